This design comes from an exercise in tuning for small area, a short achievable clock period and few clock cycles per item on the open sky130 flow, not from production work. At most, simulation tests tie the RTL to the original design; equivalence was not proved. Order is by start time. A run may have started before the one above it ended, and the first run may already hold edits. Some runs may be left out. An edit can pass the tests and still lose a function that they never use. Function not checked in runs 7, 8, 11, 16 and 19 to 22: the RTL went through the layout flow alone. Power figures rest on the tool's default switching activity, not on a simulated workload.

==> flow/design.v <==
module interpolate_cal #(
  parameter  int unsigned HALF_SIZE = 16,  
  parameter  int unsigned DATA_SIZE = 32,  
  localparam [3:0] IDLE    = 4'b1111,
  localparam [3:0] X_MINUS = 4'b0000,
  localparam [3:0] X_DIV   = 4'b0001,
  localparam [3:0] X_MULT  = 4'b0010,
  localparam [3:0] X_ADD   = 4'b0011,
  localparam [3:0] Y_MINUS = 4'b0100,
  localparam [3:0] Y_DIV   = 4'b0101,
  localparam [3:0] Y_MULT  = 4'b0110,
  localparam [3:0] Y_ADD   = 4'b0111,
  localparam [3:0] Z_MINUS = 4'b1000,
  localparam [3:0] Z_DIV   = 4'b1001,
  localparam [3:0] Z_MULT  = 4'b1010,
  localparam [3:0] Z_ADD   = 4'b1011
) (
  input clk,
  input rstn,
  input en,
  input [0:7][DATA_SIZE-1:0] feat,
  input [0:8][DATA_SIZE-1:0] x,  
  input [0:8][DATA_SIZE-1:0] y,
  input [0:8][DATA_SIZE-1:0] z,
  output logic [DATA_SIZE-1:0] interpolated_feat,
  output logic done
);
logic m_done;
logic [DATA_SIZE-1:0] f01, f01_0, f01_1, f01_upper0, f01_lower, f01_upper1;
logic [DATA_SIZE-1:0] f23, f23_0, f23_1, f23_upper0, f23_lower, f23_upper1;
logic [DATA_SIZE-1:0] f45, f45_0, f45_1, f45_upper0, f45_lower, f45_upper1;
logic [DATA_SIZE-1:0] f67, f67_0, f67_1, f67_upper0, f67_lower, f67_upper1;
logic [DATA_SIZE-1:0] f0123, f0123_0, f0123_1, f0123_upper0, f0123_lower, f0123_upper1;
logic [DATA_SIZE-1:0] f4567, f4567_0, f4567_1, f4567_upper0, f4567_lower, f4567_upper1;
logic [DATA_SIZE-1:0] fout_0, fout_1, fout_upper0, fout_lower, fout_upper1;
logic [DATA_SIZE-1:0] m_f01, m_f01_0, m_f01_1, m_f01_upper0, m_f01_lower, m_f01_upper1;
logic [DATA_SIZE-1:0] m_f23, m_f23_0, m_f23_1, m_f23_upper0, m_f23_lower, m_f23_upper1;
logic [DATA_SIZE-1:0] m_f45, m_f45_0, m_f45_1, m_f45_upper0, m_f45_lower, m_f45_upper1;
logic [DATA_SIZE-1:0] m_f67, m_f67_0, m_f67_1, m_f67_upper0, m_f67_lower, m_f67_upper1;
logic [DATA_SIZE-1:0] m_f0123, m_f0123_0, m_f0123_1, m_f0123_upper0, m_f0123_lower, m_f0123_upper1;
logic [DATA_SIZE-1:0] m_f4567, m_f4567_0, m_f4567_1, m_f4567_upper0, m_f4567_lower, m_f4567_upper1;
logic [DATA_SIZE-1:0] m_fout_0, m_fout_1, m_fout_upper0, m_fout_lower, m_fout_upper1;
logic [DATA_SIZE-1:0] m_interpolated_feat;
logic [3:0] state, m_state;
always_ff @(posedge clk) begin
  state <= m_state;
  done <= m_done;
  f01 <= m_f01;
  f01_0 <= m_f01_0;
  f01_1 <= m_f01_1;
  f01_upper0 <= m_f01_upper0;
  f01_upper1 <= m_f01_upper1;
  f01_lower <= m_f01_lower;
  f23 <= m_f23;
  f23_0 <= m_f23_0;
  f23_1 <= m_f23_1;
  f23_upper0 <= m_f23_upper0;
  f23_upper1 <= m_f23_upper1;
  f23_lower <= m_f23_lower;
  f45 <= m_f45;
  f45_0 <= m_f45_0;
  f45_1 <= m_f45_1;
  f45_upper0 <= m_f45_upper0;
  f45_upper1 <= m_f45_upper1;
  f45_lower <= m_f45_lower;
  f67 <= m_f67;
  f67_0 <= m_f67_0;
  f67_1 <= m_f67_1;
  f67_upper0 <= m_f67_upper0;
  f67_upper1 <= m_f67_upper1;
  f67_lower <= m_f67_lower;
  f0123 <= m_f0123;
  f0123_0 <= m_f0123_0;
  f0123_1 <= m_f0123_1;
  f0123_upper0 <= m_f0123_upper0;
  f0123_upper1 <= m_f0123_upper1;
  f0123_lower <= m_f0123_lower;
  f4567 <= m_f4567;
  f4567_0 <= m_f4567_0;
  f4567_1 <= m_f4567_1;
  f4567_upper0 <= m_f4567_upper0;
  f4567_upper1 <= m_f4567_upper1;
  f4567_lower <= m_f4567_lower;
  interpolated_feat <= m_interpolated_feat;
  fout_0 <= m_fout_0;
  fout_1 <= m_fout_1;
  fout_upper0 <= m_fout_upper0;
  fout_upper1 <= m_fout_upper1;
  fout_lower <= m_fout_lower;
end
always_comb begin
  m_f01 = f01;
  m_f01_0 = f01_0;
  m_f01_1 = f01_1;
  m_f01_upper0 = f01_upper0;
  m_f01_upper1 = f01_upper1;
  m_f01_lower= f01_lower;
  m_f23 = f23;
  m_f23_0 = f23_0;
  m_f23_1 = f23_1;
  m_f23_upper0 = f23_upper0;
  m_f23_upper1 = f23_upper1;
  m_f23_lower= f23_lower;
  m_f45 = f45;
  m_f45_0 = f45_0;
  m_f45_1 = f45_1;
  m_f45_upper0 = f45_upper0;
  m_f45_upper1 = f45_upper1;
  m_f45_lower= f45_lower;
  m_f67 = f67;
  m_f67_0 = f67_0;
  m_f67_1 = f67_1;
  m_f67_upper0 = f67_upper0;
  m_f67_upper1 = f67_upper1;
  m_f67_lower= f67_lower;
  m_f0123 = f0123;
  m_f0123_0 = f0123_0;
  m_f0123_1 = f0123_1;
  m_f0123_upper0 = f0123_upper0;
  m_f0123_upper1 = f0123_upper1;
  m_f0123_lower= f0123_lower;
  m_f4567 = f4567;
  m_f4567_0 = f4567_0;
  m_f4567_1 = f4567_1;
  m_f4567_upper0 = f4567_upper0;
  m_f4567_upper1 = f4567_upper1;
  m_f4567_lower= f4567_lower;
  m_interpolated_feat = 0;
  m_fout_0 = fout_0;
  m_fout_1 = fout_1;
  m_fout_upper0 = fout_upper0;
  m_fout_upper1 = fout_upper1;
  m_fout_lower= fout_lower;
  m_done = done;
  unique case (state)
    IDLE: begin
      m_state = IDLE;
      m_done = 1'b0;
      if (en) begin
        m_state = X_MINUS;
      end
    end
    X_MINUS: begin
      m_state = X_DIV;
      m_f01_upper0 = x[8] - x[0];
      m_f01_upper1 = x[1] - x[8];
      m_f01_lower  = x[1] - x[0];
      m_f23_upper0 = x[8] - x[2];
      m_f23_upper1 = x[3] - x[8];
      m_f23_lower  = x[3] - x[2];
      m_f45_upper0 = x[8] - x[4];
      m_f45_upper1 = x[5] - x[8];
      m_f45_lower  = x[5] - x[4];
      m_f67_upper0 = x[8] - x[6];
      m_f67_upper1 = x[7] - x[8];
      m_f67_lower  = x[7] - x[6];
    end
    X_DIV: begin
      m_state = X_MULT;
      m_f01_0 = f01_upper0 / f01_lower;
      m_f01_1 = f01_upper1 / f01_lower;
      m_f23_0 = f23_upper0 / f23_lower;
      m_f23_1 = f23_upper1 / f23_lower;
      m_f45_0 = f45_upper0 / f45_lower;
      m_f45_1 = f45_upper1 / f45_lower;
      m_f67_0 = f67_upper0 / f67_lower;
      m_f67_1 = f67_upper1 / f67_lower;
    end
    X_MULT: begin
      m_state = X_ADD;
      m_f01_0 = f01_0 * feat[1];
      m_f01_1 = f01_0 * feat[0];
      m_f23_0 = f23_0 * feat[3];
      m_f23_1 = f23_0 * feat[2];
      m_f45_0 = f45_0 * feat[5];
      m_f45_1 = f45_0 * feat[4];
      m_f67_0 = f67_0 * feat[7];
      m_f67_1 = f67_0 * feat[6];
    end
    X_ADD: begin
      m_state = Y_MINUS;
      m_f01 = f01_0 + f01_1;
      m_f23 = f23_0 + f23_1;
      m_f45 = f45_0 + f45_1;
      m_f67 = f67_0 + f67_1;
    end
    Y_MINUS: begin
      m_state = Y_DIV;
      m_f0123_upper0 = y[8] - y[0];
      m_f0123_upper1 = y[2] - y[8];
      m_f0123_lower = y[2] - y[0];
      m_f4567_upper0 = y[8] - y[4];
      m_f4567_upper1 = y[6] - y[8];
      m_f4567_lower = y[6] - y[4];
    end
    Y_DIV: begin
      m_state = Y_MULT;
      m_f0123_0 = f0123_upper0 / f0123_lower;
      m_f0123_1 = f0123_upper1 / f0123_lower;
      m_f4567_0 = f4567_upper0 / f4567_lower;
      m_f4567_1 = f4567_upper1 / f4567_lower;
    end
    Y_MULT: begin
      m_state = Y_ADD;
      m_f0123_0 = f0123_0 * f01;
      m_f0123_1 = f0123_1 * f23;
      m_f4567_0 = f4567_0 * f45;
      m_f4567_1 = f4567_1 * f67;
    end
    Y_ADD: begin
      m_state = Z_MINUS;
      m_f0123 = f0123_0 + f0123_1;
      m_f4567 = f4567_0 + f4567_1;
    end
    Z_MINUS: begin
      m_state = Z_DIV;
      m_fout_upper0 = z[8] - z[0];
      m_fout_upper1 = z[4] - z[8];
      m_fout_lower  = z[4] - z[0];
    end
    Z_DIV: begin
      m_state = Z_MULT;
      m_fout_0 = fout_upper0 / fout_lower;
      m_fout_1 = fout_upper1 / fout_lower;
    end
    Z_MULT: begin
      m_state = Z_ADD;
      m_fout_0 = fout_0 * f0123;
      m_fout_1 = fout_1 * f4567;
    end
    Z_ADD: begin
      m_state = IDLE;
      m_interpolated_feat = fout_0 + fout_1;
      m_done = 1'b1;
    end
    default: begin
      m_state = IDLE;
    end
  endcase
  if (!rstn) begin
    m_state = IDLE;
    m_done = 1'b0;
  end
end
endmodule
module interp_top #(
  parameter  int unsigned W = 16
) (
  input              clk,
  input              rstn,
  input              en,
  input  [8*W-1:0]   feat,
  input  [9*W-1:0]   x,
  input  [9*W-1:0]   y,
  input  [9*W-1:0]   z,
  output [W-1:0]     interpolated_feat,
  output             done
);
logic [0:7][W-1:0] feat_arr;
logic [0:8][W-1:0] x_arr, y_arr, z_arr;
genvar g;
generate
  for (g = 0; g < 8; g = g + 1) begin : feat_unpack
    assign feat_arr[g] = feat[g*W +: W];
  end
  for (g = 0; g < 9; g = g + 1) begin : xyz_unpack
    assign x_arr[g] = x[g*W +: W];
    assign y_arr[g] = y[g*W +: W];
    assign z_arr[g] = z[g*W +: W];
  end
endgenerate
interpolate_cal #(
  .DATA_SIZE(W)
) INTERP (
  .clk               (clk),
  .rstn              (rstn),
  .en                (en),
  .feat              (feat_arr),
  .x                 (x_arr),
  .y                 (y_arr),
  .z                 (z_arr),
  .interpolated_feat (interpolated_feat),
  .done              (done)
);
endmodule
==> flow/run.sh <==
#!/bin/bash
# synth_recipe.tcl (not shown) runs the flow's synth.tcl, then flattens the netlist and writes it again
# the make line also repeats each setting of config.mk as NAME=value (left out here)
make -C /OpenROAD-flow-scripts/flow DESIGN_CONFIG=/design/flow/config.mk WORK_HOME=/design/flow/orfs CLKGATE_MAP_FILE= SYNTH_SCRIPT=/design/flow/synth_recipe.tcl finish
==> flow/config.mk <==
export PLATFORM = sky130hd
export DESIGN_NAME = interp_top
export DESIGN_NICKNAME = interp_top
export VERILOG_FILES = /design/flow/design.v
export SDC_FILE = /design/flow/constraint.sdc
export NUM_CORES = 4
export LEC_CHECK = 0
export CAP_MARGIN = 20
export CORE_MARGIN = 2
export CORE_UTILIZATION = 40
export PLACE_DENSITY = 0.6
export SLEW_MARGIN = 20
==> flow/constraint.sdc <==
create_clock -name core_clock -period 33.0 [get_ports {clk}]
set_input_delay 6.6000 -clock core_clock [delete_from_list [all_inputs] [get_ports {clk}]]
set_output_delay 6.6000 -clock core_clock [all_outputs]
set_load 0.01 [all_outputs]
==> out/results.txt, run 1 <==
The filler cell count came out at 46200. The highest-delay cell along the critical path was a2111o_1. The number of enable-type register cells in the synthesized netlist was 656; the synthesized area per cell was 7.99 um^2. The run gives 33.53 ns as the worst endpoint required time.

The area of the multi-input gates came out at 153000 um^2. For this run, global-route usage on met1 was measured as 32.0%. The post-synthesis net count is 27800, and the via-per-instance ratio is 5.62.

The first global-routing pass estimated 910 mm of wire. The synthesized netlist occupies a cell area of 185000 um^2. Worst ir drop on vdd: 63.1 uV. The run gives 161000 as the number of global-route vias before repair.

The power density over cell area is 32.3 nW/um^2. For the total chip power, the log shows 6.48 mW. The tools report the category of the worst setup path capture point as a flip-flop. The routed length per instance came out at 19.9 um.

The most numerous cell type found on the critical path is ha_1. The HPWL after detailed placement is 468 mm. The run gives 4 as the number of buffers on the longest clock path. The tools report the number of nets still failing antenna checks after routing as 0. The library cells used most frequently in the layout, excluding fill and tap cells, are 3028 x ha_1, 2530 x nand2_1, 2510 x inv_1, 1607 x nor2_1, 1229 x a21oi_1. In the synthesized netlist the dominant register cell turns out to be edfxtp_1. The total of buffers placed on input and output ports was 419; the met3 track utilization from global routing was 2.28%. Final clock skew: 0.102 ns. Static timing analysis puts the maximum clock frequency at 0.0324 GHz. Compared with the post-synthesis result, the final layout area differs by 8.61%. TritonCTS built the clock tree. The number of buffers added by the clock tree synthesis step is 104, and the total overflow reported by the global router is 0. The number of synthesized register bits came out at 677. The run finished with no timing, DRC or antenna violations. For this run, design rule violations remaining after detail routing come to 0. The floorplan step defined a die boundary enclosing 467000 um^2.

At the worst endpoint, the arrival time is 31.42 ns. For the CTS sink count, the log shows 677. For the initial antenna violation count, the log shows 95. Startpoint kind of the worst setup timing path: a flip-flop.

The H-tree depth is 3, and the async set-or-reset flop fraction in the synthesized netlist is 0%. The root buffer cell chosen for the clock tree is clkbuf_16. Clock latency on the worst-skew pair, taken at its later pin, is 0.91 ns. At the end of routability-driven placement, the weighted congestion stood at 0.923. The die is 683 um wide. The logs give 25.6% for the worst max-slew margin expressed relative to the limit and 0 for the number of setup violations in the final report.

Across all layers, the routed design uses 166000 vias. The net total in the final layout was 28000; the share of post-route cells with drive strength above 1 was 5.60%. The final max-slew violation count is 0, and the detailed-routing iteration count for the pre-antenna-repair pass is 6. For the final number of hold-violating endpoints, the log shows 0. The total wirelength of the detailed-routed design is 587 mm, and the routing usage on met2 is 40.8%. After clock tree synthesis, the flow added hold-fix buffers numbering 0. The transition time at the pin with the least slew margin is 1.12 ns, and the clock transition at the registers of the reported paths is 0.07 ns. The run gives 249 as the floorplan row count.

Max-capacitance violation count: 0. The sequential-to-total area share from yosys stat was 10.9%; the post-route fraction of the period consumed by the critical path was 93.6%. met2 is the most crowded layer.

The critical path's largest stage delay is 0.70 ns, and the overall routing resource usage is 24.3%. The placed cell area came out at 196000 um^2. Number of violations reported at the end of detailed-routing iteration 0: 11400. In this run the worst hold path is classified as flip-flop to flip-flop. The instance count of the mapped netlist is 23100, and the largest fanout on the critical path is 19.

The sequential cells in the finished layout cover a total of 20100 um^2. In this run the static leakage power is 91.8 nW. For the number of warnings printed during yosys synthesis, the log shows 1. The floorplan core area is 460000 um^2. The effective utilization at floorplan is 40.2%.

The worst setup path is of the flip-flop to flip-flop kind. Leaving out fill and tap cells, the most frequent cell in the layout is ha_1. I/O pin count: 580. Floorplan die height: 683 um. The post-synthesis cell type count was 92; the post-layout minimum cycle time was 30.89 ns. The finished layout cell area came out at 200000 um^2. Entering global routing, the biggest net connects 83 pins.
[final timing paths]
check	cells past startpoint	slack, ns	end	startpoint
setup / recovery	108	2.11	INTERP.f01_0[0]	INTERP.f01_lower[3]
hold / removal	1	0.55	INTERP.state[0]	INTERP.state[0]
setup reg to reg	108	2.11	INTERP.f01_0[0]	INTERP.f01_lower[3]
hold reg to reg	1	0.55	INTERP.state[0]	INTERP.state[0]
[timing repair]
action | in CTS | in global routing
setup buffers | 0 | 5
gates resized for setup | 0 | 70
endpoints found under the setup margin | 0 | 13
[layout make-up]
| type | count | share of cell area, % |
|---|---|---|
| multi-input combinational | 19200 | 76.3 |
| sequential | 677 | 10.0 |
| inverter | 2515 | 4.71 |
| tap | 6149 | 3.84 |
| timing repair buffer | 742 | 3.35 |
| clock buffer | 124 | 1.39 |
| clock inverter | 65 | 0.334 |
| antenna | 61 | 0.0762 |
[through the flow]
step	hold WS [ns]	worst slack [ns]	setup TNS [ns]	std cells	utilization (%)
after floorplan	0.488	4.84	0	23100	-
after global placement	0.527	1.30	0	29300	42.7
after detailed placement	0.537	0.978	0	29300	42.7
after CTS	0.552	0.840	0	29400	43.5
after global routing	0.597	-0.00833	-0.0169	29500	43.6
final	0.548	2.11	0	29500	43.6
[where the power goes]
part	total, mW	internal (mW)	switching (mW)
clock	1.17	0.673	0.500
sequential	1.04	0.990	0.0512
combinational	4.27	1.91	2.36
[critical path: cells and delay by family (launching register included)]
kind / cells / cell delay [ns]
AO/OA/AOI/OAI: 59 / 16.59
adder cells (fa/ha/maj): 15 / 4.75
buffers and inverters: 2 / 0.44
flip-flops: 1 / 0.59
multiplexers: 4 / 1.25
AND/OR/NAND/NOR: 28 / 6.88
[cell families (layout without fill, tap and decap cells)]
family	count (synthesis)	in the layout	share of synthesized area, %
AO/OA/AOI/OAI	5229	5229	18.7
XOR/XNOR	1737	1737	8.24
adder cells (fa/ha/maj)	4176	4176	33.0
buffers and inverters	3226	3446	6.57
flip-flops	677	677	10.9
multiplexers	553	553	3.29
other	0	61	0
AND/OR/NAND/NOR	7485	7485	19.3
[layer usage]
metal  part of all wire [%]  up-vias
met3                    5.1      790
met1                     44    80000
met4                    4.6       10
li1                       -    81000
met2                     46     4072
met5                 0.0097        -
[Yosys cell counts (531+ instances only)]
library cell	n	area share, %
and2_1	972	3.3
nor2_1	1615	3.3
edfxtp_1	656	11
clkbuf_1	687	1.4
o21a_1	531	2.2
o21ai_0	1064	2.9
ha_1	3028	21
fa_1	1148	12
xnor2_1	1218	5.8
inv_1	2511	5.1
nand2_1	2531	5.1
a21oi_1	1238	3.4
nor3_1	657	1.8
a21o_1	553	2.2
Testbench counts, summed over its fixed seeds: cycles 31,200, items 2,400.
==> run 2, diff against run 1 <==
==> flow/design.v (replaced) <==
module interpolate_cal #(
  parameter  int unsigned HALF_SIZE = 16,
  parameter  int unsigned DATA_SIZE = 16
) (
  input clk,
  input rstn,
  input en,
  input [0:7][DATA_SIZE-1:0] feat,
  input [0:8][DATA_SIZE-1:0] x,  
  input [0:8][DATA_SIZE-1:0] y,
  input [0:8][DATA_SIZE-1:0] z,
  output logic [DATA_SIZE-1:0] interpolated_feat,
  output logic done
);
localparam int W = DATA_SIZE;
logic         busy;         
logic [3:0]   op;           
logic [1:0]   cnt;          
logic         first;        
logic [W-1:0] r;            
logic [W-1:0] d;            
logic         p_valid, p_first, p_last;
logic [3:0]   p_nib;
logic [3:0]   p_op;
logic [W-1:0] p, m, a, b;
wire idle   = !busy && !p_valid;
wire start  = idle && en;
wire last   = busy && (cnt == 2'd0);
wire load   = start || (last && op != 4'd10);
wire [3:0] lop = busy ? op + 4'd1 : 4'd1;    
logic [W-1:0] n_a, n_b, d_a, d_b;
always_comb begin
  n_a = x[8]; n_b = x[0]; d_a = x[1]; d_b = x[0];
  case (lop)
    4'd1:  begin n_a = x[8]; n_b = x[0]; d_a = x[1]; d_b = x[0]; end
    4'd2:  begin n_a = y[8]; n_b = y[0]; d_a = y[2]; d_b = y[0]; end
    4'd3:  begin n_a = x[8]; n_b = x[2]; d_a = x[3]; d_b = x[2]; end
    4'd4:  begin n_a = y[2]; n_b = y[8]; d_a = y[2]; d_b = y[0]; end
    4'd5:  begin n_a = z[8]; n_b = z[0]; d_a = z[4]; d_b = z[0]; end
    4'd6:  begin n_a = x[8]; n_b = x[4]; d_a = x[5]; d_b = x[4]; end
    4'd7:  begin n_a = y[8]; n_b = y[4]; d_a = y[6]; d_b = y[4]; end
    4'd8:  begin n_a = x[8]; n_b = x[6]; d_a = x[7]; d_b = x[6]; end
    4'd9:  begin n_a = y[6]; n_b = y[8]; d_a = y[6]; d_b = y[4]; end
    4'd10: begin n_a = z[4]; n_b = z[8]; d_a = z[4]; d_b = z[0]; end
    default: ;
  endcase
end
wire [W-1:0] n_new = n_a - n_b;
wire [W-1:0] d_raw = d_a - d_b;
logic [W-1:0] d_norm;
logic [1:0]   k_norm;
always_comb begin
  if (d_raw[15:12] != 4'd0)     begin d_norm = d_raw;         k_norm = 2'd0; end
  else if (d_raw[11:8] != 4'd0) begin d_norm = d_raw << 4;    k_norm = 2'd1; end
  else if (d_raw[7:4] != 4'd0)  begin d_norm = d_raw << 8;    k_norm = 2'd2; end
  else                          begin d_norm = d_raw << 12;   k_norm = 2'd3; end
end
logic [W-1:0] rs [0:4];
logic [3:0]   nib;
always_comb begin
  rs[0] = r;
  for (int j = 0; j < 4; j++) begin
    logic [W+3:0] t;
    t = {4'd0, rs[j]} - ({4'd0, d} << (3 - j));
    nib[3-j] = ~t[W+3];
    rs[j+1]  = nib[3-j] ? t[W-1:0] : rs[j];
  end
end
always_ff @(posedge clk) begin
  if (!rstn) begin
    busy  <= 1'b0;
    op    <= 4'd1;
  end else if (load) begin
    busy  <= 1'b1;
    op    <= lop;
  end else if (last) begin
    busy  <= 1'b0;
  end
end
always_ff @(posedge clk) begin
  first <= load;
  if (load) begin
    r   <= n_new;
    d   <= d_norm;
    cnt <= k_norm;
  end else begin
    r   <= rs[4];
    d   <= d >> 4;
    cnt <= cnt - 2'd1;
  end
end
always_ff @(posedge clk) begin
  if (!rstn) begin
    p_valid <= 1'b0;
    done    <= 1'b0;
  end else begin
    p_valid <= busy;
    done    <= p_valid && p_last && p_op == 4'd10;
  end
  p_first <= first;
  p_last  <= last;
  p_nib   <= nib;
  p_op    <= op;
end
wire x_op  = (op == 4'd1) || (op == 4'd3) || (op == 4'd6) || (op == 4'd8);
wire [W-1:0] f_a = (op == 4'd1) ? feat[0] : (op == 4'd3) ? feat[2] :
                   (op == 4'd6) ? feat[4] : feat[6];
wire [W-1:0] f_b = (op == 4'd1) ? feat[1] : (op == 4'd3) ? feat[3] :
                   (op == 4'd6) ? feat[5] : feat[7];
wire p_src_p  = (p_op == 4'd2) || (p_op == 4'd4) || (p_op == 4'd7) || (p_op == 4'd9);
wire p_src_ap = (p_op == 4'd5) || (p_op == 4'd10);
wire [W-1:0] ap   = a + p;
wire [W-1:0] meff = (p_first && p_src_p)  ? p  :
                    (p_first && p_src_ap) ? ap : m;
wire [W-1:0] pbase = p_first ? '0 : (p << 4);
wire [W-1:0] p_new = pbase + (p_nib[3] ? (meff << 3) : '0)
                           + (p_nib[2] ? (meff << 2) : '0)
                           + (p_nib[1] ? (meff << 1) : '0)
                           + (p_nib[0] ? meff : '0);
always_ff @(posedge clk) begin
  if (p_valid) p <= p_new;
  if (busy && first && x_op)
    m <= f_a + f_b;
  else if (p_valid && p_first && (p_src_p || p_src_ap))
    m <= meff;
  if (p_valid && p_first && (p_op == 4'd3 || p_op == 4'd8)) a <= p;
  if (p_valid && p_first && p_op == 4'd6) b <= p;
end
assign interpolated_feat = b + p;
endmodule
module interp_top #(
  parameter  int unsigned W = 16
) (
  input              clk,
  input              rstn,
  input              en,
  input  [8*W-1:0]   feat,
  input  [9*W-1:0]   x,
  input  [9*W-1:0]   y,
  input  [9*W-1:0]   z,
  output [W-1:0]     interpolated_feat,
  output             done
);
logic [0:7][W-1:0] feat_arr;
logic [0:8][W-1:0] x_arr, y_arr, z_arr;
genvar g;
generate
  for (g = 0; g < 8; g = g + 1) begin : feat_unpack
    assign feat_arr[g] = feat[g*W +: W];
  end
  for (g = 0; g < 9; g = g + 1) begin : xyz_unpack
    assign x_arr[g] = x[g*W +: W];
    assign y_arr[g] = y[g*W +: W];
    assign z_arr[g] = z[g*W +: W];
  end
endgenerate
interpolate_cal #(
  .DATA_SIZE(W)
) INTERP (
  .clk               (clk),
  .rstn              (rstn),
  .en                (en),
  .feat              (feat_arr),
  .x                 (x_arr),
  .y                 (y_arr),
  .z                 (z_arr),
  .interpolated_feat (interpolated_feat),
  .done              (done)
);
endmodule
==> run 2 against run 1 <==
Against the previous run:
- critical path depth fell by 69
- first-iteration DRC count is 87% lower
- largest cell class unchanged
- utilization is 10 points higher
- wire length decreased by 88%
- clock skew decreased by 0.089 ns
- non-clock buffer count is 296 lower
- setup slack improved by 19 ns
- sequential share of layout area up 3.7 points
- synthesized cell count shrank 91%
==> out/results.txt, run 2 <==
The area of the multi-input gates was 12500 um^2. Buffers inserted to repair hold after CTS numbered 0. The clock transition at the registers of the reported paths works out to 0.06 ns.

The run gives 0 as the final number of hold-violating endpoints. The startpoint kind of the worst setup timing path was a flip-flop. In this run, the number of DRC markers left after iteration 0 of detailed routing was 1520. STA classifies the critical path endpoint as a flip-flop. For this run, the post-layout net count is 3223. The critical path's largest stage delay was 0.60 ns; the met3 track utilization from global routing was 5.66%. For this configuration, the core starts out at a cell density of 40.8%.

In this run the most used layer during global routing was met2. In the global route stage, met2 resource usage came out at 55.6%. Counting the buffers created by CTS gives 17. The instance count of the mapped netlist came out at 2106. The path class of the tightest hold or removal check is flip-flop to flip-flop.

The worst register-to-register path has a setup slack of 21.15 ns. In this run the post-CTS setup repair buffer count came out at 0. By instance count, the cell type seen most on the critical path is inv_1. In this run, placement finished with an instance count of 2968.

The number of different library cells used by synthesis comes to 84. The flow ran to the end and the layout has no timing, DRC or antenna violations. For the pin with the worst max-slew slack, the measured transition is 1.01 ns. The final max-slew violation count came out at 0. The critical path startpoint was INTERP.d[1].

The floorplan step defined a core boundary enclosing 40000 um^2. Headroom to the max-slew limit came out at 32.4%. The H-tree was split into 4 levels. 580 I/O pins were placed.

The library cells used most frequently in the layout, excluding fill and tap cells, are 419 x clkdlybuf4s50_1, 214 x nand2_1, 195 x nor2_1, 151 x ha_1, 139 x o21ai_0. For this design, the slowest cell found on the critical path is and2_1. Summed over all layers, the global routing overflow is 0. TritonCTS built the clock tree. The tools report the final sum of negative setup slack as 0 ns. The worst endpoint required time was 33.29 ns; the final weighted congestion in routability-driven placement was 0.984. The share of post-route cells with drive strength above 1 is 4.69%, and the overall routing resource usage is 31.2%.

Entering global routing, the biggest net connects 77 pins. The clock passes through at most 2 buffers. The number of enable-type register cells in the synthesized netlist was 65; the number of global-route vias before repair was 17500. The via-per-instance ratio is 6.00. The die covers 42400 um^2. A synthesized cell averages 7.74 um^2.

The post-route fraction of the period consumed by the critical path works out to 35.9%. The critical path in this run is classified as flip-flop to flip-flop. The share of synthesized area in the top cell type comes to 12.0%. The first global-routing pass estimated 101 mm of wire. Summed over all instances, the cell type with the most area after synthesis is edfxtp_1.

The fraction of met1 tracks used by global routing is 36.7%. The worst path in the final design needs a cycle of 11.85 ns, including I/O delays and setup. For this run, design rule violations remaining after detail routing come to 0. The tools report the startpoint of the worst hold path as INTERP.first. Number of synthesized register bits: 116. CTS placed an instance of clkbuf_16 at the clock tree root. Measured along the y axis, the die boundary spans 206 um.

In this run, post-CTS repair resized a total of 0 instances. The tree built by TritonCTS fans out to 116 sinks. For this run, the number of Yosys warnings is 2. The finished layout holds 3011 standard cells, fillers aside. The total of buffers placed on input and output ports was 419; the area of the mapped netlist was 16300 um^2. The async set-or-reset flop fraction in the synthesized netlist works out to 0%. The tools report the detailed-routing iteration count for the pre-antenna-repair pass as 9. Setup violations remaining at the end of the flow were counted as 0. The routed layout has 18100 vias. Sequential cells were found to cover 18.2% of the synthesized design area. The max-capacitance violation count came out at 0. Setup repair after global routing left no endpoint under its margin. The logs give 73 for the floorplan row count and 3861 for the filler cell count. For this run, the leading register cell type out of synthesis is edfxtp_1.

Clock latency on the worst-skew pair, taken at its later pin, is 0.43 ns. Ranked by instance count, the synthesized netlist is headed by 214 x nand2_1, 199 x nor2_1, 152 x ha_1. The most common cell after layout, fill and taps aside was clkdlybuf4s50_1. After detailed routing, the total wire length is 67.6 mm.

Data on the critical path arrives at its endpoint at 12.14 ns. For the final database, setup skew stands at 0.0131 ns. The count of nets left with antenna violations once routing finished came out at 0. The dominant cell by count in the synthesized netlist is nand2_1. After detailed routing, the average wire length per cell comes to 22.5 um. Before CTS, the worst setup slack after placement is 21.36 ns. The wire-length estimate of the detail-placed layout is 54.3 mm. For the highest achievable clock rate, the log shows 0.0844 GHz. The worst register-to-register path begins at INTERP.d[1]. For the register cell area after layout, the log shows 2970 um^2. For the initial antenna violation count, the log shows 12. Along the worst path, the maximum fanout reaches 17. Ranked by total cell area, the synthesized netlist is headed by edfxtp_1 12%, ha_1 12%, dfxtp_1 6.3%. Post-synthesis to final-layout area growth: 32.4%. The final worst slack came out at 21.15 ns. From left edge to right edge, the die measures 206 um. The post-synthesis net count came out at 2867.
[run 2: layout make-up]
class	instances	share of cell area, %
diodes	11	0.127
clock buffers	19	2.20
clock inverters	13	0.492
inverters	119	2.07
multi-input cells	1762	57.9
flip-flops and latches	116	13.8
well taps	525	3.04
repair buffers	446	20.4
[run 2: cell families after synthesis]
logic type,after synthesis,share of synthesized area [%]
AOI/OAI and AO/OA,707,29.6
muxes,64,4.07
DFF,116,18.2
xor gates and xnor gates,109,5.98
buffers and inverters,228,5.37
and+or+nand+nor,684,19.4
adders and majority gates,198,17.3
[run 2: worst max-delay path: cells and delay by family, from the launching register on]
family,cells,cell delay (ns)
AOI/OAI and AO/OA,18,4.33
adders and majority gates,4,1.54
buffers and inverters,6,1.82
DFF,1,0.49
muxes,3,1.25
and+or+nand+nor,8,2.23
[run 2: metal layers]
layer / wire (um) / vias up
li1: - / 8595
met1: 27300 / 8648
met2: 32900 / 706
met3: 4580 / 125
met4: 2870 / 4
met5: 27 / -
[run 2: stage by stage]
| stage | util [%] | cell area [um^2] | hold slack [ns] |
|---|---|---|---|
| 6_report | 54.0 | 21600 | 0.354 |
| 5_1_grt | 53.9 | 21600 | 0.365 |
| 4_1_cts | 53.9 | 21600 | 0.358 |
| 3_5_place_dp | 52.5 | 21000 | 0.342 |
| 3_3_place_gp | 52.5 | 21000 | 0.340 |
| 2_1_floorplan | - | 16300 | 0.326 |
[run 2: worst paths after layout]
path	endpoint	depth (start not counted)
max	INTERP.r[13]	39
min	INTERP.p_first	0
max reg2reg	INTERP.r[13]	39
min reg2reg	INTERP.p_first	0
Testbench counts for the RTL of run 2, summed over its fixed seeds: cycles 65,649, items 2,400.
Power of run 2 is left out: the tool's default activity adds up to more than one toggle a clock period on the data nets, which glitch-free logic cannot reach.
==> run 3, diff against run 2 <==
--- a/flow/design.v
+++ b/flow/design.v
@@ -20,5 +20,5 @@
 logic [W-1:0] r;            
 logic [W-1:0] d;            
-logic         p_valid, p_first, p_last;
+logic         p_valid, p_last;
 logic [3:0]   p_nib;
 logic [3:0]   p_op;
@@ -29,19 +29,30 @@
 wire load   = start || (last && op != 4'd10);
 wire [3:0] lop = busy ? op + 4'd1 : 4'd1;    
-logic [W-1:0] n_a, n_b, d_a, d_b;
+logic [W-1:0] d_a, d_b, n_a, n_b;
 always_comb begin
-  n_a = x[8]; n_b = x[0]; d_a = x[1]; d_b = x[0];
+  d_a = x[1]; d_b = x[0];
   case (lop)
-    4'd1:  begin n_a = x[8]; n_b = x[0]; d_a = x[1]; d_b = x[0]; end
-    4'd2:  begin n_a = y[8]; n_b = y[0]; d_a = y[2]; d_b = y[0]; end
-    4'd3:  begin n_a = x[8]; n_b = x[2]; d_a = x[3]; d_b = x[2]; end
-    4'd4:  begin n_a = y[2]; n_b = y[8]; d_a = y[2]; d_b = y[0]; end
-    4'd5:  begin n_a = z[8]; n_b = z[0]; d_a = z[4]; d_b = z[0]; end
-    4'd6:  begin n_a = x[8]; n_b = x[4]; d_a = x[5]; d_b = x[4]; end
-    4'd7:  begin n_a = y[8]; n_b = y[4]; d_a = y[6]; d_b = y[4]; end
-    4'd8:  begin n_a = x[8]; n_b = x[6]; d_a = x[7]; d_b = x[6]; end
-    4'd9:  begin n_a = y[6]; n_b = y[8]; d_a = y[6]; d_b = y[4]; end
-    4'd10: begin n_a = z[4]; n_b = z[8]; d_a = z[4]; d_b = z[0]; end
+    4'd1:  begin d_a = x[1]; d_b = x[0]; end
+    4'd2:  begin d_a = y[2]; d_b = y[0]; end
+    4'd3:  begin d_a = x[3]; d_b = x[2]; end
+    4'd4:  begin d_a = y[2]; d_b = y[0]; end
+    4'd5:  begin d_a = z[4]; d_b = z[0]; end
+    4'd6:  begin d_a = x[5]; d_b = x[4]; end
+    4'd7:  begin d_a = y[6]; d_b = y[4]; end
+    4'd8:  begin d_a = x[7]; d_b = x[6]; end
+    4'd9:  begin d_a = y[6]; d_b = y[4]; end
+    4'd10: begin d_a = z[4]; d_b = z[0]; end
     default: ;
+  endcase
+  case (lop)
+    4'd2, 4'd7: n_a = y[8];
+    4'd5:       n_a = z[8];
+    4'd4, 4'd9, 4'd10: n_a = d_a;
+    default:    n_a = x[8];
+  endcase
+  case (lop)
+    4'd4, 4'd9: n_b = y[8];
+    4'd10:      n_b = z[8];
+    default:    n_b = d_b;
   endcase
 end
@@ -98,5 +109,4 @@
     done    <= p_valid && p_last && p_op == 4'd10;
   end
-  p_first <= first;
   p_last  <= last;
   p_nib   <= nib;
@@ -108,24 +118,27 @@
 wire [W-1:0] f_b = (op == 4'd1) ? feat[1] : (op == 4'd3) ? feat[3] :
                    (op == 4'd6) ? feat[5] : feat[7];
-wire p_src_p  = (p_op == 4'd2) || (p_op == 4'd4) || (p_op == 4'd7) || (p_op == 4'd9);
-wire p_src_ap = (p_op == 4'd5) || (p_op == 4'd10);
-wire [W-1:0] ap   = a + p;
-wire [W-1:0] meff = (p_first && p_src_p)  ? p  :
-                    (p_first && p_src_ap) ? ap : m;
-wire [W-1:0] pbase = p_first ? '0 : (p << 4);
-wire [W-1:0] p_new = pbase + (p_nib[3] ? (meff << 3) : '0)
-                           + (p_nib[2] ? (meff << 2) : '0)
-                           + (p_nib[1] ? (meff << 1) : '0)
-                           + (p_nib[0] ? meff : '0);
+wire add_a = p_last && (p_op == 4'd4 || p_op == 4'd9);
+wire add_b = p_last && (p_op == 4'd10);
+wire [W-1:0] addend = add_a ? a : add_b ? b : '0;
+wire [W-1:0] p_new = (p << 4) + addend
+                   + (p_nib[3] ? (m << 3) : '0)
+                   + (p_nib[2] ? (m << 2) : '0)
+                   + (p_nib[1] ? (m << 1) : '0)
+                   + (p_nib[0] ? m : '0);
+wire to_m = p_op == 4'd1 || p_op == 4'd3 || p_op == 4'd4 ||
+            p_op == 4'd6 || p_op == 4'd8 || p_op == 4'd9;
 always_ff @(posedge clk) begin
-  if (p_valid) p <= p_new;
+  if (start)
+    p <= '0;
+  else if (p_valid)
+    p <= (p_last && p_op != 4'd10) ? '0 : p_new;
   if (busy && first && x_op)
     m <= f_a + f_b;
-  else if (p_valid && p_first && (p_src_p || p_src_ap))
-    m <= meff;
-  if (p_valid && p_first && (p_op == 4'd3 || p_op == 4'd8)) a <= p;
-  if (p_valid && p_first && p_op == 4'd6) b <= p;
+  else if (p_valid && p_last && to_m)
+    m <= p_new;
+  if (p_valid && p_last && (p_op == 4'd2 || p_op == 4'd7)) a <= p_new;
+  if (p_valid && p_last && p_op == 4'd5) b <= p_new;
 end
-assign interpolated_feat = b + p;
+assign interpolated_feat = p;
 endmodule
 module interp_top #(
==> flow/flow/run.sh (new file) <==
#!/bin/bash
set -euo pipefail
export BUFFER_PORTS_ARGS="-buffer_cell sky130_fd_sc_hd__buf_1"
bash standard.sh > standard_flow.log 2>&1
==> flow/standard.sh (new file) <==
#!/bin/bash
# synth_recipe.tcl (not shown) runs the flow's synth.tcl, then flattens the netlist and writes it again
# the make line also repeats each setting of config.mk as NAME=value (left out here)
make -C /OpenROAD-flow-scripts/flow DESIGN_CONFIG=/design/flow/config.mk WORK_HOME=/design/flow/orfs CLKGATE_MAP_FILE= SYNTH_SCRIPT=/design/flow/synth_recipe.tcl "${@:-finish}"
removed: flow/run.sh
==> run 3 against run 2 <==
Against the previous run:
- still clean on timing, DRC and antenna
- worst hold slack improved by 0.090 ns
- final cell count down 12%
- synthesized cell count fell by 14%
==> out/results.txt, run 3 <==
In the final timing run, aggregate negative setup slack is 0 ns. Headroom to the max-slew limit came out at 32.8%. For the detailed-routing iteration count for the pre-antenna-repair pass, the log shows 9. Floorplan row count: 69.

The number of global-route vias before repair is 15900, and the floorplan die height is 194 um. The clock transition at the registers of the reported paths was 0.07 ns; the instance count of the mapped netlist was 1810. During I/O placement, the number of pins put on the boundary was 580. The cell depth of the worst hold path came out at 2.

Among cell families on the critical path, the largest total delay comes from compound AO/OA/AOI/OAI gates. The maximum number of pins on one net before global-route repair was 43. Highest-delay cell along the critical path: a31oi_2. STA classifies the critical path endpoint as a flip-flop.

The worst hold path begins at INTERP.d[4]. The logs give 40.7% for the effective utilization at floorplan and 1.02 for the final weighted congestion in routability-driven placement. The worst hold path terminates at INTERP.d[0].

The post-route fraction of the period consumed by the critical path is 36.8%, and the number of gates resized after CTS is 0. For this run, the leading register cell type out of synthesis is dfxtp_1. The share of synthesized area in the top cell type comes to 10.8%. The run gives 49.6 mm as the HPWL after detailed placement.

At the worst endpoint, the arrival time is 12.49 ns. The filler cells instantiated in the layout total 3595. The most common cell after layout, fill and taps aside is buf_1.

The net count of the finished layout is 2923. The tightest min-delay check is of the flip-flop to flip-flop type. The placed instances occupy a cell area of 16500 um^2. Worst endpoint required time: 33.35 ns. The finished cells cover 17100 um^2. The run gives 2 as the number of buffers on the longest clock path. The worst setup path is launched from a flip-flop.

Max-cap violations in this run came to 0. In this run the worst path has a maximum fanout of 20. The cell count along the critical path was 37; the final max-slew violation count was 0.

The number of synthesized register bits was 115; the critical path's largest stage delay was 0.86 ns. The run gives 0.444 ns as the final hold slack. The logs give 0 for the final number of hold-violating endpoints and 19.3% for the sequential-to-total area share from yosys stat. In this run the critical register-to-register path is captured at INTERP.r[11]. In this run the remaining antenna-violating nets after routing total 0. The region available for standard cell placement spans 35600 um^2.

The run finished with no timing, DRC or antenna violations. The die is 194 um wide. The transition time at the pin with the least slew margin was 1.01 ns. The number of nets in the synthesized netlist is 2555. The cell type with the highest aggregate area in the netlist was ha_1.

The overall routing resource usage is 31.3%. For this block, the routed nets add up to 60.2 mm of wire. For the number of violations reported at the end of detailed-routing iteration 0, the log shows 1182. By count the netlist is led by 250 x nand2_1, 125 x ha_1, 121 x nor2_1. The buffer and inverter count on the worst path was 6. The synthesized design contains 49 enable-type register cells. The average instance in the mapped netlist occupies 7.99 um^2. The first global-routing pass estimated 91.2 mm of wire. In the final layout, the share of cells above drive strength 1 is 5.16%. The clock latency of the later-clocked register in the worst-skew pair is 0.44 ns. The slack of the worst reg-to-reg path came out at 20.86 ns.

Counting every sink on the clock net gives 115. Post-synthesis to final-layout area growth: 18.6%. The initial antenna violation count is 16.

For this run, the top clock speed supported by timing is 0.0824 GHz. Setup violations remaining at the end of the flow were counted as 0. By startpoint and endpoint, the worst setup path is classified as flip-flop to flip-flop. TritonCTS built the clock tree.

Among all cell types in the netlist, the one instantiated most often is nand2_1. Number of warnings printed during yosys synthesis: 2. The area of the die is 37700 um^2. The final core area utilization is 48.2%. After detailed routing, the average wire length per cell comes to 22.6 um. The tools report the area of the mapped netlist as 14500 um^2. Setup repair after global routing left no endpoint under its margin. After clock tree synthesis, the flow added hold-fix buffers numbering 0. Buffer cell driving the clock tree root: clkbuf_16.

After clock tree synthesis, the setup repair step added 0 buffers. In this run the critical register-to-register path is launched from INTERP.d[1]. The post-synthesis cell type count was 82; the final clock skew was 0.0214 ns.

The H-tree depth is 4, and the total overflow reported by the global router is 0. The total of buffers placed on input and output ports is 419, and the post-layout minimum cycle time is 12.14 ns. The worst reg-to-reg path cell count is 37.

The async set-or-reset flop fraction in the synthesized netlist came out at 0%. After detailed routing, the number of vias per cell comes to 5.94. The top cell types in the final layout, fill and taps aside, are 419 x buf_1, 250 x nand2_1, 125 x ha_1, 121 x nor2_1, 109 x inv_1. Routed via count: 15800.

The number of buffers added by the clock tree synthesis step came out at 17. After detailed routing, the number of remaining DRC violations is 0. Yosys attributes the largest share of cell area to ha_1 11%, edfxtp_1 10%, dfxtp_1 9.1%.
-- run 3: cell count changes after synthesis, moves of 24 or more --
| cell | delta |
|---|---|
| ha_1 | -27 |
| a22oi_1 | -24 |
| o21ai_0 | -51 |
| nand3_1 | -34 |
| nand2_1 | +36 |
| a221oi_1 | +34 |
| nor2_1 | -78 |
| mux2i_1 | -37 |
-- run 3: final cells by class --
class | instances | area [um^2] | share of cell area [%]
inverter | 111 | 417 | 2.43
tap | 461 | 577 | 3.36
antenna | 10 | 25.0 | 0.146
multi-input combinational | 1492 | 11000 | 64.1
timing repair buffer | 441 | 1750 | 10.2
sequential | 115 | 2790 | 16.3
clock inverter | 15 | 181 | 1.06
clock buffer | 17 | 425 | 2.48
-- run 3: worst max-delay path by stage --
| stage | start | endpoint |
|---|---|---|
| after global placement | INTERP.d[1] | INTERP.r[0] |
| final | INTERP.d[1] | INTERP.r[11] |
| after detailed placement | INTERP.d[1] | INTERP.r[11] |
| after global routing | INTERP.d[1] | INTERP.r[11] |
| after floorplan | y[32] | INTERP.d[4] |
| after CTS | INTERP.d[1] | INTERP.r[11] |
-- run 3: metal layers --
metal	global-route usage [%]	part of all wire [%]
met1	34.4	38
met2	54.3	48
met3	6.30	6.7
met4	21.8	7.8
met5	0	0.070
-- run 3: kinds of logic (layout without fill, tap and decap cells) --
family	Yosys count	after routing	share of synthesized area (%)
other	0	10	0
flip-flops	115	115	19.3
AO/OA/AOI/OAI	598	598	29.5
buffers and inverters	203	584	5.38
XOR/XNOR	100	100	6.29
AND/OR/NAND/NOR	582	582	18.5
multiplexers	30	30	2.28
adder cells (fa/ha/maj)	182	182	18.7
-- run 3: per-stage QoR --
stage | std cells | setup slack (ns)
5_1_grt | 2655 | 20.03
4_1_cts | 2652 | 20.96
2_1_floorplan | 1810 | 22.62
3_3_place_gp | 2619 | 21.09
3_5_place_dp | 2620 | 21.02
6_report | 2662 | 20.86
-- run 3: tightest hold or removal path, cell delays in order, from the launching register on --
cell	delay, ns
dfxtp_1	0.32
nand2_1	0.05
o31ai_1	0.05
Testbench counts for the RTL of run 3, summed over its fixed seeds: cycles 65,649, items 2,400.
Power of run 3 is left out for the same reason.
==> run 4, diff against run 3 <==
--- a/flow/design.v
+++ b/flow/design.v
@@ -1,2 +1,49 @@
+module interp_add #(
+  parameter int N    = 16,
+  parameter int ARCH = 1
+) (
+  input  [N-1:0] a,
+  input  [N-1:0] b,
+  input          ci,
+  output [N-1:0] s,
+  output         co
+);
+  logic [N:0] g0, p0, g, pp;
+  always_comb begin
+    g0[0] = ci; p0[0] = 1'b0;
+    for (int i = 0; i < N; i++) begin
+      g0[i+1] = a[i] & b[i];
+      p0[i+1] = a[i] ^ b[i];
+    end
+    g = g0; pp = p0;
+    if (ARCH == 0) begin
+      for (int i = 1; i <= N; i++) g[i] = g0[i] | (p0[i] & g[i-1]);
+    end else if (ARCH == 2) begin
+      for (int l = 1; l <= N; l = l * 2) begin
+        for (int i = N; i >= l; i--) begin
+          g[i]  = g[i] | (pp[i] & g[i-l]);
+          pp[i] = pp[i] & pp[i-l];
+        end
+      end
+    end else begin
+      for (int l = 1; 2 * l <= N + 1; l = l * 2) begin
+        for (int i = 2 * l - 1; i <= N; i += 2 * l) begin
+          g[i]  = g[i] | (pp[i] & g[i-l]);
+          pp[i] = pp[i] & pp[i-l];
+        end
+      end
+      for (int l = 16; l >= 1; l = l / 2) begin
+        for (int i = 3 * l - 1; i <= N; i += 2 * l) begin
+          g[i]  = g[i] | (pp[i] & g[i-l]);
+          pp[i] = pp[i] & pp[i-l];
+        end
+      end
+    end
+  end
+  for (genvar i = 0; i < N; i++) begin : sum
+    assign s[i] = p0[i+1] ^ g[i];
+  end
+  assign co = g[N];
+endmodule
 module interpolate_cal #(
   parameter  int unsigned HALF_SIZE = 16,
@@ -20,11 +67,20 @@
 logic [W-1:0] r;            
 logic [W-1:0] d;            
-logic         p_valid, p_last;
-logic [3:0]   p_nib;
-logic [3:0]   p_op;
+logic         p_valid;      
+logic [3:0]   p_nib;        
 logic [W-1:0] p, m, a, b;
+logic [W-1:0] d_norm;
+logic [1:0]   k_norm;
+always_comb begin
+  if (d[15:12] != 4'd0)     begin d_norm = d;         k_norm = 2'd0; end
+  else if (d[11:8] != 4'd0) begin d_norm = d << 4;    k_norm = 2'd1; end
+  else if (d[7:4] != 4'd0)  begin d_norm = d << 8;    k_norm = 2'd2; end
+  else                      begin d_norm = d << 12;   k_norm = 2'd3; end
+end
+wire [W-1:0] dv   = first ? d_norm : d;
+wire [1:0]   left = first ? k_norm : cnt;
 wire idle   = !busy && !p_valid;
 wire start  = idle && en;
-wire last   = busy && (cnt == 2'd0);
+wire last   = busy && (left == 2'd0);
 wire load   = start || (last && op != 4'd10);
 wire [3:0] lop = busy ? op + 4'd1 : 4'd1;    
@@ -57,24 +113,19 @@
   endcase
 end
-wire [W-1:0] n_new = n_a - n_b;
-wire [W-1:0] d_raw = d_a - d_b;
-logic [W-1:0] d_norm;
-logic [1:0]   k_norm;
-always_comb begin
-  if (d_raw[15:12] != 4'd0)     begin d_norm = d_raw;         k_norm = 2'd0; end
-  else if (d_raw[11:8] != 4'd0) begin d_norm = d_raw << 4;    k_norm = 2'd1; end
-  else if (d_raw[7:4] != 4'd0)  begin d_norm = d_raw << 8;    k_norm = 2'd2; end
-  else                          begin d_norm = d_raw << 12;   k_norm = 2'd3; end
-end
+wire [W-1:0] n_new, d_new;
+interp_add #(W, 1) u_nsub (.a(n_a), .b(~n_b), .ci(1'b1), .s(n_new), .co());
+interp_add #(W, 1) u_dsub (.a(d_a), .b(~d_b), .ci(1'b1), .s(d_new), .co());
 logic [W-1:0] rs [0:4];
 logic [3:0]   nib;
-always_comb begin
-  rs[0] = r;
-  for (int j = 0; j < 4; j++) begin
-    logic [W+3:0] t;
-    t = {4'd0, rs[j]} - ({4'd0, d} << (3 - j));
-    nib[3-j] = ~t[W+3];
-    rs[j+1]  = nib[3-j] ? t[W-1:0] : rs[j];
-  end
+assign rs[0] = r;
+for (genvar j = 0; j < 4; j++) begin : step
+  localparam int S = 3 - j;
+  wire [W-1:0] dsh  = dv << S;
+  wire         fits = (S == 0) ? 1'b1 : ~|dv[W-1 -: (S == 0 ? 1 : S)];
+  wire [W-1:0] diff;
+  wire         nb;
+  interp_add #(W, 2) u_sub (.a(rs[j]), .b(~dsh), .ci(1'b1), .s(diff), .co(nb));
+  assign nib[S]  = nb & fits;
+  assign rs[j+1] = nib[S] ? diff : rs[j];
 end
 always_ff @(posedge clk) begin
@@ -93,11 +144,10 @@
   if (load) begin
     r   <= n_new;
-    d   <= d_norm;
-    cnt <= k_norm;
+    d   <= d_new;
   end else begin
     r   <= rs[4];
-    d   <= d >> 4;
-    cnt <= cnt - 2'd1;
-  end
+    d   <= dv >> 4;
+  end
+  cnt <= left - 2'd1;
 end
 always_ff @(posedge clk) begin
@@ -107,9 +157,7 @@
   end else begin
     p_valid <= busy;
-    done    <= p_valid && p_last && p_op == 4'd10;
-  end
-  p_last  <= last;
+    done    <= p_valid && !busy;
+  end
   p_nib   <= nib;
-  p_op    <= op;
 end
 wire x_op  = (op == 4'd1) || (op == 4'd3) || (op == 4'd6) || (op == 4'd8);
@@ -118,6 +166,9 @@
 wire [W-1:0] f_b = (op == 4'd1) ? feat[1] : (op == 4'd3) ? feat[3] :
                    (op == 4'd6) ? feat[5] : feat[7];
-wire add_a = p_last && (p_op == 4'd4 || p_op == 4'd9);
-wire add_b = p_last && (p_op == 4'd10);
+wire [W-1:0] f_sum;
+interp_add #(W, 1) u_fadd (.a(f_a), .b(f_b), .ci(1'b0), .s(f_sum), .co());
+wire p_fin  = first || !busy;                               
+wire add_a  = first && (op == 4'd5 || op == 4'd10);         
+wire add_b  = !busy;                                        
 wire [W-1:0] addend = add_a ? a : add_b ? b : '0;
 wire [W-1:0] p_new = (p << 4) + addend
@@ -126,17 +177,13 @@
                    + (p_nib[1] ? (m << 1) : '0)
                    + (p_nib[0] ? m : '0);
-wire to_m = p_op == 4'd1 || p_op == 4'd3 || p_op == 4'd4 ||
-            p_op == 4'd6 || p_op == 4'd8 || p_op == 4'd9;
 always_ff @(posedge clk) begin
   if (start)
     p <= '0;
   else if (p_valid)
-    p <= (p_last && p_op != 4'd10) ? '0 : p_new;
-  if (busy && first && x_op)
-    m <= f_a + f_b;
-  else if (p_valid && p_last && to_m)
-    m <= p_new;
-  if (p_valid && p_last && (p_op == 4'd2 || p_op == 4'd7)) a <= p_new;
-  if (p_valid && p_last && p_op == 4'd5) b <= p_new;
+    p <= (p_fin && busy) ? '0 : p_new;
+  if (busy && first)
+    m <= x_op ? f_sum : p_new;
+  if (p_valid && first && (op == 4'd3 || op == 4'd8)) a <= p_new;   
+  if (p_valid && first && op == 4'd6) b <= p_new;                    
 end
 assign interpolated_feat = p;
==> run 4 against run 3 <==
Against the previous run:
- still clean
- cell area fell by 2.2%
- clock skew is 0.0067 ns higher
- utilization shrank 0.93 points
- highest routed layer unchanged
==> out/results.txt, run 4 <==
At the pin with the least slew margin, the transition time is 1.04 ns. nand2_1 is the most common cell in the netlist. The largest total area in the synthesized netlist belongs to ha_1. TritonCTS built the clock tree. In this run the horizontal extent of the chip is 193 um. Yosys mapped a number of flops with a built-in enable equal to 49. The I/O pin count is 580.

The final number of hold-violating endpoints is 0, and the number of global-route vias before repair is 15100. In the synthesized netlist the dominant register cell turns out to be dfxtp_1. After floorplanning, the core was divided into 69 placement rows. The routed length per instance was 23.4 um; the total wirelength of the detailed-routed design was 61.1 mm. Clock tree synthesis selected as its root buffer the cell clkbuf_16.

The arrival time of data at the critical path endpoint came out at 13.66 ns. After detailed routing, the number of vias per cell comes to 5.90. For the effective utilization at floorplan, the log shows 40.4%. Post-CTS timing repair inserted 0 buffers for setup. In this run the cell area measured after placement is 16400 um^2. The area fraction of the dominant cell type after synthesis came out at 10.7%.

Area of the die: 37400 um^2. The worst hold path belongs to the class flip-flop to flip-flop. The first global-routing pass estimated 90.6 mm of wire. On the final layout, the worst clock skew is 0.0280 ns. Entering global routing, the biggest net connects 64 pins. The routed layout has 15400 vias. At the later pin of the worst-skew pair, clock insertion delay measures 0.37 ns. For the area of the mapped netlist, the log shows 14300 um^2.

The most common cell after layout, fill and taps aside was buf_1. Once layout is done, the placed cells without fillers occupy 16800 um^2. For this run the aggregate overflow at the end of global routing stands at 0. The number of warnings printed during yosys synthesis is 5.

The flow ran to the end and the layout has no timing, DRC or antenna violations. Setup repair after global routing left no endpoint under its margin. The logs give 110 for the CTS sink count and 0 for the hold buffer count at cts.

In this run the number of H-tree levels came out at 3. In this run the standard cell core region covers 35500 um^2. The wire-length estimate of the detail-placed layout is 49.7 mm.

After routing, the total negative slack on setup checks comes to 0 ns. For the sequential-to-total area share from yosys stat, the log shows 18.8%. The instance count of the mapped netlist was 1766; the worst endpoint required time was 33.23 ns. After detailed routing, the number of remaining DRC violations is 0. The number of buffers on the longest clock path was 2; the share of post-route cells with drive strength above 1 was 5.63%. The floorplan step set the die height to 193 um.

The run gives 0 as the final max-slew violation count. Post-synthesis to final-layout area growth: 16.9%. The tools report the net total in the final layout as 2882.

The final core area utilization is 47.3%. At the end of routability-driven placement, the weighted congestion stood at 1.04. The clock transition at the registers of the reported paths is 0.09 ns, and the critical path's largest stage delay is 0.72 ns. The tools report the post-synthesis cell type count as 97. The top cell types in the final layout, fill and taps aside, are 419 x buf_1, 197 x nand2_1, 159 x a21oi_1, 123 x inv_1, 123 x ha_1. The synthesized design contains 110 register bits. Dividing the synthesized area by the synthesized cell count gives 8.12 um^2. The initial antenna violation count was 33. The tools report the startpoint kind of the worst setup timing path as a flip-flop. Post-layout minimum cycle time: 13.43 ns.

During placement, the flow inserted port buffers numbering 419. In the post-synthesis netlist, the biggest area contributors are ha_1 11%, edfxtp_1 10%, fa_1 9.9%. The async set-or-reset flop fraction in the synthesized netlist works out to 0%. Once the clock tree was built, the resizer swapped 0 gates to a different size. Highest-delay cell along the critical path: o41ai_1.

The logs give 30.9% for the worst max-slew margin expressed relative to the limit and 0 for the number of nets still failing antenna checks after routing. Max-cap violations in this run came to 0. STA classifies the critical path endpoint as a flip-flop.

The highest achievable clock rate was 0.0744 GHz; the overall routing resource usage was 31.6%. The tools report the number of violations reported at the end of detailed-routing iteration 0 as 1298. In this run the worst path has a maximum fanout of 20. Post-synthesis net count: 2523. The class of the most critical setup path was flip-flop to flip-flop. The commonest cells after synthesis are 197 x nand2_1, 159 x a21oi_1, 129 x nor2_1. Clock tree synthesis inserted a total of 9 buffers. The most used cell along the critical path was a21oi_1.

The run gives 0 as the number of setup violations in the final report. The detailed-routing iteration count for the pre-antenna-repair pass was 9. In the finished design, the share of the clock period the worst path needs comes to 40.7%.
## run 4: changes by cell type after synthesis, sizes merged, moves of 15 or more
| cell | delta |
|---|---|
| nand3 | +22 |
| a21oi | +52 |
| a211oi | -15 |
| o22ai | -16 |
| mux2i | +23 |
| nand2 | -53 |
| a31oi | -24 |
| nor3 | -22 |
| nor3b | +15 |
## run 4: critical path, delay by kind of cell, from the launching register on
| family | cells | cell delay [ns] |
|---|---|---|
| adders and majority gates | 4 | 1.28 |
| and+or+nand+nor | 8 | 2.43 |
| DFF | 1 | 0.39 |
| buffers and inverters | 7 | 1.97 |
| muxes | 2 | 0.67 |
| AOI/OAI and AO/OA | 23 | 6.51 |
## run 4: final timing paths
path / startpoint / endpoint / slack [ns] / cells after the start
max reg2reg: INTERP.first / INTERP.r[3] / 19.57 / 44
max: INTERP.first / INTERP.r[3] / 19.57 / 44
min: INTERP.cnt[0] / INTERP.cnt[0] / 0.45 / 1
min reg2reg: INTERP.cnt[0] / INTERP.cnt[0] / 0.45 / 1
## run 4: cell families (layout without fill, tap and decap cells)
group / after synthesis / after routing / share of synthesized area (%)
flops: 110 / 110 / 18.8
mux: 55 / 55 / 4.27
other cells: 0 / 23 / 0
xor+xnor: 96 / 96 / 5.86
compound gates: 530 / 530 / 25.6
buf+inv: 228 / 592 / 6.20
simple gates: 552 / 552 / 18.6
fa+ha+maj: 195 / 195 / 20.7
## run 4: layout make-up
cell class                 count  area (um^2)
timing repair buffer         450         1820
multi-input combinational   1428        10800
sequential                   110         2690
clock buffer                  10          250
clock inverter                 6         68.8
antenna                       23         57.6
inverter                     126          473
tap                          461          577
fill                        3603        18700
## run 4: per-layer routing
metal	GRT usage (%)	wire (um)
met4	19.8	4420
met5	0	58
met1	37.7	23400
met2	50.0	26800
met3	9.31	6460
## run 4: stage by stage
stage | setup slack (ns) | hold slack (ns) | cells
2_1_floorplan | 23.00 | 0.407 | 1766
3_3_place_gp | 19.76 | 0.422 | 2573
3_5_place_dp | 19.64 | 0.431 | 2573
4_1_cts | 19.58 | 0.443 | 2589
5_1_grt | 18.29 | 0.480 | 2593
6_report | 19.57 | 0.447 | 2614
Testbench counts for the RTL of run 4, summed over its fixed seeds: cycles 65,649, items 2,400.
Power of run 4 is left out for the same reason.
==> run 5, diff against run 4 <==
==> flow/flow/run.sh (replaced) <==
#!/bin/bash
set -euo pipefail
export BUFFER_PORTS_ARGS="-buffer_cell sky130_fd_sc_hd__buf_1"
export SETUP_SLACK_MARGIN=22
bash standard.sh > standard_flow.log 2>&1
==> run 5 against run 4 <==
Against the previous run:
- register-to-register slack better by 3.0 ns
- critical path depth rose by 3
- via count increased by 0.25%
- synthesized area unchanged
- still clean on timing, DRC and antenna
- clock skew barely moved
- non-clock buffer count rose by 13
- flip-flop and latch count did not move
- utilization rose by 0.64 points
==> out/results.txt, run 5 <==
STA classifies the critical path endpoint as a flip-flop. The worst reg-to-reg path cell count came out at 47. In the routed design, unresolved DRC markers number 0. The final max-slew violation count was 0; the transition time at the pin with the least slew margin was 1.03 ns. At the end of routability-driven placement, the weighted congestion stood at 1.04. After synthesis, the cell types taking the most area are ha_1 11%, edfxtp_1 10%, fa_1 9.9%.

Setup violations remaining at the end of the flow were counted as 0. Class of the most critical setup path: flip-flop to flip-flop. Synthesis produced a netlist whose cell count is 1766. Clock-pin slew was measured on the worst setup and hold paths at 0.09 ns.

After floorplanning, the core was sized to cover 35500 um^2. Measured against its own limit, the worst slew margin works out to 31.4%. Once detail routing completed, the nets flagged for antenna violations numbered 0. Startpoint kind of the worst setup timing path: a flip-flop. Final number of hold-violating endpoints: 0. Setup slack on the critical path of the routed design comes to 22.59 ns. For the number of global-route vias before repair, the log shows 15100. Once the floorplan was initialized, standard cells occupied 40.4% of the core. STA puts the critical path data arrival time at 10.67 ns. The number of enable-type register cells in the synthesized netlist was 49; the floorplan row count was 69. The floorplan step defined a die boundary enclosing 37400 um^2. On the worst path, the slowest cell contributes a delay of 0.55 ns.

After synthesis, flip-flops and latches occupy 18.8% of the total area. The worst register-to-register path ends at INTERP.r[4]. Leaving out fill and tap cells, the most frequent cell in the layout is buf_1. For the max-capacitance violation count, the log shows 0.

Leaving out fill and tap cells, the most frequent cells in the layout are 419 x buf_1, 196 x nand2_1, 157 x a21oi_1, 123 x ha_1, 121 x inv_1. In this run the cell area of the synthesized design comes to 14300 um^2. During placement, the flow inserted port buffers numbering 419. The tools report the routed via count as 15500.

The tools report the HPWL after detailed placement as 49.7 mm. The worst hold path terminates at INTERP.cnt[0]. The cell type with the highest aggregate area in the netlist is ha_1. During synthesis, Yosys emitted a total of 5 warnings. Global routing used 31.8% of the available tracks across all layers. Setup repair after global routing left no endpoint under its margin. The number of synthesized register bits came out at 110. Among all flip-flop cells after synthesis, the most frequent one is dfxtp_1. The floorplan die height was 193 um; the via-per-instance ratio was 5.88. The first-pass GRT wire length is 90.9 mm, and the share of post-route cells with drive strength above 1 is 7.09%. The horizontal die dimension works out to 193 um. Timing would allow up to 0.0960 GHz.

STA puts the critical path data required time at 33.26 ns. Startpoint of the worst hold path: INTERP.cnt[0]. In this run, the number of DRC markers left after iteration 0 of detailed routing was 1225. The routed length per instance came out at 23.3 um. The synthesized area per cell is 8.12 um^2. TritonCTS built the clock tree. CTS placed an instance of clkbuf_16 at the clock tree root. The share of synthesized area in the top cell type comes to 10.7%. The logs give 3586 for the filler cell count and 2523 for the post-synthesis net count.

Compared with the post-synthesis result, the final layout area differs by 18.5%. The initial antenna violation count was 33; the post-synthesis cell type count was 97. For the clock latency of the later-clocked register in the worst-skew pair, the log shows 0.37 ns. Among all cell types in the netlist, the one instantiated most often is nand2_1. In this run the worst path has a maximum fanout of 18.

The startpoint identified for the worst register-to-register timing path is INTERP.first. The run gives 19.64 ns as the pre-CTS setup slack. The run finished with no timing, DRC or antenna violations. The total overflow left after global routing is 0. Summed over all layers, the routed wires come to 61.2 mm. In the final timing run, aggregate negative setup slack is 0 ns.

The post-layout minimum cycle time is 10.41 ns. The clock passes through at most 2 buffers. CTS saw 110 sinks. Counting flops with an async set or reset pin after synthesis yields a share of 0%. The post-route fraction of the period consumed by the critical path is 31.6%, and the hold buffer count at cts is 0.

The cell depth of the worst hold path works out to 1. Clock tree synthesis inserted a total of 9 buffers. The tightest min-delay check is of the flip-flop to flip-flop type. For this design the top-level I/O count stands at 580. In this run the register-to-register setup slack is 22.59 ns.

For the H-tree depth, the log shows 3. The commonest cells after synthesis are 197 x nand2_1, 159 x a21oi_1, 129 x nor2_1. The largest individual stage delay along the critical path comes from the cell or3b_2.

The pre-antenna-repair detailed-routing pass consisted of 8 iterations. The net total in the final layout was 2896; the final clock skew was 0.0280 ns. Entering global routing, the biggest net connects 64 pins.
run 5: critical path: cells and delay by family, from the launching register on:
kind | cells | cell delay, ns
DFF | 1 | 0.41
AOI/OAI and AO/OA | 23 | 4.60
buffers and inverters | 7 | 1.00
and+or+nand+nor | 10 | 1.90
adders and majority gates | 4 | 1.40
muxes | 3 | 0.97
run 5: area by class of cell:
cell class / count / area [um^2] / area share [%]
inverters: 126 / 484 / 2.85
flip-flops and latches: 110 / 2690 / 15.8
multi-input cells: 1428 / 10900 / 64.3
diodes: 26 / 65.1 / 0.383
repair buffers: 463 / 1930 / 11.4
clock buffers: 10 / 250 / 1.47
well taps: 461 / 577 / 3.39
repair inverters: 1 / 5.00 / 0.0294
clock inverters: 6 / 68.8 / 0.405
run 5: worst max path at each step:
stage                       end  depth (start not counted)         start  slack [ns]
global route        INTERP.r[4]                         46  INTERP.first       21.99
finish              INTERP.r[4]                         47  INTERP.first       22.59
detailed placement  INTERP.r[3]                         44  INTERP.first       19.64
floorplan           INTERP.r[5]                         47   INTERP.d[9]       23.00
CTS                 INTERP.r[3]                         46  INTERP.first       22.08
global placement    INTERP.r[3]                         44  INTERP.first       19.76
run 5: kinds of logic (layout without fill, tap and decap cells):
logic type,after synthesis,after routing,share of synthesized area (%)
AND/OR/NAND/NOR,552,552,18.6
AO/OA/AOI/OAI,530,530,25.6
buffers and inverters,228,606,6.20
adder cells (fa/ha/maj),195,195,20.7
flip-flops,110,110,18.8
XOR/XNOR,96,96,5.86
multiplexers,55,55,4.27
other,0,26,0
run 5: routing by layer:
metal / global-route usage [%] / share of wire [%] / up-vias
li1: - / - / 7227
met1: 37.9 / 38 / 7310
met2: 50.2 / 44 / 750
met3: 9.64 / 11 / 159
met4: 19.6 / 7.2 / 12
met5: 0 / 0.091 / -
run 5: through the flow:
step                      hold slack, ns  std cells  cell area, um^2  utilization, %
after floorplan                    0.407       1766            14300               -
after global placement             0.422       2573            16400            46.1
after detailed placement           0.431       2573            16400            46.1
after CTS                          0.443       2593            16800            47.3
after global routing               0.480       2607            16900            47.7
final                              0.445       2631            17000            47.9
run 5: repair_timing:
| action | CTS | global route |
|---|---|---|
| gates resized for setup | 17 | 10 |
| setup endpoints to repair | 18 | 18 |
| setup buffers | 3 | 10 |
| pin swaps | 2 | 8 |
| gates cloned | 1 | 0 |
Power of run 5 is left out for the same reason.
==> run 6, diff against run 5 <==
==> flow/flow/run.sh (replaced) <==
#!/bin/bash
set -euo pipefail
export BUFFER_PORTS_ARGS="-buffer_cell sky130_fd_sc_hd__buf_1"
export SETUP_SLACK_MARGIN=24
bash standard.sh > standard_flow.log 2>&1
==> run 6 against run 5 <==
Against the previous run:
- still clean on timing, DRC and antenna
- sequential share of layout area shrank 1.3 points
- utilization increased by 4.5 points
- fmax is 8.1% higher
==> out/results.txt, run 6 <==
The run finished with no timing, DRC or antenna violations. The count of cells in the finished layout, fillers not included, comes to 2702. The hold buffer count at cts is 0, and the via-per-instance ratio is 5.90. The clock period could shrink to 9.64 ns. The tools report the category of the worst setup path capture point as a flip-flop. Number of global-route vias before repair: 15300.

Once detail routing completed, the nets flagged for antenna violations numbered 0. The largest fanout on the critical path was 2. After detailed placement, the design holds a cell count of 2571. The cell that appears most often on the critical path is o21a_1. The post-synthesis net count came out at 2523. The critical path's largest stage delay is 0.51 ns, and the I/O pin count is 580. The initialized floorplan defines 69 standard-cell rows. The post-synthesis to final-layout area growth works out to 29.7%. In the synthesized netlist the dominant register cell turns out to be dfxtp_1. Across the routed clock network, the largest skew measured is 0.0162 ns. After detailed routing, the average wire length per cell comes to 23.2 um.

The floorplan core area is 35500 um^2. The highest-delay cell along the critical path was a222oi_1. Pre-CTS setup slack: 20.85 ns. The buffer cell driving the clock tree root is clkbuf_16.

Filler cell count: 3423. The area fraction of the dominant cell type after synthesis was 10.7%; the H-tree depth was 3. The floorplan die height was 193 um.

The worst setup path is of the input port to flip-flop kind. The number of enable-type register cells in the synthesized netlist was 49. Global routing consumed, over all layers together, 32.0% of the routing resources.

After detailed routing, the number of remaining DRC violations is 0. ha_1 takes more of the synthesized area than any other cell. The total wirelength of the detailed-routed design came out at 62.7 mm. The number of clock buffers added by TritonCTS is 9. Sequential elements use 18.8% of the synthesized area.

For hold timing, the worst endpoint is INTERP.cnt[0]. The startpoint identified for the worst hold timing path is INTERP.cnt[0]. The horizontal die dimension works out to 193 um.

The number of buffers on the longest clock path was 2. After layout, the worst setup slack is 23.37 ns. The async set-or-reset flop fraction in the synthesized netlist works out to 0%.

The first global-routing pass estimated 91.5 mm of wire. After clock tree synthesis, the clock-pin slew on the worst setup and hold paths is 0.09 ns. Worst endpoint required time: 33.25 ns. Setup repair after global routing could not meet its margin everywhere. Max-cap violations in this run came to 0. The buffer and inverter count on the worst path is 1, and the final sum of negative setup slack is 0 ns. The maximum number of pins on one net before global-route repair is 65.

The post-route fraction of the period consumed by the critical path works out to 29.2%. The final number of hold-violating endpoints is 0, and the instance count of the mapped netlist is 1766. The number of warnings printed during yosys synthesis was 5. Data arrives at the worst endpoint at 9.88 ns.

In the layout the commonest cells are 419 x buf_1, 188 x nand2_1, 133 x a21oi_1, 117 x inv_1, 114 x nor2_1. The signal on the critical path passes through buf_1 > a22oi_2 > nand3_1 > a222oi_1 > a21oi_1 > ha_1 > o21ai_2 > a21oi_2 > o41ai_2 > o21a_1 > o2bb2ai_2 > o21a_1 > fa_2 > xor2_2 > nor2_1 > a221o_1. The die covers 37400 um^2. The HPWL after detailed placement is 49.3 mm, and the total of buffers placed on input and output ports is 419. A synthesized cell averages 8.12 um^2.

Static timing analysis puts the maximum clock frequency at 0.104 GHz. The startpoint identified for the worst register-to-register timing path is INTERP.d[13]. The routed via count is 15900, and the final max-slew violation count is 0. In the post-synthesis netlist, the biggest area contributors are ha_1 11%, edfxtp_1 10%, fa_1 9.9%.

In this run the tightest slew margin relative to its limit is 34.1%. For the total overflow reported by the global router, the log shows 0. After synthesis the netlist holds a flip-flop and latch count of 110. The number of setup violations in the final report was 0; the slack of the worst reg-to-reg path was 23.60 ns. The final layout contains 2964 nets.

For this configuration, the core starts out at a cell density of 40.4%. The worst reg-to-reg path cell count is 43. By count the netlist is led by 197 x nand2_1, 159 x a21oi_1, 129 x nor2_1. The number of different library cells used by synthesis comes to 97. In this run the worst hold path is classified as flip-flop to flip-flop. The run gives 0.441 ns as the final hold slack. Capture instance of the worst register-to-register path: INTERP.r[15].

TritonCTS built the clock tree. The first detailed-routing pass ran for 8 iterations. The final weighted congestion in routability-driven placement was 1.00.

The dominant cell by count in the synthesized netlist was nand2_1. The clock latency of the later-clocked register in the worst-skew pair was 0.37 ns. The synthesized netlist occupies a cell area of 14300 um^2.

The first routing iteration left 1629 violations. The CTS sink count came out at 110. The most common cell after layout, fill and taps aside is buf_1. The cell family contributing the most delay on the critical path is compound AO/OA/AOI/OAI gates. The startpoint kind of the worst setup timing path was an input port.

In the final layout, the share of cells above drive strength 1 is 16.3%. The initial antenna violation count is 35. Cell depth of the worst hold path: 1. The transition time at the pin with the least slew margin works out to 0.988 ns.
==> run 6: cell counts after synthesis <==
No cell type changed its count.
==> run 6: metrics by stage <==
stage          cell area (um^2)  util, %
6_report                  18600     52.5
2_1_floorplan             14700        -
3_3_place_gp              16700     46.9
5_1_grt                   18600     52.3
4_1_cts                   18000     50.7
3_5_place_dp              16700     46.9
==> run 6: layout make-up <==
type | instances | area, um^2 | share of cell area (%)
antenna | 29 | 72.6 | 0.390
clock inverter | 7 | 71.3 | 0.383
timing repair inverter | 2 | 13.8 | 0.0739
multi-input combinational | 1428 | 12000 | 64.3
clock buffer | 9 | 225 | 1.21
inverter | 126 | 499 | 2.68
sequential | 110 | 2700 | 14.5
timing repair buffer | 530 | 2490 | 13.4
tap | 461 | 577 | 3.10
==> run 6: what timing repair did <==
action	4_1_cts	5_1_grt
setup endpoints to repair	34	34
setup buffers	64	18
cloned	1	2
resized for setup	101	77
pin swaps	78	71
==> run 6: cells by family after synthesis <==
logic type,Yosys count,synth area share (%)
buffers and inverters,228,6.20
xor gates and xnor gates,96,5.86
muxes,55,4.27
adders and majority gates,195,20.7
AOI/OAI and AO/OA,530,25.6
DFF,110,18.8
and+or+nand+nor,552,18.6
==> run 6: worst max path at each step <==
stage	start	to	slack (ns)	cells past startpoint
after floorplan	x[33]	INTERP.r[13]	23.54	15
after global placement	INTERP.first	INTERP.r[5]	20.97	42
after detailed placement	INTERP.first	INTERP.r[5]	20.85	41
after CTS	x[33]	INTERP.r[13]	23.28	16
after global routing	x[50]	INTERP.r[13]	23.21	14
final	y[98]	INTERP.r[14]	23.37	16
==> run 6: layer usage <==
metal  GRT usage, %  wire length [um]
met1           38.9             24000
met2           50.8             28100
met3           8.70              6410
met4           19.1              4170
met5              0                66
Power of run 6 is left out for the same reason.
==> run 7, diff against run 6 <==
--- a/flow/design.v
+++ b/flow/design.v
@@ -70,14 +70,21 @@
 logic [3:0]   p_nib;        
 logic [W-1:0] p, m, a, b;
-logic [W-1:0] d_norm;
-logic [1:0]   k_norm;
+logic [1:0] k_norm;
 always_comb begin
-  if (d[15:12] != 4'd0)     begin d_norm = d;         k_norm = 2'd0; end
-  else if (d[11:8] != 4'd0) begin d_norm = d << 4;    k_norm = 2'd1; end
-  else if (d[7:4] != 4'd0)  begin d_norm = d << 8;    k_norm = 2'd2; end
-  else                      begin d_norm = d << 12;   k_norm = 2'd3; end
-end
-wire [W-1:0] dv   = first ? d_norm : d;
-wire [1:0]   left = first ? k_norm : cnt;
+  if (d[15:12] != 4'd0)     k_norm = 2'd0;
+  else if (d[11:8] != 4'd0) k_norm = 2'd1;
+  else if (d[7:4] != 4'd0)  k_norm = 2'd2;
+  else                      k_norm = 2'd3;
+end
+wire [1:0]   left = first ? k_norm : cnt;    
+logic [W-1:0] dv;
+always_comb begin
+  case (left)
+    2'd0: dv = d;
+    2'd1: dv = d << 4;
+    2'd2: dv = d << 8;
+    default: dv = d << 12;
+  endcase
+end
 wire idle   = !busy && !p_valid;
 wire start  = idle && en;
@@ -101,14 +108,17 @@
     default: ;
   endcase
+  n_a = x[8]; n_b = x[0];
   case (lop)
-    4'd2, 4'd7: n_a = y[8];
-    4'd5:       n_a = z[8];
-    4'd4, 4'd9, 4'd10: n_a = d_a;
-    default:    n_a = x[8];
-  endcase
-  case (lop)
-    4'd4, 4'd9: n_b = y[8];
-    4'd10:      n_b = z[8];
-    default:    n_b = d_b;
+    4'd1:  begin n_a = x[8]; n_b = x[0]; end
+    4'd2:  begin n_a = y[8]; n_b = y[0]; end
+    4'd3:  begin n_a = x[8]; n_b = x[2]; end
+    4'd4:  begin n_a = y[2]; n_b = y[8]; end
+    4'd5:  begin n_a = z[8]; n_b = z[0]; end
+    4'd6:  begin n_a = x[8]; n_b = x[4]; end
+    4'd7:  begin n_a = y[8]; n_b = y[4]; end
+    4'd8:  begin n_a = x[8]; n_b = x[6]; end
+    4'd9:  begin n_a = y[6]; n_b = y[8]; end
+    4'd10: begin n_a = z[4]; n_b = z[8]; end
+    default: ;
   endcase
 end
@@ -147,5 +157,4 @@
   end else begin
     r   <= rs[4];
-    d   <= dv >> 4;
   end
   cnt <= left - 2'd1;
==> flow/flow/run.sh (replaced) <==
#!/bin/bash
set -euo pipefail
export BUFFER_PORTS_ARGS="-buffer_cell sky130_fd_sc_hd__buf_1"
export SETUP_SLACK_MARGIN=23
bash standard.sh > standard_flow.log 2>&1
==> run 7 against run 6 <==
Against the previous run:
- synthesized area up 3.8%
- non-clock buffer count down 38
- global-route usage down 1.2 points
- cell area down 0.87%
- synthesized cell count up 2.5%
- register-to-register slack worse by 0.42 ns
- critical path depth up 2
- clock skew down 0.0022 ns
- highest routed layer unchanged
- via count up 3.1%
- clock-buffer cell count up 3
- utilization down 2.1 points
- fmax down 2.3%
==> out/results.txt, run 7 <==
In the synthesized netlist the async set-or-reset flop fraction comes to 0%. The run gives 0 as the max-capacitance violation count. Setup violations remaining at the end of the flow were counted as 0.

The run finished with no timing, DRC or antenna violations. The number of enable-type register cells in the synthesized netlist was 65. The gate family responsible for the most delay along the worst path was compound AO/OA/AOI/OAI gates. The floorplan has 70 rows. The final cell count without fillers is 2710.

For this run the aggregate overflow at the end of global routing stands at 0. At the pin with the least slew margin, the transition time is 0.893 ns. The post-layout minimum cycle time is 9.86 ns, and the area of the die is 38800 um^2. The tools report the final number of hold-violating endpoints as 0. Final max-slew violation count: 0. Data on the critical path is required at its endpoint by 33.28 ns. The largest individual stage delay along the critical path comes from the cell a31oi_2. The sequential cells in the finished layout cover a total of 2850 um^2.

The run gives 63.0 mm as the total wirelength of the detailed-routed design. The net total in the final layout came out at 2977. The overall routing resource usage was 30.8%. Sorting the synthesized cells by how often they occur yields 210 x nand2_1, 148 x inv_1, 129 x ha_1.

The worst reg-to-reg path cell count is 44, and the largest fanout on the critical path is 3. TritonCTS built the clock tree. In this run, placement finished with an instance count of 2626. The H-tree generated during clock tree synthesis spans 3 levels.

The floorplan die height is 197 um, and the buffer and inverter count on the worst path is 2. The top cell types in the final layout, fill and taps aside, are 419 x buf_1, 202 x nand2_1, 144 x inv_1, 113 x a21oi_1, 113 x nor2_1. Data arrives at the worst endpoint at 10.14 ns. The slack of the worst reg-to-reg path is 23.18 ns. During placement, the flow inserted port buffers numbering 419.

The number of global-route vias before repair was 15200. The prevailing post-synth register cell was edfxtp_1. nand2_1 is the most common cell in the netlist. The critical path's largest stage delay was 0.45 ns. The worst setup path is of the input port to flip-flop kind. For this run, the number of Yosys warnings is 5.

The area of the mapped netlist was 14900 um^2; the number of violations reported at the end of detailed-routing iteration 0 was 2004. The cell count along the critical path is 18, and the number of buffers added by the clock tree synthesis step is 9. The share of post-route cells with drive strength above 1 came out at 10.9%. During I/O placement, the number of pins put on the boundary was 580.

The tools report the category of the worst setup path capture point as a flip-flop. The first TritonRoute pass finished after 10 iterations. The clock reaches the later pin of the worst-skew pair after 0.37 ns. The clock transition at the registers of the reported paths was 0.08 ns; the final sum of negative setup slack was 0 ns. Buffer cell driving the clock tree root: clkbuf_16. The horizontal die dimension is 197 um. The number of buffers on the longest clock path came out at 2.

The highest achievable clock rate is 0.101 GHz, and the area fraction of the dominant cell type after synthesis is 13.1%. Relative to the synthesized area, the layout overhead comes to 23.9%. In the routed design, unresolved DRC markers number 0. In this run the standard cell core region covers 36600 um^2. When the netlist entered floorplanning its net count stood at 2573.

The startpoint kind of the worst setup timing path is an input port. Worst min-delay path class: flip-flop to flip-flop. Counting the fill cells in the layout gives 3636. The sequential-to-total area share from yosys stat was 19.2%. Headroom to the max-slew limit came out at 40.5%. The synthesized area per cell came out at 8.23 um^2. In the final routed layout, each cell accounts on average for 23.3 um. The count of nets left with antenna violations once routing finished came out at 0. The post-route fraction of the period consumed by the critical path works out to 29.9%.

Leaving out fill and tap cells, the most frequent cell in the layout is buf_1. The logs give 40.7% for the effective utilization at floorplan and 23 for the initial antenna violation count. In this run, synthesis produced a sequential element count of 110. The final weighted congestion in routability-driven placement was 1.01.

The signal on the critical path passes through buf_1 > nor2b_1 > a21oi_1 > o2bb2ai_1 > a222oi_1 > a31oi_2 > inv_1 > ha_1 > o21a_1 > nor2_1 > a211oi_2 > nor2_1 > a211o_1 > o21a_1 > fa_1 > xnor2_2 > o21ai_0 > a21oi_1. Between clock sinks in the finished design, the worst skew comes to 0.0140 ns. Counting instances, the worst hold path has a depth of 2. Summing all multi-input logic gate instances after layout gives 11900 um^2. The cell type with the highest aggregate area in the netlist is edfxtp_1. Ranked by total cell area, the synthesized netlist is headed by edfxtp_1 13%, ha_1 11%, fa_1 9.5%. Buffers inserted to repair hold after CTS numbered 0.

The post-synthesis cell type count is 79, and the HPWL after detailed placement is 49.6 mm. The CTS sink count came out at 110. Setup repair after global routing left no endpoint under its margin. Using the TritonRoute via totals, the vias-per-cell ratio works out to 6.06.

The logs give 16400 for the routed via count and 1810 for the instance count of the mapped netlist. The first global-routing pass estimated 90.8 mm of wire. The tools report the maximum number of pins on one net before global-route repair as 63.
## run 7: changes by cell type after synthesis, sizes merged, moves of 16 or more
cell and change:
dfxtp -16, a221oi -22, mux2i +18, a222oi +50, a22oi -24, a31oi +25, inv +26, nand3 -18
a21oi -37, edfxtp +16
## run 7: worst paths after layout
check,startpoint,to
worst max-delay path,z[5],INTERP.r[14]
worst min register to register,INTERP.p[15],INTERP.p[15]
worst max register to register,INTERP.d[9],INTERP.r[5]
worst min-delay path,INTERP.p[15],INTERP.p[15]
## run 7: cell type report
class | count | area share [%]
Tap cell | 468 | 3.17
Timing Repair Buffer | 492 | 11.8
Sequential cell | 110 | 15.5
Antenna cell | 23 | 0.312
Inverter | 150 | 3.14
Clock buffer | 12 | 1.34
Multi-Input combinational cell | 1451 | 64.6
Clock inverter | 4 | 0.203
## run 7: kinds of logic after synthesis
| logic type | share of synthesized area [%] |
|---|---|
| AO/OA/AOI/OAI | 26.3 |
| XOR/XNOR | 5.16 |
| adder cells (fa/ha/maj) | 20.4 |
| buffers and inverters | 6.53 |
| flip-flops | 19.1 |
| multiplexers | 5.40 |
| AND/OR/NAND/NOR | 17.1 |
## run 7: per-layer routing
metal	vias to the layer above	part of all wire [%]	GRT usage, %
met5	-	0.032	0
met4	4	4.5	13.1
met3	145	8.4	5.24
met2	879	47	50.3
met1	7894	40	40.3
li1	7510	-	-
## run 7: repair_timing
item,in CTS,in global routing
setup buffers,16,28
gates cloned,1,0
hold endpoints to repair,0,0
pin swaps,10,33
gates resized for setup,27,119
endpoints found under the setup margin,20,22
## run 7: through the flow
| stage | util (%) | hold slack, ns | area (um^2) | setup slack [ns] |
|---|---|---|---|---|
| finish | 50.4 | 0.466 | 18500 | 23.14 |
| floorplan | - | 0.483 | 14900 | 23.30 |
| CTS | 47.7 | 0.467 | 17500 | 23.00 |
| global route | 50.3 | 0.512 | 18400 | 22.90 |
| detailed placement | 46.3 | 0.450 | 16900 | 20.36 |
| global placement | 46.3 | 0.448 | 16900 | 20.56 |
## run 7: worst reg2reg max path: cells and delay by family (launching register included)
family / cells / cell delay [ns]
AOI/OAI and AO/OA: 20 / 4.18
DFF: 1 / 0.41
adders and majority gates: 5 / 1.24
buffers and inverters: 6 / 0.97
muxes: 3 / 0.77
and+or+nand+nor: 10 / 2.14
Power of run 7 is left out for the same reason.
==> run 8, diff against run 7 <==
--- a/flow/design.v
+++ b/flow/design.v
@@ -135,5 +135,5 @@
   wire [W-1:0] diff;
   wire         nb;
-  interp_add #(W, 2) u_sub (.a(rs[j]), .b(~dsh), .ci(1'b1), .s(diff), .co(nb));
+  interp_add #(W, 1) u_sub (.a(rs[j]), .b(~dsh), .ci(1'b1), .s(diff), .co(nb));
   assign nib[S]  = nb & fits;
   assign rs[j+1] = nib[S] ? diff : rs[j];
==> run 8 against run 7 <==
Against the previous run:
- clock-buffer cell count fell by 3
- non-clock buffer count rose by 17
- register-to-register slack got worse by 1.6 ns
- synthesized cell count shrank 2.7%
- critical path depth is 39 higher
- flip-flop and latch count stayed put
==> out/results.txt, run 8 <==
In the final design database the tool counted 2972 nets. On the critical path, the stage with the largest delay is an instance of or4_4. On the final layout, the worst clock skew is 0.0184 ns. TritonCTS built the clock tree. The effective utilization at floorplan was 40.3%.

The slack of the worst reg-to-reg path was 21.54 ns; the number of enable-type register cells in the synthesized netlist was 65. Clock latency of the later-clocked register in the worst-skew pair: 0.38 ns. After synthesis, flip-flops and latches occupy 19.4% of the total area. The worst reg-to-reg path cell count works out to 57. The die covers 38300 um^2. The capture instance of the worst register-to-register path is INTERP.r[7]. The worst min-delay path class is flip-flop to flip-flop.

STA classifies the critical path startpoint as a flip-flop. The logs give 0 ns for the final sum of negative setup slack and 110 for the CTS sink count. Once detail routing completed, the nets flagged for antenna violations numbered 0.

The run finished with no timing, DRC or antenna violations. The HPWL after detailed placement is 50.8 mm. For this run, the number of Yosys warnings is 4. Once layout is done, the placed cells without fillers occupy 18500 um^2.

Ranked by instance count, the synthesized netlist is headed by 255 x nand2_1, 146 x inv_1, 125 x ha_1. Of all flip-flops after synthesis, the portion carrying an async set or reset was 0%. The worst setup path is of the flip-flop to flip-flop kind. The post-synthesis net count is 2550, and the I/O pin count is 580.

In the routed layout, each cell is associated on average with a via count of 5.86. The final route contains 15700 vias. Measured against its own limit, the worst slew margin works out to 27.6%. The top cell types in the final layout, fill and taps aside, are 419 x buf_1, 246 x nand2_1, 143 x inv_1, 108 x ha_1, 103 x nor2_1. Entering global routing, the biggest net connects 67 pins. The total area inside the core boundary comes to 36400 um^2.

The routed length per instance came out at 23.5 um. The final max-slew violation count was 0. At the worst endpoint, the required time is 33.26 ns. By area the synthesized netlist is led by fa_1 14%, edfxtp_1 13%, ha_1 11%. In this run the core area contains 70 standard-cell rows.

The dominant cell by count in the synthesized netlist was nand2_1. For this run, design rule violations remaining after detail routing come to 0. The worst register-to-register path begins at INTERP.d[9]. The arrival time of data at the critical path endpoint came out at 11.71 ns.

After layout, the worst path uses 34.7% of the clock period. The die is 196 um wide. At the pin with the least slew margin, the transition time is 1.08 ns.

For the max-capacitance violation count, the log shows 0. The largest fanout on the critical path is 7. Counting along the longest clock path gives a buffer depth of 2.

Summed over all layers, the global routing overflow is 0. The tools report the buffer cell driving the clock tree root as clkbuf_16. The clock transition at the registers of the reported paths is 0.08 ns, and the filler cell count is 3543. The worst hold path begins at INTERP.p[12].

Setup violations remaining at the end of the flow were counted as 0. The category of the worst setup path capture point was a flip-flop. Based on the critical path, the design can be clocked at up to 0.0873 GHz. Subtracting the final worst setup slack from the clock period gives 11.46 ns.

In this run, CTS created clock tree buffers numbering 9. Averaged over all synthesized cells, the footprint is 8.34 um^2. The cell type with the highest aggregate area in the netlist was fa_1. The floorplan die height came out at 196 um. In the synthesized netlist the dominant register cell turns out to be edfxtp_1. For this block, the initial DRC count from the detailed router was 1901. Area fraction of the dominant cell type after synthesis: 13.6%. The area of the multi-input gates was 11700 um^2; the share of post-route cells with drive strength above 1 was 11.8%. After synthesis the netlist holds a flip-flop and latch count of 110. For the first-pass GRT wire length, the log shows 92.1 mm. The area of the mapped netlist was 14700 um^2; the placed cell area was 17000 um^2. Setup repair after global routing could not meet its margin everywhere.

The final weighted congestion in routability-driven placement was 1.00; the cell depth of the worst hold path was 1. Compared with the post-synthesis result, the final layout area differs by 25.8%. The total wirelength of the detailed-routed design was 63.2 mm. Synthesis handed over a netlist of 1762 instances. The tools report the end point of the most critical hold path as INTERP.p[12]. The most common cell after layout, fill and taps aside was buf_1. The total of buffers placed on input and output ports was 419.

The post-synthesis cell type count is 82. The largest single stage delay on the critical path is 0.57 ns. CTS built an H-tree with a depth of 3. Registers take 2850 um^2. The final number of hold-violating endpoints came out at 0. The initial antenna violation count came out at 31. The detailed-routing iteration count for the pre-antenna-repair pass came out at 10.

Overall routing resource usage: 32.0%. The number of global-route vias before repair is 14900.
==> run 8: cell count changes in the layout (fill, tap and decap cells not counted), sizes merged, moves of 14 or more <==
| cell | delta |
|---|---|
| nor3 | -15 |
| buf | +17 |
| a21oi | -31 |
| o2bb2ai | -15 |
| nand3 | +16 |
| o22a | +14 |
| a222oi | -24 |
| a31oi | -31 |
| a22oi | +14 |
| nand2 | +46 |
| fa | +29 |
| nor2b | -19 |
==> run 8: cell families (layout without fill, tap and decap cells) <==
group	count (synthesis)	count (layout)	synth area share [%]
AND/OR/NAND/NOR	559	560	17.3
flip-flops	110	110	19.4
XOR/XNOR	78	78	4.65
other	1	31	0.0255
buffers and inverters	247	673	6.38
adder cells (fa/ha/maj)	225	225	24.3
AO/OA/AOI/OAI	472	472	23.0
multiplexers	70	70	4.98
==> run 8: how the worst max path moves through the flow <==
stage / from / end / slack, ns / depth (start not counted)
3_3_place_gp: INTERP.d[11] / INTERP.r[15] / 20.15 / 56
3_5_place_dp: INTERP.d[11] / INTERP.r[15] / 19.98 / 55
6_report: INTERP.d[9] / INTERP.r[7] / 21.54 / 57
5_1_grt: INTERP.d[9] / INTERP.r[7] / 21.15 / 63
4_1_cts: INTERP.d[9] / INTERP.r[15] / 21.55 / 59
2_1_floorplan: INTERP.d[11] / INTERP.r[15] / 21.95 / 63
==> run 8: through the flow <==
step           std cells  hold WS, ns  util (%)  worst slack, ns
5_1_grt             2669        0.498      50.6            21.15
6_report            2687        0.485      50.8            21.54
4_1_cts             2637        0.478      49.5            21.55
3_3_place_gp        2578        0.459      46.6            20.15
2_1_floorplan       1762        0.495         -            21.95
3_5_place_dp        2578        0.459      46.6            19.98
==> run 8: layer usage <==
layer	track usage, %	vias up	share of wire [%]
met2	51.5	809	46
met4	10.3	4	3.0
li1	-	7244	-
met5	0	-	0.041
met1	43.7	7583	41
met3	5.81	98	9.4
==> run 8: area by class of cell <==
class                      instances  share of cell area, %
multi-input combinational       1406                   63.2
sequential                       110                   15.4
timing repair buffer             509                   12.9
tap                              468                   3.17
inverter                         148                   3.16
clock buffer                       9                   1.22
clock inverter                     7                  0.514
antenna                           30                  0.406
==> run 8: worst max-delay path, delay by kind of cell (launching register included) <==
family / cells / cell delay (ns)
AO/OA/AOI/OAI: 23 / 3.55
adder cells (fa/ha/maj): 9 / 2.54
buffers and inverters: 10 / 1.24
flip-flops: 1 / 0.38
multiplexers: 2 / 0.68
AND/OR/NAND/NOR: 13 / 2.91
==> run 8: what timing repair did <==
action | in CTS | in global routing
hold buffers | 0 | 0
pin swaps | 42 | 28
buffers inserted | 41 | 18
endpoints found under the setup margin | 19 | 23
resized for setup | 65 | 49
gates cloned | 2 | 1
Power of run 8 is left out for the same reason.
==> run 9, diff against run 8 <==
--- a/flow/design.v
+++ b/flow/design.v
@@ -70,21 +70,14 @@
 logic [3:0]   p_nib;        
 logic [W-1:0] p, m, a, b;
-logic [1:0] k_norm;
+logic [W-1:0] d_norm;
+logic [1:0]   k_norm;
 always_comb begin
-  if (d[15:12] != 4'd0)     k_norm = 2'd0;
-  else if (d[11:8] != 4'd0) k_norm = 2'd1;
-  else if (d[7:4] != 4'd0)  k_norm = 2'd2;
-  else                      k_norm = 2'd3;
-end
-wire [1:0]   left = first ? k_norm : cnt;    
-logic [W-1:0] dv;
-always_comb begin
-  case (left)
-    2'd0: dv = d;
-    2'd1: dv = d << 4;
-    2'd2: dv = d << 8;
-    default: dv = d << 12;
-  endcase
-end
+  if (d[15:12] != 4'd0)     begin d_norm = d;         k_norm = 2'd0; end
+  else if (d[11:8] != 4'd0) begin d_norm = d << 4;    k_norm = 2'd1; end
+  else if (d[7:4] != 4'd0)  begin d_norm = d << 8;    k_norm = 2'd2; end
+  else                      begin d_norm = d << 12;   k_norm = 2'd3; end
+end
+wire [W-1:0] dv   = first ? d_norm : d;
+wire [1:0]   left = first ? k_norm : cnt;
 wire idle   = !busy && !p_valid;
 wire start  = idle && en;
@@ -108,17 +101,14 @@
     default: ;
   endcase
-  n_a = x[8]; n_b = x[0];
   case (lop)
-    4'd1:  begin n_a = x[8]; n_b = x[0]; end
-    4'd2:  begin n_a = y[8]; n_b = y[0]; end
-    4'd3:  begin n_a = x[8]; n_b = x[2]; end
-    4'd4:  begin n_a = y[2]; n_b = y[8]; end
-    4'd5:  begin n_a = z[8]; n_b = z[0]; end
-    4'd6:  begin n_a = x[8]; n_b = x[4]; end
-    4'd7:  begin n_a = y[8]; n_b = y[4]; end
-    4'd8:  begin n_a = x[8]; n_b = x[6]; end
-    4'd9:  begin n_a = y[6]; n_b = y[8]; end
-    4'd10: begin n_a = z[4]; n_b = z[8]; end
-    default: ;
+    4'd2, 4'd7: n_a = y[8];
+    4'd5:       n_a = z[8];
+    4'd4, 4'd9, 4'd10: n_a = d_a;
+    default:    n_a = x[8];
+  endcase
+  case (lop)
+    4'd4, 4'd9: n_b = y[8];
+    4'd10:      n_b = z[8];
+    default:    n_b = d_b;
   endcase
 end
@@ -135,5 +125,5 @@
   wire [W-1:0] diff;
   wire         nb;
-  interp_add #(W, 1) u_sub (.a(rs[j]), .b(~dsh), .ci(1'b1), .s(diff), .co(nb));
+  interp_add #(W, 2) u_sub (.a(rs[j]), .b(~dsh), .ci(1'b1), .s(diff), .co(nb));
   assign nib[S]  = nb & fits;
   assign rs[j+1] = nib[S] ? diff : rs[j];
@@ -157,4 +147,5 @@
   end else begin
     r   <= rs[4];
+    d   <= dv >> 4;
   end
   cnt <= left - 2'd1;
==> run 9 against run 8 <==
Against the previous run:
- register-to-register slack improved by 1.8 ns
- synthesized area decreased by 2.4%
- worst hold slack got worse by 0.053 ns
- global-route usage decreased by 0.58 points
- utilization decreased by 1.6 points
- synthesized cell count increased by 0.23%
- die area decreased by 2.3%
- first-iteration DRC count decreased by 25%
- critical endpoint is now INTERP.r[14]
==> out/results.txt, run 9 <==
Entering global routing, the biggest net connects 64 pins. The run gives 38 as the initial antenna violation count. By area the synthesized netlist is led by ha_1 11%, edfxtp_1 10%, fa_1 9.9%.

The largest fanout on the critical path works out to 3. In the final routed layout, each cell accounts on average for 23.2 um. The worst hold path begins at INTERP.cnt[0]. The congestion estimate from routability-driven global placement came to 1.00.

The filler cells instantiated in the layout total 3533. The tools report the arrival time of data at the critical path endpoint as 10.12 ns. The final max-slew violation count is 0, and the worst max-slew margin expressed relative to the limit is 30.3%. The run gives 0 as the post-detailed-route DRC marker count. The critical path goes through buf_1 > a222oi_1 > nand2_1 > a221oi_2 > nor2_1 > a221o_1 > inv_1 > ha_1 > nor3_1 > nor2_1 > o41ai_2 > buf_4 > o21a_4 > o2bb2ai_4 > o21a_1 > fa_2 > xor2_1 > nor2_1 > a221o_1. By area, the combinational part of the netlist is dominated by compound AO/OA/AOI/OAI gates. The net total in the final layout was 2915. The xor-xnor portion of the synthesized cell area came out at 5.86%. The buffer and inverter count on the worst path is 3, and the total wirelength of the detailed-routed design is 61.5 mm. The region available for standard cell placement spans 35500 um^2.

The tree is rooted in a clkbuf_16. The async set-or-reset flop fraction in the synthesized netlist came out at 0%. Leaving out fill and tap cells, the most frequent cell in the layout is buf_1.

Of the post-synthesis cell area, the part taken by muxes is 4.27%. The prevailing post-synth register cell was dfxtp_1. The cell type with the highest aggregate area in the netlist is ha_1. The worst setup path is captured at a flip-flop.

The effective utilization at floorplan was 40.4%; the fraction of the mapped netlist area in compound gates was 25.6%. Detailed routing inserted a total of 15500 vias. In this run the core area contains 69 standard-cell rows.

Once detail routing completed, the nets flagged for antenna violations numbered 0. At the worst endpoint, the required time is 33.26 ns. The post-synthesis to final-layout area growth works out to 21.7%.

The clock drives 110 sinks. For the finished layout, the period the worst path requires is 9.87 ns. The post-route fraction of the period consumed by the critical path is 29.9%. Grouping stages by cell kind, the critical path spends the most delay in compound AO/OA/AOI/OAI gates. Horizontal die dimension: 193 um.

For the sequential-to-total area share from yosys stat, the log shows 18.8%. Sorting the synthesized cells by how often they occur yields 197 x nand2_1, 159 x a21oi_1, 129 x nor2_1. The first global-routing pass estimated 89.2 mm of wire. Clock-pin slew was measured on the worst setup and hold paths at 0.09 ns. Of the total synthesized cell area, the portion taken by full adders, half adders and majority gates is 20.7%. The final number of hold-violating endpoints was 0. The tool flagged a number of max-cap violations equal to 0. Final sum of negative setup slack: 0 ns. The worst setup path is launched from an input port. The path class of the tightest hold or removal check is flip-flop to flip-flop. Yosys mapped a number of flops with a built-in enable equal to 49.

Summed over all layers, the global routing overflow is 0. The synthesized netlist devotes 18.6% of its cell area to simple gates. TritonCTS built the clock tree.

In this run the deepest clock path goes through 2 buffers. The synthesized area per cell was 8.12 um^2; the I/O pin count was 580. Class of the most critical setup path: input port to flip-flop. The run finished with no timing, DRC or antenna violations.

In this run, distinct cell masters in the synthesized netlist total 97. The cell count after synthesis came out at 1766. The critical path's largest stage delay is 0.36 ns. The top cell type by area accounts for 10.7% of the synthesized area.

For the pin with the worst max-slew slack, the measured transition is 1.04 ns. On the final layout, the worst clock skew is 0.0173 ns. Setup violations remaining at the end of the flow were counted as 0. The top cell types in the final layout, fill and taps aside, are 419 x buf_1, 195 x nand2_1, 152 x a21oi_1, 120 x inv_1, 118 x nor2_1. Counting stages on the worst path, the most repeated cell is nor2_1. Via-per-instance ratio: 5.84. Total of buffers placed on input and output ports: 419. The slowest stage of the critical path is the a221oi_2 cell.

The die is 193 um tall. nand2_1 is the most common cell in the netlist. For the number of violations reported at the end of detailed-routing iteration 0, the log shows 1431.

Buffers inserted to repair hold after CTS numbered 0. Cells with a size suffix above 1 make up 9.62% of the layout. The tools report the HPWL after detailed placement as 49.7 mm.

Synthesis produced a netlist with a net count of 2523. After synthesis the cells add up to 14300 um^2. The number of global-route vias before repair is 14900, and the detailed-routing iteration count for the pre-antenna-repair pass is 9. The overall routing resource usage was 31.4%; the highest achievable clock rate was 0.101 GHz.

Yosys printed 5 warnings. Critical register-to-register path startpoint: INTERP.d[13]. The floorplan step defined a die boundary enclosing 37400 um^2. The clock latency of the later-clocked register in the worst-skew pair was 0.37 ns.

In this run the number of H-tree levels came out at 3. Number of buffers added by the clock tree synthesis step: 9. Setup repair after global routing could not meet its margin everywhere.

The number of synthesized register bits was 110. The tools report the critical path startpoint as x[37].
[run 9: changes by cell type after synthesis, sizes merged, moves of 16 or more]
cell,delta
a21oi,+68
nand2,-58
fa,-29
a222oi,-26
a221oi,+23
inv,-22
mux2i,-19
nor2,+19
dfxtp,+16
edfxtp,-16
o21a,+16
[run 9: metal layers]
metal  wire length [um]  global-route usage [%]
met5                120                       0
met1              22500                    36.8
met4               4400                    20.1
met3               6570                    8.18
met2              27900                    51.1
[run 9: layout make-up]
type / instances / area (um^2) / share of cell area (%)
clock buffers: 10 / 250 / 1.43
repair buffers: 482 / 2060 / 11.8
diodes: 29 / 72.6 / 0.416
well taps: 461 / 577 / 3.30
clock inverters: 6 / 57.6 / 0.330
repair inverters: 1 / 7.51 / 0.0430
inverters: 126 / 489 / 2.80
multi-input cells: 1428 / 11200 / 64.4
flip-flops and latches: 110 / 2690 / 15.4
[run 9: path summary, 6_finish.rpt]
kind | to | cells after the start | slack [ns]
hold reg to reg | INTERP.cnt[0] | 1 | 0.43
hold / removal | INTERP.cnt[0] | 1 | 0.43
setup / recovery | INTERP.r[14] | 19 | 23.13
setup reg to reg | INTERP.r[4] | 46 | 23.34
[run 9: cell families after synthesis]
kind of cell	count (synthesis)
multiplexers	55
XOR/XNOR	96
flip-flops	110
buffers and inverters	228
adder cells (fa/ha/maj)	195
AND/OR/NAND/NOR	552
AO/OA/AOI/OAI	530
[run 9: through the flow]
step | area (um^2) | hold slack [ns] | util (%) | setup slack [ns] | cells
CTS | 17000 | 0.436 | 47.8 | 23.01 | 2601
detailed placement | 16300 | 0.424 | 46.1 | 19.50 | 2569
finish | 17500 | 0.433 | 49.2 | 23.13 | 2653
floorplan | 14400 | 0.407 | - | 23.09 | 1766
global placement | 16300 | 0.418 | 46.1 | 19.61 | 2569
global route | 17400 | 0.476 | 49.0 | 22.95 | 2628
[run 9: repair_timing]
item / in CTS / in global routing
pin swaps: 12 / 24
gates resized for setup: 39 / 44
setup buffers: 15 / 22
gates cloned: 1 / 0
endpoints found under the setup margin: 24 / 22
Testbench counts for the RTL of run 9, summed over its fixed seeds: cycles 65,649, items 2,400.
Power of run 9 is left out for the same reason.
==> run 10, diff against run 9 <==
--- a/flow/config.mk
+++ b/flow/config.mk
@@ -8,5 +8,5 @@
 export CAP_MARGIN = 20
 export CORE_MARGIN = 2
-export CORE_UTILIZATION = 40
-export PLACE_DENSITY = 0.6
+export CORE_UTILIZATION = 65
+export PLACE_DENSITY = 0.8
 export SLEW_MARGIN = 20
==> run 10 against run 9 <==
Against the previous run:
- the run now fails in 3_2_place_iop
- synthesized cell count unchanged
- synthesized area unchanged
==> out/results.txt, run 10 <==
The flow halted during 3_2_place_iop. The cell area that synthesis handed to floorplanning was 14300 um^2. For this run, asynchronously set or reset flops after synthesis account for 0%. In this run, synthesis produced a sequential element count of 110.

The number of nets in the synthesized netlist is 2523. Sequential elements use 18.8% of the synthesized area. Ranked by instance count, the synthesized netlist is headed by 197 x nand2_1, 159 x a21oi_1, 129 x nor2_1.

The number of enable-type register cells in the synthesized netlist was 49. The area fraction of the dominant cell type after synthesis was 10.7%. For this run, the number of Yosys warnings is 5.

The largest total area in the synthesized netlist belongs to ha_1. The first error in the log reads "[ERROR PPL-0024] Number of IO pins (580) exceeds maximum number of available positions (544). Increase the die perimeter from 610.28um to 788.80um". Once the floorplan was initialized, standard cells occupied 65.9% of the core.

The post-synthesis cell type count was 97. In this run the vertical extent of the chip is 153 um. Yosys instantiated no cell more often than nand2_1.

In this run the core area contains 54 standard-cell rows. Dividing the synthesized area by the synthesized cell count gives 8.12 um^2. The die is 153 um wide. The flow did not finish. The prevailing post-synth register cell was dfxtp_1. Ranked by total cell area, the synthesized netlist is headed by ha_1 11%, edfxtp_1 10%, fa_1 9.9%. The run gives 1766 as the instance count of the mapped netlist.
run 10: cell counts after synthesis:
No cell type changed its count.
run 10: kinds of logic after synthesis:
group,share of synthesized area (%)
AOI/OAI and AO/OA,25.6
muxes,4.27
and+or+nand+nor,18.6
adders and majority gates,20.7
DFF,18.8
buffers and inverters,6.20
xor gates and xnor gates,5.86
==> run 11, diff against run 10 <==
--- a/flow/design.v
+++ b/flow/design.v
@@ -70,17 +70,16 @@
 logic [3:0]   p_nib;        
 logic [W-1:0] p, m, a, b;
-logic [W-1:0] d_norm;
-logic [1:0]   k_norm;
+logic [W-1:0] dv;
 always_comb begin
-  if (d[15:12] != 4'd0)     begin d_norm = d;         k_norm = 2'd0; end
-  else if (d[11:8] != 4'd0) begin d_norm = d << 4;    k_norm = 2'd1; end
-  else if (d[7:4] != 4'd0)  begin d_norm = d << 8;    k_norm = 2'd2; end
-  else                      begin d_norm = d << 12;   k_norm = 2'd3; end
-end
-wire [W-1:0] dv   = first ? d_norm : d;
-wire [1:0]   left = first ? k_norm : cnt;
+  case (cnt)
+    2'd0: dv = d;
+    2'd1: dv = d << 4;
+    2'd2: dv = d << 8;
+    default: dv = d << 12;
+  endcase
+end
 wire idle   = !busy && !p_valid;
 wire start  = idle && en;
-wire last   = busy && (left == 2'd0);
+wire last   = busy && (cnt == 2'd0);
 wire load   = start || (last && op != 4'd10);
 wire [3:0] lop = busy ? op + 4'd1 : 4'd1;    
@@ -116,4 +115,7 @@
 interp_add #(W, 1) u_nsub (.a(n_a), .b(~n_b), .ci(1'b1), .s(n_new), .co());
 interp_add #(W, 1) u_dsub (.a(d_a), .b(~d_b), .ci(1'b1), .s(d_new), .co());
+wire [1:0] k_new = (d_new[15:12] != 4'd0) ? 2'd0 :
+                   (d_new[11:8]  != 4'd0) ? 2'd1 :
+                   (d_new[7:4]   != 4'd0) ? 2'd2 : 2'd3;
 logic [W-1:0] rs [0:4];
 logic [3:0]   nib;
@@ -145,9 +147,9 @@
     r   <= n_new;
     d   <= d_new;
+    cnt <= k_new;
   end else begin
     r   <= rs[4];
-    d   <= dv >> 4;
-  end
-  cnt <= left - 2'd1;
+    cnt <= cnt - 2'd1;
+  end
 end
 always_ff @(posedge clk) begin
--- a/flow/config.mk
+++ b/flow/config.mk
@@ -8,5 +8,5 @@
 export CAP_MARGIN = 20
 export CORE_MARGIN = 2
-export CORE_UTILIZATION = 65
-export PLACE_DENSITY = 0.8
+export CORE_UTILIZATION = 40
+export PLACE_DENSITY = 0.6
 export SLEW_MARGIN = 20
==> run 11 against run 10 <==
Against the previous run:
- the run now finishes clean
- synthesized area up 0.97%
- synthesized cell count grew 0.68%
==> out/results.txt, run 11 <==
The tightest min-delay check is of the flip-flop to flip-flop type. The clock latency of the later-clocked register in the worst-skew pair was 0.38 ns. Setup repair after global routing could not meet its margin everywhere. Critical register-to-register path startpoint: INTERP.cnt[0]. The post-detailed-route DRC marker count is 0.

The run finished with no timing, DRC or antenna violations. The worst register-to-register path has a setup slack of 23.22 ns. The library cell used most frequently in the layout, excluding fill and tap cells, is buf_1. Counting flops with a built-in enable in the synthesized netlist gives 65. Of the available clock period, the critical path in the final layout requires 30.2%. The critical path crosses 15 cells after its start point. The final number of hold-violating endpoints is 0. The run gives 0 ns as the final sum of negative setup slack. After detailed routing, the number of vias per cell comes to 5.87.

The pre-antenna-repair detailed-routing pass consisted of 20 iterations. For the overall routing resource usage, the log shows 30.6%. For the number of buffers added by the clock tree synthesis step, the log shows 9.

The run gives 88.5 mm as the first-pass GRT wire length. The xor-xnor portion of the synthesized cell area works out to 5.55%. The cell that appears most often on the critical path is a221oi_2. The sequential-to-total area share from yosys stat is 19.7%, and the number of global-route vias before repair is 14800.

The worst register-to-register path ends at INTERP.r[13]. Summing every instance area after synthesis gives 14500 um^2. The most used flip-flop cell after synthesis is edfxtp_1.

Combinational family with the most area after synthesis: compound AO/OA/AOI/OAI gates. For the final weighted congestion in routability-driven placement, the log shows 1.04. For this run, the top clock speed supported by timing is 0.100 GHz. The clock transition at the registers of the reported paths came out at 0.09 ns.

The synthesized netlist contains 87 unique library cells. The post-synthesis to final-layout area growth is 19.4%. The largest total area in the synthesized netlist belongs to edfxtp_1. HPWL after detailed placement: 48.9 mm. The tools report the arrival time of data at the critical path endpoint as 10.23 ns. The signal on the critical path passes through buf_2 > a222oi_1 > nand4_1 > o21ai_2 > nor2_1 > a221oi_2 > ha_1 > o21ai_1 > a21oi_1 > o41a_1 > a211oi_2 > nand2_1 > a41oi_2 > fa_1 > a221oi_2. In the final layout, the share of cells above drive strength 1 is 8.09%.

For this run the aggregate overflow at the end of global routing stands at 0. The tools report the final max-slew violation count as 0. The number of violations reported at the end of detailed-routing iteration 0 came out at 1349. Synthesis produced a netlist whose cell count is 1778.

The number of buffers on the longest clock path is 2, and the worst reg-to-reg path cell count is 41. The maximum number of pins on one net before global-route repair was 63. After synthesis, the cell types taking the most area are edfxtp_1 13%, ha_1 11%, fa_1 9.8%. The clock tree synthesis step divided the H-tree into 3 levels.

The final layout contains routed wiring with a total length of 59.9 mm. For the worst max-slew margin expressed relative to the limit, the log shows 27.0%. The tools report the initial antenna violation count as 11. The portion of netlist area occupied by mux cells was 3.71%; the filler cell count was 3582.

The commonest cells after synthesis are 220 x nand2_1, 140 x a21oi_1, 134 x inv_1. For the number of setup violations in the final report, the log shows 0. The area fraction of the dominant cell type after synthesis was 13.5%. For this run, the number of Yosys warnings is 5. In this run the horizontal extent of the chip is 194 um. Summing the areas of all and, or, nand and nor instances in the mapped netlist gives 17.8% of the synthesized area.

The tools report the critical path startpoint as x[98]. The effective utilization at floorplan is 40.6%. Gate family responsible for the most delay along the worst path: compound AO/OA/AOI/OAI gates. The run gives 0.0199 ns as the final clock skew.

The tree built by TritonCTS fans out to 110 sinks. The critical path's largest stage delay is 0.49 ns, and the final hold slack is 0.477 ns. For the finished layout, the period the worst path requires is 9.95 ns. For the max-capacitance violation count, the log shows 0.

The tools report the category of the worst setup path capture point as a flip-flop. After synthesis, the share of flip-flops with an asynchronous set or reset is 0%. The routed length per instance is 22.7 um, and the post-synthesis net count is 2541.

Dominant cell by count in the synthesized netlist: nand2_1. TritonCTS built the clock tree. The tools report the endpoint of the most critical setup path as INTERP.r[13]. The floorplan row count is 69.

The floorplan core area is 35700 um^2, and the adder and majority gate portion of the synthesized area is 21.0%. In this run the count of I/O pins placed on the die edge is 580. Floorplan die height: 194 um. Routed via count: 15500. Port buffering added 419 buffers.

After synthesis, the mean cell area works out to 8.15 um^2. The number of synthesized register bits came out at 110. The setup path with the least slack is of type input port to flip-flop.

The library cells used most frequently in the layout, excluding fill and tap cells, are 418 x buf_1, 217 x nand2_1, 133 x a21oi_1, 132 x inv_1, 125 x ha_1. The startpoint kind of the worst setup timing path was an input port. The run gives 37800 um^2 as the area of the die.

The detail route stage leaves a number of antenna-violating nets equal to 0. The largest fanout on the critical path came out at 2. Startpoint of the worst hold path: INTERP.p[13]. The tree is rooted in a clkbuf_16. At the pin with the least slew margin, the transition time is 1.09 ns.

The fraction of the mapped netlist area in compound gates works out to 25.9%. For this design, the slowest cell found on the critical path is a222oi_1. The worst endpoint required time was 33.28 ns. The buffer and inverter count on the worst path works out to 1.

For this run, the post-layout net count is 2922.
## run 11: cell count changes after synthesis, moves of 12 or more
cell      previous run  this run
edfxtp_1            49        65
a221oi_1            25        10
o21a_1              31        15
nor2_1             129       100
o21ai_0             74       109
a21oi_1            159       140
a41oi_1              2        19
o211ai_1            18         6
dfxtp_1             61        45
nand3_1             57        43
nand2_1            197       220
a22oi_1             54        38
## run 11: worst min-delay path by stage
stage | endpoint | slack, ns | depth (start not counted)
floorplan | INTERP.p[15] | 0.48 | 2
global route | INTERP.p[12] | 0.51 | 1
global placement | INTERP.p[12] | 0.46 | 1
finish | INTERP.p[13] | 0.48 | 1
detailed placement | INTERP.p[12] | 0.47 | 1
CTS | INTERP.p[12] | 0.49 | 1
## run 11: metal layers
metal / up-vias / wire length, um / global-route usage [%] / part of all wire, %
li1: 7291 / - / - / -
met1: 7483 / 26400 / 42.2 / 44
met2: 633 / 27600 / 49.4 / 46
met3: 77 / 4120 / 4.44 / 6.9
met4: 0 / 1810 / 9.94 / 3.0
met5: - / 0 / 0 / 0
## run 11: layout make-up
| type | instances | area (um^2) | area share, % |
|---|---|---|---|
| clock inverter | 4 | 32.5 | 0.188 |
| clock buffer | 12 | 236 | 1.37 |
| timing repair buffer | 470 | 1960 | 11.3 |
| tap | 461 | 577 | 3.34 |
| multi-input combinational | 1430 | 11100 | 64.1 |
| antenna | 11 | 27.5 | 0.159 |
| sequential | 110 | 2850 | 16.5 |
| inverter | 138 | 527 | 3.05 |
## run 11: repair_timing
action | CTS | global route
hold buffers | 0 | 0
endpoints found under the setup margin | 20 | 22
pin swaps | 18 | 30
endpoints found under the hold margin | 0 | 0
resized for setup | 45 | 26
buffers inserted | 15 | 15
gates cloned | 2 | 0
## run 11: cells by family after synthesis
logic type / Yosys count
adder cells (fa/ha/maj): 200
XOR/XNOR: 91
flip-flops: 110
buffers and inverters: 240
AND/OR/NAND/NOR: 544
AO/OA/AOI/OAI: 542
multiplexers: 51
## run 11: metrics by stage
step	utilization [%]	worst slack [ns]	instance area (um^2)	instances
after CTS	47.7	23.02	17000	2609
after global placement	46.1	20.73	16400	2576
after global routing	48.5	22.87	17300	2634
final	48.5	23.05	17300	2636
after floorplan	-	23.10	14500	1778
after detailed placement	46.1	20.56	16400	2576
## run 11: worst register-to-register path: cells and delay by family (launching register included)
kind / cells / cell delay [ns]
adders and majority gates: 5 / 1.46
DFF: 1 / 0.39
AOI/OAI and AO/OA: 19 / 4.18
buffers and inverters: 6 / 0.66
muxes: 3 / 0.83
and+or+nand+nor: 8 / 2.12
Power of run 11 is left out for the same reason.
==> run 12, diff against run 11 <==
--- a/flow/design.v
+++ b/flow/design.v
@@ -174,9 +174,20 @@
 wire add_b  = !busy;                                        
 wire [W-1:0] addend = add_a ? a : add_b ? b : '0;
-wire [W-1:0] p_new = (p << 4) + addend
-                   + (p_nib[3] ? (m << 3) : '0)
-                   + (p_nib[2] ? (m << 2) : '0)
-                   + (p_nib[1] ? (m << 1) : '0)
-                   + (p_nib[0] ? m : '0);
+wire [W-1:0] t0 = addend;
+wire [W-1:0] t1 = p << 4;
+wire [W-1:0] t2 = p_nib[3] ? (m << 3) : '0;
+wire [W-1:0] t3 = p_nib[2] ? (m << 2) : '0;
+wire [W-1:0] t4 = p_nib[1] ? (m << 1) : '0;
+wire [W-1:0] t5 = p_nib[0] ? m : '0;
+wire [W-1:0] s1 = t0 ^ t1 ^ t2;
+wire [W-1:0] c1 = ((t0 & t1) | (t0 & t2) | (t1 & t2)) << 1;
+wire [W-1:0] s2 = t3 ^ t4 ^ t5;
+wire [W-1:0] c2 = ((t3 & t4) | (t3 & t5) | (t4 & t5)) << 1;
+wire [W-1:0] s3 = s1 ^ c1 ^ s2;
+wire [W-1:0] c3 = ((s1 & c1) | (s1 & s2) | (c1 & s2)) << 1;
+wire [W-1:0] s4 = s3 ^ c3 ^ c2;
+wire [W-1:0] c4 = ((s3 & c3) | (s3 & c2) | (c3 & c2)) << 1;
+wire [W-1:0] p_new;
+interp_add #(W, 0) u_pcpa (.a(s4), .b(c4), .ci(1'b0), .s(p_new), .co());
 always_ff @(posedge clk) begin
   if (start)
--- a/flow/config.mk
+++ b/flow/config.mk
@@ -9,4 +9,4 @@
 export CORE_MARGIN = 2
 export CORE_UTILIZATION = 40
-export PLACE_DENSITY = 0.6
+export PLACE_DENSITY = 0.75
 export SLEW_MARGIN = 20
==> run 12 against run 11 <==
Against the previous run:
- still clean on timing, DRC and antenna
- clock skew down 0.0076 ns
- wire length up 0.57%
- synthesized cell count down 3.2%
- critical path depth up 2
- fmax up 0.76%
- utilization up 0.61 points
- final cell count down 0.80%
==> out/results.txt, run 12 <==
Setup repair after global routing could not meet its margin everywhere. The share of synthesized area in the top cell type comes to 13.6%. After detailed routing, the number of vias per cell comes to 5.85. During synthesis, Yosys emitted a total of 6 warnings. For the net total in the final layout, the log shows 2888. The routed length per instance is 23.0 um, and the synthesized area per cell is 8.35 um^2. The tools report the overall routing resource usage as 30.7%. At the placement stage, the worst setup path has a slack of 21.84 ns. The floorplan die height is 194 um, and the total overflow reported by the global router is 0. The die is 194 um wide. The logs give 0 for the number of setup violations in the final report and 0.37 ns for the clock latency of the later-clocked register in the worst-skew pair. Of all flip-flops after synthesis, the portion carrying an async set or reset was 0%. The final route contains 15300 vias. The most used flip-flop cell after synthesis is edfxtp_1.

The top cell types in the final layout, fill and taps aside, are 419 x buf_1, 185 x nand2_1, 135 x inv_1, 114 x ha_1, 113 x nor2_1. The effective utilization at floorplan is 40.5%, and the share of post-route cells with drive strength above 1 is 9.16%. Counting every sink on the clock net gives 110.

The final worst slack was 23.12 ns. The cell type with the highest aggregate area in the netlist is edfxtp_1. The post-detailed-route DRC marker count came out at 0. For the initial antenna violation count, the log shows 34.

The signal on the critical path passes through buf_1 > a222oi_1 > a41oi_2 > buf_4 > a221oi_4 > inv_2 > ha_4 > a21oi_4 > o211ai_1 > a41o_1 > o41ai_4 > inv_1 > a21oi_2 > fa_1 > nand2_1 > o31ai_2 > a31oi_1. Buffers inserted during clock tree synthesis total 9. The first global-routing pass estimated 87.6 mm of wire. CTS placed an instance of clkbuf_16 at the clock tree root. Counting along the longest clock path gives a buffer depth of 2. The number of global-route vias before repair is 14700.

At the worst endpoint, the required time is 33.29 ns. Max-capacitance violation count: 0. Filler cell count: 3373.

Synthesis produced a netlist whose cell count is 1721. Post-layout minimum cycle time: 9.88 ns. The logs give 0 for the hold buffer count at cts and 60.2 mm for the total wirelength of the detailed-routed design.

Ranked by instance count, the synthesized netlist is headed by 187 x nand2_1, 140 x inv_1, 120 x ha_1. Between clock sinks in the finished design, the worst skew comes to 0.0122 ns. Entering global routing, the biggest net connects 63 pins. The final sum of negative setup slack came out at 0 ns. The run gives 0.101 GHz as the highest achievable clock rate. The category of the worst setup path capture point was a flip-flop.

The HPWL after detailed placement is 49.4 mm. In this run the worst path has a maximum fanout of 3. The worst setup path is of the input port to flip-flop kind. The final number of hold-violating endpoints came out at 0. In this run, placement finished with an instance count of 2531. Yosys mapped a number of flops with a built-in enable equal to 65. In this run the standard cell core region covers 35500 um^2. The first detailed-routing pass ran for 9 iterations. After synthesis, the netlist uses 87 different library cells. The area of the die was 37500 um^2. The area of the mapped netlist was 14400 um^2.

The I/O pin count was 580. For this run, the register share of the synthesized area comes to 19.8%. The path class of the tightest hold or removal check is flip-flop to flip-flop. The number of buffers and inverters on the critical path is 4.

TritonCTS built the clock tree. The number of violations reported at the end of detailed-routing iteration 0 was 1636. The number of nets handed over by synthesis was 2485. Synthesis inferred 110 register bits.

The flow ran to the end and the layout has no timing, DRC or antenna violations. Once layout is complete, the cells apart from fillers number 2615. The total of buffers placed on input and output ports was 419. Highest-delay cell along the critical path: a222oi_1. At the end of routability-driven placement, the weighted congestion stood at 1.04. The worst max-slew margin expressed relative to the limit came out at 22.6%. The tools report the startpoint kind of the worst setup timing path as an input port. From synthesis to final layout, the design area changed by 21.2%. On the worst path, the slowest cell contributes a delay of 0.50 ns.

Row generation in the floorplan step produced 69 rows. Data on the critical path arrives at its endpoint at 10.16 ns. The library cell used most frequently in the layout, excluding fill and tap cells, is buf_1. In this run the remaining antenna-violating nets after routing total 0. At the pin with the least slew margin, the transition time is 1.16 ns.

In the post-synthesis netlist, the biggest area contributors are edfxtp_1 14%, fa_1 11%, ha_1 10%. The post-route fraction of the period consumed by the critical path is 29.9%. Dominant cell by count in the synthesized netlist: nand2_1. Grouping stages by cell kind, the critical path spends the most delay in compound AO/OA/AOI/OAI gates. The final max-slew violation count is 0, and the clock transition at the registers of the reported paths is 0.08 ns. The H-tree depth is 3.
run 12: cell count changes in the layout (fill, tap and decap cells not counted), moves of 15 or more:
cell / before / now
a21oi_1: 133 / 88
and2_1: 25 / 67
nand2_1: 217 / 185
mux2i_1: 28 / 50
o21ai_0: 102 / 84
nand3_1: 42 / 26
nor2_1: 97 / 113
o21a_1: 15 / 31
nor3b_1: 18 / 3
run 12: final cells by class:
cell class              count  area (um^2)  share of cell area [%]
diodes                     25         62.6                   0.359
clock buffers              12          258                    1.48
clock inverters             4         27.5                   0.158
inverters                 144          543                    3.12
multi-input cells        1373        11000                    63.2
flip-flops and latches    110         2860                    16.4
well taps                 461          577                    3.31
repair buffers            486         2100                    12.0
run 12: what timing repair did:
item                                    in CTS  in global routing
cloned                                       0                  2
pin swaps                                    9                 33
setup buffers                                8                 33
gates resized for setup                     34                 44
endpoints found under the setup margin      21                 24
run 12: per-layer routing:
layer	vias to the layer above	global-route usage (%)	wire, um	part of all wire (%)
li1	7065	-	-	-
met1	7325	35.5	21800	36
met2	776	49.6	27500	46
met3	126	11.0	7280	12
met4	12	16.6	3630	6.0
met5	-	0	69	0.11
run 12: worst min-delay path, stage by stage (launching register included):
cell      delay [ns]
dfxtp_1         0.32
nand2b_1        0.06
a21oi_1         0.05
run 12: kinds of logic (layout without fill, tap and decap cells):
kind of cell	count (synthesis)	after routing	synth area share, %
simple gates	536	536	17.9
compound gates	478	478	23.3
buf+inv	238	646	6.61
fa+ha+maj	201	201	21.7
flops	110	110	19.8
xor+xnor	84	84	5.17
mux	74	74	5.37
other cells	0	25	0
run 12: metrics by stage:
step / util (%) / instance area, um^2 / hold slack (ns)
2_1_floorplan: - / 14400 / 0.487
3_3_place_gp: 46.2 / 16400 / 0.458
3_5_place_dp: 46.2 / 16400 / 0.463
4_1_cts: 47.6 / 16900 / 0.476
5_1_grt: 49.0 / 17400 / 0.497
6_report: 49.1 / 17400 / 0.475
run 12: final timing paths:
path	from	to	depth (start not counted)	slack, ns
worst min-delay path	INTERP.p[15]	INTERP.p[15]	2	0.48
worst max register to register	INTERP.cnt[1]	INTERP.r[4]	47	23.41
worst min register to register	INTERP.p[15]	INTERP.p[15]	2	0.48
worst max-delay path	x[113]	INTERP.r[11]	17	23.12
Testbench counts for the RTL of run 12, summed over its fixed seeds: cycles 65,649, items 2,400.
Power of run 12 is left out for the same reason.
==> run 13, diff against run 12 <==
==> flow/flow/run.sh (replaced) <==
#!/bin/bash
set -euo pipefail
export BUFFER_PORTS_ARGS="-buffer_cell sky130_fd_sc_hd__buf_1"
export SETUP_SLACK_MARGIN=23.5
bash standard.sh > standard_flow.log 2>&1
--- a/flow/config.mk
+++ b/flow/config.mk
@@ -9,4 +9,4 @@
 export CORE_MARGIN = 2
 export CORE_UTILIZATION = 40
-export PLACE_DENSITY = 0.75
+export PLACE_DENSITY = 0.6
 export SLEW_MARGIN = 20
==> run 13 against run 12 <==
Against the previous run:
- global-route usage is 0.22 points higher
- sequential share of layout area is 0.24 points lower
- flip-flop and latch count stayed put
- first-iteration DRC count is 7.9% lower
- clock skew hardly changed
- critical path depth is 3 lower
- cell area is 1.7% higher
==> out/results.txt, run 13 <==
At the end of routability-driven placement, the weighted congestion stood at 1.00. The number of global-route vias before repair came out at 14600. The cell sitting at the root of the clock tree is a clkbuf_16. The post-layout minimum cycle time is 9.69 ns, and the net total in the final layout is 2895. The transition time at the pin with the least slew margin was 1.05 ns. Gate family responsible for the most delay along the worst path: compound AO/OA/AOI/OAI gates. The initial utilization of the core area, before any placement, comes to 40.5%. Summing over every cut layer, the via total after detailed routing is 15000.

After Yosys synthesis, XOR and XNOR cells account for 5.17% of the synthesized area. The synthesized design contains 65 enable-type register cells. Buffers inserted to repair hold after CTS numbered 0. The tools report the initial antenna violation count as 29.

Cell type with the highest aggregate area in the netlist: edfxtp_1. The I/O pin count is 580. STA puts the critical path data arrival time at 9.98 ns. Worst min-delay path class: flip-flop to flip-flop. The tools report the final clock skew as 0.0126 ns. Traced cell by cell, the critical path runs through buf_1 > a222oi_1 > a41oi_2 > a221oi_2 > inv_1 > ha_4 > nand2_2 > o211ai_1 > a41o_1 > o41ai_4 > o2111ai_1 > o211ai_1 > or4_4 > a32oi_1.

The run gives 0 as the final max-slew violation count. The HPWL after detailed placement is 49.0 mm. The placed cell area was 16400 um^2; the area fraction of the dominant cell type after synthesis was 13.6%. Critical register-to-register path startpoint: INTERP.cnt[1].

TritonCTS built the clock tree. Startpoint of the worst hold path: INTERP.p[15]. Synthesis produced a netlist with a net count of 2485. The core region is 35500 um^2.

STA classifies the critical path startpoint as an input port. In the final layout, the multi-input gates occupy 11200 um^2. Multiplexer cells account for 5.37% of the synthesized area. The final number of hold-violating endpoints was 0; the max-capacitance violation count was 0.

Yosys attributes the largest share of cell area to edfxtp_1 14%, fa_1 11%, ha_1 10%. The run gives 3475 as the filler cell count. In the layout the commonest cells are 418 x buf_1, 178 x nand2_1, 136 x inv_1, 112 x nor2_1, 107 x ha_1. The clock net in this run drives a total of 110 sinks. The most numerous cell type found on the critical path is o211ai_1. The share of synthesized cell area in and, or, nand and nor gates works out to 17.9%. The flow ran to the end and the layout has no timing, DRC or antenna violations.

The highest achievable clock rate came out at 0.103 GHz. For this run, design rule violations remaining after detail routing come to 0. The number of setup violations in the final report came out at 0.

The post-route fraction of the period consumed by the critical path was 29.4%. Dividing the detail-routed via count by the number of cells gives 5.71. Combinational family with the most area after synthesis: compound AO/OA/AOI/OAI gates. The critical path contains buffers and inverters numbering 2 combined. After global routing the overflow that remains totals 0. The tools report the post-synthesis cell type count as 87. The clock transition at the registers of the reported paths is 0.09 ns.

The total of buffers placed on input and output ports is 419, and the number of nets still failing antenna checks after routing is 0. The area of the die came out at 37500 um^2. The logs give 0.37 ns for the clock latency of the later-clocked register in the worst-skew pair and 69 for the floorplan row count. The routed design has 60.0 mm of wire. The worst endpoint required time is 33.29 ns. The tools report the instance count of the mapped netlist as 1721. The number of synthesized register bits came out at 110. The synthesized area per cell came out at 8.35 um^2.

In this run the cell area of the synthesized design comes to 14400 um^2. The synthesized netlist devotes 23.3% of its cell area to compound gates. Of all nets on the critical path, the largest fanout is 3. The library cell used most frequently in the layout, excluding fill and tap cells, is buf_1. Across the whole layout, storage elements account for 2860 um^2. The adder and majority gate portion of the synthesized area is 21.7%, and the async set-or-reset flop fraction in the synthesized netlist is 0%. The run gives 19.8% as the sequential-to-total area share from yosys stat. The category of the worst setup path capture point is a flip-flop.

Horizontal die dimension: 194 um. For this design, the slowest cell found on the critical path is or4_4. Critical path's largest stage delay: 0.47 ns. The commonest cells after synthesis are 187 x nand2_1, 140 x inv_1, 120 x ha_1. For the detailed-routing iteration count for the pre-antenna-repair pass, the log shows 8.

The routed length per instance was 22.9 um; the number of buffers added by the clock tree synthesis step was 9. Entering global routing, the biggest net connects 63 pins. After routing, the total negative slack on setup checks comes to 0 ns. The worst setup path is of the input port to flip-flop kind. The number of warnings printed during yosys synthesis came out at 6. The dominant cell by count in the synthesized netlist is nand2_1. The area growth from synthesis to layout is 23.2%. The floorplan die height is 194 um, and the number of buffers on the longest clock path is 2. For this run, the leading register cell type out of synthesis is edfxtp_1.

Across every metal layer, demand over resource in global routing totals 30.9%. For this block, the initial DRC count from the detailed router was 1506. The post-route netlist has 11.5% of its cells at a drive strength greater than 1. The worst pin sits at a relative slew slack of 29.8%. Tracing the worst setup path back leads to its startpoint at x[115].

Once layout is done, the placed cells without fillers occupy 17700 um^2. Setup repair after global routing could not meet its margin everywhere. The tools report the first-pass GRT wire length as 87.4 mm.

For the H-tree depth, the log shows 3.
## run 13: cell types whose count changed in the layout (fill, tap and decap cells not counted), sizes merged
| cell | change |
|---|---|
| diode | +1 |
| clkinvlp | -1 |
| clkbuf | -3 |
| clkinv | +3 |
| clkdlybuf4s15 | -1 |
| buf | +9 |
## run 13: final timing paths
| kind | endpoint | depth (start not counted) | slack, ns |
|---|---|---|---|
| min reg2reg | INTERP.p[15] | 2 | 0.49 |
| max reg2reg | INTERP.r[4] | 47 | 23.76 |
| min | INTERP.p[15] | 2 | 0.49 |
| max | INTERP.r[15] | 14 | 23.31 |
## run 13: metal layers
metal / share of wire [%] / wire length, um / track usage (%) / vias to the layer above
met5: 0.022 / 13 / 0 / -
met4: 7.1 / 4260 / 18.9 / 2
met3: 8.5 / 5120 / 5.51 / 119
met2: 46 / 27600 / 50.4 / 664
met1: 38 / 22900 / 38.0 / 7095
li1: - / - / - / 7090
## run 13: cells by family (layout without fill, tap and decap cells)
logic type	count (synthesis)	after routing
multiplexers	74	74
XOR/XNOR	84	84
adder cells (fa/ha/maj)	201	201
AND/OR/NAND/NOR	536	536
other	0	26
buffers and inverters	238	653
AO/OA/AOI/OAI	478	478
flip-flops	110	110
## run 13: metrics by stage
stage / util (%) / cells / hold WS (ns) / setup WS, ns
6_report: 49.9 / 2623 / 0.485 / 23.31
5_1_grt: 49.7 / 2597 / 0.520 / 23.21
4_1_cts: 48.2 / 2570 / 0.489 / 23.34
3_5_place_dp: 46.3 / 2532 / 0.474 / 21.55
3_3_place_gp: 46.3 / 2532 / 0.455 / 21.56
2_1_floorplan: - / 1721 / 0.487 / 23.42
## run 13: cell type report
cell class | count | area share [%]
antenna | 26 | 0.367
clock buffer | 10 | 1.29
clock inverter | 6 | 0.311
inverter | 144 | 3.13
multi-input combinational | 1373 | 63.3
sequential | 110 | 16.1
tap | 461 | 3.26
timing repair buffer | 493 | 12.2
## run 13: timing repair
item | CTS | global route
cloned | 0 | 0
hold endpoints to repair | 0 | 0
setup buffers | 22 | 27
pin swaps | 25 | 35
endpoints found under the setup margin | 25 | 27
gates resized for setup | 59 | 71
## run 13: worst min-delay path: cells and delay by family, from the launching register on
family,cells,cell delay (ns)
flip-flops,1,0.32
AND/OR/NAND/NOR,1,0.06
AO/OA/AOI/OAI,1,0.06
Power of run 13 is left out for the same reason.
==> run 14, diff against run 13 <==
==> flow/flow/run.sh (replaced) <==
#!/bin/bash
set -euo pipefail
export BUFFER_PORTS_ARGS="-buffer_cell sky130_fd_sc_hd__buf_1"
export SETUP_SLACK_MARGIN=23
bash standard.sh > standard_flow.log 2>&1
--- a/flow/config.mk
+++ b/flow/config.mk
@@ -7,6 +7,7 @@
 export LEC_CHECK = 0
 export CAP_MARGIN = 20
+export CORE_ASPECT_RATIO = 0.25
 export CORE_MARGIN = 2
-export CORE_UTILIZATION = 40
-export PLACE_DENSITY = 0.6
+export CORE_UTILIZATION = 55
+export PLACE_DENSITY = 0.65
 export SLEW_MARGIN = 20
==> run 14 against run 13 <==
Against the previous run:
- still clean on timing, DRC and antenna
- worst hold slack lost 0.0078 ns
- via count grew 0.88%
- clock-buffer cell count decreased by 1
- synthesized area unchanged
- critical endpoint is now INTERP.r[11]
- highest routed layer unchanged
==> out/results.txt, run 14 <==
The longest clock path from root to sink contains 2 buffers. The sequential-to-total area share from yosys stat is 19.8%. The smallest clock period supported by the final layout is computed as 10.07 ns. Dividing the detail-routed wire length by the instance count gives 21.0 um. Synthesis produced a netlist with a net count of 2485. Number of nets still failing antenna checks after routing: 0. The mapped netlist covers 14400 um^2. The logs give 0 for the max-capacitance violation count and 10.36 ns for the arrival time of data at the critical path endpoint.

Across every metal layer, demand over resource in global routing totals 36.7%. The clock transition at the registers of the reported paths was 0.08 ns. Setup violations remaining at the end of the flow were counted as 0. In the synthesized netlist, the cells that appear most often are 187 x nand2_1, 140 x inv_1, 120 x ha_1. Across all layers, the routed design uses 15100 vias. The tools report the startpoint kind of the worst setup timing path as an input port. The worst pin sits at a relative slew slack of 33.7%.

The post-synthesis to final-layout area growth is 19.6%, and the number of synthesized register bits is 110. The worst setup path is captured at a flip-flop. The via-per-instance ratio was 6.08. Leaving out fill and tap cells, the most frequent cell in the layout is buf_1.

The horizontal die dimension was 327 um. Worst min-delay path class: flip-flop to flip-flop. Final max-slew violation count: 0. By instance count, the leading cell after synthesis is nand2_1. The final number of hold-violating endpoints is 0, and the filler cell count is 2225. The tools report the slack of the worst reg-to-reg path as 23.30 ns. The post-route fraction of the period consumed by the critical path was 30.5%; the initial antenna violation count was 10.

Across all setup checks in the final design, the least slack found is 22.93 ns. The run gives 25500 um^2 as the floorplan core area. Entering global routing, the biggest net connects 63 pins.

OpenSTA, run right after detailed placement, puts the worst setup slack at 21.59 ns. The tree is rooted in a clkbuf_16. The prevailing post-synth register cell is edfxtp_1. The startpoint identified for the worst register-to-register timing path is INTERP.cnt[0]. The final layout contains 2877 nets.

The first-pass GRT wire length came out at 77.9 mm. The cell type with the highest aggregate area in the netlist is edfxtp_1. Of the post-synthesis cell area, the dominant cell type holds 13.6%. The number of warnings printed during yosys synthesis was 6.

The highest achievable clock rate was 0.0993 GHz. The synthesized design contains 65 enable-type register cells. The run gives 9 as the number of buffers added by the clock tree synthesis step.

The detailed-routing iteration count for the pre-antenna-repair pass is 12, and the floorplan row count is 29. The initial utilization of the core area, before any placement, comes to 56.4%. The run gives 41.8 mm as the HPWL after detailed placement. In this run the worst path has a maximum fanout of 3. The worst hold path begins at INTERP.p[15]. At the pin with the least slew margin, the transition time is 0.993 ns. In this run the count of I/O pins placed on the die edge is 580.

The flow ran to the end and the layout has no timing, DRC or antenna violations. The clock reaches the later pin of the worst-skew pair after 0.38 ns. Global routing finished with a remaining overflow of 0.

Setup repair after global routing could not meet its margin everywhere. Counting every sink on the clock net gives 110. The async set-or-reset flop fraction in the synthesized netlist was 0%. In the post-synthesis netlist, the biggest area contributors are edfxtp_1 14%, fa_1 11%, ha_1 10%. After technology mapping, the gate count stands at 1721. For the final database, setup skew stands at 0.00906 ns. The count of buffers added on input and output ports is 419. The final weighted congestion in routability-driven placement came out at 1.01. Tracing the worst setup path back leads to its startpoint at x[117]. The worst endpoint required time was 33.29 ns; the number of violations reported at the end of detailed-routing iteration 0 was 1547.

The tools report the post-detailed-route DRC marker count as 0. The routed design has 52.1 mm of wire. In the layout the commonest cells are 418 x buf_1, 183 x nand2_1, 139 x inv_1, 116 x ha_1, 114 x nor2_1.

Cells with a size suffix above 1 make up 9.02% of the layout. TritonCTS built the clock tree. Yosys mapped the design onto 87 distinct sky130hd cell types. The H-tree depth is 3, and the synthesized area per cell is 8.35 um^2. The final sum of negative setup slack was 0 ns. The critical path is of the input port to flip-flop type. The number of global-route vias before repair is 14100. The floorplan die height was 84.8 um; the area of the die was 27800 um^2.
==> run 14: cell types whose count changed in the layout (fill, tap and decap cells not counted), sizes merged <==
cell	change
buf	-18
diode	-17
clkinv	-2
clkbuf	-1
inv	+3
==> run 14: worst paths after layout <==
path,to,cells past startpoint
worst max-delay path,INTERP.r[11],16
worst max register to register,INTERP.r[4],43
worst min register to register,INTERP.p[15],2
worst min-delay path,INTERP.p[15],2
==> run 14: worst max-delay path, stage by stage <==
cell and delay, ns:
buf_8 0.11, a222oi_1 0.85, a41oi_2 0.22, buf_6 0.19, a221oi_4 0.22, inv_1 0.07, ha_1 0.29, o21a_1 0.12
a41o_1 0.22, o41ai_4 0.32, inv_1 0.10, a21oi_2 0.16, fa_1 0.49, nand2_2 0.12, o31ai_4 0.08, a31oi_2 0.20
==> run 14: timing repair <==
item | in CTS | in global routing
pin swaps | 13 | 26
buffers inserted | 11 | 18
hold buffers | 0 | 0
endpoints found under the setup margin | 21 | 26
cloned | 0 | 1
resized for setup | 30 | 56
endpoints found under the hold margin | 0 | 0
==> run 14: cells by family after synthesis <==
logic type | count (synthesis) | synth area share, %
buf+inv | 238 | 6.61
fa+ha+maj | 201 | 21.7
xor+xnor | 84 | 5.17
mux | 74 | 5.37
flops | 110 | 19.8
simple gates | 536 | 17.9
compound gates | 478 | 23.3
==> run 14: area by class of cell <==
class	instances	area (um^2)	share of cell area, %
tap	356	445	2.59
multi-input combinational	1373	11000	64.0
clock inverter	7	82.6	0.480
timing repair buffer	475	2020	11.7
clock buffer	9	225	1.31
sequential	110	2860	16.6
antenna	9	22.5	0.131
inverter	144	543	3.16
==> run 14: stage by stage <==
stage	hold slack, ns	cell area [um^2]	utilization [%]	instances
after floorplan	0.487	14400	-	1721
after global placement	0.463	16300	63.9	2428
after detailed placement	0.472	16300	63.9	2428
after CTS	0.485	16800	65.9	2455
after global routing	0.501	17200	67.5	2478
final	0.477	17200	67.5	2483
==> run 14: routing by layer <==
metal  GRT usage (%)  routed length [um]  vias to the layer above
met5            2.84                 112                        -
met4            9.38                1200                        2
met2            54.0               21800                      795
met3            12.0                5960                      100
li1                -                   -                     7030
met1            51.7               23100                     7174
Power of run 14 is left out for the same reason.
==> run 15, diff against run 14 <==
--- a/flow/config.mk
+++ b/flow/config.mk
@@ -7,7 +7,6 @@
 export LEC_CHECK = 0
 export CAP_MARGIN = 20
-export CORE_ASPECT_RATIO = 0.25
 export CORE_MARGIN = 2
-export CORE_UTILIZATION = 55
-export PLACE_DENSITY = 0.65
+export CORE_UTILIZATION = 40
+export PLACE_DENSITY = 0.6
 export SLEW_MARGIN = 20
==> run 15 against run 14 <==
Against the previous run:
- still clean
- final cell count rose by 4.6%
- die area rose by 35%
- wire length rose by 15%
- via count fell by 1.5%
- register-to-register slack improved by 0.13 ns
- flip-flop and latch count did not move
- non-clock buffer count fell by 10
- global-route usage fell by 5.6 points
- clock skew rose by 0.0091 ns
- cell area rose by 0.31%
- utilization fell by 19 points
- synthesized area did not move
- critical path type unchanged
- critical endpoint is now INTERP.r[13]
- largest cell class unchanged
==> out/results.txt, run 15 <==
The share of synthesized cell area in and, or, nand and nor gates was 17.9%. The tools report the worst endpoint required time as 33.30 ns. Headroom to the max-slew limit came out at 16.0%.

Counting instances, the worst hold path has a depth of 2. Area of the die: 37500 um^2. The H-tree generated during clock tree synthesis spans 3 levels.

After floorplanning, the core was divided into 69 placement rows. Critical register-to-register path startpoint: INTERP.cnt[0]. At the worst endpoint, the arrival time is 10.24 ns. The layout has 3556 filler cells.

The adder and majority gate portion of the synthesized area was 21.7%. Adding up every negative setup slack in the final design gives 0 ns. The congestion estimate from routability-driven global placement came to 0.987. Among all cell types in the netlist, the one instantiated most often is nand2_1. TritonCTS built the clock tree. Wires add up to 59.7 mm. The share of post-route cells with drive strength above 1 was 7.97%. The netlist uses 87 different library cells.

In this run the worst hold path is classified as flip-flop to flip-flop. In the post-synthesis netlist, the biggest area contributors are edfxtp_1 14%, fa_1 11%, ha_1 10%. On the final layout, the worst clock skew is 0.0182 ns. CTS saw 110 sinks. The startpoint of the worst hold path was INTERP.p[15]. The via-per-instance ratio came out at 5.73. Measured in cells, the most critical reg-to-reg path has a length of 43. After clock tree synthesis, the clock-pin slew on the worst setup and hold paths is 0.08 ns. Derived from the worst setup path, the maximum achievable clock frequency is 0.101 GHz. The setup check on the worst reg-to-reg path leaves a slack of 23.43 ns. The capture instance of the worst register-to-register path is INTERP.r[6].

The area of the multi-input gates was 10900 um^2. The placed instances occupy a cell area of 16400 um^2. The category of the worst setup path capture point is a flip-flop. The I/O pin count came out at 580. Synthesis produced a netlist with a net count of 2485. For this run, the post-layout net count is 2867.

The worst path needs 9.94 ns of the cycle, external delays included. The detailed-routing iteration count for the pre-antenna-repair pass is 7. The run finished with no timing, DRC or antenna violations. The number of enable-type register cells in the synthesized netlist was 65. The fraction of the mapped netlist area in compound gates is 23.3%. The initial utilization of the core area, before any placement, comes to 40.5%.

The number of warnings printed during yosys synthesis is 6, and the post-route fraction of the period consumed by the critical path is 30.1%. The transition time at the pin with the least slew margin was 1.26 ns; the number of setup violations in the final report was 0. For this run the aggregate overflow at the end of global routing stands at 0.

The sequential cells in the finished layout cover a total of 2860 um^2. The async set-or-reset flop fraction in the synthesized netlist came out at 0%. In the layout the commonest cells are 419 x buf_1, 182 x nand2_1, 140 x inv_1, 113 x nor2_1, 113 x ha_1.

The post-synthesis to final-layout area growth is 20.0%. Setup repair after global routing could not meet its margin everywhere. The final number of hold-violating endpoints came out at 0.

The max-capacitance violation count is 0, and the first-pass GRT wire length is 88.3 mm. Along the worst path, the maximum fanout reaches 3. For this block, the initial DRC count from the detailed router was 1231. The xor-xnor portion of the synthesized cell area is 5.17%, and the routed via count is 14900. Synthesis inferred 110 register bits. The die is 194 um wide.

By area, the combinational part of the netlist is dominated by compound AO/OA/AOI/OAI gates. The number of buffers added by the clock tree synthesis step was 9. The library cell used most frequently in the layout, excluding fill and tap cells, is buf_1. The floorplan die height was 194 um; the finished layout cell area was 17300 um^2. Summed over all instances, the cell type with the most area after synthesis is edfxtp_1. The synthesized area per cell came out at 8.35 um^2. The path with the worst hold slack has its endpoint at INTERP.p[15].

The logs give 1721 for the instance count of the mapped netlist and 36 for the initial antenna violation count. The clock reaches the later pin of the worst-skew pair after 0.37 ns. Global routing consumed, over all layers together, 31.1% of the routing resources. The clock passes through at most 2 buffers. Once detail routing completed, the nets flagged for antenna violations numbered 0.

The HPWL after detailed placement came out at 49.5 mm. Class of the most critical setup path: input port to flip-flop. The portion of netlist area occupied by mux cells works out to 5.37%. Entering global routing, the biggest net connects 63 pins.

Of the synthesized area, sequential elements account for 19.8%. In this run the clock root is driven by a clkbuf_16. The commonest cells after synthesis are 187 x nand2_1, 140 x inv_1, 120 x ha_1. In the final routed layout, each cell accounts on average for 23.0 um.

Of the post-synthesis cell area, the dominant cell type holds 13.6%. The total area inside the core boundary comes to 35500 um^2. STA classifies the critical path startpoint as an input port. The tools report the final max-slew violation count as 0. The total of buffers placed on input and output ports is 419.

The number of global-route vias before repair came out at 14700. In the synthesized netlist the dominant register cell turns out to be edfxtp_1. In the routed design, unresolved DRC markers number 0. The critical path startpoint was x[113]. The area of the mapped netlist was 14400 um^2.
[run 15: changes by cell type in the layout (fill, tap and decap cells not counted), moves of 3 or more]
cell     delta
xnor2_2     -4
ha_1        -3
buf_6       -3
xnor2_1     +4
mux2i_2     -4
diode_2    +20
buf_4       -9
mux2i_1     +4
ha_4        +3
[run 15: worst max-delay path by stage]
| stage | slack (ns) | end | cells past startpoint |
|---|---|---|---|
| finish | 23.06 | INTERP.r[13] | 16 |
| global route | 22.90 | INTERP.r[14] | 17 |
| CTS | 23.05 | INTERP.r[13] | 15 |
| detailed placement | 21.58 | INTERP.r[4] | 42 |
| global placement | 21.71 | INTERP.r[4] | 42 |
| floorplan | 23.19 | INTERP.r[13] | 14 |
[run 15: final cells by class]
| class | instances | share of cell area, % |
|---|---|---|
| tap | 461 | 3.34 |
| sequential | 110 | 16.6 |
| clock buffer | 11 | 1.53 |
| timing repair buffer | 465 | 11.3 |
| antenna | 29 | 0.421 |
| clock inverter | 5 | 0.312 |
| inverter | 144 | 3.16 |
| multi-input combinational | 1373 | 63.3 |
[run 15: per-stage QoR]
step	instances	hold WS [ns]	util [%]	worst slack [ns]
floorplan	1721	0.487	-	23.19
global placement	2529	0.456	46.1	21.71
detailed placement	2529	0.462	46.1	21.58
CTS	2554	0.474	47.5	23.05
global route	2571	0.499	48.4	22.90
finish	2598	0.478	48.6	23.06
[run 15: kinds of logic after synthesis]
group                      count (synthesis)
muxes                                     74
AOI/OAI and AO/OA                        478
DFF                                      110
buffers and inverters                    238
xor gates and xnor gates                  84
and+or+nand+nor                          536
adders and majority gates                201
[run 15: critical path: stages]
cell	delay, ns
buf_1	0.09
a222oi_1	0.39
a41oi_2	0.23
buf_4	0.22
a221oi_4	0.26
inv_1	0.12
ha_4	0.23
a21oi_2	0.17
o211ai_1	0.14
a41o_1	0.25
o41ai_4	0.37
nor2_1	0.12
nor3_2	0.25
fa_1	0.48
nand2_1	0.11
o221a_1	0.18
[run 15: what timing repair did]
| action | in CTS | in global routing |
|---|---|---|
| pin swaps | 5 | 22 |
| hold buffers | 0 | 0 |
| gates resized for setup | 21 | 40 |
| endpoints found under the setup margin | 20 | 26 |
| setup buffers | 9 | 15 |
[run 15: per-layer routing]
metal | global-route usage [%] | vias to the layer above | part of all wire, %
met5 | 0 | - | 0.15
met2 | 48.5 | 620 | 44
met1 | 36.6 | 7084 | 37
met4 | 20.9 | 14 | 7.5
li1 | - | 7036 | -
met3 | 9.90 | 127 | 11
Power of run 15 is left out for the same reason.
==> run 16, diff against run 15 <==
--- a/flow/design.v
+++ b/flow/design.v
@@ -100,18 +100,21 @@
     default: ;
   endcase
+  n_a = x[8]; n_b = x[0];
   case (lop)
-    4'd2, 4'd7: n_a = y[8];
-    4'd5:       n_a = z[8];
-    4'd4, 4'd9, 4'd10: n_a = d_a;
-    default:    n_a = x[8];
+    4'd1:  begin n_a = x[8]; n_b = x[0]; end
+    4'd2:  begin n_a = y[8]; n_b = y[0]; end
+    4'd3:  begin n_a = x[8]; n_b = x[2]; end
+    4'd4:  begin n_a = y[2]; n_b = y[8]; end
+    4'd5:  begin n_a = z[8]; n_b = z[0]; end
+    4'd6:  begin n_a = x[8]; n_b = x[4]; end
+    4'd7:  begin n_a = y[8]; n_b = y[4]; end
+    4'd8:  begin n_a = x[8]; n_b = x[6]; end
+    4'd9:  begin n_a = y[6]; n_b = y[8]; end
+    4'd10: begin n_a = z[4]; n_b = z[8]; end
+    default: ;
   endcase
-  case (lop)
-    4'd4, 4'd9: n_b = y[8];
-    4'd10:      n_b = z[8];
-    default:    n_b = d_b;
-  endcase
 end
 wire [W-1:0] n_new, d_new;
-interp_add #(W, 1) u_nsub (.a(n_a), .b(~n_b), .ci(1'b1), .s(n_new), .co());
+interp_add #(W, 2) u_nsub (.a(n_a), .b(~n_b), .ci(1'b1), .s(n_new), .co());
 interp_add #(W, 1) u_dsub (.a(d_a), .b(~d_b), .ci(1'b1), .s(d_new), .co());
 wire [1:0] k_new = (d_new[15:12] != 4'd0) ? 2'd0 :
==> flow/flow/run.sh (replaced) <==
#!/bin/bash
set -euo pipefail
export BUFFER_PORTS_ARGS="-buffer_cell sky130_fd_sc_hd__buf_1"
export SETUP_SLACK_MARGIN=24
bash standard.sh > standard_flow.log 2>&1
==> run 16 against run 15 <==
Against the previous run:
- worst hold slack got worse by 0.0023 ns
- non-clock buffer count increased by 70
- synthesized area up 4.1%
- clock skew down 0.0071 ns
- fmax up 1.9%
- flip-flop and latch count is the same
- utilization is 3.3 points higher
- first-iteration DRC count increased by 26%
- wire length increased by 4.2%
- clock-buffer cell count fell by 2
==> out/results.txt, run 16 <==
The run gives 580 as the I/O pin count. The final max-slew violation count was 0; the floorplan row count was 70. Data on the critical path arrives at its endpoint at 10.03 ns.

The most used cell along the critical path was nand2_1. Leaving out fill and tap cells, the most frequent cell in the layout is buf_1. The worst setup path is captured at a flip-flop.

The commonest cells after synthesis are 237 x nand2_1, 138 x inv_1, 121 x ha_1. After the first detailed-routing iteration, the DRC count stood at 1554. The instance count of the mapped netlist is 1823, and the total routed wire length on the met1 layer is 25.6 mm. Counting tap cells, the placed design contains a total of 2630 instances. The tools report the floorplan core area as 36700 um^2.

Detailed routing placed a total of 5.00 mm of wire on met3. The final layout contains routed wiring with a total length of 62.3 mm. The largest single stage delay on the critical path is 0.44 ns.

After synthesis, the share of flip-flops with an asynchronous set or reset is 0%. The tools report the final hold slack as 0.475 ns. The clock latency of the later-clocked register in the worst-skew pair was 0.37 ns; the fraction of the mapped netlist area in compound gates was 23.8%. The post-synthesis cell type count was 76; the number of warnings printed during yosys synthesis was 6. The transition time at the pin with the least slew margin is 1.08 ns. In the layout the commonest cells are 417 x buf_1, 229 x nand2_1, 125 x inv_1, 102 x ha_1, 98 x nor2_1. Ranked by total cell area, the synthesized netlist is headed by edfxtp_1 13%, ha_1 10%, fa_1 9.9%. The congestion estimate from routability-driven global placement came to 0.998.

The run finished with no timing, DRC or antenna violations. The share of synthesized cell area in and, or, nand and nor gates is 19.8%, and the overall routing resource usage is 30.3%. The number of global-route vias before repair is 15200, and the area fraction of the dominant cell type after synthesis is 13.0%. The area growth from synthesis to layout is 27.4%. For this run, the post-layout net count is 3022. The post-route fraction of the period consumed by the critical path is 29.6%, and the worst reg-to-reg path cell count is 45.

In this run the critical register-to-register path is launched from INTERP.cnt[0]. TritonCTS built the clock tree. The number of buffers on the longest clock path came out at 2.

The xor-xnor portion of the synthesized cell area was 4.62%; the final cell count without fillers was 2764. In the routed design, unresolved DRC markers number 0. The run gives 39000 um^2 as the area of the die. After clock tree synthesis, the clock-pin slew on the worst setup and hold paths is 0.09 ns. Input and output buffers added on the ports amount to 419. Synthesis inferred 110 register bits.

The most used flip-flop cell after synthesis is edfxtp_1. The min-delay analysis places its worst path in the category flip-flop to flip-flop. The largest fanout on the critical path is 2, and the routed length per instance is 22.5 um. Between clock sinks in the finished design, the worst skew comes to 0.0110 ns. From bottom edge to top edge, the die measures 197 um. The signal on the critical path passes through buf_6 > a222oi_1 > nand2_1 > o22a_1 > inv_1 > ha_1 > nor2b_1 > o21ai_1 > nand2b_1 > a311oi_2 > o41ai_2 > a41oi_2 > nor2b_4 > fa_2 > xnor2_4 > nor4_4 > nand2_1 > o22ai_1. The tools report the initial antenna violation count as 29. Data on the critical path is required at its endpoint by 33.27 ns. For the slack of the worst reg-to-reg path, the log shows 23.45 ns.

Among all cell types in the netlist, the one instantiated most often is nand2_1. The H-tree was split into 3 levels. The tools report the first-pass GRT wire length as 90.0 mm. The number of enable-type register cells in the synthesized netlist is 65.

The buffer and inverter count on the worst path was 2; the max-capacitance violation count was 0. The detailed router placed 16200 vias in this run. Timing would allow up to 0.103 GHz. Setup repair after global routing could not meet its margin everywhere.

In this run, CTS created clock tree buffers numbering 9. Entering global routing, the biggest net connects 77 pins. Summing every instance area after synthesis gives 15000 um^2. edfxtp_1 takes more of the synthesized area than any other cell. Total overflow reported by the global router: 0.

Post-synthesis net count: 2581. The tools report the endpoint of the most critical setup path as INTERP.cnt[1]. Of the cells placed in the final design, the portion with a size suffix greater than 1 is 14.9%. Once detail routing completed, the nets flagged for antenna violations numbered 0. The final number of hold-violating endpoints was 0. In this run the top signal layer used is met5. STA classifies the critical path startpoint as an input port. The adder and majority gate portion of the synthesized area works out to 20.0%. In this run the mean area of a mapped cell was 8.21 um^2. In this run the critical register-to-register path is captured at INTERP.r[12]. The run gives 48.8 mm as the HPWL after detailed placement. Class of the most critical setup path: input port to flip-flop. The tools report the number of setup violations in the final report as 0. The detailed-routing iteration count for the pre-antenna-repair pass was 9. The tree is rooted in a clkbuf_16. The portion of netlist area occupied by mux cells is 6.50%. The clock net in this run drives a total of 110 sinks.

Gate family responsible for the most delay along the worst path: compound AO/OA/AOI/OAI gates. After detailed routing, the number of vias per cell comes to 5.86. The effective utilization at floorplan was 40.8%.

The highest-delay cell along the critical path is a222oi_1. The horizontal die dimension came out at 197 um. After synthesis, flip-flops and latches occupy 19.1% of the total area.

For the final core area utilization, the log shows 52.0%. The post-layout minimum cycle time was 9.75 ns. The cell count along the critical path came out at 18. The routed design uses 29.0 mm of met2 wire. For the worst max-slew margin expressed relative to the limit, the log shows 27.4%. The final sum of negative setup slack was 0 ns. By area, the combinational part of the netlist is dominated by compound AO/OA/AOI/OAI gates.

The tools report the critical path startpoint as x[97].
-- run 16: cell count changes after synthesis, moves of 16 or more --
cell / change
nand2_1: +50
clkbuf_1: +27
a222oi_1: +26
o22ai_1: +25
a22oi_1: -22
a221o_1: +18
mux2_2: +16
nand3b_1: +16
-- run 16: worst register-to-register path, delay by kind of cell, from the launching register on --
kind | cells | cell delay (ns)
buffers and inverters | 10 | 1.31
adder cells (fa/ha/maj) | 5 | 1.11
AO/OA/AOI/OAI | 17 | 3.57
flip-flops | 1 | 0.37
multiplexers | 3 | 0.87
AND/OR/NAND/NOR | 10 | 2.19
-- run 16: how the worst min path moves through the flow --
| stage | startpoint | to | slack [ns] | cells past startpoint |
|---|---|---|---|---|
| 4_1_cts | INTERP.p[14] | INTERP.p[14] | 0.47 | 2 |
| 6_report | INTERP.p[14] | INTERP.p[14] | 0.48 | 2 |
| 5_1_grt | INTERP.p[14] | INTERP.p[14] | 0.50 | 2 |
| 3_5_place_dp | INTERP.p[15] | INTERP.p[15] | 0.46 | 2 |
| 2_1_floorplan | INTERP.p[15] | INTERP.p[15] | 0.49 | 2 |
| 3_3_place_gp | INTERP.p[14] | INTERP.p[14] | 0.46 | 2 |
-- run 16: stage by stage --
stage               area (um^2)  setup slack [ns]
global placement          17100             21.37
floorplan                 15100             23.52
detailed placement        17100             21.28
CTS                       18000             23.31
global route              19000             23.08
finish                    19100             23.25
-- run 16: cells by family after synthesis --
logic type / Yosys count
compound gates: 493
xor+xnor: 79
mux: 92
simple gates: 611
buf+inv: 243
fa+ha+maj: 195
flops: 110
-- run 16: layer usage --
metal | vias to the layer above | track usage [%]
met5 | - | 0
li1 | 7578 | -
met3 | 121 | 5.69
met2 | 730 | 48.5
met4 | 4 | 12.7
met1 | 7774 | 40.0
-- run 16: what timing repair did --
action / 4_1_cts / 5_1_grt
resized for setup: 63 / 138
pin swaps: 38 / 88
setup buffers: 46 / 42
hold buffers: 0 / 0
cloned: 1 / 1
endpoints found under the setup margin: 37 / 43
-- run 16: cell type report --
type | count | area (um^2)
inverter | 138 | 542
timing repair buffer | 535 | 2590
tap | 468 | 586
multi-input combinational | 1470 | 12100
antenna | 27 | 67.6
clock buffer | 9 | 225
clock inverter | 7 | 75.1
sequential | 110 | 2870
fill | 3522 | 17600
Power of run 16 is left out for the same reason.
==> run 17, diff against run 16 <==
--- a/flow/design.v
+++ b/flow/design.v
@@ -100,21 +100,18 @@
     default: ;
   endcase
-  n_a = x[8]; n_b = x[0];
   case (lop)
-    4'd1:  begin n_a = x[8]; n_b = x[0]; end
-    4'd2:  begin n_a = y[8]; n_b = y[0]; end
-    4'd3:  begin n_a = x[8]; n_b = x[2]; end
-    4'd4:  begin n_a = y[2]; n_b = y[8]; end
-    4'd5:  begin n_a = z[8]; n_b = z[0]; end
-    4'd6:  begin n_a = x[8]; n_b = x[4]; end
-    4'd7:  begin n_a = y[8]; n_b = y[4]; end
-    4'd8:  begin n_a = x[8]; n_b = x[6]; end
-    4'd9:  begin n_a = y[6]; n_b = y[8]; end
-    4'd10: begin n_a = z[4]; n_b = z[8]; end
-    default: ;
+    4'd2, 4'd7: n_a = y[8];
+    4'd5:       n_a = z[8];
+    4'd4, 4'd9, 4'd10: n_a = d_a;
+    default:    n_a = x[8];
+  endcase
+  case (lop)
+    4'd4, 4'd9: n_b = y[8];
+    4'd10:      n_b = z[8];
+    default:    n_b = d_b;
   endcase
 end
 wire [W-1:0] n_new, d_new;
-interp_add #(W, 2) u_nsub (.a(n_a), .b(~n_b), .ci(1'b1), .s(n_new), .co());
+interp_add #(W, 1) u_nsub (.a(n_a), .b(~n_b), .ci(1'b1), .s(n_new), .co());
 interp_add #(W, 1) u_dsub (.a(d_a), .b(~d_b), .ci(1'b1), .s(d_new), .co());
 wire [1:0] k_new = (d_new[15:12] != 4'd0) ? 2'd0 :
==> flow/flow/run.sh (replaced) <==
#!/bin/bash
set -euo pipefail
export BUFFER_PORTS_ARGS="-buffer_cell sky130_fd_sc_hd__buf_1"
export SETUP_SLACK_MARGIN=23
bash standard.sh > standard_flow.log 2>&1
--- a/flow/config.mk
+++ b/flow/config.mk
@@ -6,4 +6,5 @@
 export NUM_CORES = 4
 export LEC_CHECK = 0
+export ABC_AREA = 1
 export CAP_MARGIN = 20
 export CORE_MARGIN = 2
==> run 17 against run 16 <==
Against the previous run:
- synthesized area decreased by 0.67%
- synthesized cell count increased by 17%
- flip-flop and latch count unchanged
- register-to-register slack improved by 0.11 ns
- utilization decreased by 4.7 points
- critical path type unchanged
- largest cell class unchanged
==> out/results.txt, run 17 <==
The flow ran to the end and the layout has no timing, DRC or antenna violations. The max-capacitance violation count was 0. By count the netlist is led by 602 x nand2_1, 281 x inv_1, 147 x nand3_1. For the number of buffers on the longest clock path, the log shows 2.

Sorting the synthesized cells by area gives the leading types as nand2_1 15%, edfxtp_1 13%, fa_1 11%. The initial antenna violation count is 21. The first TritonRoute pass finished after 6 iterations. In this run the horizontal extent of the chip is 197 um. The number of synthesized register bits came out at 110.

The floorplan row count is 70. Headroom to the max-slew limit came out at 34.8%. Startpoint kind of the worst setup timing path: an input port.

In the final layout, the share of cells above drive strength 1 is 4.77%. The run gives 0 as the final number of hold-violating endpoints. The top cell types in the final layout, fill and taps aside, are 596 x nand2_1, 418 x buf_1, 280 x inv_1, 147 x nand3_1, 124 x a21oi_1. The worst endpoint required time is 33.32 ns, and the transition time at the pin with the least slew margin is 0.977 ns. The final core area utilization was 47.2%; the total overflow reported by the global router was 0.

The filler cell count was 3815. The first global-routing pass estimated 92.9 mm of wire. The cell sitting at the root of the clock tree is a clkbuf_16. Setup repair after global routing could not meet its margin everywhere. Compared with the post-synthesis result, the final layout area differs by 16.3%. The final max-slew violation count was 0; the total of buffers placed on input and output ports was 419. Summing every instance area after synthesis gives 14900 um^2. Setup violations remaining at the end of the flow were counted as 0. Of the post-synthesis cell area, the dominant cell type holds 15.2%. The detail route stage leaves a number of antenna-violating nets equal to 0. The clock transition at the registers of the reported paths was 0.09 ns. The highest achievable clock rate came out at 0.101 GHz. In the final routed layout, each cell accounts on average for 21.2 um. Counting every instance in the synthesized netlist gives 2139. The run gives 580 as the I/O pin count. For the clock latency of the later-clocked register in the worst-skew pair, the log shows 0.37 ns. The floorplan step defined a core boundary enclosing 36600 um^2.

In the final timing run, aggregate negative setup slack is 0 ns. The most used flip-flop cell after synthesis is edfxtp_1. The die covers 38700 um^2. The biggest area contributor in the post-synthesis netlist is nand2_1.

The hold buffer count at cts came out at 0. The tools report the number of global-route vias before repair as 15600. The synthesized design contains 65 enable-type register cells. Global routing used 32.0% of the available tracks across all layers. The most common cell in the synthesized netlist is nand2_1.

For the worst setup path, the data arrival time is 10.24 ns. Detailed placement ended at an HPWL of 52.7 mm. The initial utilization of the core area, before any placement, comes to 40.6%.

CTS saw 110 sinks. At the end of routability-driven placement, the weighted congestion stood at 1.05. The run gives 3275 as the net total in the final layout.

The post-synthesis net count was 2903. The worst min-delay path class was flip-flop to flip-flop. Along the worst path, the maximum fanout reaches 4. Across the routed clock network, the largest skew measured is 0.0168 ns. The floorplan die height works out to 197 um. The tools report the sequential-to-total area share from yosys stat as 19.2%.

After layout, the worst path uses 30.1% of the clock period. The synthesized area per cell was 6.95 um^2. For this run, asynchronously set or reset flops after synthesis account for 0%.

The library cell used most frequently in the layout, excluding fill and tap cells, is nand2_1. The tools report the maximum number of pins on one net before global-route repair as 64. The via-per-instance ratio works out to 5.53. Summed over all layers, the routed wires come to 63.6 mm. For the post-synthesis cell type count, the log shows 53. Category of the worst setup path capture point: a flip-flop.

The slack of the worst reg-to-reg path was 23.56 ns. TritonCTS built the clock tree. The post-layout minimum cycle time is 9.92 ns, and the number of violations reported at the end of detailed-routing iteration 0 is 1612. The clock tree synthesis step divided the H-tree into 3 levels.

In the routed design, unresolved DRC markers number 0. The tools report the number of buffers added by the clock tree synthesis step as 9. Class of the most critical setup path: input port to flip-flop. For this run, the number of Yosys warnings is 6. For the routed via count, the log shows 16600.
[run 17: cell count changes after synthesis, sizes merged, moves of 31 or more]
cell,before,now
mux2,38,0
o21ai,83,133
a21oi,95,129
mux2i,54,0
a222oi,75,0
clkbuf,87,51
nand2,237,606
nor2b,31,0
nand3,27,154
and2,71,6
inv,138,294
[run 17: kinds of logic (layout without fill, tap and decap cells)]
group,after synthesis,in the layout,share of synthesized area (%)
compound gates,442,442,18.5
simple gates,931,931,26.7
fa+ha+maj,201,201,21.0
flops,110,110,19.2
buf+inv,378,755,10.1
xor+xnor,77,77,4.54
other cells,0,21,0
[run 17: worst paths after layout]
check | start | end | depth (start not counted)
max | z[66] | INTERP.r[13] | 20
min | INTERP.p[12] | INTERP.p[12] | 2
max reg2reg | INTERP.op[0] | INTERP.m[15] | 29
min reg2reg | INTERP.p[12] | INTERP.p[12] | 2
[run 17: cell type report]
| cell class | instances | area [um^2] | share of cell area (%) |
|---|---|---|---|
| clock inverter | 5 | 63.8 | 0.369 |
| antenna | 21 | 52.6 | 0.304 |
| timing repair inverter | 1 | 7.51 | 0.0434 |
| inverter | 298 | 1130 | 6.54 |
| multi-input combinational | 1651 | 10600 | 61.5 |
| timing repair buffer | 440 | 1730 | 10.0 |
| clock buffer | 11 | 233 | 1.35 |
| tap | 468 | 586 | 3.39 |
| sequential | 110 | 2850 | 16.5 |
[run 17: through the flow]
stage | hold slack [ns] | instances | setup WS (ns) | area [um^2]
final | 0.474 | 3005 | 23.08 | 17300
after floorplan | 0.475 | 2139 | 23.46 | 14900
after global routing | 0.488 | 2999 | 22.96 | 17300
after global placement | 0.456 | 2960 | 22.11 | 16800
after detailed placement | 0.465 | 2960 | 22.09 | 16800
after CTS | 0.478 | 2976 | 23.04 | 17100
[run 17: critical path, stage by stage]
cell and delay (ns):
clkbuf_2 0.18, a22o_1 0.21, a21oi_1 0.16, nand3_1 0.13
o21ai_1 0.13, inv_1 0.15, nand2_1 0.08, a21oi_1 0.10
ha_1 0.38, nand2_1 0.09, nand2_1 0.06, a31oi_2 0.19
inv_1 0.09, a221o_1 0.39, a21oi_2 0.21, nor3_1 0.06
nor2_1 0.14, fa_1 0.44, or2_2 0.35, nand3_1 0.09
[run 17: layer usage]
layer	routed length [um]	track usage [%]	share of wire [%]	up-vias
li1	-	-	-	7893
met1	28400	46.8	45	7833
met2	27100	48.0	43	806
met3	6320	5.44	9.9	87
met4	1770	9.80	2.8	4
met5	23	0	0.036	-
[run 17: repair_timing]
item,CTS,global route
pin swaps,0,2
cloned,0,1
setup buffers,0,7
setup endpoints to repair,18,24
resized for setup,4,24
Testbench counts for the RTL of run 17, summed over its fixed seeds: cycles 65,649, items 2,400.
Power of run 17 is left out for the same reason.
==> run 18, diff against run 17 <==
==> flow/run.sh (new file) <==
#!/bin/bash
# synth_recipe.tcl (not shown) runs the flow's synth.tcl, then flattens the netlist and writes it again
# the make line also repeats each setting of config.mk as NAME=value (left out here)
make -C /OpenROAD-flow-scripts/flow DESIGN_CONFIG=/design/flow/config.mk WORK_HOME=/design/flow/orfs CLKGATE_MAP_FILE= SYNTH_SCRIPT=/design/flow/synth_recipe.tcl finish
--- a/flow/config.mk
+++ b/flow/config.mk
@@ -6,5 +6,4 @@
 export NUM_CORES = 4
 export LEC_CHECK = 0
-export ABC_AREA = 1
 export CAP_MARGIN = 20
 export CORE_MARGIN = 2
removed: flow/flow/run.sh
removed: flow/standard.sh
==> run 18 against run 17 <==
Against the previous run:
- cell area grew 12%
- synthesized area shrank 3.3%
- register-to-register slack lost 2.3 ns
- synthesized cell count shrank 20%
- clock-buffer cell count is the same
- fmax shrank 16%
- critical endpoint is now INTERP.r[4]
==> out/results.txt, run 18 <==
The run finished with no timing, DRC or antenna violations. The final max-slew violation count was 0; the via-per-instance ratio was 5.71. The worst hold path passes through 2 cells.

The class of the most critical setup path was flip-flop to flip-flop. The initial antenna violation count is 32, and the post-synthesis cell type count is 87. The floorplan has 69 rows.

In the routed design, unresolved DRC markers number 0. The area of the die came out at 37500 um^2. The worst reg-to-reg path cell count came out at 42. The largest fanout on the critical path came out at 19. The number of hold buffers added after CTS was 0. Timing would allow up to 0.0849 GHz. The number of warnings printed during yosys synthesis came out at 6. The startpoint kind of the worst setup timing path was a flip-flop.

Synthesis produced a netlist whose cell count is 1721. The run gives 3376 as the filler cell count. Clock-pin slew was measured on the worst setup and hold paths at 0.08 ns. For the max-capacitance violation count, the log shows 0. The prevailing post-synth register cell is edfxtp_1.

Across all register-to-register paths, the minimum setup slack is 21.22 ns. nand2_1 is the most common cell in the netlist. Among all stages on the critical path, the largest delay is contributed by ha_1. TritonCTS built the clock tree. Summing all non-filler instances in the final layout gives an area of 19300 um^2. The initial utilization of the core area, before any placement, comes to 40.5%. The number of nets still failing antenna checks after routing was 0. By area the synthesized netlist is led by edfxtp_1 14%, fa_1 11%, ha_1 10%.

The end point of the most critical hold path was INTERP.p[14]. The logs give 14800 for the number of global-route vias before repair and 14700 for the routed via count. For the final clock skew, the log shows 0.00910 ns.

Buffers placed on the I/O ports in this run total 419. Global routing used 32.3% of the available tracks across all layers. After detailed placement, the total cell area comes to 19000 um^2.

The first TritonRoute pass finished after 6 iterations. The buffer cell driving the clock tree root was clkbuf_16. The synthesized area per cell works out to 8.35 um^2.

Subtracting the final worst setup slack from the clock period gives 11.78 ns. Of the synthesized area, sequential elements account for 19.8%. The area fraction of the dominant cell type after synthesis was 13.6%; the H-tree depth was 3. Clock tree synthesis found a total of 110 sinks. Post-CTS repair changed the size of 0 cells. Entering global routing, the biggest net connects 63 pins.

The run gives 2485 as the post-synthesis net count. The synthesized design contains 65 enable-type register cells. The number of clock buffers added by TritonCTS is 9. Routability-driven placement finished with a final weighted congestion of 0.971. The post-route fraction of the period consumed by the critical path came out at 35.7%. The number of buffers inserted to repair setup after CTS was 0.

Horizontal die dimension: 194 um. From synthesis to final layout, the design area changed by 34.6%. After synthesis the netlist holds a flip-flop and latch count of 110. Number of violations reported at the end of detailed-routing iteration 0: 1502.

The final number of hold-violating endpoints is 0, and the total overflow reported by the global router is 0. The total wirelength of the detailed-routed design is 61.5 mm, and the async set-or-reset flop fraction in the synthesized netlist is 0%. The most common cell after layout, fill and taps aside is clkdlybuf4s50_1. The cell area that synthesis handed to floorplanning was 14400 um^2. In this run the standard cell core region covers 35500 um^2. For the worst max-slew margin expressed relative to the limit, the log shows 26.9%.

Floorplan die height: 194 um. The startpoint identified for the worst register-to-register timing path is INTERP.cnt[0]. Final sum of negative setup slack: 0 ns.

Net total in the final layout: 2843. Setup repair after global routing left no endpoint under its margin. For the first-pass GRT wire length, the log shows 90.8 mm. The startpoint identified for the worst hold timing path is INTERP.p[14].

For this design the top-level I/O count stands at 580. The clock latency of the later-clocked register in the worst-skew pair is 0.36 ns, and the arrival time of data at the critical path endpoint is 12.04 ns. The number of setup violations in the final report was 0; the transition time at the pin with the least slew margin was 1.09 ns. The routed length per instance is 24.0 um, and the area of the multi-input gates is 10700 um^2.

The cell type with the highest aggregate area in the netlist is edfxtp_1. Ranked by instance count, the synthesized netlist is headed by 187 x nand2_1, 140 x inv_1, 120 x ha_1. The register cell area after layout came out at 2850 um^2. The path class of the tightest hold or removal check is flip-flop to flip-flop. The worst setup path is captured at a flip-flop.

On the worst path, the slowest cell contributes a delay of 0.52 ns. After legalization and detailed placement, the total HPWL measured 51.3 mm. The share of post-route cells with drive strength above 1 came out at 4.80%. The top cell types in the final layout, fill and taps aside, are 419 x clkdlybuf4s50_1, 186 x nand2_1, 140 x inv_1, 120 x ha_1, 114 x nor2_1. The logs give 2 for the number of buffers on the longest clock path and 33.26 ns for the worst endpoint required time.

The tools report the capture instance of the worst register-to-register path as INTERP.r[4].
[run 18: changes by cell type in the layout (fill, tap and decap cells not counted), sizes merged, moves of 49 or more]
cell           before  now
mux2i               0   52
nand3             154   28
a222oi              0   49
clkdlybuf4s50       0  419
nand2             606  187
inv               296  143
and2                6   69
buf               439   22
[run 18: final cells by class]
| type | instances | area share (%) |
|---|---|---|
| Antenna cell | 23 | 0.298 |
| Clock buffer | 11 | 1.20 |
| Clock inverter | 5 | 0.298 |
| Inverter | 144 | 2.79 |
| Multi-Input combinational cell | 1373 | 55.1 |
| Sequential cell | 110 | 14.7 |
| Tap cell | 461 | 2.98 |
| Timing Repair Buffer | 441 | 22.5 |
[run 18: cells by family after synthesis]
family          synth area share, %
simple gates                   17.9
compound gates                 23.3
buf+inv                        6.61
fa+ha+maj                      21.7
flops                          19.8
xor+xnor                       5.17
mux                            5.37
[run 18: critical path, delay by kind of cell, from the launching register on]
kind | cells | cell delay, ns
AND/OR/NAND/NOR | 8 | 2.20
adder cells (fa/ha/maj) | 5 | 1.89
buffers and inverters | 7 | 1.60
flip-flops | 1 | 0.35
multiplexers | 2 | 0.74
AO/OA/AOI/OAI | 20 | 4.86
[run 18: worst max-delay path by stage]
stage / slack, ns / cells after the start / from / to
after global routing: 20.44 / 42 / INTERP.cnt[0] / INTERP.r[4]
after floorplan: 23.19 / 14 / x[113] / INTERP.r[13]
after global placement: 21.52 / 42 / INTERP.cnt[0] / INTERP.r[4]
after detailed placement: 21.35 / 42 / INTERP.cnt[0] / INTERP.r[4]
final: 21.22 / 42 / INTERP.cnt[0] / INTERP.r[4]
after CTS: 21.29 / 42 / INTERP.cnt[0] / INTERP.r[4]
[run 18: metal layers]
metal / up-vias / track usage (%) / part of all wire, %
li1: 6969 / - / -
met1: 6990 / 37.9 / 38
met2: 603 / 54.2 / 47
met3: 103 / 7.27 / 9.3
met4: 4 / 18.5 / 6.4
met5: - / 0 / 0.037
[run 18: through the flow]
stage	util, %	instances	setup WS, ns	hold slack, ns
floorplan	-	1721	23.19	0.487
global placement	53.5	2529	21.52	0.460
detailed placement	53.5	2529	21.35	0.462
CTS	54.4	2545	21.29	0.474
global route	54.4	2545	20.44	0.517
finish	54.5	2568	21.22	0.478
Power of run 18 is not shown: the default activity estimate is doubtful for this run.
==> run 19, diff against run 18 <==
--- a/flow/design.v
+++ b/flow/design.v
@@ -70,16 +70,10 @@
 logic [3:0]   p_nib;        
 logic [W-1:0] p, m, a, b;
-logic [W-1:0] dv;
-always_comb begin
-  case (cnt)
-    2'd0: dv = d;
-    2'd1: dv = d << 4;
-    2'd2: dv = d << 8;
-    default: dv = d << 12;
-  endcase
-end
+wire skip = first && (cnt != 2'd0) && (r[15:12] < d[15:12]);
+wire [W-1:0] dv   = skip ? (d >> 4) : d;
+wire [1:0]   left = skip ? cnt - 2'd1 : cnt;
 wire idle   = !busy && !p_valid;
 wire start  = idle && en;
-wire last   = busy && (cnt == 2'd0);
+wire last   = busy && (left == 2'd0);
 wire load   = start || (last && op != 4'd10);
 wire [3:0] lop = busy ? op + 4'd1 : 4'd1;    
@@ -115,7 +109,12 @@
 interp_add #(W, 1) u_nsub (.a(n_a), .b(~n_b), .ci(1'b1), .s(n_new), .co());
 interp_add #(W, 1) u_dsub (.a(d_a), .b(~d_b), .ci(1'b1), .s(d_new), .co());
-wire [1:0] k_new = (d_new[15:12] != 4'd0) ? 2'd0 :
-                   (d_new[11:8]  != 4'd0) ? 2'd1 :
-                   (d_new[7:4]   != 4'd0) ? 2'd2 : 2'd3;
+logic [W-1:0] d_norm;
+logic [1:0]   k_new;
+always_comb begin
+  if (d_new[15:12] != 4'd0)     begin d_norm = d_new;       k_new = 2'd0; end
+  else if (d_new[11:8] != 4'd0) begin d_norm = d_new << 4;  k_new = 2'd1; end
+  else if (d_new[7:4] != 4'd0)  begin d_norm = d_new << 8;  k_new = 2'd2; end
+  else                          begin d_norm = d_new << 12; k_new = 2'd3; end
+end
 logic [W-1:0] rs [0:4];
 logic [3:0]   nib;
@@ -146,9 +145,10 @@
   if (load) begin
     r   <= n_new;
-    d   <= d_new;
+    d   <= d_norm;
     cnt <= k_new;
   end else begin
     r   <= rs[4];
-    cnt <= cnt - 2'd1;
+    d   <= dv >> 4;
+    cnt <= left - 2'd1;
   end
 end
==> flow/flow/run.sh (new file) <==
#!/bin/bash
set -euo pipefail
export BUFFER_PORTS_ARGS="-buffer_cell sky130_fd_sc_hd__buf_1"
export SETUP_SLACK_MARGIN=23
bash standard.sh > standard_flow.log 2>&1
==> flow/standard.sh (new file) <==
#!/bin/bash
# synth_recipe.tcl (not shown) runs the flow's synth.tcl, then flattens the netlist and writes it again
# the make line also repeats each setting of config.mk as NAME=value (left out here)
make -C /OpenROAD-flow-scripts/flow DESIGN_CONFIG=/design/flow/config.mk WORK_HOME=/design/flow/orfs CLKGATE_MAP_FILE= SYNTH_SCRIPT=/design/flow/synth_recipe.tcl "${@:-finish}"
removed: flow/run.sh
==> run 19 against run 18 <==
Against the previous run:
- cell area grew 2.2%
- synthesized area grew 4.3%
- final cell count is 12% higher
- worst hold slack improved by 0.0035 ns
- global-route usage grew 1.8 points
- setup slack better by 1.3 ns
- clock skew is essentially flat
- register-to-register slack better by 1.8 ns
- die area grew 4.2%
- via count rose by 16%
- still clean on timing, DRC and antenna
- largest cell class unchanged
- synthesized cell count rose by 9.7%
==> out/results.txt, run 19 <==
The flow ran to the end and the layout has no timing, DRC or antenna violations. Yosys instantiated no cell more often than nand2_1. Synthesis produced a netlist with a net count of 2640. The H-tree was split into 3 levels. In this run the count of I/O pins placed on the die edge is 580. In the synthesized netlist the dominant register cell turns out to be dfxtp_1. The combinational family with the most area after synthesis is compound AO/OA/AOI/OAI gates.

The synthesized design devotes to its leading area cell type 10.8% of total area. The tools report the capture instance of the worst register-to-register path as INTERP.r[1]. Counting flops with an async set or reset pin after synthesis yields a share of 0%. For this run, design rule violations remaining after detail routing come to 0. Summing the areas of all xor and xnor instances in the mapped netlist gives 5.26% of the synthesized area. For the post-synthesis cell type count, the log shows 97. STA classifies the critical path endpoint as a flip-flop.

The total wirelength of the detailed-routed design was 69.3 mm. In this run the critical register-to-register path is launched from INTERP.r[13]. The detail route stage leaves a number of antenna-violating nets equal to 0.

The initial antenna violation count was 23; the slack of the worst reg-to-reg path was 23.00 ns. The highest-delay cell along the critical path was a222oi_1. The critical path's largest stage delay works out to 0.49 ns. Counting instances, the worst hold path has a depth of 2. Clock tree synthesis selected as its root buffer the cell clkbuf_16. The floorplan step set the die height to 198 um.

The final max-slew violation count came out at 0. The startpoint kind of the worst setup timing path was an input port. In this run the most critical hold path is launched from INTERP.p[14]. The synthesized area per cell is 7.94 um^2. The core region is 36800 um^2. TritonCTS built the clock tree.

Once layout is complete, the cells apart from fillers number 2865. Horizontal die dimension: 198 um. By area the synthesized netlist is led by fa_1 11%, edfxtp_1 9.8%, ha_1 9.0%. From synthesis to final layout, the design area changed by 31.9%.

The total overflow left after global routing is 0. By count the netlist is led by 191 x nand2_1, 163 x nor2_1, 145 x inv_1. Number of global-route vias before repair: 15900. For the hold buffer count at cts, the log shows 0.

In the layout the commonest cells are 417 x buf_1, 188 x nand2_1, 152 x nor2_1, 143 x inv_1, 134 x buf_4. Setup repair after global routing could not meet its margin everywhere. The initial utilization of the core area, before any placement, comes to 40.8%. End point of the most critical hold path: INTERP.p[14]. The share of synthesized cell area in and, or, nand and nor gates works out to 20.7%. The synthesized design spends more area on one cell type than any other, namely fa_1. In the final design database the tool counted 3124 nets. After floorplanning, the core was divided into 70 placement rows. The final number of hold-violating endpoints was 0. Filler cell count: 3521. The detailed router placed 17000 vias in this run. Measured against the total synthesized area, the mux share comes to 5.27%.

Along the worst path, the maximum fanout reaches 2. Measured in cells, the most critical reg-to-reg path has a length of 47. Leaving out fill and tap cells, the most frequent cell in the layout is buf_1. The first detailed-routing pass took 9 iterations. Adding up every negative setup slack in the final design gives 0 ns. The logs give 0.00951 ns for the final clock skew and 10.71 ns for the arrival time of data at the critical path endpoint.

Of the total synthesized cell area, the portion taken by full adders, half adders and majority gates is 20.4%. Entering global routing, the biggest net connects 65 pins. Including well taps, the total number of placed cells is 2698. At the pin with the least slew margin, the transition time is 1.16 ns. Timing would allow up to 0.0954 GHz.

The critical path in this run is classified as input port to flip-flop. Counting I/O delays and the setup requirement, the final critical path takes 10.48 ns. The overall routing resource usage is 34.0%, and the max-capacitance violation count is 0. The worst max-slew margin expressed relative to the limit came out at 22.5%.

Summing the sequential cell areas from Yosys gives 18.0% of the chip area. The number of synthesized register bits works out to 110. The worst min-delay path class is flip-flop to flip-flop.

For the worst setup path, the data required time is 33.22 ns. The total of buffers placed on input and output ports is 419. Setup violations remaining at the end of the flow were counted as 0.

The clock latency of the later-clocked register in the worst-skew pair came out at 0.37 ns. The number of violations reported at the end of detailed-routing iteration 0 was 1660. Clock transition at the registers of the reported paths: 0.08 ns. The number of enable-type register cells in the synthesized netlist is 49.

Routability-driven placement finished with a final weighted congestion of 1.02. The instance count of the mapped netlist is 1888, and the number of warnings printed during yosys synthesis is 6. For the number of buffers added by the clock tree synthesis step, the log shows 9. The clock net in this run drives a total of 110 sinks.

Cells with a size suffix above 1 make up 17.7% of the layout. For the HPWL after detailed placement, the log shows 54.6 mm. First-pass GRT wire length: 98.0 mm. The routed length per instance is 24.2 um, and the number of buffers on the longest clock path is 2. Via-per-instance ratio: 5.93.

The floorplan step defined a die boundary enclosing 39000 um^2. Of the available clock period, the critical path in the final layout requires 31.8%. In this run the cell area of the synthesized design comes to 15000 um^2. The fraction of the mapped netlist area in compound gates was 23.8%.
run 19: cell count changes in the layout (fill, tap and decap cells not counted), moves of 24 or more:
cell	delta
a21oi_2	+24
buf_1	+417
buf_4	+112
clkdlybuf4s50_1	-419
ha_1	-37
nand4_1	+25
nor2_1	+38
run 19: kinds of logic after synthesis:
family	after synthesis
mux	74
fa+ha+maj	197
xor+xnor	90
simple gates	637
flops	110
buf+inv	254
compound gates	526
run 19: worst max path at each step:
stage | cells past startpoint | endpoint | slack, ns | start
after floorplan | 21 | INTERP.d[5] | 22.80 | y[97]
after global placement | 46 | INTERP.r[11] | 20.33 | INTERP.d[13]
after detailed placement | 46 | INTERP.r[4] | 20.42 | INTERP.d[13]
after CTS | 25 | INTERP.r[14] | 22.51 | y[97]
after global routing | 25 | INTERP.r[14] | 22.22 | y[97]
final | 25 | INTERP.r[14] | 22.52 | y[97]
run 19: final cells by class:
type / instances / area [um^2] / area share (%)
multi-input combinational: 1529 / 12700 / 64.3
timing repair buffer: 568 / 2800 / 14.1
sequential: 110 / 2700 / 13.7
inverter: 151 / 606 / 3.06
tap: 468 / 586 / 2.96
clock buffer: 10 / 229 / 1.16
clock inverter: 6 / 53.8 / 0.272
antenna: 20 / 50.0 / 0.253
timing repair inverter: 3 / 28.8 / 0.146
run 19: routing by layer:
layer | wire, um | up-vias | global-route usage, %
li1 | - | 7754 | -
met1 | 27600 | 8151 | 44.4
met2 | 30300 | 902 | 51.8
met3 | 7860 | 169 | 9.24
met4 | 3440 | 8 | 16.7
met5 | 42 | - | 0
run 19: critical path, delay by kind of cell:
| family | cells | cell delay [ns] |
|---|---|---|
| buf+inv | 2 | 0.29 |
| simple gates | 4 | 0.39 |
| fa+ha+maj | 2 | 0.51 |
| xor+xnor | 1 | 0.15 |
| compound gates | 16 | 2.75 |
run 19: repair_timing:
action,in CTS,in global routing
setup buffers,65,58
endpoints found under the setup margin,40,39
gates resized for setup,137,124
hold endpoints to repair,0,0
pin swaps,68,67
cloned,6,2
run 19: metrics by stage:
stage          instance area [um^2]  util, %  setup WS, ns  hold slack [ns]
6_report                      19800     53.8         22.52            0.481
3_5_place_dp                  17100     46.5         20.42            0.469
2_1_floorplan                 15100        -         22.80            0.490
4_1_cts                       18600     50.6         22.51            0.479
5_1_grt                       19700     53.7         22.22            0.503
3_3_place_gp                  17100     46.5         20.33            0.457
Power of run 19 is not shown: default switching activity piles up to over one toggle a cycle in this logic, so the estimate is an artifact.
==> run 20, diff against run 19 <==
==> flow/flow/run.sh (replaced) <==
#!/bin/bash
set -euo pipefail
export BUFFER_PORTS_ARGS="-buffer_cell sky130_fd_sc_hd__buf_1"
export SETUP_SLACK_MARGIN=22
bash standard.sh > standard_flow.log 2>&1
==> run 20 against run 19 <==
Against the previous run:
- still clean
- synthesized area unchanged
- die area did not move
- first-iteration DRC count fell by 12%
- fmax shrank 2.5%
- via count decreased by 4.7%
- largest cell class unchanged
- highest routed layer unchanged
==> out/results.txt, run 20 <==
Summed over its instances, the top area cell type makes up 10.8% of the synthesized netlist area. The detailed-routing iteration count for the pre-antenna-repair pass is 9. Of the cells placed in the final design, the portion with a size suffix greater than 1 is 9.06%.

The finished cells cover 18000 um^2. The number of buffers added by the clock tree synthesis step is 9, and the initial antenna violation count is 21. Walking the worst path, the cells encountered are clkbuf_2 > a222oi_1 > a41oi_2 > ha_1 > nor2b_1 > o21ai_1 > a21boi_1 > o21a_1 > o21a_1 > o21ai_1 > a21boi_0 > o21ai_1 > a21boi_0 > o21ai_1 > a21boi_1 > o21ai_1 > and2_1 > fa_1 > xor2_2 > and3_1 > o21ai_2 > buf_2 > or3_1 > a31oi_1. The die is 198 um tall.

The max-capacitance violation count was 0; the final clock skew was 0.00942 ns. Total of buffers placed on input and output ports: 419. Among all cell types in the netlist, the one instantiated most often is nand2_1. The tools report the buffer cell driving the clock tree root as clkbuf_16.

The post-synthesis cell type count came out at 97. After clock tree synthesis, the clock-pin slew on the worst setup and hold paths is 0.07 ns. Yosys mapped a number of flops with a built-in enable equal to 49. After the last flow step, the layout net total stands at 3031. Yosys attributes the largest share of cell area to fa_1 11%, edfxtp_1 9.8%, ha_1 9.0%. At the pin with the least slew margin, the transition time is 1.18 ns. After detailed routing, the number of vias per cell comes to 5.85. The run gives 1455 as the number of violations reported at the end of detailed-routing iteration 0. Setup repair after global routing left no endpoint under its margin. Capture instance of the worst register-to-register path: INTERP.r[1]. The prevailing post-synth register cell is dfxtp_1. The buffer and inverter count on the worst path is 2, and the final sum of negative setup slack is 0 ns. The final max-slew violation count came out at 0.

The class of the most critical setup path is input port to flip-flop. The first-pass GRT wire length is 95.4 mm. The number of cells on the worst reg-to-reg path is 47. The maximum number of pins on one net before global-route repair was 63.

After floorplanning, the core was divided into 70 placement rows. Pin placement for this block handled 580 I/O pins. Once placement finished, the instance area stood at 17000 um^2. The tools report the clock latency of the later-clocked register in the worst-skew pair as 0.36 ns. The region available for standard cell placement spans 36800 um^2. The clock period could shrink to 10.76 ns. The total wirelength of the detailed-routed design came out at 66.1 mm. The cell type with the highest aggregate area in the netlist was fa_1. For the arrival time of data at the critical path endpoint, the log shows 11.05 ns.

The tools report the final number of hold-violating endpoints as 0. Async set-or-reset flop fraction in the synthesized netlist: 0%. The CTS sink count was 110; the number of setup violations in the final report was 0.

STA classifies the critical path endpoint as a flip-flop. In this run the worst path has a maximum fanout of 6. The final weighted congestion in routability-driven placement is 1.06, and the post-route fraction of the period consumed by the critical path is 32.6%. Compared with the post-synthesis result, the final layout area differs by 20.3%. TritonCTS built the clock tree. The H-tree was split into 3 levels.

The run finished with no timing, DRC or antenna violations. Global routing finished with a remaining overflow of 0. The worst setup path is launched from an input port. The HPWL after detailed placement was 54.8 mm; the critical path's largest stage delay was 0.41 ns.

Counting buffers and inverters, the worst setup path is 24 cells deep. Once detail routing completed, the nets flagged for antenna violations numbered 0. The synthesized area per cell works out to 7.94 um^2.

Most common cell after layout, fill and taps aside: buf_1. After clock tree synthesis, the flow added hold-fix buffers numbering 0. The number of synthesized register bits is 110.

The instance count of the mapped netlist came out at 1888. In this design, the largest share of critical-path delay is due to compound AO/OA/AOI/OAI gates. The path class of the tightest hold or removal check is flip-flop to flip-flop. The routed length per instance works out to 23.9 um.

Critical register-to-register path startpoint: INTERP.d[15]. Measured against its own limit, the worst slew margin works out to 20.4%. The final worst slack was 22.24 ns; the number of warnings printed during yosys synthesis was 6. The area of the die was 39000 um^2; the slack of the worst reg-to-reg path was 22.38 ns. Area of the mapped netlist: 15000 um^2. The routed via count was 16200. The highest-delay cell along the critical path is a222oi_1. Critical path startpoint: y[97]. The pre-CTS setup slack is 20.11 ns, and the horizontal die dimension is 198 um. Ranked by instance count, the synthesized netlist is headed by 191 x nand2_1, 163 x nor2_1, 145 x inv_1. The number of global-route vias before repair was 15600; the worst endpoint required time was 33.29 ns. Once the floorplan was initialized, standard cells occupied 40.8% of the core.

The tools report the post-synthesis net count as 2640. The run gives 2 as the number of buffers on the longest clock path. In this design, the critical path's most frequently occurring cell is o21ai_1. Derived from the worst setup path, the maximum achievable clock frequency is 0.0930 GHz. For the overall routing resource usage, the log shows 33.0%. After synthesis, flip-flops and latches occupy 18.0% of the total area. The most critical setup path has its endpoint at INTERP.d[7]. Leaving out fill and tap cells, the most frequent cells in the layout are 417 x buf_1, 190 x nand2_1, 156 x nor2_1, 145 x inv_1, 112 x a21oi_1. Hold is met by 0.477 ns. The post-detailed-route DRC marker count is 0.
## run 20: cell counts after synthesis
No cell type changed its count.
## run 20: area by class of cell
type | count | area (um^2)
Antenna cell | 14 | 35.0
Sequential cell | 110 | 2700
Fill cell | 3761 | 18700
Multi-Input combinational cell | 1525 | 11800
Tap cell | 468 | 586
Clock inverter | 4 | 47.5
Clock buffer | 12 | 236
Timing Repair Buffer | 481 | 2050
Timing Repair inverter | 1 | 6.26
Inverter | 151 | 577
## run 20: logic make-up (layout without fill, tap and decap cells)
logic type	count (synthesis)	after routing	synth area share, %
AO/OA/AOI/OAI	526	526	23.8
XOR/XNOR	90	90	5.26
adder cells (fa/ha/maj)	197	197	20.4
buffers and inverters	254	649	6.63
flip-flops	110	110	18.0
multiplexers	74	74	5.27
other	0	14	0
AND/OR/NAND/NOR	637	638	20.7
## run 20: worst min path at each step
| stage | slack, ns | end | startpoint | cells after the start |
|---|---|---|---|---|
| finish | 0.48 | INTERP.p[14] | INTERP.p[14] | 2 |
| global route | 0.48 | INTERP.p[14] | INTERP.p[14] | 2 |
| CTS | 0.47 | INTERP.p[14] | INTERP.p[14] | 2 |
| detailed placement | 0.46 | INTERP.p[14] | INTERP.p[14] | 2 |
| global placement | 0.46 | INTERP.p[15] | INTERP.p[15] | 2 |
| floorplan | 0.49 | INTERP.p[15] | INTERP.p[15] | 2 |
## run 20: stage by stage
step	util [%]	cells
final	49.0	2766
after global routing	49.0	2758
after CTS	47.7	2730
after detailed placement	46.2	2698
after global placement	46.2	2698
after floorplan	-	1888
## run 20: metal layers
layer  wire (um)  GRT usage, %
met1       26600          41.5
met2       29100          50.8
met3        6580          9.63
met4        3800          18.5
met5          43             0
## run 20: worst register-to-register path, delay by kind of cell (launching register included)
family	cells	cell delay [ns]
buf+inv	2	0.19
xor+xnor	3	0.61
mux	2	0.46
flops	1	0.42
compound gates	24	5.24
simple gates	11	1.84
fa+ha+maj	5	1.75
## run 20: repair_timing
| item | in CTS | in global routing |
|---|---|---|
| buffers inserted | 15 | 19 |
| setup endpoints to repair | 32 | 36 |
| gates resized for setup | 36 | 67 |
| pin swaps | 8 | 26 |
| cloned | 1 | 3 |
Power of run 20 is left out for the same reason.
==> run 21, diff against run 20 <==
==> flow/flow/run.sh (replaced) <==
#!/bin/bash
set -euo pipefail
export BUFFER_PORTS_ARGS="-buffer_cell sky130_fd_sc_hd__buf_1"
export SETUP_SLACK_MARGIN=22.5
bash standard.sh > standard_flow.log 2>&1
==> run 21 against run 20 <==
Against the previous run:
- register-to-register slack improved by 0.46 ns
- first-iteration DRC count decreased by 5.6%
- worst hold slack got worse by 0.0035 ns
- still clean on timing, DRC and antenna
- die area unchanged
- global-route usage increased by 0.42 points
- clock-buffer cell count decreased by 2
- synthesized area unchanged
==> out/results.txt, run 21 <==
The routed via count was 16600; the worst endpoint required time was 33.30 ns. During synthesis, Yosys emitted a total of 6 warnings. STA classifies the critical path startpoint as an input port.

The critical path's largest stage delay works out to 0.53 ns. Before antenna repair, the detailed router went through 8 iterations. The floorplan step defined a die boundary enclosing 39000 um^2. The arrival time of data at the critical path endpoint was 10.94 ns. In the final routed layout, each cell accounts on average for 23.8 um.

The post-layout minimum cycle time came out at 10.64 ns. The transition time at the pin with the least slew margin is 1.10 ns, and the post-route fraction of the period consumed by the critical path is 32.3%. The most used cell along the critical path was a21boi_1. The total routed wire length on the met1 layer came out at 26.8 mm. Top layer used by detailed routing: met5.

The run gives 0.0939 GHz as the highest achievable clock rate. The flow ran to the end and the layout has no timing, DRC or antenna violations. CTS built an H-tree with a depth of 3.

Number of global-route vias before repair: 15900. After synthesis, the most frequently instantiated cells are 191 x nand2_1, 163 x nor2_1, 145 x inv_1. The final number of hold-violating endpoints came out at 0. In the layout the commonest cells are 417 x buf_1, 191 x nand2_1, 151 x nor2_1, 144 x inv_1, 108 x buf_4. TritonCTS built the clock tree.

Sequential cells were found to cover 18.0% of the synthesized design area. In the synthesized netlist the async set-or-reset flop fraction comes to 0%. Max-cap violations in this run came to 0. The tools report the filler cell count as 3595. The cell type with the highest aggregate area in the netlist was fa_1. The tools report the hold buffer count at cts as 0. Leaving out fill and tap cells, the most frequent cell in the layout is buf_1.

Largest fanout on the critical path: 5. Walking the worst path, the cells encountered are buf_12 > a222oi_1 > a41oi_2 > buf_4 > ha_4 > nor2b_4 > o21ai_2 > a21boi_1 > o21a_1 > o21a_1 > o21ai_2 > a21boi_1 > o21ai_1 > a21boi_1 > o21ai_1 > a21boi_1 > o21ai_2 > and2_4 > fa_2 > and3_4 > o21ai_4 > buf_2 > or3_1 > a31oi_1. The run gives 9 as the number of buffers added by the clock tree synthesis step.

Between clock sinks in the finished design, the worst skew comes to 0.0102 ns. In this run the count of I/O pins placed on the die edge is 580. The mapped netlist covers 15000 um^2. Final weighted congestion in routability-driven placement: 1.05. The worst setup path is captured at a flip-flop.

The floorplan core area was 36800 um^2; the first-pass GRT wire length was 96.9 mm. Once detail routing completed, the nets flagged for antenna violations numbered 0. The horizontal die dimension was 198 um. The number of enable-type register cells in the synthesized netlist works out to 49.

Headroom to the max-slew limit came out at 26.4%. The instance count of the mapped netlist is 1888, and the amount of wire on met3 after detailed routing is 7.14 mm. The class of the most critical setup path was input port to flip-flop.

During placement, the flow inserted port buffers numbering 419. Detailed placement ended at an HPWL of 54.6 mm. The floorplan has 70 rows. Setup repair after global routing could not meet its margin everywhere.

The effective utilization at floorplan was 40.8%; the floorplan die height was 198 um. The multi-input combinational cells in the finished layout cover a total of 12300 um^2. Final max-slew violation count: 0. The area fraction of the dominant cell type after synthesis came out at 10.8%. Summed over all nets, wire length on met2 after detailed routing comes to 29.6 mm. The gate family responsible for the most delay along the worst path is compound AO/OA/AOI/OAI gates. After clock tree synthesis, the clock-pin slew on the worst setup and hold paths is 0.08 ns. Entering global routing, the biggest net connects 65 pins. Post-synthesis net count: 2640.

The largest individual stage delay along the critical path comes from the cell fa_2. No sink is reached through more buffers than the 2 on the longest clock path. The post-synthesis to final-layout area growth was 26.9%; the synthesized area per cell was 7.94 um^2. Prevailing post-synth register cell: dfxtp_1.

The initial antenna violation count was 18. The clock reaches the later pin of the worst-skew pair after 0.37 ns. By area the synthesized netlist is led by fa_1 11%, edfxtp_1 9.8%, ha_1 9.0%.

The most common cell in the synthesized netlist is nand2_1. The share of post-route cells with drive strength above 1 was 14.2%; the post-detailed-route DRC marker count was 0. The net total in the final layout was 3088; the buffer and inverter count on the worst path was 3. The CTS sink count came out at 110. The number of setup violations in the final report came out at 0. In this run the worst hold path is classified as flip-flop to flip-flop. Counting distinct cell types in the post-synthesis netlist gives 97. The tools report the final sum of negative setup slack as 0 ns.

The register cell area after layout was 2700 um^2; the via-per-instance ratio was 5.88. Global routing finished with a remaining overflow of 0. Number of violations reported at the end of detailed-routing iteration 0: 1373. Buffer cell driving the clock tree root: clkbuf_16. Number of synthesized register bits: 110.

The total wirelength of the detailed-routed design was 67.2 mm; the overall routing resource usage was 33.5%.
[run 21: cell counts after synthesis]
No cell type changed its count.
[run 21: logic make-up after synthesis]
| kind of cell | count (synthesis) | synth area share [%] |
|---|---|---|
| AND/OR/NAND/NOR | 637 | 20.7 |
| AO/OA/AOI/OAI | 526 | 23.8 |
| buffers and inverters | 254 | 6.63 |
| adder cells (fa/ha/maj) | 197 | 20.4 |
| flip-flops | 110 | 18.0 |
| XOR/XNOR | 90 | 5.26 |
| multiplexers | 74 | 5.27 |
[run 21: stage by stage]
stage | cells | utilization (%) | setup slack [ns] | hold WS, ns | area, um^2
2_1_floorplan | 1888 | - | 22.50 | 0.490 | 15000
5_1_grt | 2813 | 51.7 | 22.17 | 0.507 | 19000
6_report | 2823 | 51.7 | 22.36 | 0.473 | 19000
4_1_cts | 2763 | 48.9 | 22.34 | 0.479 | 18000
3_3_place_gp | 2698 | 46.2 | 19.83 | 0.455 | 17000
3_5_place_dp | 2698 | 46.2 | 19.79 | 0.469 | 17000
[run 21: worst min-delay path: cells and delay by family, from the launching register on]
kind / cells / cell delay, ns
flip-flops: 1 / 0.31
AND/OR/NAND/NOR: 1 / 0.06
AO/OA/AOI/OAI: 1 / 0.05
[run 21: timing repair]
action,in CTS,in global routing
resized for setup,87,126
pin swaps,37,92
endpoints found under the setup margin,37,39
hold endpoints to repair,0,0
gates cloned,3,0
setup buffers,46,46
[run 21: routing by layer]
layer  vias up  GRT usage, %
met5         -             0
met4        12          17.3
met3       128          10.2
met2       768          51.1
met1      7997          42.5
li1       7682             -
[run 21: worst paths after layout]
check          startpoint            to  slack [ns]  cells after the start
max                 y[97]   INTERP.d[4]       22.36                     24
min          INTERP.p[15]  INTERP.p[15]        0.47                      2
max reg2reg  INTERP.d[15]   INTERP.r[1]       22.84                     46
min reg2reg  INTERP.p[15]  INTERP.p[15]        0.47                      2
[run 21: layout make-up]
class / instances / share of cell area (%)
inverter: 151 / 3.09
multi-input combinational: 1525 / 64.4
sequential: 110 / 14.2
clock buffer: 10 / 1.20
antenna: 14 / 0.184
tap: 468 / 3.08
clock inverter: 6 / 0.368
timing repair buffer: 539 / 13.4
Power of run 21 is left out for the same reason.
==> run 22, diff against run 21 <==
==> flow/flow/run.sh (replaced) <==
#!/bin/bash
set -euo pipefail
export BUFFER_PORTS_ARGS="-buffer_cell sky130_fd_sc_hd__buf_1"
export SETUP_SLACK_MARGIN=21
bash standard.sh > standard_flow.log 2>&1
==> run 22 against run 21 <==
Against the previous run:
- largest cell class unchanged
- still clean
- flip-flop and latch count did not move
- critical path depth fell by 1
- synthesized area did not move
- fmax shrank 7.3%
- cell area shrank 7.9%
- synthesized cell count unchanged
- non-clock buffer count fell by 80
==> out/results.txt, run 22 <==
The final number of hold-violating endpoints was 0; the horizontal die dimension was 198 um. Prevailing post-synth register cell: dfxtp_1. The run gives 39000 um^2 as the area of the die.

The detailed router finished its first iteration with 1508 violations. The final max-slew violation count was 0; the instance count of the mapped netlist was 1888. The number of cells on the worst reg-to-reg path is 48.

For hold timing, the worst endpoint is INTERP.p[14]. H-tree depth: 3. In the global route stage, met1 resource usage came out at 42.0%. After legalization and detailed placement, the total HPWL measured 54.8 mm.

The net count of the finished layout is 3008. The flow ran to the end and the layout has no timing, DRC or antenna violations. The initial antenna violation count is 19. The class of the most critical setup path was input port to flip-flop. TritonCTS created 9 clock buffers. By area the synthesized netlist is led by fa_1 11%, edfxtp_1 9.8%, ha_1 9.0%.

The area fraction of the dominant cell type after synthesis was 10.8%; the overall routing resource usage was 32.9%. For the finished layout cell area, the log shows 17500 um^2. The tools report the area of the mapped netlist as 15000 um^2. The floorplan die height was 198 um. The clock latency of the later-clocked register in the worst-skew pair was 0.36 ns. The tree is rooted in a clkbuf_16. The congestion estimate from routability-driven global placement came to 1.06. The placed instances occupy a cell area of 17000 um^2. The final clock skew was 0.00936 ns; the clock transition at the registers of the reported paths was 0.07 ns. The final critical path takes up 34.8% of the cycle. The total of buffers placed on input and output ports is 419. The tools report the category of the worst setup path capture point as a flip-flop. Counting I/O delays and the setup requirement, the final critical path takes 11.48 ns. The setup check on the worst reg-to-reg path leaves a slack of 21.59 ns. Setup repair after global routing left no endpoint under its margin. Measured against its own limit, the worst slew margin works out to 19.8%.

The synthesized netlist contains 97 unique library cells. Summed over all layers, the global routing overflow is 0. Hold repair after CTS inserted 0 buffers. Entering global routing, the biggest net connects 63 pins.

The top cell types in the final layout, fill and taps aside, are 419 x buf_1, 191 x nand2_1, 160 x nor2_1, 145 x inv_1, 126 x o21ai_0. After detailed routing, the number of vias per cell comes to 5.88. The tool flagged a number of max-cap violations equal to 0.

The final core area utilization was 47.6%; the cell depth of the worst hold path was 2. The floorplan step defined a core boundary enclosing 36800 um^2. For the post-detailed-route DRC marker count, the log shows 0. Final worst slack: 21.52 ns. The run gives 2 as the number of buffers on the longest clock path. Before antenna repair, the detailed router went through 6 iterations. Among all cell types in the netlist, the one instantiated most often is nand2_1. The startpoint of the worst hold path was INTERP.p[14].

The number of setup violations in the final report is 0, and the post-synthesis to final-layout area growth is 16.9%. The final route contains 16100 vias. In this run, synthesis produced a sequential element count of 110.

The number of enable-type register cells in the synthesized netlist works out to 49. For the effective utilization at floorplan, the log shows 40.8%. In this run the worst path has a maximum fanout of 24. For the arrival time of data at the critical path endpoint, the log shows 11.77 ns. The floorplan row count came out at 70.

The cell type with the highest aggregate area in the netlist was fa_1. When the netlist entered floorplanning its net count stood at 2640. Dividing the detail-routed wire length by the instance count gives 23.9 um. Timing would allow up to 0.0871 GHz. For met2 alone, demand over resource in global routing was 50.5%.

Capture instance of the worst register-to-register path: INTERP.r[1]. For the pin with the worst max-slew slack, the measured transition is 1.19 ns. Startpoint kind of the worst setup timing path: an input port. Sequential elements use 18.0% of the synthesized area. In this run the mean area of a mapped cell was 7.94 um^2. The critical register-to-register path startpoint is INTERP.d[13]. In the synthesized netlist, the cells that appear most often are 191 x nand2_1, 163 x nor2_1, 145 x inv_1.

The min-delay analysis places its worst path in the category flip-flop to flip-flop. The most common cell after layout, fill and taps aside was buf_1. In the final timing run, aggregate negative setup slack is 0 ns. The number of nets still failing antenna checks after routing was 0.

For this design, the sink count on the clock tree is 110. TritonCTS built the clock tree. The share of post-route cells with drive strength above 1 is 6.32%, and the number of warnings printed during yosys synthesis is 6. The filler cells instantiated in the layout total 3797.

The pre-CTS setup slack was 20.11 ns. The most heavily used metal layer in global routing was met2. Counting flops with an async set or reset pin after synthesis yields a share of 0%. The met3 track utilization from global routing was 8.71%. The number of global-route vias before repair was 15500. At the worst endpoint, the required time is 33.29 ns. I/O pin count: 580.

The first global-routing pass estimated 94.9 mm of wire. The total wirelength of the detailed-routed design is 65.4 mm.
## run 22: layout make-up
class                           count  area, um^2  share of cell area (%)
Inverter                          151         577                    3.29
Clock inverter                      4        47.5                   0.271
Multi-Input combinational cell   1525       11500                    65.4
Sequential cell                   110        2700                    15.4
Clock buffer                       12         236                    1.35
Timing Repair Buffer              459        1890                    10.8
Tap cell                          468         586                    3.34
Antenna cell                       12        30.0                   0.171
## run 22: per-layer routing
metal  up-vias  part of all wire (%)  wire (um)
met1      7704                    41      26600
li1       7506                     -          -
met5         -                 0.054         35
met3       122                   9.9       6470
met2       775                    44      28500
met4         8                   5.7       3730
## run 22: worst max-delay path, stage by stage
cell	delay, ns
buf_1	0.32
a222oi_1	0.18
a41oi_1	0.66
ha_1	0.35
nor2b_1	0.12
o21ai_0	0.17
a21boi_0	0.12
o21a_1	0.19
o21a_1	0.17
o21ai_0	0.23
a21boi_0	0.12
o21ai_0	0.22
a21boi_0	0.12
o21ai_0	0.22
a21boi_0	0.12
o21ai_0	0.23
and2_1	0.19
fa_1	0.43
and3_1	0.17
o21ai_1	0.07
buf_4	0.25
mux2_2	0.38
mux2i_1	0.13
## run 22: logic make-up (layout without fill, tap and decap cells)
kind of cell	count (synthesis)	in the layout	synth area share, %
and+or+nand+nor	637	638	20.7
xor gates and xnor gates	90	90	5.26
buffers and inverters	254	626	6.63
adders and majority gates	197	197	20.4
DFF	110	110	18.0
AOI/OAI and AO/OA	526	526	23.8
other	0	12	0
muxes	74	74	5.27
## run 22: timing repair
item                                    4_1_cts  5_1_grt
setup buffers                                 1       13
gates cloned                                  1        0
hold endpoints to repair                      0        0
pin swaps                                     1        7
endpoints found under the setup margin       18       18
gates resized for setup                       5       19
## run 22: worst max-delay path by stage
stage                       startpoint          end  slack [ns]  cells past startpoint
after global placement    INTERP.d[13]  INTERP.r[1]       20.22                     48
after global routing      INTERP.d[13]  INTERP.r[1]       20.98                     48
after detailed placement  INTERP.d[13]  INTERP.r[4]       20.11                     47
after floorplan           INTERP.d[15]  INTERP.r[1]       22.36                     53
final                            y[97]  INTERP.d[5]       21.52                     23
after CTS                 INTERP.d[13]  INTERP.r[4]       21.09                     48
## run 22: per-stage QoR
step,hold WS (ns),cells
final,0.473,2741
after global routing,0.482,2734
after CTS,0.471,2716
after detailed placement,0.460,2698
after global placement,0.456,2698
after floorplan,0.490,1888
Power of run 22 is left out for the same reason.
==> run 23, diff against run 22 <==
--- a/flow/design.v
+++ b/flow/design.v
@@ -70,7 +70,23 @@
 logic [3:0]   p_nib;        
 logic [W-1:0] p, m, a, b;
-wire skip = first && (cnt != 2'd0) && (r[15:12] < d[15:12]);
-wire [W-1:0] dv   = skip ? (d >> 4) : d;
-wire [1:0]   left = skip ? cnt - 2'd1 : cnt;
+logic [3:0] d_top;
+always_comb begin
+  case (cnt)
+    2'd1:    d_top = d[11:8];
+    2'd2:    d_top = d[7:4];
+    default: d_top = d[3:0];
+  endcase
+end
+wire skip = first && (cnt != 2'd0) && (r[15:12] < d_top);
+wire [1:0] left = cnt - {1'b0, skip};
+logic [W-1:0] dv;
+always_comb begin
+  case (left)
+    2'd0: dv = d;
+    2'd1: dv = d << 4;
+    2'd2: dv = d << 8;
+    default: dv = d << 12;
+  endcase
+end
 wire idle   = !busy && !p_valid;
 wire start  = idle && en;
@@ -109,12 +125,7 @@
 interp_add #(W, 1) u_nsub (.a(n_a), .b(~n_b), .ci(1'b1), .s(n_new), .co());
 interp_add #(W, 1) u_dsub (.a(d_a), .b(~d_b), .ci(1'b1), .s(d_new), .co());
-logic [W-1:0] d_norm;
-logic [1:0]   k_new;
-always_comb begin
-  if (d_new[15:12] != 4'd0)     begin d_norm = d_new;       k_new = 2'd0; end
-  else if (d_new[11:8] != 4'd0) begin d_norm = d_new << 4;  k_new = 2'd1; end
-  else if (d_new[7:4] != 4'd0)  begin d_norm = d_new << 8;  k_new = 2'd2; end
-  else                          begin d_norm = d_new << 12; k_new = 2'd3; end
-end
+wire [1:0] k_new = (d_new[15:12] != 4'd0) ? 2'd0 :
+                   (d_new[11:8]  != 4'd0) ? 2'd1 :
+                   (d_new[7:4]   != 4'd0) ? 2'd2 : 2'd3;
 logic [W-1:0] rs [0:4];
 logic [3:0]   nib;
@@ -145,9 +156,8 @@
   if (load) begin
     r   <= n_new;
-    d   <= d_norm;
+    d   <= d_new;
     cnt <= k_new;
   end else begin
     r   <= rs[4];
-    d   <= dv >> 4;
     cnt <= left - 2'd1;
   end
==> flow/flow/run.sh (replaced) <==
#!/bin/bash
set -euo pipefail
export BUFFER_PORTS_ARGS="-buffer_cell sky130_fd_sc_hd__buf_1"
export SETUP_SLACK_MARGIN=22
bash standard.sh > standard_flow.log 2>&1
==> run 23 against run 22 <==
Against the previous run:
- sequential share of layout area is 0.57 points higher
- synthesized cell count is 7.9% lower
- synthesized area is 1.9% lower
- first-iteration DRC count is 3.6% lower
- global-route usage is 3.3 points lower
- still clean
- via count is 5.9% lower
- worst hold slack better by 0.012 ns
- highest routed layer unchanged
- register-to-register slack better by 0.69 ns
- critical path type is now flip-flop to flip-flop
- cell area is 2.3% higher
- die area is 1.9% lower
==> out/results.txt, run 23 <==
The run finished with no timing, DRC or antenna violations. The first detailed-routing pass took 10 iterations. Gate family responsible for the most delay along the worst path: compound AO/OA/AOI/OAI gates.

The area of the multi-input gates came out at 11600 um^2. In this run the remaining antenna-violating nets after routing total 0. On the final layout, the worst hold slack is 0.486 ns. A synthesized cell averages 8.46 um^2. In this run the tightest slew margin relative to its limit is 29.5%. Setup repair after global routing left no endpoint under its margin. 580 I/O pins were placed.

The post-layout minimum cycle time is 10.72 ns, and the number of enable-type register cells in the synthesized netlist is 65. The clock latency of the later-clocked register in the worst-skew pair is 0.37 ns. Wires add up to 58.8 mm. Area of the mapped netlist: 14700 um^2.

The final max-slew violation count was 0; the number of buffers added by the clock tree synthesis step was 9. Worst endpoint required time: 33.25 ns. The class of the most critical setup path is flip-flop to flip-flop. The buffer cell driving the clock tree root was clkbuf_16. The number of placed instances, taps included, is 2548. The tools report the number of buffers on the longest clock path as 2.

Max-cap violations in this run came to 0. In the final layout, flip-flops and latches occupy 2860 um^2. For this block, the initial DRC count from the detailed router was 1454. Post-route fraction of the period consumed by the critical path: 32.5%. Post-detailed-route DRC marker count: 0. The async set-or-reset flop fraction in the synthesized netlist is 0%. The via-per-instance ratio came out at 5.80. For the instance count of the mapped netlist, the log shows 1739. The number of setup violations in the final report was 0. The final core area utilization came out at 49.2%. The first global-routing pass estimated 85.4 mm of wire.

By instance count, the cell type seen most on the critical path is ha_4. For the H-tree depth, the log shows 3. The largest fanout on the critical path works out to 9. The count of cells in the finished layout, fillers not included, comes to 2614. Worst min-delay path class: flip-flop to flip-flop.

Post-synthesis cell type count: 88. In the final layout, the share of cells above drive strength 1 is 11.1%. In this design, the stage delay of the slowest critical-path cell is 0.47 ns. Together, buffers and inverters on the worst path number 8. The logs give 6 for the number of warnings printed during yosys synthesis and 10.96 ns for the arrival time of data at the critical path endpoint. The startpoint kind of the worst setup timing path is a flip-flop. Fill cells in the final layout number 3662.

STA classifies the critical path endpoint as a flip-flop. The post-synthesis to final-layout area growth was 21.9%. After routing, the total negative slack on setup checks comes to 0 ns. Measured along the x axis, the die boundary spans 196 um. Input and output buffers added on the ports amount to 419.

Entering global routing, the biggest net connects 65 pins. The number of synthesized register bits is 110, and the floorplan row count is 70. The tools report the final clock skew as 0.0141 ns.

By area the synthesized netlist is led by edfxtp_1 13%, fa_1 11%, ha_1 11%. For the net total in the final layout, the log shows 2906. The tools report the final number of hold-violating endpoints as 0. For this configuration, the core starts out at a cell density of 40.4%. The routed length per instance is 22.5 um. For this run, the total global-route usage over all layers was measured as 29.5%.

The transition time at the pin with the least slew margin works out to 1.05 ns. The clock transition at the registers of the reported paths works out to 0.08 ns. Detailed placement ended at an HPWL of 48.1 mm. TritonCTS built the clock tree.

edfxtp_1 takes more of the synthesized area than any other cell. The tools report the routed via count as 15200. The clock net in this run drives a total of 110 sinks. The share of the Yosys chip area taken by registers is 19.4%. The run gives 14000 as the number of global-route vias before repair. Prevailing post-synth register cell: edfxtp_1. Highest achievable clock rate: 0.0933 GHz. Among all cell types in the netlist, the one instantiated most often is nor2_1. The floorplan die height was 196 um; the total overflow reported by the global router was 0. Routability-driven placement finished with a final weighted congestion of 0.987. After synthesis, the largest area contributor takes up 13.3% of total cell area.

Sorting the synthesized cells by how often they occur yields 139 x nor2_1, 130 x inv_1, 127 x ha_1. For the area of the die, the log shows 38300 um^2. The region available for standard cell placement spans 36400 um^2.

The initial antenna violation count came out at 8. Highest-delay cell along the critical path: a2111oi_4. The library cells used most frequently in the layout, excluding fill and tap cells, are 419 x buf_1, 132 x nor2_1, 126 x inv_1, 114 x nand2_1, 113 x o21ai_0.

The number of nets in the synthesized netlist is 2510. The most common cell after layout, fill and taps aside is buf_1.
run 23: cell count changes in the layout (fill, tap and decap cells not counted), moves of 18 or more:
cell / delta
buf_4: +18
inv_1: -19
a22o_1: +29
a221oi_1: +30
a21oi_1: -31
nand2_1: -77
ha_4: +23
nand4_1: -30
nor2_1: -28
run 23: tightest hold or removal path: stages, from the launching register on:
cell and delay, ns:
dfxtp_1 0.32, nand2b_1 0.07, a21oi_1 0.05
run 23: routing by layer:
metal / global-route usage, % / vias to the layer above / part of all wire (%) / wire [um]
met3: 3.83 / 54 / 6.3 / 3680
met4: 6.00 / 4 / 1.6 / 942
met5: 0 / - / 0.044 / 26
met2: 48.0 / 560 / 47 / 27700
met1: 42.1 / 7424 / 45 / 26500
li1: - / 7126 / - / -
run 23: cell families after synthesis:
group	share of synthesized area, %
buffers and inverters	6.18
muxes	5.68
and+or+nand+nor	17.0
AOI/OAI and AO/OA	25.1
DFF	19.4
adders and majority gates	21.8
xor gates and xnor gates	4.88
run 23: metrics by stage:
stage / area (um^2) / setup WS, ns
floorplan: 14700 / 22.02
global placement: 16700 / 19.88
detailed placement: 16700 / 19.81
CTS: 17300 / 22.01
global route: 17900 / 21.86
finish: 17900 / 22.28
run 23: repair_timing:
action	4_1_cts	5_1_grt
hold buffers	0	0
gates resized for setup	34	87
cloned	1	0
endpoints found under the hold margin	0	0
setup buffers	18	25
setup endpoints to repair	18	18
pin swaps	19	43
run 23: final cells by class:
type,instances,share of cell area [%]
Multi-Input combinational cell,1399,64.7
Sequential cell,110,16.0
Timing Repair Buffer,482,11.5
Tap cell,468,3.27
Inverter,133,2.91
Clock buffer,10,1.28
Clock inverter,6,0.307
Antenna cell,6,0.0838
run 23: path summary, 6_finish.rpt:
kind                 start            to  slack (ns)  cells after the start
max          INTERP.cnt[1]   INTERP.r[5]       22.28                     54
min           INTERP.p[14]  INTERP.p[14]        0.49                      2
max reg2reg  INTERP.cnt[1]   INTERP.r[5]       22.28                     54
min reg2reg   INTERP.p[14]  INTERP.p[14]        0.49                      2
Testbench counts for the RTL of run 23, summed over its fixed seeds: cycles 56,492, items 2,400.
Power of run 23 is left out for the same reason.
==> run 24, diff against run 23 <==
==> flow/flow/run.sh (replaced) <==
#!/bin/bash
set -euo pipefail
export BUFFER_PORTS_ARGS="-buffer_cell sky130_fd_sc_hd__buf_1"
export SETUP_SLACK_MARGIN=21.5
bash standard.sh > standard_flow.log 2>&1
==> run 24 against run 23 <==
Against the previous run:
- sequential share of layout area is 0.37 points higher
- fmax is 2.7% lower
- first-iteration DRC count is 7.5% lower
- wire length is 1.5% higher
- synthesized cell count stayed put
- register-to-register slack worse by 0.30 ns
- via count is 0.63% lower
- cell area is 2.5% lower
- flip-flop and latch count stayed put
- clock skew is 0.0012 ns higher
- critical path depth is 5 lower
- largest cell class unchanged
- clock-buffer cell count stayed put
==> out/results.txt, run 24 <==
Setup violations remaining at the end of the flow were counted as 0. The run finished with no timing, DRC or antenna violations. The startpoint identified for the worst hold timing path is INTERP.p[15].

Highest-delay cell along the critical path: ha_4. The async set-or-reset flop fraction in the synthesized netlist was 0%. Yosys printed 6 warnings. By area the synthesized netlist is led by edfxtp_1 13%, fa_1 11%, ha_1 11%. Once placement completed, the tool counted placed cells totaling 2549. Startpoint kind of the worst setup timing path: a flip-flop.

The run gives 21.98 ns as the slack of the worst reg-to-reg path. Counting every instance in the synthesized netlist gives 1739. Counting stages on the worst path, the most repeated cell is ha_1. At the worst endpoint, the required time is 33.24 ns. The tools report the end point of the most critical hold path as INTERP.p[15]. Between clock sinks in the finished design, the worst skew comes to 0.0152 ns. For the initial antenna violation count, the log shows 8. Critical path's largest stage delay: 0.43 ns. The prevailing post-synth register cell was edfxtp_1.

The library cells used most frequently in the layout, excluding fill and tap cells, are 419 x buf_1, 135 x nor2_1, 129 x inv_1, 119 x o21ai_0, 116 x nand2_1. The logs give 0 for the number of nets still failing antenna checks after routing and 1345 for the number of violations reported at the end of detailed-routing iteration 0. The I/O pin count was 580. By instance count, the leading cell after synthesis is nor2_1. By count the netlist is led by 139 x nor2_1, 130 x inv_1, 127 x ha_1. In this run, distinct cell masters in the synthesized netlist total 88. At the pin with the least slew margin, the transition time is 1.07 ns.

The floorplan core area is 36400 um^2. Max-cap violations in this run came to 0. Global routing consumed, over all layers together, 30.2% of the routing resources.

The tightest min-delay check is of the flip-flop to flip-flop type. Static timing analysis puts the maximum clock frequency at 0.0907 GHz. In the final layout, the share of cells above drive strength 1 is 8.68%. Detailed routing inserted a total of 15100 vias. Routability-driven placement finished with a final weighted congestion of 1.00. No sink is reached through more buffers than the 2 on the longest clock path. The effective utilization at floorplan was 40.4%; the worst max-slew margin expressed relative to the limit was 28.4%. The sequential-to-total area share from yosys stat is 19.4%, and the floorplan die height is 196 um. The share of synthesized area in the top cell type comes to 13.3%. The tools report the category of the worst setup path capture point as a flip-flop. Data on the critical path arrives at its endpoint at 11.26 ns. The maximum number of pins on one net before global-route repair is 64. Global routing finished with a remaining overflow of 0. The HPWL after detailed placement came out at 49.4 mm. For the clock latency of the later-clocked register in the worst-skew pair, the log shows 0.37 ns. The via-per-instance ratio was 5.81. After detailed routing, the number of remaining DRC violations is 0. In this run the worst path has a maximum fanout of 13.

Dividing the detail-routed wire length by the instance count gives 23.0 um. The critical path in this run is classified as flip-flop to flip-flop. Counting the buffers created by CTS gives 9. TritonCTS built the clock tree. The count of buffers added on input and output ports is 419.

The logs give 38300 um^2 for the area of the die and 3 for the H-tree depth. The tools report the final sum of negative setup slack as 0 ns. The worst hold path was traced through 2 stages. The startpoint identified for the worst register-to-register timing path is INTERP.cnt[1]. In this run the mean area of a mapped cell was 8.46 um^2. The number of synthesized register bits works out to 110.

The cell type with the highest aggregate area in the netlist is edfxtp_1. For this design, the sink count on the clock tree is 110. The run gives 2510 as the post-synthesis net count.

The total wirelength of the detailed-routed design was 59.7 mm. The final number of hold-violating endpoints was 0; the post-layout minimum cycle time was 11.02 ns. Counting cells, the worst reg-to-reg path comes to 49. The number of global-route vias before repair is 14400, and the final cell count without fillers is 2596. Horizontal die dimension: 196 um. Buffer cell driving the clock tree root: clkbuf_16.

The run gives 2885 as the net total in the final layout. For the final max-slew violation count, the log shows 0. The post-synthesis to final-layout area growth came out at 18.9%.

The capture instance of the worst register-to-register path is INTERP.r[5]. In the finished design, the share of the clock period the worst path needs comes to 33.4%. The number of enable-type register cells in the synthesized netlist works out to 65. The logs give 14700 um^2 for the area of the mapped netlist and 87.5 mm for the first-pass GRT wire length.

The floorplan has 70 rows. Setup repair after global routing left no endpoint under its margin. Before antenna repair, the detailed router went through 9 iterations. Clock-pin slew was measured on the worst setup and hold paths at 0.09 ns. The library cell used most frequently in the layout, excluding fill and tap cells, is buf_1.
==> run 24: cell counts after synthesis <==
Identical to the previous run, type by type.
==> run 24: through the flow <==
step                cell area, um^2  worst slack (ns)  utilization, %  hold WS (ns)
floorplan                     14700             21.57               -         0.490
global placement              16700             19.78            45.8         0.460
detailed placement            16700             19.66            45.8         0.467
CTS                           17200             21.53            47.1         0.478
global route                  17500             21.45            48.0         0.518
finish                        17500             21.98            48.0         0.476
==> run 24: repair_timing <==
action / in CTS / in global routing
buffers inserted: 12 / 9
gates cloned: 1 / 0
gates resized for setup: 16 / 37
hold buffers: 0 / 0
setup endpoints to repair: 18 / 18
pin swaps: 10 / 19
==> run 24: worst max path at each step <==
stage | to | depth (start not counted) | start
after floorplan | INTERP.r[5] | 57 | INTERP.cnt[1]
after global placement | INTERP.r[13] | 50 | INTERP.cnt[1]
after detailed placement | INTERP.r[13] | 50 | INTERP.cnt[1]
after CTS | INTERP.r[5] | 52 | INTERP.cnt[1]
after global routing | INTERP.r[13] | 51 | INTERP.cnt[0]
final | INTERP.r[5] | 49 | INTERP.cnt[1]
==> run 24: area by class of cell <==
cell class / instances / area [um^2]
fill: 3631 / 19000
multi-input combinational: 1399 / 11300
sequential: 110 / 2850
timing repair buffer: 461 / 1890
tap: 468 / 586
inverter: 133 / 504
clock buffer: 10 / 239
clock inverter: 6 / 65.1
antenna: 9 / 22.5
==> run 24: layer usage <==
metal	part of all wire (%)	GRT usage, %
met1	45	42.8
met2	47	50.1
met3	5.6	2.68
met4	2.2	6.93
met5	0	0
==> run 24: critical path, delay by kind of cell (launching register included) <==
family | cells | cell delay, ns
flops | 1 | 0.37
simple gates | 9 | 1.93
fa+ha+maj | 8 | 2.45
mux | 3 | 0.96
buf+inv | 7 | 0.87
compound gates | 22 | 4.30
==> run 24: logic make-up (layout without fill, tap and decap cells) <==
logic type	count (synthesis)	count (layout)	synth area share, %
DFF	110	110	19.4
buffers and inverters	231	610	6.18
and+or+nand+nor	507	507	17.0
other	0	9	0
xor gates and xnor gates	82	82	4.88
AOI/OAI and AO/OA	524	525	25.1
adders and majority gates	208	208	21.8
muxes	77	77	5.68
Power of run 24 is left out for the same reason.
==> run 25, diff against run 24 <==
==> flow/flow/run.sh (replaced) <==
#!/bin/bash
set -euo pipefail
export BUFFER_PORTS_ARGS="-buffer_cell sky130_fd_sc_hd__buf_1"
export SETUP_SLACK_MARGIN=22.5
bash standard.sh > standard_flow.log 2>&1
==> run 25 against run 24 <==
Against the previous run:
- still clean
- wire length decreased by 0.67%
- clock skew increased by 0.0012 ns
- via count increased by 1.1%
- cell area increased by 4.7%
- flip-flop and latch count unchanged
- non-clock buffer count increased by 34
- first-iteration DRC count increased by 6.5%
- fmax increased by 5.6%
- critical path depth increased by 2
- global-route usage decreased by 0.47 points
==> out/results.txt, run 25 <==
After clock tree synthesis, the clock-pin slew on the worst setup and hold paths is 0.08 ns. The worst endpoint required time was 33.26 ns. The flow ran to the end and the layout has no timing, DRC or antenna violations.

Before antenna repair, the detailed router went through 10 iterations. The final clock skew was 0.0165 ns. In the layout the commonest cells are 419 x buf_1, 130 x nor2_1, 126 x inv_1, 115 x nand2_1, 111 x o21ai_0. In the synthesized netlist, the cells that appear most often are 139 x nor2_1, 130 x inv_1, 127 x ha_1. In this run the worst hold path is classified as flip-flop to flip-flop. The synthesized area per cell came out at 8.46 um^2.

The die covers 38300 um^2. The floorplan has 70 rows. For this block, the initial DRC count from the detailed router was 1433.

Setup repair after global routing could not meet its margin everywhere. STA classifies the critical path endpoint as a flip-flop. The first-pass GRT wire length was 85.9 mm. Based on the critical path, the design can be clocked at up to 0.0959 GHz. Once the floorplan was initialized, standard cells occupied 40.4% of the core.

From synthesis to final layout, the design area changed by 24.5%. The dominant cell by count in the synthesized netlist was nor2_1. The number of enable-type register cells in the synthesized netlist was 65; the horizontal die dimension was 196 um. The async set-or-reset flop fraction in the synthesized netlist came out at 0%.

Floorplan core area: 36400 um^2. The synthesized design spends more area on one cell type than any other, namely edfxtp_1. The clock latency of the later-clocked register in the worst-skew pair is 0.37 ns, and the area fraction of the dominant cell type after synthesis is 13.3%.

Dividing the detail-routed wire length by the instance count gives 22.5 um. For the number of warnings printed during yosys synthesis, the log shows 6. Synthesis instantiated 88 different standard cells from the library. In the synthesized netlist the dominant register cell turns out to be edfxtp_1. The number of setup violations in the final report is 0. The hold buffer count at cts came out at 0.

TritonCTS built the clock tree. The tools report the H-tree depth as 3. The tools report the buffer cell driving the clock tree root as clkbuf_16.

The HPWL after detailed placement came out at 47.8 mm. By area the synthesized netlist is led by edfxtp_1 13%, fa_1 11%, ha_1 11%. For this block, the via count after detailed routing is 15200.

Summing every instance area after synthesis gives 14700 um^2. The run gives 0 as the total overflow reported by the global router. At the pin with the least slew margin, the transition time is 1.07 ns.

Across every metal layer, demand over resource in global routing totals 29.8%. In this run the vertical extent of the chip is 196 um. For the worst setup path, the data arrival time is 10.69 ns. The largest individual stage delay along the critical path comes from the cell a2111oi_4. Entering global routing, the biggest net connects 66 pins. The number of buffers on the longest clock path is 2. For the final number of hold-violating endpoints, the log shows 0.

During I/O placement, the number of pins put on the boundary was 580. Synthesis produced a netlist with a net count of 2510. Final sum of negative setup slack: 0 ns. Of the cells placed in the final design, the portion with a size suffix greater than 1 is 12.6%. Headroom to the max-slew limit came out at 28.8%.

The number of global-route vias before repair is 14300, and the number of buffers added by the clock tree synthesis step is 9. The most common cell after layout, fill and taps aside was buf_1. Initial antenna violation count: 18. The final max-slew violation count was 0; the via-per-instance ratio was 5.77. The post-route fraction of the period consumed by the critical path works out to 31.6%. The total wirelength of the detailed-routed design came out at 59.3 mm. The tool flagged a number of max-cap violations equal to 0. Net total in the final layout: 2920. The largest fanout on the critical path was 8; the number of nets still failing antenna checks after routing was 0. In the routed design, unresolved DRC markers number 0.

The critical path is of the flip-flop to flip-flop type. Of the synthesized area, sequential elements account for 19.4%. Counting every sink on the clock net gives 110.

At the end of routability-driven placement, the weighted congestion stood at 0.982. Port buffering added 419 buffers. Number of synthesized register bits: 110.

The startpoint kind of the worst setup timing path was a flip-flop. Counting every instance in the synthesized netlist gives 1739. On the worst path, the slowest cell contributes a delay of 0.41 ns.

For the finished layout, the period the worst path requires is 10.43 ns.
-- run 25: what timing repair did --
item	4_1_cts	5_1_grt
endpoints found under the setup margin	18	19
endpoints found under the hold margin	0	0
buffers inserted	38	18
cloned	2	0
gates resized for setup	75	57
pin swaps	34	43
-- run 25: per-layer routing --
metal	GRT usage (%)	up-vias	share of wire [%]
met5	0	-	0.25
met4	9.93	6	2.8
met3	6.03	75	7.4
met2	47.8	611	47
met1	40.1	7374	43
li1	-	7166	-
-- run 25: critical path, delay by kind of cell, from the launching register on --
family / cells / cell delay, ns
compound gates: 25 / 4.80
fa+ha+maj: 8 / 1.82
buf+inv: 5 / 0.40
xor+xnor: 1 / 0.09
simple gates: 9 / 1.77
mux: 3 / 1.02
flops: 1 / 0.39
-- run 25: path summary, 6_finish.rpt --
path,slack [ns],end,start,depth (start not counted)
max,22.57,INTERP.r[5],INTERP.cnt[0],51
min reg2reg,0.48,INTERP.p[15],INTERP.p[15],2
max reg2reg,22.57,INTERP.r[5],INTERP.cnt[0],51
min,0.48,INTERP.p[15],INTERP.p[15],2
-- run 25: per-stage QoR --
| step | utilization (%) | instance area (um^2) | instances | hold WS [ns] | setup slack, ns |
|---|---|---|---|---|---|
| 6_report | 50.2 | 18300 | 2638 | 0.476 | 22.57 |
| 4_1_cts | 48.9 | 17800 | 2603 | 0.473 | 22.50 |
| 3_5_place_dp | 46.2 | 16800 | 2547 | 0.460 | 20.01 |
| 5_1_grt | 50.2 | 18300 | 2637 | 0.500 | 22.13 |
| 2_1_floorplan | - | 14900 | 1739 | 0.490 | 22.53 |
| 3_3_place_gp | 46.2 | 16800 | 2547 | 0.458 | 20.25 |
-- run 25: cells by family after synthesis --
| kind of cell | after synthesis | synth area share, % |
|---|---|---|
| muxes | 77 | 5.68 |
| and+or+nand+nor | 507 | 17.0 |
| adders and majority gates | 208 | 21.8 |
| DFF | 110 | 19.4 |
| xor gates and xnor gates | 82 | 4.88 |
| AOI/OAI and AO/OA | 524 | 25.1 |
| buffers and inverters | 231 | 6.18 |
-- run 25: layout make-up --
cell class | instances | area [um^2]
antenna | 16 | 40.0
timing repair buffer | 495 | 2200
fill | 3573 | 18100
inverter | 133 | 527
tap | 468 | 586
clock buffer | 10 | 239
multi-input combinational | 1400 | 11800
clock inverter | 6 | 53.8
sequential | 110 | 2860
Power of run 25 is left out for the same reason.

==> what the ideal ports hide <==
Ports are ideal in the flow. The routed layouts listed here were re-timed in OpenROAD.
Step 1: set_driving_cell puts a clkbuf_16 on clk and a buf_2 on each other input, an assumption about the parent block.
Step 2 also shifts input and output timing later by t, the mid clock arrival at the registers, as if the neighbouring blocks saw the same clock.
Slacks: ideal ports / drivers / drivers and shift; pairs: ideal ports / drivers.
run	shift t [ns]	slack for setup (ns)	latest minus earliest clock arrival (ns)	worst slew at a driven data input, ns	pins driven straight from the clock port
run 1	0.972	2.107 / 2.107 / 2.107	0.103 / 0.103	0.34	1
run 2	0.480	21.147 / 21.147 / 21.147	0.014 / 0.013	0.13	1
run 3	0.479	20.863 / 20.863 / 20.863	0.021 / 0.021	0.17	1
run 4	0.400	19.566 / 19.566 / 19.566	0.028 / 0.028	0.20	1
run 5	0.400	22.586 / 22.586 / 22.337	0.028 / 0.028	0.20	1
run 6	0.406	23.365 / 23.366 / 22.960	0.016 / 0.016	0.22	1
run 7	0.406	23.137 / 23.013 / 22.606	0.014 / 0.015	0.21	1
run 8	0.417	21.545 / 21.545 / 21.545	0.021 / 0.021	0.19	1
run 9	0.402	23.134 / 23.069 / 22.667	0.017 / 0.018	0.19	1
run 11	0.411	23.048 / 23.068 / 22.657	0.019 / 0.020	0.18	1
run 12	0.401	23.123 / 23.143 / 22.742	0.012 / 0.012	0.23	1
run 13	0.405	23.308 / 23.333 / 22.928	0.014 / 0.014	0.20	1
run 14	0.417	22.927 / 22.933 / 22.516	0.010 / 0.009	0.09	1
run 15	0.404	23.059 / 23.082 / 22.678	0.018 / 0.018	0.21	1
run 16	0.409	23.246 / 23.260 / 22.851	0.013 / 0.013	0.17	1
run 17	0.412	23.076 / 23.086 / 22.673	0.017 / 0.017	0.17	1
run 18	0.401	21.219 / 21.219 / 21.219	0.009 / 0.009	0.20	1
run 19	0.410	22.515 / 22.447 / 22.037	0.009 / 0.010	0.21	1
run 20	0.412	22.243 / 22.236 / 21.824	0.010 / 0.010	0.21	1
run 21	0.413	22.356 / 22.357 / 21.944	0.010 / 0.010	0.20	1
run 22	0.408	21.519 / 21.490 / 21.082	0.010 / 0.010	0.20	1
run 23	0.417	22.282 / 22.282 / 22.282	0.014 / 0.014	0.10	1
run 24	0.411	21.980 / 21.980 / 21.980	0.016 / 0.015	0.12	1
run 25	0.411	22.570 / 22.570 / 22.356	0.016 / 0.017	0.12	1
After both steps every run listed still meets setup and hold. For run 7, which loses most, drivers alone change the setup slack by -0.124 ns; drivers and shift together by -0.531 ns.
